What follows belongs to an exercise in optimizing a design on an open flow for small area and a short achievable clock period; a production flow would make more cautious choices.
Function was checked by simulation only, so behaviour that the tests miss may differ from the original.
Order is by start time. A run may have started before the one above it ended, and the first run may already hold edits.
Not every run is shown, and edits may drop behaviour that the tests do not exercise.

[flow/design.v]
module EdgeRasterizer(clock,									 
						in_sig_start_new_triangle, 				 
						in_sig_get_boundary_coords, 			 
						in_sig_form_edges, 						 
						in_sig_pixel_loop_setup,				 
						in_sig_rasterize_pixels, 				 
						in_v0_screen_x, in_v0_screen_y,			 
						in_v1_screen_x, in_v1_screen_y,			 
						in_v2_screen_x, in_v2_screen_y,			 
						in_v0_depth, in_v1_depth, in_v2_depth,	 
						in_color,								 
						out_sig_rasterize_write_pixel,			 
						out_sig_rasterize_done, 				 
						out_pixel_x, out_pixel_y,				 
						out_pixel_depth,						 
						out_pixel_color);						 
	input [0:0] clock;
	input [0:0] in_sig_start_new_triangle;
	input [0:0] in_sig_get_boundary_coords;
	input [0:0] in_sig_form_edges;
	input [0:0] in_sig_pixel_loop_setup;
	input [0:0] in_sig_rasterize_pixels;
	input [15:0] in_v0_screen_x, in_v0_screen_y;
	input [15:0] in_v1_screen_x, in_v1_screen_y;
	input [15:0] in_v2_screen_x, in_v2_screen_y;
	input [1:0] in_v0_depth, in_v1_depth, in_v2_depth;
	input [15:0] in_color;
	output [0:0] out_sig_rasterize_write_pixel;
	output [0:0] out_sig_rasterize_done;
	output [15:0] out_pixel_x, out_pixel_y;
	output [1:0] out_pixel_depth;
	output [15:0] out_pixel_color;
	reg [15:0] start_v0_screen_x, start_v0_screen_y;
	reg [15:0] start_v1_screen_x, start_v1_screen_y;
	reg [15:0] start_v2_screen_x, start_v2_screen_y;
	reg [1:0] start_v0_depth, start_v1_depth, start_v2_depth;
	reg [15:0] start_color;
	always @(posedge clock) begin
		if (in_sig_start_new_triangle) begin
			start_v0_screen_x <= in_v0_screen_x;
			start_v0_screen_y <= in_v0_screen_y;
			start_v1_screen_x <= in_v1_screen_x;
			start_v1_screen_y <= in_v1_screen_y;
			start_v2_screen_x <= in_v2_screen_x;
			start_v2_screen_y <= in_v2_screen_y;
			start_v0_depth <= in_v0_depth;
			start_v1_depth <= in_v1_depth;
			start_v2_depth <= in_v2_depth;
			start_color <= in_color;
		end
	end
	reg [15:0] min_x, min_y;
	reg [15:0] max_x, max_y;
	reg [15:0] triangle_area;
	reg [15:0] v0_depth_16, v1_depth_16, v2_depth_16;
	always @(posedge clock) begin
		if (in_sig_get_boundary_coords) begin
			if (start_v0_screen_x < start_v1_screen_x &&
				start_v0_screen_x < start_v2_screen_x) begin
				min_x <= start_v0_screen_x;
			end
			else if (start_v1_screen_x < start_v0_screen_x &&
					start_v1_screen_x < start_v2_screen_x) begin
				min_x <= start_v1_screen_x;	
			end
			else begin
				min_x <= start_v2_screen_x;
			end
			if (start_v0_screen_y < start_v1_screen_y &&
				start_v0_screen_y < start_v2_screen_y) begin
				min_y <= start_v0_screen_y;
			end
			else if (start_v1_screen_y < start_v0_screen_y &&
				start_v1_screen_y < start_v2_screen_y) begin
				min_y <= start_v1_screen_y;
			end
			else begin
				min_y <= start_v2_screen_y;
			end
			if (start_v0_screen_x > start_v1_screen_x &&
				start_v0_screen_x > start_v2_screen_x) begin
				max_x <= start_v0_screen_x;
			end
			else if (start_v1_screen_x > start_v0_screen_x &&
					start_v1_screen_x > start_v2_screen_x) begin
				max_x <= start_v1_screen_x;
			end
			else begin
				max_x <= start_v2_screen_x;
			end
			if (start_v0_screen_y > start_v1_screen_y &&
				start_v0_screen_y > start_v2_screen_y) begin
				max_y <= start_v0_screen_y;
			end
			else if (start_v1_screen_y > start_v0_screen_y &&
					start_v1_screen_y > start_v2_screen_y) begin
				max_y <= start_v1_screen_y;
			end
			else begin
				max_y <= start_v2_screen_y;
			end
			triangle_area <= 	(start_v0_screen_x * start_v1_screen_y) +
								(start_v1_screen_x * start_v2_screen_y) +
								(start_v2_screen_x * start_v0_screen_y) -
								(start_v0_screen_x * start_v2_screen_y) -
								(start_v1_screen_x * start_v0_screen_y) - 
								(start_v2_screen_x * start_v1_screen_y);
			v0_depth_16 <= 16'b0 + (start_v0_depth << 7);
			v1_depth_16 <= 16'b0 + (start_v1_depth << 7);
			v2_depth_16 <= 16'b0 + (start_v2_depth << 7);
		end
	end
	reg [15:0] edge0_a, edge0_b, edge0_c;
	reg [15:0] edge1_a, edge1_b, edge1_c;
	reg [15:0] edge2_a, edge2_b, edge2_c;
	reg [15:0] inverse_triangle_area;
	always @(posedge clock) begin
		if (in_sig_form_edges) begin
			edge0_a <= start_v1_screen_y - start_v2_screen_y;
			edge0_b <= start_v2_screen_x - start_v1_screen_x;
			edge0_c <= start_v2_screen_y * start_v1_screen_x -
						start_v2_screen_x * start_v1_screen_y;
			edge1_a <= start_v2_screen_y - start_v0_screen_y;
			edge1_b <= start_v0_screen_x - start_v2_screen_x;
			edge1_c <= start_v0_screen_y * start_v2_screen_x -
						start_v0_screen_x * start_v2_screen_y;
			edge2_a <= start_v0_screen_y - start_v1_screen_y;
			edge2_b <= start_v1_screen_x - start_v0_screen_x;
			edge2_c <= start_v1_screen_y * start_v0_screen_x - 
						start_v1_screen_x * start_v0_screen_y;
			inverse_triangle_area <= (triangle_area == 16'd0) ? 16'd0 : (1'b1 << 7) / (triangle_area);
		end
	end
	reg [15:0] x_pixel_iter;
	reg [15:0] y_pixel_iter;
	reg [15:0] out_pixel_x_reg, out_pixel_y_reg;
	reg [15:0] out_pixel_depth_reg;	 
	reg [15:0] out_pixel_color_reg;
	reg [0:0] out_sig_rasterize_write_pixel_reg;	 
	reg [0:0] out_sig_rasterize_done_reg;	 
	always @(posedge clock) begin
		if (in_sig_pixel_loop_setup) begin
			x_pixel_iter <= min_x;
			y_pixel_iter <= min_y;
		end
		if (in_sig_rasterize_pixels) begin
			if ( (edge0_a * x_pixel_iter + edge0_b * y_pixel_iter + edge0_c) <= 16'h7FFF && 		 
				 (edge1_a * x_pixel_iter + edge1_b * y_pixel_iter + edge1_c) <= 16'h7FFF && 		 
				 (edge2_a * x_pixel_iter + edge2_b * y_pixel_iter + edge2_c) <= 16'h7FFF ) begin 	 
				out_pixel_x_reg <= x_pixel_iter;
				out_pixel_y_reg <= y_pixel_iter;
				out_pixel_color_reg <= start_color; 
				out_pixel_depth_reg <= v0_depth_16
										+
										(
										(v1_depth_16 - v0_depth_16) * 
										((edge1_a * x_pixel_iter + edge1_b * y_pixel_iter + edge1_c) * inverse_triangle_area)
										>> 7)
										+
										(
										(v2_depth_16 - v0_depth_16) * 
										((edge2_a * x_pixel_iter + edge2_b * y_pixel_iter + edge2_c) * inverse_triangle_area)
										>> 7);	
				out_sig_rasterize_write_pixel_reg <= 1'b1;
			end
			else begin
				out_sig_rasterize_write_pixel_reg <= 1'b0;
			end
			if (x_pixel_iter < max_x) begin
				x_pixel_iter <= x_pixel_iter + 16'd1;
			end
			else if (x_pixel_iter >= max_x && y_pixel_iter < max_y) begin
				x_pixel_iter <= min_x;
				y_pixel_iter <= y_pixel_iter + 16'd1;
			end
			if (x_pixel_iter >= max_x && y_pixel_iter >= max_y) begin
				out_sig_rasterize_done_reg <= 1'b1;
			end
			else begin	 
				out_sig_rasterize_done_reg <= 1'b0;
			end
		end
		else begin
			out_sig_rasterize_done_reg <= 1'b0;
			out_sig_rasterize_write_pixel_reg <= 1'b0;
		end
	end
	assign out_sig_rasterize_done = out_sig_rasterize_done_reg;
	assign out_sig_rasterize_write_pixel = out_sig_rasterize_write_pixel_reg;
	assign out_pixel_x = out_pixel_x_reg;
	assign out_pixel_y = out_pixel_y_reg;
	assign out_pixel_depth = (out_pixel_depth_reg >= 16'b101000000) ? 2'b11 :	 
							((out_pixel_depth_reg[6] == 1'b1) ? (out_pixel_depth_reg[8:7] + 1'b1) : (out_pixel_depth_reg[8:7]));
	assign out_pixel_color = out_pixel_color_reg;
endmodule
[flow/run.sh]
#!/bin/bash
# synth_recipe.tcl (not shown) runs the flow's synth.tcl, then flattens the netlist and writes it again
# the make line also repeats each setting of config.mk as NAME=value (left out here)
make -C /OpenROAD-flow-scripts/flow DESIGN_CONFIG=/design/flow/config.mk WORK_HOME=/design/flow/orfs CLKGATE_MAP_FILE= SYNTH_SCRIPT=/design/flow/synth_recipe.tcl finish
[flow/config.mk]
export PLATFORM = sky130hd
export DESIGN_NAME = EdgeRasterizer
export DESIGN_NICKNAME = EdgeRasterizer
export VERILOG_FILES = /design/flow/design.v
export SDC_FILE = /design/flow/constraint.sdc
export NUM_CORES = 4
export LEC_CHECK = 0
export CAP_MARGIN = 20
export CORE_MARGIN = 2
export CORE_UTILIZATION = 40
export SLEW_MARGIN = 20
[flow/constraint.sdc]
create_clock -name core_clock -period 28.0 [get_ports {clock}]
set_input_delay 5.6000 -clock core_clock [delete_from_list [all_inputs] [get_ports {clock}]]
set_output_delay 5.6000 -clock core_clock [all_outputs]
set_load 0.01 [all_outputs]
==> results of run 1 <==
[critical path: cells and delay by family (launching register included)]
kind,cells,cell delay (ps)
AO/OA/AOI/OAI,58,11770
AND/OR/NAND/NOR,38,6430
adder cells (fa/ha/maj),14,4220
buffers and inverters,9,1370
multiplexers,5,1250
flip-flops,1,470
XOR/XNOR,1,180
[worst max path at each step]
| stage | endpoint | slack (ps) |
|---|---|---|
| floorplan | inverse_triangle_area[0] | 2650 |
| global placement | inverse_triangle_area[0] | 1000 |
| detailed placement | inverse_triangle_area[0] | 910 |
| CTS | inverse_triangle_area[0] | 720 |
| global route | inverse_triangle_area[0] | -20 |
| finish | inverse_triangle_area[0] | 1990 |
[metal layers]
layer / vias up / routed length (um) / part of all wire [%] / global-route usage [%]
li1: 29600 / - / - / -
met1: 33600 / 125000 / 42 / 38.7
met2: 3047 / 130000 / 44 / 43.5
met3: 732 / 28800 / 9.6 / 6.03
met4: 10 / 14900 / 5.0 / 11.7
met5: - / 244 / 0.082 / 0
[cell families after synthesis]
group / share of synthesized area [%]
simple gates: 14.6
mux: 1.28
flops: 15.8
fa+ha+maj: 43.7
buf+inv: 10.1
compound gates: 7.48
xor+xnor: 7.01
[cell type report]
cell class / instances / share of cell area [%]
antenna: 15 / 0.0406
clock buffer: 62 / 1.56
clock inverter: 31 / 0.343
inverter: 1891 / 7.68
multi-input combinational: 6591 / 66.8
sequential: 450 / 14.3
tap: 2704 / 3.66
timing repair buffer: 634 / 5.65
[through the flow]
step	instance area [um^2]	std cells	hold WS [ps]	utilization [%]
detailed placement	90500	12300	405	43.7
global placement	90500	12300	401	43.7
finish	92400	12400	415	44.7
floorplan	83100	9264	400	-
CTS	92300	12400	420	44.6
global route	92400	12400	423	44.7
[cells in the mapped netlist, drive strengths merged, types with 41 or more instances]
library cell | number | area [um^2]
nor2b | 93 | 582
o21ai | 221 | 1110
fa | 1191 | 23800
a21oi | 242 | 1220
edfxtp | 416 | 12500
nor3 | 92 | 465
xor2 | 135 | 1180
and2 | 368 | 2300
xnor2 | 528 | 4620
clkbuf | 291 | 1090
buf | 41 | 169
inv | 1851 | 6950
o21a | 75 | 563
a21o | 98 | 736
ha | 1000 | 12500
a21boi | 48 | 360
mux2i | 68 | 681
nor2 | 714 | 2680
nand2b | 57 | 357
nand2 | 1129 | 4240
nand3 | 68 | 340
[what timing repair did]
item,4_1_cts,5_1_grt
resized for setup,0,23
setup endpoints to repair,0,2
buffers inserted,0,4
==> qor.yml, run 1 <==
critical_path:
  critPathLaunch: "triangle_area[14]"
  slowest_delay_ps: 640
  r2r-start: "triangle_area[14]"
  worstSetupPathType: "register to register"
  worstPathRequired_ps: 28440
  r2r_slack_ps: 1990
  r2r-end: "inverse_triangle_area[0]"
  critPathMaxFanout: 8
  critPathLaunchType: "register"
  end_kind: "register"
  critPathSlowestCell: "or4_4"
  worstPathArrival_ps: 26450
  rr_worst_depth: 125
timing:
  slew_headroom_pct: 27.4
  period_share_pct: 92.9
  setup_violations: 0
  final_max_slew_viol_count: 0
  min_period_ps: 26010
  fin_ws_ps: 1990
  fin_tns_setup_ps: 0
  fmax_mhz: 38.4
  clock_skew_ps: 31.9
  tightestPinTransition_ps: 1090
  finalHoldViolations: 0
clock_network:
  clockBufferDepth: 3
  path_clk_slew_ps: 70
  clkLatencyLatePin_ps: 720
  cts_made_buffers: 51
  cts_sinks: 450
  htreeDepth: 2
  cts_tree: "yes"
  cts_root_buf: "clkbuf_16"
  hold_buffers: 0
hold_path:
  hold_path_class: "register to register"
  holdPathStages: 0
  whs_endpoint: "v2_depth_16[7]"
  hp-start: "start_v2_depth[0]"
drt:
  vias: 67000
  drc: 0
  dr.pass1.iters: 6
  wl_per_cell_um: 24.1
  vias_per_cell: 5.41
  first_iter_violations: 6396
  wirelength_um: 299000
  ant_nets: 0
synthesis:
  ys.flop_type: "edfxtp_1"
  ys_seq_area_share_pct: 15.8
  synth-edff-count: 416
  yosys_warnings: 1
  syn-cell-area_um2: 83100
  synthCells: 9264
  synthArstFlopShare_pct: 0
  ys_ff_latch: 450
  avgSynthCellArea_um2: 8.97
  synth_nets: 11600
  ys_types: 93
finish:
  fillCellCount: 20200
  ff_latch_area_um2: 13200
  multiInputGateArea_um2: 61700
  drive_above_1_share_pct: 7.05
  layout_common_cells: "inv_1 (1,844), fa_1 (1,191), nand2_1 (1,127), ha_1 (1,000), nor2_1 (713)"
  mostFrequentLayoutCell: "inv_1"
  nets: 11900
  syn_to_final_growth_pct: 11.1
die:
  die_w_um: 460
  boundaryPins: 176
  core-area_um2: 207000
  die_area_um2: 212000
  placementRows: 167
  start_util_pct: 40.2
  die_y_um: 460
global_route:
  grt_pass1_vias: 68700
  grt_pass1_wl_um: 443000
  antenna_found_initial: 20
  track_usage_pct: 28.3
  grt_max_degree: 87
  grt-ovfl-total: 0
place:
  dp_hpwl_um: 233000
  io_buffer_count: 175
  place_congestion: 1.00
  dp_slack_ps: 908
run_status:
  outcome: "timing/DRC/antenna clean"
flow_run:
  drv_cap: 0
Power of run 1 is left out: the tool's default activity adds up to more than one toggle a clock period on the data nets, which glitch-free logic cannot reach.
==> inputs of run 2 (changes only) <==
==> flow/design.v (replaced) <==
module EdgeRasterizer(clock,
						in_sig_start_new_triangle,
						in_sig_get_boundary_coords,
						in_sig_form_edges,
						in_sig_pixel_loop_setup,
						in_sig_rasterize_pixels,
						in_v0_screen_x, in_v0_screen_y,
						in_v1_screen_x, in_v1_screen_y,
						in_v2_screen_x, in_v2_screen_y,
						in_v0_depth, in_v1_depth, in_v2_depth,
						in_color,
						out_sig_rasterize_write_pixel,
						out_sig_rasterize_done,
						out_pixel_x, out_pixel_y,
						out_pixel_depth,
						out_pixel_color);
	input [0:0] clock;
	input [0:0] in_sig_start_new_triangle;
	input [0:0] in_sig_get_boundary_coords;
	input [0:0] in_sig_form_edges;
	input [0:0] in_sig_pixel_loop_setup;
	input [0:0] in_sig_rasterize_pixels;
	input [15:0] in_v0_screen_x, in_v0_screen_y;
	input [15:0] in_v1_screen_x, in_v1_screen_y;
	input [15:0] in_v2_screen_x, in_v2_screen_y;
	input [1:0] in_v0_depth, in_v1_depth, in_v2_depth;
	input [15:0] in_color;
	output [0:0] out_sig_rasterize_write_pixel;
	output [0:0] out_sig_rasterize_done;
	output [15:0] out_pixel_x, out_pixel_y;
	output [1:0] out_pixel_depth;
	output [15:0] out_pixel_color;
	wire st = in_sig_start_new_triangle;
	wire bd = in_sig_get_boundary_coords;
	wire fe = in_sig_form_edges;
	wire ls = in_sig_pixel_loop_setup;
	wire rs = in_sig_rasterize_pixels;
	reg ph_b, ph_c, ph_d;	 
	always @(posedge clock) begin
		if (st | bd | fe | ls | rs) begin
			ph_b <= bd;
			ph_c <= fe;
			ph_d <= ls;
		end
	end
	reg [15:0] r0, r1, r2, r3, r4, r5;
	reg [1:0] dep0, dep1, dep2;
	reg [15:0] color;
	reg [15:0] max_x;
	reg [15:0] x, y;
	reg [15:0] area;
	reg [15:0] e1, e2;
	reg [8:0] m1, m2;
	reg j1, j2;
	wire [15:0] vx0 = r0, vy0 = r1, vx1 = r2, vy1 = r3, vx2 = r4, vy2 = r5;
	wire [16:0] sa1 = {1'b0, vy2} - {1'b0, vy0};	 
	wire [16:0] sa2 = {1'b0, vy0} - {1'b0, vy1};	 
	wire [16:0] sb1 = {1'b0, vx0} - {1'b0, vx2};	 
	wire [16:0] sb2 = {1'b0, vx1} - {1'b0, vx0};	 
	wire za1 = ~|sa1[15:0], za2 = ~|sa2[15:0], zb1 = ~|sb1[15:0], zb2 = ~|sb2[15:0];
	wire x10 = sb2[16], x01 = ~sb2[16] & ~zb2;	 
	wire x02 = sb1[16], x20 = ~sb1[16] & ~zb1;
	wire x12 = vx1 < vx2, x21 = vx2 < vx1;
	wire y20 = sa1[16], y02 = ~sa1[16] & ~za1;
	wire y01 = sa2[16], y10 = ~sa2[16] & ~za2;
	wire y12 = vy1 < vy2, y21 = vy2 < vy1;
	wire ix0 = x01 & x02, ix1 = x10 & x12;		 
	wire iy0 = y01 & y02, iy1 = y10 & y12;		 
	wire kx0 = x10 & x20, kx1 = x01 & x21;		 
	wire ky0 = y10 & y20, ky1 = y01 & y21;		 
	wire [15:0] mnx = ix0 ? vx0 : ix1 ? vx1 : vx2;
	wire [15:0] mny = iy0 ? vy0 : iy1 ? vy1 : vy2;
	wire [15:0] mxx = kx0 ? vx0 : kx1 ? vx1 : vx2;
	wire [15:0] mxy = ky0 ? vy0 : ky1 ? vy1 : vy2;
	wire [15:0] xj = iy0 ? vx0 : iy1 ? vx1 : vx2;
	wire [15:0] q1 = ph_b ? r3 : r4;
	wire [15:0] q2 = ph_b ? r2 : r4;
	wire [15:0] z1 = ph_b ? 16'd0 : ph_c ? (j1 ? area : 16'd0) : r2;
	wire [15:0] z2 = ph_b ? 16'd0 : ph_c ? (j2 ? area : 16'd0) : r3;
	wire [15:0] p1 = r0 * q1 + z1;
	wire [15:0] p2 = r1 * q2 + z2;
	wire [7:0] inv = (area[15:8] != 8'd0 || area[7:0] == 8'd0) ? 8'd0 :
		(area[7:0] <= 8'd1) ? 8'd128 :
		(area[7:0] <= 8'd2) ? 8'd64 :
		(area[7:0] <= 8'd3) ? 8'd42 :
		(area[7:0] <= 8'd4) ? 8'd32 :
		(area[7:0] <= 8'd5) ? 8'd25 :
		(area[7:0] <= 8'd6) ? 8'd21 :
		(area[7:0] <= 8'd7) ? 8'd18 :
		(area[7:0] <= 8'd8) ? 8'd16 :
		(area[7:0] <= 8'd9) ? 8'd14 :
		(area[7:0] <= 8'd10) ? 8'd12 :
		(area[7:0] <= 8'd11) ? 8'd11 :
		(area[7:0] <= 8'd12) ? 8'd10 :
		(area[7:0] <= 8'd14) ? 8'd9 :
		(area[7:0] <= 8'd16) ? 8'd8 :
		(area[7:0] <= 8'd18) ? 8'd7 :
		(area[7:0] <= 8'd21) ? 8'd6 :
		(area[7:0] <= 8'd25) ? 8'd5 :
		(area[7:0] <= 8'd32) ? 8'd4 :
		(area[7:0] <= 8'd42) ? 8'd3 :
		(area[7:0] <= 8'd64) ? 8'd2 :
		(area[7:0] <= 8'd128) ? 8'd1 : 8'd0;
	wire [8:0] dd1 = {7'd0, dep1} - {7'd0, dep0};
	wire [8:0] dd2 = {7'd0, dep2} - {7'd0, dep0};
	wire [15:0] e0 = area - e1 - e2;
	wire in_tri = ~e0[15] & ~e1[15] & ~e2[15];
	wire [8:0] t1 = m1 * e1[8:0];
	wire [8:0] t2 = m2 * e2[8:0];
	wire [10:0] dsum = {2'b00, dep0, 7'b0} + {2'b00, t1} + {2'b00, t2};
	wire [1:0] dq = (dsum >= 11'd320) ? 2'b11 : (dsum[6] ? dsum[8:7] + 2'd1 : dsum[8:7]);
	wire atx = (x == max_x);
	wire aty = (y == r5);
	reg [15:0] ox, oy;
	reg [1:0] od;
	reg wr, dn;
	always @(posedge clock) begin
		if (st) begin
			r0 <= in_v0_screen_x; r1 <= in_v0_screen_y;
			r2 <= in_v1_screen_x; r3 <= in_v1_screen_y;
			r4 <= in_v2_screen_x; r5 <= in_v2_screen_y;
			dep0 <= in_v0_depth; dep1 <= in_v1_depth; dep2 <= in_v2_depth;
			color <= in_color;
		end
		if (bd) begin
			r0 <= sa1[15:0];
			r1 <= sa2[15:0];
			r2 <= sb1[15:0];
			r3 <= sb2[15:0];
			r4 <= mnx - xj;
			r5 <= mxy;
			max_x <= mxx;
			x <= mnx;
			y <= mny;
			j1 <= iy1;
			j2 <= ~iy0 & ~iy1;
		end
		if (fe) begin
			area <= p1 - p2;
		end
		if (ls) begin
			e1 <= p1;
			e2 <= p2;
			m1 <= dd1 * {1'b0, inv};
			m2 <= dd2 * {1'b0, inv};
			r4 <= x - max_x;
		end
		if (rs) begin
			if (ph_d) begin
				r2 <= p1;		 
				r3 <= p2;		 
				r4 <= x;		 
			end
			if (!atx) begin
				x <= x + 16'd1;
				e1 <= e1 + r0;
				e2 <= e2 + r1;
			end else if (!aty) begin
				x <= ph_d ? x : r4;
				y <= y + 16'd1;
				e1 <= e1 + r2;
				e2 <= e2 + r3;
			end
			ox <= x;
			oy <= y;
			od <= dq;
			wr <= in_tri;
			dn <= atx & aty;
		end else begin
			wr <= 1'b0;
			dn <= 1'b0;
		end
	end
	assign out_sig_rasterize_write_pixel = wr;
	assign out_sig_rasterize_done = dn;
	assign out_pixel_x = ox;
	assign out_pixel_y = oy;
	assign out_pixel_depth = od;
	assign out_pixel_color = color;
endmodule
==> qor.yml, run 2 <==
clock_network:
  cts_made_buffers: 39  # -24%
  cts_sinks: 273  # -39%
  hold_buffers: 0  # unchanged
  htreeDepth: 2  # unchanged
  clkLatencyLatePin_ps: 600  # -120 ps
  cts_tree: "yes"
  cts_root_buf: "clkbuf_16"
  path_clk_slew_ps: 60  # about the same
  clockBufferDepth: 3  # unchanged
  cts_resized: 0  # unchanged
  post-cts-setup-buffers: 0  # unchanged
place:
  dp_slack_ps: 19820  # +18,920 ps
  place_inst: 5595  # -54%
  dp_hpwl_um: 107000  # -54%
  place_congestion: 1.04  # +4.2%
  io_buffer_count: 175  # unchanged
synthesis:
  synth_nets: 5159  # -55%
  synthTopCellsByCount: "inv_1 (565), nand2_1 (555), ha_1 (399)"
  avgSynthCellArea_um2: 8.24  # -8.2%
  synthCells: 4367  # -53%
  synth_top_area_share_pct: 15.0  # -14 points
  synthArstFlopShare_pct: 0  # unchanged
  synth-edff-count: 175  # -58%
  yosysMostFrequentCell: "inv_1"
  synth_area_leaders: "fa_1 (15%), edfxtp_1 (15%), ha_1 (14%)"
  ys_seq_area_share_pct: 20.1  # +4.2 points
  ys_types: 77  # -17%
  yosys_warnings: 1  # unchanged
  ys_ff_latch: 273  # -39%
  ys.flop_type: "edfxtp_1"
  syn-cell-area_um2: 36000  # -57%
  synth_area_leader_cell: "fa_1"
critical_path:
  end_kind: "register"
  cp.buffers_inverters: 5  # -4
  worstPathRequired_ps: 28330  # -110 ps
  cpMostUsedCell: "fa_1"
  r2r-start: "ph_b"
  critPathLaunchType: "register"
  r2r_slack_ps: 19630  # +17,650 ps
  cp_num_cells: 24  # -81%
  slowest_delay_ps: 760  # +120 ps
  worstPathArrival_ps: 8690  # -17,760 ps
  rr_worst_depth: 24  # -81%
  r2r-end: "area[15]"
  critPathMaxFanout: 61  # +53
  cp_cell_sequence: "buf_4 -> nand2b_1 -> nand2_1 -> nand2_1 -> fa_1 -> inv_1 -> fa_1 -> inv_1 -> fa_1 -> fa_1 -> inv_1 -> fa_1 -> fa_1 -> ha_1 -> nand2_1 -> o21ai_0 -> nor2_1 -> xnor2_1 -> inv_1 -> ha_1 -> a21o_1 -> a31oi_1 -> o21ai_0 -> xnor2_1"
  worstSetupPathType: "register to register"
  endpoint: "area[15]"
  critPathLaunch: "ph_b"
  critPathSlowestCell: "nand2b_1"
  crit_family: "adder cells"
die:
  die_w_um: 304  # -34%
  core-area_um2: 88800  # -57%
  placementRows: 109  # -35%
  start_util_pct: 40.5  # +0.33 points
  die_area_um2: 92400  # -56%
  die_y_um: 304  # -34%
  boundaryPins: 176  # unchanged
timing:
  slew_headroom_pct: 8.68  # -19 points
  clock_skew_ps: 26.7  # -5.20 ps
  fin_tns_setup_ps: 0  # unchanged
  hold_ws_ps: 528  # +113 ps
  fmax_mhz: 120  # +210%
  fin_ws_ps: 19630  # +17,650 ps
  final_max_slew_viol_count: 0  # unchanged
  tightestPinTransition_ps: 1360  # +273 ps
  setup_violations: 0  # unchanged
  min_period_ps: 8370  # -17,650 ps
  period_share_pct: 29.9  # -63 points
  finalHoldViolations: 0  # unchanged
  grt_setup_unrepaired: "false"
global_route:
  antenna_found_initial: 5  # -75%
  grt_max_degree: 80  # -8.0%
  grt_pass1_vias: 31800  # -54%
  track_usage_pct: 29.1  # +0.71 points
  grt_pass1_wl_um: 203000  # -54%
  grt-ovfl-total: 0  # unchanged
drt:
  vias_per_cell: 5.79  # +6.9%
  dr.pass1.iters: 6  # unchanged
  drc: 0  # unchanged
  first_iter_violations: 3632  # -43%
  wl_per_cell_um: 24.1  # -0.27%
  vias: 32800  # -51%
  wirelength_um: 137000  # -54%
  ant_nets: 0  # unchanged
hold_path:
  hold_path_class: "register to register"
flow_run:
  drv_cap: 0  # unchanged
finish:
  drive_above_1_share_pct: 4.13  # -2.9 points
  nets: 5265  # -56%
  mostFrequentLayoutCell: "inv_1"
  syn_to_final_growth_pct: 12.0
  stdcell_count: 5670  # -54%
  layout_common_cells: "inv_1 (565), nand2_1 (554), ha_1 (399), a21oi_1 (321), nor2_1 (299)"
run_status:
  outcome: "timing/DRC/antenna clean"
-- run 2: logic make-up after synthesis --
family / share of synthesized area [%]
buf+inv: 7.77
flops: 20.1
fa+ha+maj: 28.8
compound gates: 16.9
simple gates: 16.4
xor+xnor: 6.91
mux: 3.16
-- run 2: layout make-up --
| cell class | count | area [um^2] |
|---|---|---|
| Fill cell | 8730 | 48500 |
| Inverter | 570 | 2140 |
| Multi-Input combinational cell | 3354 | 26000 |
| Tap cell | 1165 | 1460 |
| Antenna cell | 2 | 5.00 |
| Clock inverter | 21 | 216 |
| Timing Repair Buffer | 235 | 2200 |
| Sequential cell | 273 | 7220 |
| Clock buffer | 50 | 1030 |
-- run 2: layer usage --
metal	part of all wire (%)	wire length, um	global-route usage [%]
met5	0.0095	13	0
met4	5.0	6770	12.9
met3	11	14900	6.31
met2	42	57900	43.5
met1	42	57000	40.1
-- run 2: per-stage QoR --
step	util, %	area (um^2)
after global routing	45.4	40300
after floorplan	-	36000
after CTS	45.3	40300
after detailed placement	43.9	39000
final	45.4	40300
after global placement	43.9	39000
-- run 2: worst min path at each step --
stage	start	endpoint	slack [ps]	depth (start not counted)
final	y[12]	oy[12]	530	0
after global routing	y[12]	oy[12]	530	0
after CTS	y[9]	oy[9]	530	0
after detailed placement	y[15]	oy[15]	520	0
after global placement	y[5]	oy[5]	520	0
after floorplan	y[2]	oy[2]	410	0
-- run 2: worst reg2reg max path, cell delays in order, from the launching register on --
cell and delay, ps:
edfxtp_1 340, buf_4 470, nand2b_1 800, nand2_1 500, nand2_1 230, fa_1 440, inv_1 100, fa_1 400
inv_1 90, fa_1 450, fa_1 550, inv_1 50, fa_1 490, fa_1 420, ha_1 350, nand2_1 60
o21ai_0 230, nor2_1 90, xnor2_1 530, inv_1 330, ha_1 420, a21o_1 180, a31oi_1 260, o21ai_0 190
xnor2_1 150
Power of run 2 is left out for the same reason.
==> inputs of run 3 (changes only) <==
==> flow/design.v (replaced) <==
module EdgeRasterizer_add16(a, b, ci, s, co);
	input [15:0] a, b;
	input ci;
	output [15:0] s;
	output co;
	wire [15:0] p = a ^ b;
	wire [15:0] G [0:7];
	wire [15:0] P [0:7];
	assign G[0] = (a & b) | {15'd0, p[0] & ci};
	assign P[0] = p;
	genvar l, i;
	generate
		for (l = 0; l < 7; l = l + 1) begin : lv
			localparam integer D = (l < 4) ? (1 << l) : (1 << (6 - l));
			for (i = 0; i < 16; i = i + 1) begin : bt
				if ((l < 4 && i % (2 * D) == 2 * D - 1) || (l >= 4 && i >= 3 * D - 1 && (i - (3 * D - 1)) % (2 * D) == 0)) begin : op
					assign G[l + 1][i] = G[l][i] | (P[l][i] & G[l][i - D]);
					assign P[l + 1][i] = P[l][i] & P[l][i - D];
				end else begin : pass
					assign G[l + 1][i] = G[l][i];
					assign P[l + 1][i] = P[l][i];
				end
			end
		end
	endgenerate
	assign s = p ^ {G[7][14:0], ci};
	assign co = G[7][15];
endmodule
module EdgeRasterizer(clock,
						in_sig_start_new_triangle,
						in_sig_get_boundary_coords,
						in_sig_form_edges,
						in_sig_pixel_loop_setup,
						in_sig_rasterize_pixels,
						in_v0_screen_x, in_v0_screen_y,
						in_v1_screen_x, in_v1_screen_y,
						in_v2_screen_x, in_v2_screen_y,
						in_v0_depth, in_v1_depth, in_v2_depth,
						in_color,
						out_sig_rasterize_write_pixel,
						out_sig_rasterize_done,
						out_pixel_x, out_pixel_y,
						out_pixel_depth,
						out_pixel_color);
	input [0:0] clock;
	input [0:0] in_sig_start_new_triangle;
	input [0:0] in_sig_get_boundary_coords;
	input [0:0] in_sig_form_edges;
	input [0:0] in_sig_pixel_loop_setup;
	input [0:0] in_sig_rasterize_pixels;
	input [15:0] in_v0_screen_x, in_v0_screen_y;
	input [15:0] in_v1_screen_x, in_v1_screen_y;
	input [15:0] in_v2_screen_x, in_v2_screen_y;
	input [1:0] in_v0_depth, in_v1_depth, in_v2_depth;
	input [15:0] in_color;
	output [0:0] out_sig_rasterize_write_pixel;
	output [0:0] out_sig_rasterize_done;
	output [15:0] out_pixel_x, out_pixel_y;
	output [1:0] out_pixel_depth;
	output [15:0] out_pixel_color;
	wire st = in_sig_start_new_triangle;
	wire bd = in_sig_get_boundary_coords;
	wire fe = in_sig_form_edges;
	wire ls = in_sig_pixel_loop_setup;
	wire rs = in_sig_rasterize_pixels;
	reg ph_a, ph_b, ph_c, ph_d;	 
	always @(posedge clock) begin
		if (st | bd | fe | ls | rs) begin
			ph_a <= st;
			ph_b <= bd;
			ph_c <= fe;
			ph_d <= ls;
		end
	end
	reg [15:0] r0, r1, r2, r3, r4, r5;
	reg [1:0] dep0, dep1, dep2;
	reg [15:0] color;
	reg [15:0] max_x;
	reg [15:0] x, y;
	reg [15:0] area;
	reg [15:0] e1, e2;
	reg [8:0] m1, m2;
	reg j1, j2;
	reg nsel, nincx, nincy;	 
	wire [15:0] vx0 = r0, vy0 = r1, vx1 = r2, vy1 = r3, vx2 = r4, vy2 = r5;
	wire [15:0] a1, a2, b1, b2;
	wire ca1, ca2, cb1, cb2;	 
	EdgeRasterizer_add16 u_a1(vy2, ~vy0, 1'b1, a1, ca1);	 
	EdgeRasterizer_add16 u_a2(vy0, ~vy1, 1'b1, a2, ca2);	 
	EdgeRasterizer_add16 u_b1(vx0, ~vx2, 1'b1, b1, cb1);	 
	EdgeRasterizer_add16 u_b2(vx1, ~vx0, 1'b1, b2, cb2);	 
	wire za1 = ~|a1, za2 = ~|a2, zb1 = ~|b1, zb2 = ~|b2;
	wire x10 = ~cb2, x01 = cb2 & ~zb2;	 
	wire x02 = ~cb1, x20 = cb1 & ~zb1;
	wire x12 = vx1 < vx2, x21 = ~x12 & (vx1 != vx2);
	wire y20 = ~ca1, y02 = ca1 & ~za1;
	wire y01 = ~ca2, y10 = ca2 & ~za2;
	wire y12 = vy1 < vy2, y21 = ~y12 & (vy1 != vy2);
	wire ix0 = x01 & x02, ix1 = x10 & x12;		 
	wire iy0 = y01 & y02, iy1 = y10 & y12;		 
	wire kx0 = x10 & x20, kx1 = x01 & x21;		 
	wire ky0 = y10 & y20, ky1 = y01 & y21;		 
	wire [15:0] mnx = ix0 ? vx0 : ix1 ? vx1 : vx2;
	wire [15:0] mny = iy0 ? vy0 : iy1 ? vy1 : vy2;
	wire [15:0] mxx = kx0 ? vx0 : kx1 ? vx1 : vx2;
	wire [15:0] mxy = ky0 ? vy0 : ky1 ? vy1 : vy2;
	wire [15:0] xj = iy0 ? vx0 : iy1 ? vx1 : vx2;
	wire [15:0] q1 = ph_b ? r3 : r4;
	wire [15:0] q2 = ph_b ? r2 : r4;
	wire m1t_p1 = r0[0] & q1[0];
	wire m1t_p2 = r0[1] & q1[0];
	wire m1t_p3 = r0[2] & q1[0];
	wire m1t_p4 = r0[3] & q1[0];
	wire m1t_p5 = r0[4] & q1[0];
	wire m1t_p6 = r0[5] & q1[0];
	wire m1t_p7 = r0[6] & q1[0];
	wire m1t_p8 = r0[7] & q1[0];
	wire m1t_p9 = r0[8] & q1[0];
	wire m1t_p10 = r0[9] & q1[0];
	wire m1t_p11 = r0[10] & q1[0];
	wire m1t_p12 = r0[11] & q1[0];
	wire m1t_p13 = r0[12] & q1[0];
	wire m1t_p14 = r0[13] & q1[0];
	wire m1t_p15 = r0[14] & q1[0];
	wire m1t_p16 = r0[15] & q1[0];
	wire m1t_p17 = r0[0] & q1[1];
	wire m1t_p18 = r0[1] & q1[1];
	wire m1t_p19 = r0[2] & q1[1];
	wire m1t_p20 = r0[3] & q1[1];
	wire m1t_p21 = r0[4] & q1[1];
	wire m1t_p22 = r0[5] & q1[1];
	wire m1t_p23 = r0[6] & q1[1];
	wire m1t_p24 = r0[7] & q1[1];
	wire m1t_p25 = r0[8] & q1[1];
	wire m1t_p26 = r0[9] & q1[1];
	wire m1t_p27 = r0[10] & q1[1];
	wire m1t_p28 = r0[11] & q1[1];
	wire m1t_p29 = r0[12] & q1[1];
	wire m1t_p30 = r0[13] & q1[1];
	wire m1t_p31 = r0[14] & q1[1];
	wire m1t_p32 = r0[0] & q1[2];
	wire m1t_p33 = r0[1] & q1[2];
	wire m1t_p34 = r0[2] & q1[2];
	wire m1t_p35 = r0[3] & q1[2];
	wire m1t_p36 = r0[4] & q1[2];
	wire m1t_p37 = r0[5] & q1[2];
	wire m1t_p38 = r0[6] & q1[2];
	wire m1t_p39 = r0[7] & q1[2];
	wire m1t_p40 = r0[8] & q1[2];
	wire m1t_p41 = r0[9] & q1[2];
	wire m1t_p42 = r0[10] & q1[2];
	wire m1t_p43 = r0[11] & q1[2];
	wire m1t_p44 = r0[12] & q1[2];
	wire m1t_p45 = r0[13] & q1[2];
	wire m1t_p46 = r0[0] & q1[3];
	wire m1t_p47 = r0[1] & q1[3];
	wire m1t_p48 = r0[2] & q1[3];
	wire m1t_p49 = r0[3] & q1[3];
	wire m1t_p50 = r0[4] & q1[3];
	wire m1t_p51 = r0[5] & q1[3];
	wire m1t_p52 = r0[6] & q1[3];
	wire m1t_p53 = r0[7] & q1[3];
	wire m1t_p54 = r0[8] & q1[3];
	wire m1t_p55 = r0[9] & q1[3];
	wire m1t_p56 = r0[10] & q1[3];
	wire m1t_p57 = r0[11] & q1[3];
	wire m1t_p58 = r0[12] & q1[3];
	wire m1t_p59 = r0[0] & q1[4];
	wire m1t_p60 = r0[1] & q1[4];
	wire m1t_p61 = r0[2] & q1[4];
	wire m1t_p62 = r0[3] & q1[4];
	wire m1t_p63 = r0[4] & q1[4];
	wire m1t_p64 = r0[5] & q1[4];
	wire m1t_p65 = r0[6] & q1[4];
	wire m1t_p66 = r0[7] & q1[4];
	wire m1t_p67 = r0[8] & q1[4];
	wire m1t_p68 = r0[9] & q1[4];
	wire m1t_p69 = r0[10] & q1[4];
	wire m1t_p70 = r0[11] & q1[4];
	wire m1t_p71 = r0[0] & q1[5];
	wire m1t_p72 = r0[1] & q1[5];
	wire m1t_p73 = r0[2] & q1[5];
	wire m1t_p74 = r0[3] & q1[5];
	wire m1t_p75 = r0[4] & q1[5];
	wire m1t_p76 = r0[5] & q1[5];
	wire m1t_p77 = r0[6] & q1[5];
	wire m1t_p78 = r0[7] & q1[5];
	wire m1t_p79 = r0[8] & q1[5];
	wire m1t_p80 = r0[9] & q1[5];
	wire m1t_p81 = r0[10] & q1[5];
	wire m1t_p82 = r0[0] & q1[6];
	wire m1t_p83 = r0[1] & q1[6];
	wire m1t_p84 = r0[2] & q1[6];
	wire m1t_p85 = r0[3] & q1[6];
	wire m1t_p86 = r0[4] & q1[6];
	wire m1t_p87 = r0[5] & q1[6];
	wire m1t_p88 = r0[6] & q1[6];
	wire m1t_p89 = r0[7] & q1[6];
	wire m1t_p90 = r0[8] & q1[6];
	wire m1t_p91 = r0[9] & q1[6];
	wire m1t_p92 = r0[0] & q1[7];
	wire m1t_p93 = r0[1] & q1[7];
	wire m1t_p94 = r0[2] & q1[7];
	wire m1t_p95 = r0[3] & q1[7];
	wire m1t_p96 = r0[4] & q1[7];
	wire m1t_p97 = r0[5] & q1[7];
	wire m1t_p98 = r0[6] & q1[7];
	wire m1t_p99 = r0[7] & q1[7];
	wire m1t_p100 = r0[8] & q1[7];
	wire m1t_p101 = r0[0] & q1[8];
	wire m1t_p102 = r0[1] & q1[8];
	wire m1t_p103 = r0[2] & q1[8];
	wire m1t_p104 = r0[3] & q1[8];
	wire m1t_p105 = r0[4] & q1[8];
	wire m1t_p106 = r0[5] & q1[8];
	wire m1t_p107 = r0[6] & q1[8];
	wire m1t_p108 = r0[7] & q1[8];
	wire m1t_p109 = r0[0] & q1[9];
	wire m1t_p110 = r0[1] & q1[9];
	wire m1t_p111 = r0[2] & q1[9];
	wire m1t_p112 = r0[3] & q1[9];
	wire m1t_p113 = r0[4] & q1[9];
	wire m1t_p114 = r0[5] & q1[9];
	wire m1t_p115 = r0[6] & q1[9];
	wire m1t_p116 = r0[0] & q1[10];
	wire m1t_p117 = r0[1] & q1[10];
	wire m1t_p118 = r0[2] & q1[10];
	wire m1t_p119 = r0[3] & q1[10];
	wire m1t_p120 = r0[4] & q1[10];
	wire m1t_p121 = r0[5] & q1[10];
	wire m1t_p122 = r0[0] & q1[11];
	wire m1t_p123 = r0[1] & q1[11];
	wire m1t_p124 = r0[2] & q1[11];
	wire m1t_p125 = r0[3] & q1[11];
	wire m1t_p126 = r0[4] & q1[11];
	wire m1t_p127 = r0[0] & q1[12];
	wire m1t_p128 = r0[1] & q1[12];
	wire m1t_p129 = r0[2] & q1[12];
	wire m1t_p130 = r0[3] & q1[12];
	wire m1t_p131 = r0[0] & q1[13];
	wire m1t_p132 = r0[1] & q1[13];
	wire m1t_p133 = r0[2] & q1[13];
	wire m1t_p134 = r0[0] & q1[14];
	wire m1t_p135 = r0[1] & q1[14];
	wire m1t_p136 = r0[0] & q1[15];
	wire m1t_s137 = m1t_p14 ^ m1t_p29;
	wire m1t_c138 = m1t_p14 & m1t_p29;
	wire m1t_s139 = m1t_p15 ^ m1t_p30 ^ m1t_p44;
	wire m1t_c140 = (m1t_p15 & m1t_p30) | (m1t_p15 & m1t_p44) | (m1t_p30 & m1t_p44);
	wire m1t_s141 = m1t_p57 ^ m1t_p69;
	wire m1t_c142 = m1t_p57 & m1t_p69;
	wire m1t_s143 = m1t_p16 ^ m1t_p31 ^ m1t_p45;
	wire m1t_c144 = (m1t_p16 & m1t_p31) | (m1t_p16 & m1t_p45) | (m1t_p31 & m1t_p45);
	wire m1t_s145 = m1t_p58 ^ m1t_p70 ^ m1t_p81;
	wire m1t_c146 = (m1t_p58 & m1t_p70) | (m1t_p58 & m1t_p81) | (m1t_p70 & m1t_p81);
	wire m1t_s147 = m1t_p91 ^ m1t_p100;
	wire m1t_c148 = m1t_p91 & m1t_p100;
	wire m1t_s149 = m1t_p10 ^ m1t_p25;
	wire m1t_c150 = m1t_p10 & m1t_p25;
	wire m1t_s151 = m1t_p11 ^ m1t_p26 ^ m1t_p40;
	wire m1t_c152 = (m1t_p11 & m1t_p26) | (m1t_p11 & m1t_p40) | (m1t_p26 & m1t_p40);
	wire m1t_s153 = m1t_p53 ^ m1t_p65;
	wire m1t_c154 = m1t_p53 & m1t_p65;
	wire m1t_s155 = m1t_p12 ^ m1t_p27 ^ m1t_p41;
	wire m1t_c156 = (m1t_p12 & m1t_p27) | (m1t_p12 & m1t_p41) | (m1t_p27 & m1t_p41);
	wire m1t_s157 = m1t_p54 ^ m1t_p66 ^ m1t_p77;
	wire m1t_c158 = (m1t_p54 & m1t_p66) | (m1t_p54 & m1t_p77) | (m1t_p66 & m1t_p77);
	wire m1t_s159 = m1t_p87 ^ m1t_p96;
	wire m1t_c160 = m1t_p87 & m1t_p96;
	wire m1t_s161 = m1t_p13 ^ m1t_p28 ^ m1t_p42;
	wire m1t_c162 = (m1t_p13 & m1t_p28) | (m1t_p13 & m1t_p42) | (m1t_p28 & m1t_p42);
	wire m1t_s163 = m1t_p55 ^ m1t_p67 ^ m1t_p78;
	wire m1t_c164 = (m1t_p55 & m1t_p67) | (m1t_p55 & m1t_p78) | (m1t_p67 & m1t_p78);
	wire m1t_s165 = m1t_p88 ^ m1t_p97 ^ m1t_p105;
	wire m1t_c166 = (m1t_p88 & m1t_p97) | (m1t_p88 & m1t_p105) | (m1t_p97 & m1t_p105);
	wire m1t_s167 = m1t_p112 ^ m1t_p118;
	wire m1t_c168 = m1t_p112 & m1t_p118;
	wire m1t_s169 = m1t_s137 ^ m1t_p43 ^ m1t_p56;
	wire m1t_c170 = (m1t_s137 & m1t_p43) | (m1t_s137 & m1t_p56) | (m1t_p43 & m1t_p56);
	wire m1t_s171 = m1t_p68 ^ m1t_p79 ^ m1t_p89;
	wire m1t_c172 = (m1t_p68 & m1t_p79) | (m1t_p68 & m1t_p89) | (m1t_p79 & m1t_p89);
	wire m1t_s173 = m1t_p98 ^ m1t_p106 ^ m1t_p113;
	wire m1t_c174 = (m1t_p98 & m1t_p106) | (m1t_p98 & m1t_p113) | (m1t_p106 & m1t_p113);
	wire m1t_s175 = m1t_p119 ^ m1t_p124 ^ m1t_p128;
	wire m1t_c176 = (m1t_p119 & m1t_p124) | (m1t_p119 & m1t_p128) | (m1t_p124 & m1t_p128);
	wire m1t_s177 = m1t_s139 ^ m1t_s141 ^ m1t_p80;
	wire m1t_c178 = (m1t_s139 & m1t_s141) | (m1t_s139 & m1t_p80) | (m1t_s141 & m1t_p80);
	wire m1t_s179 = m1t_p90 ^ m1t_p99 ^ m1t_p107;
	wire m1t_c180 = (m1t_p90 & m1t_p99) | (m1t_p90 & m1t_p107) | (m1t_p99 & m1t_p107);
	wire m1t_s181 = m1t_p114 ^ m1t_p120 ^ m1t_p125;
	wire m1t_c182 = (m1t_p114 & m1t_p120) | (m1t_p114 & m1t_p125) | (m1t_p120 & m1t_p125);
	wire m1t_s183 = m1t_p129 ^ m1t_p132 ^ m1t_p134;
	wire m1t_c184 = (m1t_p129 & m1t_p132) | (m1t_p129 & m1t_p134) | (m1t_p132 & m1t_p134);
	wire m1t_s185 = m1t_s143 ^ m1t_s145 ^ m1t_s147;
	wire m1t_c186 = (m1t_s143 & m1t_s145) | (m1t_s143 & m1t_s147) | (m1t_s145 & m1t_s147);
	wire m1t_s187 = m1t_p108 ^ m1t_p115 ^ m1t_p121;
	wire m1t_c188 = (m1t_p108 & m1t_p115) | (m1t_p108 & m1t_p121) | (m1t_p115 & m1t_p121);
	wire m1t_s189 = m1t_p126 ^ m1t_p130 ^ m1t_p133;
	wire m1t_c190 = (m1t_p126 & m1t_p130) | (m1t_p126 & m1t_p133) | (m1t_p130 & m1t_p133);
	wire m1t_s191 = m1t_p135 ^ m1t_p136 ^ m1t_c140;
	wire m1t_c192 = (m1t_p135 & m1t_p136) | (m1t_p135 & m1t_c140) | (m1t_p136 & m1t_c140);
	wire m1t_s193 = m1t_p7 ^ m1t_p22;
	wire m1t_c194 = m1t_p7 & m1t_p22;
	wire m1t_s195 = m1t_p8 ^ m1t_p23 ^ m1t_p37;
	wire m1t_c196 = (m1t_p8 & m1t_p23) | (m1t_p8 & m1t_p37) | (m1t_p23 & m1t_p37);
	wire m1t_s197 = m1t_p50 ^ m1t_p62;
	wire m1t_c198 = m1t_p50 & m1t_p62;
	wire m1t_s199 = m1t_p9 ^ m1t_p24 ^ m1t_p38;
	wire m1t_c200 = (m1t_p9 & m1t_p24) | (m1t_p9 & m1t_p38) | (m1t_p24 & m1t_p38);
	wire m1t_s201 = m1t_p51 ^ m1t_p63 ^ m1t_p74;
	wire m1t_c202 = (m1t_p51 & m1t_p63) | (m1t_p51 & m1t_p74) | (m1t_p63 & m1t_p74);
	wire m1t_s203 = m1t_p84 ^ m1t_p93;
	wire m1t_c204 = m1t_p84 & m1t_p93;
	wire m1t_s205 = m1t_s149 ^ m1t_p39 ^ m1t_p52;
	wire m1t_c206 = (m1t_s149 & m1t_p39) | (m1t_s149 & m1t_p52) | (m1t_p39 & m1t_p52);
	wire m1t_s207 = m1t_p64 ^ m1t_p75 ^ m1t_p85;
	wire m1t_c208 = (m1t_p64 & m1t_p75) | (m1t_p64 & m1t_p85) | (m1t_p75 & m1t_p85);
	wire m1t_s209 = m1t_p94 ^ m1t_p102 ^ m1t_p109;
	wire m1t_c210 = (m1t_p94 & m1t_p102) | (m1t_p94 & m1t_p109) | (m1t_p102 & m1t_p109);
	wire m1t_s211 = m1t_s151 ^ m1t_s153 ^ m1t_p76;
	wire m1t_c212 = (m1t_s151 & m1t_s153) | (m1t_s151 & m1t_p76) | (m1t_s153 & m1t_p76);
	wire m1t_s213 = m1t_p86 ^ m1t_p95 ^ m1t_p103;
	wire m1t_c214 = (m1t_p86 & m1t_p95) | (m1t_p86 & m1t_p103) | (m1t_p95 & m1t_p103);
	wire m1t_s215 = m1t_p110 ^ m1t_p116 ^ m1t_c150;
	wire m1t_c216 = (m1t_p110 & m1t_p116) | (m1t_p110 & m1t_c150) | (m1t_p116 & m1t_c150);
	wire m1t_s217 = m1t_s155 ^ m1t_s157 ^ m1t_s159;
	wire m1t_c218 = (m1t_s155 & m1t_s157) | (m1t_s155 & m1t_s159) | (m1t_s157 & m1t_s159);
	wire m1t_s219 = m1t_p104 ^ m1t_p111 ^ m1t_p117;
	wire m1t_c220 = (m1t_p104 & m1t_p111) | (m1t_p104 & m1t_p117) | (m1t_p111 & m1t_p117);
	wire m1t_s221 = m1t_p122 ^ m1t_c152 ^ m1t_c154;
	wire m1t_c222 = (m1t_p122 & m1t_c152) | (m1t_p122 & m1t_c154) | (m1t_c152 & m1t_c154);
	wire m1t_s223 = m1t_s161 ^ m1t_s163 ^ m1t_s165;
	wire m1t_c224 = (m1t_s161 & m1t_s163) | (m1t_s161 & m1t_s165) | (m1t_s163 & m1t_s165);
	wire m1t_s225 = m1t_s167 ^ m1t_p123 ^ m1t_p127;
	wire m1t_c226 = (m1t_s167 & m1t_p123) | (m1t_s167 & m1t_p127) | (m1t_p123 & m1t_p127);
	wire m1t_s227 = m1t_c156 ^ m1t_c158 ^ m1t_c160;
	wire m1t_c228 = (m1t_c156 & m1t_c158) | (m1t_c156 & m1t_c160) | (m1t_c158 & m1t_c160);
	wire m1t_s229 = m1t_s169 ^ m1t_s171 ^ m1t_s173;
	wire m1t_c230 = (m1t_s169 & m1t_s171) | (m1t_s169 & m1t_s173) | (m1t_s171 & m1t_s173);
	wire m1t_s231 = m1t_s175 ^ m1t_p131 ^ m1t_c162;
	wire m1t_c232 = (m1t_s175 & m1t_p131) | (m1t_s175 & m1t_c162) | (m1t_p131 & m1t_c162);
	wire m1t_s233 = m1t_c164 ^ m1t_c166 ^ m1t_c168;
	wire m1t_c234 = (m1t_c164 & m1t_c166) | (m1t_c164 & m1t_c168) | (m1t_c166 & m1t_c168);
	wire m1t_s235 = m1t_s177 ^ m1t_s179 ^ m1t_s181;
	wire m1t_c236 = (m1t_s177 & m1t_s179) | (m1t_s177 & m1t_s181) | (m1t_s179 & m1t_s181);
	wire m1t_s237 = m1t_s183 ^ m1t_c138 ^ m1t_c170;
	wire m1t_c238 = (m1t_s183 & m1t_c138) | (m1t_s183 & m1t_c170) | (m1t_c138 & m1t_c170);
	wire m1t_s239 = m1t_c172 ^ m1t_c174 ^ m1t_c176;
	wire m1t_c240 = (m1t_c172 & m1t_c174) | (m1t_c172 & m1t_c176) | (m1t_c174 & m1t_c176);
	wire m1t_s241 = m1t_s185 ^ m1t_s187 ^ m1t_s189;
	wire m1t_c242 = (m1t_s185 & m1t_s187) | (m1t_s185 & m1t_s189) | (m1t_s187 & m1t_s189);
	wire m1t_s243 = m1t_s191 ^ m1t_c142 ^ m1t_c178;
	wire m1t_c244 = (m1t_s191 & m1t_c142) | (m1t_s191 & m1t_c178) | (m1t_c142 & m1t_c178);
	wire m1t_s245 = m1t_c180 ^ m1t_c182 ^ m1t_c184;
	wire m1t_c246 = (m1t_c180 & m1t_c182) | (m1t_c180 & m1t_c184) | (m1t_c182 & m1t_c184);
	wire m1t_s247 = m1t_p5 ^ m1t_p20;
	wire m1t_c248 = m1t_p5 & m1t_p20;
	wire m1t_s249 = m1t_p6 ^ m1t_p21 ^ m1t_p35;
	wire m1t_c250 = (m1t_p6 & m1t_p21) | (m1t_p6 & m1t_p35) | (m1t_p21 & m1t_p35);
	wire m1t_s251 = m1t_p48 ^ m1t_p60;
	wire m1t_c252 = m1t_p48 & m1t_p60;
	wire m1t_s253 = m1t_s193 ^ m1t_p36 ^ m1t_p49;
	wire m1t_c254 = (m1t_s193 & m1t_p36) | (m1t_s193 & m1t_p49) | (m1t_p36 & m1t_p49);
	wire m1t_s255 = m1t_p61 ^ m1t_p72 ^ m1t_p82;
	wire m1t_c256 = (m1t_p61 & m1t_p72) | (m1t_p61 & m1t_p82) | (m1t_p72 & m1t_p82);
	wire m1t_s257 = m1t_s195 ^ m1t_s197 ^ m1t_p73;
	wire m1t_c258 = (m1t_s195 & m1t_s197) | (m1t_s195 & m1t_p73) | (m1t_s197 & m1t_p73);
	wire m1t_s259 = m1t_p83 ^ m1t_p92 ^ m1t_c194;
	wire m1t_c260 = (m1t_p83 & m1t_p92) | (m1t_p83 & m1t_c194) | (m1t_p92 & m1t_c194);
	wire m1t_s261 = m1t_s199 ^ m1t_s201 ^ m1t_s203;
	wire m1t_c262 = (m1t_s199 & m1t_s201) | (m1t_s199 & m1t_s203) | (m1t_s201 & m1t_s203);
	wire m1t_s263 = m1t_p101 ^ m1t_c196 ^ m1t_c198;
	wire m1t_c264 = (m1t_p101 & m1t_c196) | (m1t_p101 & m1t_c198) | (m1t_c196 & m1t_c198);
	wire m1t_s265 = m1t_s205 ^ m1t_s207 ^ m1t_s209;
	wire m1t_c266 = (m1t_s205 & m1t_s207) | (m1t_s205 & m1t_s209) | (m1t_s207 & m1t_s209);
	wire m1t_s267 = m1t_c200 ^ m1t_c202 ^ m1t_c204;
	wire m1t_c268 = (m1t_c200 & m1t_c202) | (m1t_c200 & m1t_c204) | (m1t_c202 & m1t_c204);
	wire m1t_s269 = m1t_s211 ^ m1t_s213 ^ m1t_s215;
	wire m1t_c270 = (m1t_s211 & m1t_s213) | (m1t_s211 & m1t_s215) | (m1t_s213 & m1t_s215);
	wire m1t_s271 = m1t_c206 ^ m1t_c208 ^ m1t_c210;
	wire m1t_c272 = (m1t_c206 & m1t_c208) | (m1t_c206 & m1t_c210) | (m1t_c208 & m1t_c210);
	wire m1t_s273 = m1t_s217 ^ m1t_s219 ^ m1t_s221;
	wire m1t_c274 = (m1t_s217 & m1t_s219) | (m1t_s217 & m1t_s221) | (m1t_s219 & m1t_s221);
	wire m1t_s275 = m1t_c212 ^ m1t_c214 ^ m1t_c216;
	wire m1t_c276 = (m1t_c212 & m1t_c214) | (m1t_c212 & m1t_c216) | (m1t_c214 & m1t_c216);
	wire m1t_s277 = m1t_s223 ^ m1t_s225 ^ m1t_s227;
	wire m1t_c278 = (m1t_s223 & m1t_s225) | (m1t_s223 & m1t_s227) | (m1t_s225 & m1t_s227);
	wire m1t_s279 = m1t_c218 ^ m1t_c220 ^ m1t_c222;
	wire m1t_c280 = (m1t_c218 & m1t_c220) | (m1t_c218 & m1t_c222) | (m1t_c220 & m1t_c222);
	wire m1t_s281 = m1t_s229 ^ m1t_s231 ^ m1t_s233;
	wire m1t_c282 = (m1t_s229 & m1t_s231) | (m1t_s229 & m1t_s233) | (m1t_s231 & m1t_s233);
	wire m1t_s283 = m1t_c224 ^ m1t_c226 ^ m1t_c228;
	wire m1t_c284 = (m1t_c224 & m1t_c226) | (m1t_c224 & m1t_c228) | (m1t_c226 & m1t_c228);
	wire m1t_s285 = m1t_s235 ^ m1t_s237 ^ m1t_s239;
	wire m1t_c286 = (m1t_s235 & m1t_s237) | (m1t_s235 & m1t_s239) | (m1t_s237 & m1t_s239);
	wire m1t_s287 = m1t_c230 ^ m1t_c232 ^ m1t_c234;
	wire m1t_c288 = (m1t_c230 & m1t_c232) | (m1t_c230 & m1t_c234) | (m1t_c232 & m1t_c234);
	wire m1t_s289 = m1t_s241 ^ m1t_s243 ^ m1t_s245;
	wire m1t_c290 = (m1t_s241 & m1t_s243) | (m1t_s241 & m1t_s245) | (m1t_s243 & m1t_s245);
	wire m1t_s291 = m1t_c236 ^ m1t_c238 ^ m1t_c240;
	wire m1t_c292 = (m1t_c236 & m1t_c238) | (m1t_c236 & m1t_c240) | (m1t_c238 & m1t_c240);
	wire m1t_s293 = m1t_p4 ^ m1t_p19;
	wire m1t_c294 = m1t_p4 & m1t_p19;
	wire m1t_s295 = m1t_s247 ^ m1t_p34 ^ m1t_p47;
	wire m1t_c296 = (m1t_s247 & m1t_p34) | (m1t_s247 & m1t_p47) | (m1t_p34 & m1t_p47);
	wire m1t_s297 = m1t_s249 ^ m1t_s251 ^ m1t_p71;
	wire m1t_c298 = (m1t_s249 & m1t_s251) | (m1t_s249 & m1t_p71) | (m1t_s251 & m1t_p71);
	wire m1t_s299 = m1t_s253 ^ m1t_s255 ^ m1t_c250;
	wire m1t_c300 = (m1t_s253 & m1t_s255) | (m1t_s253 & m1t_c250) | (m1t_s255 & m1t_c250);
	wire m1t_s301 = m1t_s257 ^ m1t_s259 ^ m1t_c254;
	wire m1t_c302 = (m1t_s257 & m1t_s259) | (m1t_s257 & m1t_c254) | (m1t_s259 & m1t_c254);
	wire m1t_s303 = m1t_s261 ^ m1t_s263 ^ m1t_c258;
	wire m1t_c304 = (m1t_s261 & m1t_s263) | (m1t_s261 & m1t_c258) | (m1t_s263 & m1t_c258);
	wire m1t_s305 = m1t_s265 ^ m1t_s267 ^ m1t_c262;
	wire m1t_c306 = (m1t_s265 & m1t_s267) | (m1t_s265 & m1t_c262) | (m1t_s267 & m1t_c262);
	wire m1t_s307 = m1t_s269 ^ m1t_s271 ^ m1t_c266;
	wire m1t_c308 = (m1t_s269 & m1t_s271) | (m1t_s269 & m1t_c266) | (m1t_s271 & m1t_c266);
	wire m1t_s309 = m1t_s273 ^ m1t_s275 ^ m1t_c270;
	wire m1t_c310 = (m1t_s273 & m1t_s275) | (m1t_s273 & m1t_c270) | (m1t_s275 & m1t_c270);
	wire m1t_s311 = m1t_s277 ^ m1t_s279 ^ m1t_c274;
	wire m1t_c312 = (m1t_s277 & m1t_s279) | (m1t_s277 & m1t_c274) | (m1t_s279 & m1t_c274);
	wire m1t_s313 = m1t_s281 ^ m1t_s283 ^ m1t_c278;
	wire m1t_c314 = (m1t_s281 & m1t_s283) | (m1t_s281 & m1t_c278) | (m1t_s283 & m1t_c278);
	wire m1t_s315 = m1t_s285 ^ m1t_s287 ^ m1t_c282;
	wire m1t_c316 = (m1t_s285 & m1t_s287) | (m1t_s285 & m1t_c282) | (m1t_s287 & m1t_c282);
	wire m1t_s317 = m1t_s289 ^ m1t_s291 ^ m1t_c286;
	wire m1t_c318 = (m1t_s289 & m1t_s291) | (m1t_s289 & m1t_c286) | (m1t_s291 & m1t_c286);
	wire m1t_s319 = m1t_p3 ^ m1t_p18;
	wire m1t_c320 = m1t_p3 & m1t_p18;
	wire m1t_s321 = m1t_s293 ^ m1t_p33 ^ m1t_p46;
	wire m1t_c322 = (m1t_s293 & m1t_p33) | (m1t_s293 & m1t_p46) | (m1t_p33 & m1t_p46);
	wire m1t_s323 = m1t_s295 ^ m1t_p59 ^ m1t_c294;
	wire m1t_c324 = (m1t_s295 & m1t_p59) | (m1t_s295 & m1t_c294) | (m1t_p59 & m1t_c294);
	wire m1t_s325 = m1t_s297 ^ m1t_c248 ^ m1t_c296;
	wire m1t_c326 = (m1t_s297 & m1t_c248) | (m1t_s297 & m1t_c296) | (m1t_c248 & m1t_c296);
	wire m1t_s327 = m1t_s299 ^ m1t_c252 ^ m1t_c298;
	wire m1t_c328 = (m1t_s299 & m1t_c252) | (m1t_s299 & m1t_c298) | (m1t_c252 & m1t_c298);
	wire m1t_s329 = m1t_s301 ^ m1t_c256 ^ m1t_c300;
	wire m1t_c330 = (m1t_s301 & m1t_c256) | (m1t_s301 & m1t_c300) | (m1t_c256 & m1t_c300);
	wire m1t_s331 = m1t_s303 ^ m1t_c260 ^ m1t_c302;
	wire m1t_c332 = (m1t_s303 & m1t_c260) | (m1t_s303 & m1t_c302) | (m1t_c260 & m1t_c302);
	wire m1t_s333 = m1t_s305 ^ m1t_c264 ^ m1t_c304;
	wire m1t_c334 = (m1t_s305 & m1t_c264) | (m1t_s305 & m1t_c304) | (m1t_c264 & m1t_c304);
	wire m1t_s335 = m1t_s307 ^ m1t_c268 ^ m1t_c306;
	wire m1t_c336 = (m1t_s307 & m1t_c268) | (m1t_s307 & m1t_c306) | (m1t_c268 & m1t_c306);
	wire m1t_s337 = m1t_s309 ^ m1t_c272 ^ m1t_c308;
	wire m1t_c338 = (m1t_s309 & m1t_c272) | (m1t_s309 & m1t_c308) | (m1t_c272 & m1t_c308);
	wire m1t_s339 = m1t_s311 ^ m1t_c276 ^ m1t_c310;
	wire m1t_c340 = (m1t_s311 & m1t_c276) | (m1t_s311 & m1t_c310) | (m1t_c276 & m1t_c310);
	wire m1t_s341 = m1t_s313 ^ m1t_c280 ^ m1t_c312;
	wire m1t_c342 = (m1t_s313 & m1t_c280) | (m1t_s313 & m1t_c312) | (m1t_c280 & m1t_c312);
	wire m1t_s343 = m1t_s315 ^ m1t_c284 ^ m1t_c314;
	wire m1t_c344 = (m1t_s315 & m1t_c284) | (m1t_s315 & m1t_c314) | (m1t_c284 & m1t_c314);
	wire m1t_s345 = m1t_s317 ^ m1t_c288 ^ m1t_c316;
	wire m1t_c346 = (m1t_s317 & m1t_c288) | (m1t_s317 & m1t_c316) | (m1t_c288 & m1t_c316);
	wire [15:0] s1v = {m1t_s345, m1t_s343, m1t_s341, m1t_s339, m1t_s337, m1t_s335, m1t_s333, m1t_s331, m1t_s329, m1t_s327, m1t_s325, m1t_s323, m1t_s321, m1t_s319, m1t_p2, m1t_p1};
	wire [15:0] c1v = {m1t_c344, m1t_c342, m1t_c340, m1t_c338, m1t_c336, m1t_c334, m1t_c332, m1t_c330, m1t_c328, m1t_c326, m1t_c324, m1t_c322, m1t_c320, m1t_p32, m1t_p17, 1'b0};
	wire m2t_p1 = r1[0] & q2[0];
	wire m2t_p2 = r1[1] & q2[0];
	wire m2t_p3 = r1[2] & q2[0];
	wire m2t_p4 = r1[3] & q2[0];
	wire m2t_p5 = r1[4] & q2[0];
	wire m2t_p6 = r1[5] & q2[0];
	wire m2t_p7 = r1[6] & q2[0];
	wire m2t_p8 = r1[7] & q2[0];
	wire m2t_p9 = r1[8] & q2[0];
	wire m2t_p10 = r1[9] & q2[0];
	wire m2t_p11 = r1[10] & q2[0];
	wire m2t_p12 = r1[11] & q2[0];
	wire m2t_p13 = r1[12] & q2[0];
	wire m2t_p14 = r1[13] & q2[0];
	wire m2t_p15 = r1[14] & q2[0];
	wire m2t_p16 = r1[15] & q2[0];
	wire m2t_p17 = r1[0] & q2[1];
	wire m2t_p18 = r1[1] & q2[1];
	wire m2t_p19 = r1[2] & q2[1];
	wire m2t_p20 = r1[3] & q2[1];
	wire m2t_p21 = r1[4] & q2[1];
	wire m2t_p22 = r1[5] & q2[1];
	wire m2t_p23 = r1[6] & q2[1];
	wire m2t_p24 = r1[7] & q2[1];
	wire m2t_p25 = r1[8] & q2[1];
	wire m2t_p26 = r1[9] & q2[1];
	wire m2t_p27 = r1[10] & q2[1];
	wire m2t_p28 = r1[11] & q2[1];
	wire m2t_p29 = r1[12] & q2[1];
	wire m2t_p30 = r1[13] & q2[1];
	wire m2t_p31 = r1[14] & q2[1];
	wire m2t_p32 = r1[0] & q2[2];
	wire m2t_p33 = r1[1] & q2[2];
	wire m2t_p34 = r1[2] & q2[2];
	wire m2t_p35 = r1[3] & q2[2];
	wire m2t_p36 = r1[4] & q2[2];
	wire m2t_p37 = r1[5] & q2[2];
	wire m2t_p38 = r1[6] & q2[2];
	wire m2t_p39 = r1[7] & q2[2];
	wire m2t_p40 = r1[8] & q2[2];
	wire m2t_p41 = r1[9] & q2[2];
	wire m2t_p42 = r1[10] & q2[2];
	wire m2t_p43 = r1[11] & q2[2];
	wire m2t_p44 = r1[12] & q2[2];
	wire m2t_p45 = r1[13] & q2[2];
	wire m2t_p46 = r1[0] & q2[3];
	wire m2t_p47 = r1[1] & q2[3];
	wire m2t_p48 = r1[2] & q2[3];
	wire m2t_p49 = r1[3] & q2[3];
	wire m2t_p50 = r1[4] & q2[3];
	wire m2t_p51 = r1[5] & q2[3];
	wire m2t_p52 = r1[6] & q2[3];
	wire m2t_p53 = r1[7] & q2[3];
	wire m2t_p54 = r1[8] & q2[3];
	wire m2t_p55 = r1[9] & q2[3];
	wire m2t_p56 = r1[10] & q2[3];
	wire m2t_p57 = r1[11] & q2[3];
	wire m2t_p58 = r1[12] & q2[3];
	wire m2t_p59 = r1[0] & q2[4];
	wire m2t_p60 = r1[1] & q2[4];
	wire m2t_p61 = r1[2] & q2[4];
	wire m2t_p62 = r1[3] & q2[4];
	wire m2t_p63 = r1[4] & q2[4];
	wire m2t_p64 = r1[5] & q2[4];
	wire m2t_p65 = r1[6] & q2[4];
	wire m2t_p66 = r1[7] & q2[4];
	wire m2t_p67 = r1[8] & q2[4];
	wire m2t_p68 = r1[9] & q2[4];
	wire m2t_p69 = r1[10] & q2[4];
	wire m2t_p70 = r1[11] & q2[4];
	wire m2t_p71 = r1[0] & q2[5];
	wire m2t_p72 = r1[1] & q2[5];
	wire m2t_p73 = r1[2] & q2[5];
	wire m2t_p74 = r1[3] & q2[5];
	wire m2t_p75 = r1[4] & q2[5];
	wire m2t_p76 = r1[5] & q2[5];
	wire m2t_p77 = r1[6] & q2[5];
	wire m2t_p78 = r1[7] & q2[5];
	wire m2t_p79 = r1[8] & q2[5];
	wire m2t_p80 = r1[9] & q2[5];
	wire m2t_p81 = r1[10] & q2[5];
	wire m2t_p82 = r1[0] & q2[6];
	wire m2t_p83 = r1[1] & q2[6];
	wire m2t_p84 = r1[2] & q2[6];
	wire m2t_p85 = r1[3] & q2[6];
	wire m2t_p86 = r1[4] & q2[6];
	wire m2t_p87 = r1[5] & q2[6];
	wire m2t_p88 = r1[6] & q2[6];
	wire m2t_p89 = r1[7] & q2[6];
	wire m2t_p90 = r1[8] & q2[6];
	wire m2t_p91 = r1[9] & q2[6];
	wire m2t_p92 = r1[0] & q2[7];
	wire m2t_p93 = r1[1] & q2[7];
	wire m2t_p94 = r1[2] & q2[7];
	wire m2t_p95 = r1[3] & q2[7];
	wire m2t_p96 = r1[4] & q2[7];
	wire m2t_p97 = r1[5] & q2[7];
	wire m2t_p98 = r1[6] & q2[7];
	wire m2t_p99 = r1[7] & q2[7];
	wire m2t_p100 = r1[8] & q2[7];
	wire m2t_p101 = r1[0] & q2[8];
	wire m2t_p102 = r1[1] & q2[8];
	wire m2t_p103 = r1[2] & q2[8];
	wire m2t_p104 = r1[3] & q2[8];
	wire m2t_p105 = r1[4] & q2[8];
	wire m2t_p106 = r1[5] & q2[8];
	wire m2t_p107 = r1[6] & q2[8];
	wire m2t_p108 = r1[7] & q2[8];
	wire m2t_p109 = r1[0] & q2[9];
	wire m2t_p110 = r1[1] & q2[9];
	wire m2t_p111 = r1[2] & q2[9];
	wire m2t_p112 = r1[3] & q2[9];
	wire m2t_p113 = r1[4] & q2[9];
	wire m2t_p114 = r1[5] & q2[9];
	wire m2t_p115 = r1[6] & q2[9];
	wire m2t_p116 = r1[0] & q2[10];
	wire m2t_p117 = r1[1] & q2[10];
	wire m2t_p118 = r1[2] & q2[10];
	wire m2t_p119 = r1[3] & q2[10];
	wire m2t_p120 = r1[4] & q2[10];
	wire m2t_p121 = r1[5] & q2[10];
	wire m2t_p122 = r1[0] & q2[11];
	wire m2t_p123 = r1[1] & q2[11];
	wire m2t_p124 = r1[2] & q2[11];
	wire m2t_p125 = r1[3] & q2[11];
	wire m2t_p126 = r1[4] & q2[11];
	wire m2t_p127 = r1[0] & q2[12];
	wire m2t_p128 = r1[1] & q2[12];
	wire m2t_p129 = r1[2] & q2[12];
	wire m2t_p130 = r1[3] & q2[12];
	wire m2t_p131 = r1[0] & q2[13];
	wire m2t_p132 = r1[1] & q2[13];
	wire m2t_p133 = r1[2] & q2[13];
	wire m2t_p134 = r1[0] & q2[14];
	wire m2t_p135 = r1[1] & q2[14];
	wire m2t_p136 = r1[0] & q2[15];
	wire m2t_s137 = m2t_p14 ^ m2t_p29;
	wire m2t_c138 = m2t_p14 & m2t_p29;
	wire m2t_s139 = m2t_p15 ^ m2t_p30 ^ m2t_p44;
	wire m2t_c140 = (m2t_p15 & m2t_p30) | (m2t_p15 & m2t_p44) | (m2t_p30 & m2t_p44);
	wire m2t_s141 = m2t_p57 ^ m2t_p69;
	wire m2t_c142 = m2t_p57 & m2t_p69;
	wire m2t_s143 = m2t_p16 ^ m2t_p31 ^ m2t_p45;
	wire m2t_c144 = (m2t_p16 & m2t_p31) | (m2t_p16 & m2t_p45) | (m2t_p31 & m2t_p45);
	wire m2t_s145 = m2t_p58 ^ m2t_p70 ^ m2t_p81;
	wire m2t_c146 = (m2t_p58 & m2t_p70) | (m2t_p58 & m2t_p81) | (m2t_p70 & m2t_p81);
	wire m2t_s147 = m2t_p91 ^ m2t_p100;
	wire m2t_c148 = m2t_p91 & m2t_p100;
	wire m2t_s149 = m2t_p10 ^ m2t_p25;
	wire m2t_c150 = m2t_p10 & m2t_p25;
	wire m2t_s151 = m2t_p11 ^ m2t_p26 ^ m2t_p40;
	wire m2t_c152 = (m2t_p11 & m2t_p26) | (m2t_p11 & m2t_p40) | (m2t_p26 & m2t_p40);
	wire m2t_s153 = m2t_p53 ^ m2t_p65;
	wire m2t_c154 = m2t_p53 & m2t_p65;
	wire m2t_s155 = m2t_p12 ^ m2t_p27 ^ m2t_p41;
	wire m2t_c156 = (m2t_p12 & m2t_p27) | (m2t_p12 & m2t_p41) | (m2t_p27 & m2t_p41);
	wire m2t_s157 = m2t_p54 ^ m2t_p66 ^ m2t_p77;
	wire m2t_c158 = (m2t_p54 & m2t_p66) | (m2t_p54 & m2t_p77) | (m2t_p66 & m2t_p77);
	wire m2t_s159 = m2t_p87 ^ m2t_p96;
	wire m2t_c160 = m2t_p87 & m2t_p96;
	wire m2t_s161 = m2t_p13 ^ m2t_p28 ^ m2t_p42;
	wire m2t_c162 = (m2t_p13 & m2t_p28) | (m2t_p13 & m2t_p42) | (m2t_p28 & m2t_p42);
	wire m2t_s163 = m2t_p55 ^ m2t_p67 ^ m2t_p78;
	wire m2t_c164 = (m2t_p55 & m2t_p67) | (m2t_p55 & m2t_p78) | (m2t_p67 & m2t_p78);
	wire m2t_s165 = m2t_p88 ^ m2t_p97 ^ m2t_p105;
	wire m2t_c166 = (m2t_p88 & m2t_p97) | (m2t_p88 & m2t_p105) | (m2t_p97 & m2t_p105);
	wire m2t_s167 = m2t_p112 ^ m2t_p118;
	wire m2t_c168 = m2t_p112 & m2t_p118;
	wire m2t_s169 = m2t_s137 ^ m2t_p43 ^ m2t_p56;
	wire m2t_c170 = (m2t_s137 & m2t_p43) | (m2t_s137 & m2t_p56) | (m2t_p43 & m2t_p56);
	wire m2t_s171 = m2t_p68 ^ m2t_p79 ^ m2t_p89;
	wire m2t_c172 = (m2t_p68 & m2t_p79) | (m2t_p68 & m2t_p89) | (m2t_p79 & m2t_p89);
	wire m2t_s173 = m2t_p98 ^ m2t_p106 ^ m2t_p113;
	wire m2t_c174 = (m2t_p98 & m2t_p106) | (m2t_p98 & m2t_p113) | (m2t_p106 & m2t_p113);
	wire m2t_s175 = m2t_p119 ^ m2t_p124 ^ m2t_p128;
	wire m2t_c176 = (m2t_p119 & m2t_p124) | (m2t_p119 & m2t_p128) | (m2t_p124 & m2t_p128);
	wire m2t_s177 = m2t_s139 ^ m2t_s141 ^ m2t_p80;
	wire m2t_c178 = (m2t_s139 & m2t_s141) | (m2t_s139 & m2t_p80) | (m2t_s141 & m2t_p80);
	wire m2t_s179 = m2t_p90 ^ m2t_p99 ^ m2t_p107;
	wire m2t_c180 = (m2t_p90 & m2t_p99) | (m2t_p90 & m2t_p107) | (m2t_p99 & m2t_p107);
	wire m2t_s181 = m2t_p114 ^ m2t_p120 ^ m2t_p125;
	wire m2t_c182 = (m2t_p114 & m2t_p120) | (m2t_p114 & m2t_p125) | (m2t_p120 & m2t_p125);
	wire m2t_s183 = m2t_p129 ^ m2t_p132 ^ m2t_p134;
	wire m2t_c184 = (m2t_p129 & m2t_p132) | (m2t_p129 & m2t_p134) | (m2t_p132 & m2t_p134);
	wire m2t_s185 = m2t_s143 ^ m2t_s145 ^ m2t_s147;
	wire m2t_c186 = (m2t_s143 & m2t_s145) | (m2t_s143 & m2t_s147) | (m2t_s145 & m2t_s147);
	wire m2t_s187 = m2t_p108 ^ m2t_p115 ^ m2t_p121;
	wire m2t_c188 = (m2t_p108 & m2t_p115) | (m2t_p108 & m2t_p121) | (m2t_p115 & m2t_p121);
	wire m2t_s189 = m2t_p126 ^ m2t_p130 ^ m2t_p133;
	wire m2t_c190 = (m2t_p126 & m2t_p130) | (m2t_p126 & m2t_p133) | (m2t_p130 & m2t_p133);
	wire m2t_s191 = m2t_p135 ^ m2t_p136 ^ m2t_c140;
	wire m2t_c192 = (m2t_p135 & m2t_p136) | (m2t_p135 & m2t_c140) | (m2t_p136 & m2t_c140);
	wire m2t_s193 = m2t_p7 ^ m2t_p22;
	wire m2t_c194 = m2t_p7 & m2t_p22;
	wire m2t_s195 = m2t_p8 ^ m2t_p23 ^ m2t_p37;
	wire m2t_c196 = (m2t_p8 & m2t_p23) | (m2t_p8 & m2t_p37) | (m2t_p23 & m2t_p37);
	wire m2t_s197 = m2t_p50 ^ m2t_p62;
	wire m2t_c198 = m2t_p50 & m2t_p62;
	wire m2t_s199 = m2t_p9 ^ m2t_p24 ^ m2t_p38;
	wire m2t_c200 = (m2t_p9 & m2t_p24) | (m2t_p9 & m2t_p38) | (m2t_p24 & m2t_p38);
	wire m2t_s201 = m2t_p51 ^ m2t_p63 ^ m2t_p74;
	wire m2t_c202 = (m2t_p51 & m2t_p63) | (m2t_p51 & m2t_p74) | (m2t_p63 & m2t_p74);
	wire m2t_s203 = m2t_p84 ^ m2t_p93;
	wire m2t_c204 = m2t_p84 & m2t_p93;
	wire m2t_s205 = m2t_s149 ^ m2t_p39 ^ m2t_p52;
	wire m2t_c206 = (m2t_s149 & m2t_p39) | (m2t_s149 & m2t_p52) | (m2t_p39 & m2t_p52);
	wire m2t_s207 = m2t_p64 ^ m2t_p75 ^ m2t_p85;
	wire m2t_c208 = (m2t_p64 & m2t_p75) | (m2t_p64 & m2t_p85) | (m2t_p75 & m2t_p85);
	wire m2t_s209 = m2t_p94 ^ m2t_p102 ^ m2t_p109;
	wire m2t_c210 = (m2t_p94 & m2t_p102) | (m2t_p94 & m2t_p109) | (m2t_p102 & m2t_p109);
	wire m2t_s211 = m2t_s151 ^ m2t_s153 ^ m2t_p76;
	wire m2t_c212 = (m2t_s151 & m2t_s153) | (m2t_s151 & m2t_p76) | (m2t_s153 & m2t_p76);
	wire m2t_s213 = m2t_p86 ^ m2t_p95 ^ m2t_p103;
	wire m2t_c214 = (m2t_p86 & m2t_p95) | (m2t_p86 & m2t_p103) | (m2t_p95 & m2t_p103);
	wire m2t_s215 = m2t_p110 ^ m2t_p116 ^ m2t_c150;
	wire m2t_c216 = (m2t_p110 & m2t_p116) | (m2t_p110 & m2t_c150) | (m2t_p116 & m2t_c150);
	wire m2t_s217 = m2t_s155 ^ m2t_s157 ^ m2t_s159;
	wire m2t_c218 = (m2t_s155 & m2t_s157) | (m2t_s155 & m2t_s159) | (m2t_s157 & m2t_s159);
	wire m2t_s219 = m2t_p104 ^ m2t_p111 ^ m2t_p117;
	wire m2t_c220 = (m2t_p104 & m2t_p111) | (m2t_p104 & m2t_p117) | (m2t_p111 & m2t_p117);
	wire m2t_s221 = m2t_p122 ^ m2t_c152 ^ m2t_c154;
	wire m2t_c222 = (m2t_p122 & m2t_c152) | (m2t_p122 & m2t_c154) | (m2t_c152 & m2t_c154);
	wire m2t_s223 = m2t_s161 ^ m2t_s163 ^ m2t_s165;
	wire m2t_c224 = (m2t_s161 & m2t_s163) | (m2t_s161 & m2t_s165) | (m2t_s163 & m2t_s165);
	wire m2t_s225 = m2t_s167 ^ m2t_p123 ^ m2t_p127;
	wire m2t_c226 = (m2t_s167 & m2t_p123) | (m2t_s167 & m2t_p127) | (m2t_p123 & m2t_p127);
	wire m2t_s227 = m2t_c156 ^ m2t_c158 ^ m2t_c160;
	wire m2t_c228 = (m2t_c156 & m2t_c158) | (m2t_c156 & m2t_c160) | (m2t_c158 & m2t_c160);
	wire m2t_s229 = m2t_s169 ^ m2t_s171 ^ m2t_s173;
	wire m2t_c230 = (m2t_s169 & m2t_s171) | (m2t_s169 & m2t_s173) | (m2t_s171 & m2t_s173);
	wire m2t_s231 = m2t_s175 ^ m2t_p131 ^ m2t_c162;
	wire m2t_c232 = (m2t_s175 & m2t_p131) | (m2t_s175 & m2t_c162) | (m2t_p131 & m2t_c162);
	wire m2t_s233 = m2t_c164 ^ m2t_c166 ^ m2t_c168;
	wire m2t_c234 = (m2t_c164 & m2t_c166) | (m2t_c164 & m2t_c168) | (m2t_c166 & m2t_c168);
	wire m2t_s235 = m2t_s177 ^ m2t_s179 ^ m2t_s181;
	wire m2t_c236 = (m2t_s177 & m2t_s179) | (m2t_s177 & m2t_s181) | (m2t_s179 & m2t_s181);
	wire m2t_s237 = m2t_s183 ^ m2t_c138 ^ m2t_c170;
	wire m2t_c238 = (m2t_s183 & m2t_c138) | (m2t_s183 & m2t_c170) | (m2t_c138 & m2t_c170);
	wire m2t_s239 = m2t_c172 ^ m2t_c174 ^ m2t_c176;
	wire m2t_c240 = (m2t_c172 & m2t_c174) | (m2t_c172 & m2t_c176) | (m2t_c174 & m2t_c176);
	wire m2t_s241 = m2t_s185 ^ m2t_s187 ^ m2t_s189;
	wire m2t_c242 = (m2t_s185 & m2t_s187) | (m2t_s185 & m2t_s189) | (m2t_s187 & m2t_s189);
	wire m2t_s243 = m2t_s191 ^ m2t_c142 ^ m2t_c178;
	wire m2t_c244 = (m2t_s191 & m2t_c142) | (m2t_s191 & m2t_c178) | (m2t_c142 & m2t_c178);
	wire m2t_s245 = m2t_c180 ^ m2t_c182 ^ m2t_c184;
	wire m2t_c246 = (m2t_c180 & m2t_c182) | (m2t_c180 & m2t_c184) | (m2t_c182 & m2t_c184);
	wire m2t_s247 = m2t_p5 ^ m2t_p20;
	wire m2t_c248 = m2t_p5 & m2t_p20;
	wire m2t_s249 = m2t_p6 ^ m2t_p21 ^ m2t_p35;
	wire m2t_c250 = (m2t_p6 & m2t_p21) | (m2t_p6 & m2t_p35) | (m2t_p21 & m2t_p35);
	wire m2t_s251 = m2t_p48 ^ m2t_p60;
	wire m2t_c252 = m2t_p48 & m2t_p60;
	wire m2t_s253 = m2t_s193 ^ m2t_p36 ^ m2t_p49;
	wire m2t_c254 = (m2t_s193 & m2t_p36) | (m2t_s193 & m2t_p49) | (m2t_p36 & m2t_p49);
	wire m2t_s255 = m2t_p61 ^ m2t_p72 ^ m2t_p82;
	wire m2t_c256 = (m2t_p61 & m2t_p72) | (m2t_p61 & m2t_p82) | (m2t_p72 & m2t_p82);
	wire m2t_s257 = m2t_s195 ^ m2t_s197 ^ m2t_p73;
	wire m2t_c258 = (m2t_s195 & m2t_s197) | (m2t_s195 & m2t_p73) | (m2t_s197 & m2t_p73);
	wire m2t_s259 = m2t_p83 ^ m2t_p92 ^ m2t_c194;
	wire m2t_c260 = (m2t_p83 & m2t_p92) | (m2t_p83 & m2t_c194) | (m2t_p92 & m2t_c194);
	wire m2t_s261 = m2t_s199 ^ m2t_s201 ^ m2t_s203;
	wire m2t_c262 = (m2t_s199 & m2t_s201) | (m2t_s199 & m2t_s203) | (m2t_s201 & m2t_s203);
	wire m2t_s263 = m2t_p101 ^ m2t_c196 ^ m2t_c198;
	wire m2t_c264 = (m2t_p101 & m2t_c196) | (m2t_p101 & m2t_c198) | (m2t_c196 & m2t_c198);
	wire m2t_s265 = m2t_s205 ^ m2t_s207 ^ m2t_s209;
	wire m2t_c266 = (m2t_s205 & m2t_s207) | (m2t_s205 & m2t_s209) | (m2t_s207 & m2t_s209);
	wire m2t_s267 = m2t_c200 ^ m2t_c202 ^ m2t_c204;
	wire m2t_c268 = (m2t_c200 & m2t_c202) | (m2t_c200 & m2t_c204) | (m2t_c202 & m2t_c204);
	wire m2t_s269 = m2t_s211 ^ m2t_s213 ^ m2t_s215;
	wire m2t_c270 = (m2t_s211 & m2t_s213) | (m2t_s211 & m2t_s215) | (m2t_s213 & m2t_s215);
	wire m2t_s271 = m2t_c206 ^ m2t_c208 ^ m2t_c210;
	wire m2t_c272 = (m2t_c206 & m2t_c208) | (m2t_c206 & m2t_c210) | (m2t_c208 & m2t_c210);
	wire m2t_s273 = m2t_s217 ^ m2t_s219 ^ m2t_s221;
	wire m2t_c274 = (m2t_s217 & m2t_s219) | (m2t_s217 & m2t_s221) | (m2t_s219 & m2t_s221);
	wire m2t_s275 = m2t_c212 ^ m2t_c214 ^ m2t_c216;
	wire m2t_c276 = (m2t_c212 & m2t_c214) | (m2t_c212 & m2t_c216) | (m2t_c214 & m2t_c216);
	wire m2t_s277 = m2t_s223 ^ m2t_s225 ^ m2t_s227;
	wire m2t_c278 = (m2t_s223 & m2t_s225) | (m2t_s223 & m2t_s227) | (m2t_s225 & m2t_s227);
	wire m2t_s279 = m2t_c218 ^ m2t_c220 ^ m2t_c222;
	wire m2t_c280 = (m2t_c218 & m2t_c220) | (m2t_c218 & m2t_c222) | (m2t_c220 & m2t_c222);
	wire m2t_s281 = m2t_s229 ^ m2t_s231 ^ m2t_s233;
	wire m2t_c282 = (m2t_s229 & m2t_s231) | (m2t_s229 & m2t_s233) | (m2t_s231 & m2t_s233);
	wire m2t_s283 = m2t_c224 ^ m2t_c226 ^ m2t_c228;
	wire m2t_c284 = (m2t_c224 & m2t_c226) | (m2t_c224 & m2t_c228) | (m2t_c226 & m2t_c228);
	wire m2t_s285 = m2t_s235 ^ m2t_s237 ^ m2t_s239;
	wire m2t_c286 = (m2t_s235 & m2t_s237) | (m2t_s235 & m2t_s239) | (m2t_s237 & m2t_s239);
	wire m2t_s287 = m2t_c230 ^ m2t_c232 ^ m2t_c234;
	wire m2t_c288 = (m2t_c230 & m2t_c232) | (m2t_c230 & m2t_c234) | (m2t_c232 & m2t_c234);
	wire m2t_s289 = m2t_s241 ^ m2t_s243 ^ m2t_s245;
	wire m2t_c290 = (m2t_s241 & m2t_s243) | (m2t_s241 & m2t_s245) | (m2t_s243 & m2t_s245);
	wire m2t_s291 = m2t_c236 ^ m2t_c238 ^ m2t_c240;
	wire m2t_c292 = (m2t_c236 & m2t_c238) | (m2t_c236 & m2t_c240) | (m2t_c238 & m2t_c240);
	wire m2t_s293 = m2t_p4 ^ m2t_p19;
	wire m2t_c294 = m2t_p4 & m2t_p19;
	wire m2t_s295 = m2t_s247 ^ m2t_p34 ^ m2t_p47;
	wire m2t_c296 = (m2t_s247 & m2t_p34) | (m2t_s247 & m2t_p47) | (m2t_p34 & m2t_p47);
	wire m2t_s297 = m2t_s249 ^ m2t_s251 ^ m2t_p71;
	wire m2t_c298 = (m2t_s249 & m2t_s251) | (m2t_s249 & m2t_p71) | (m2t_s251 & m2t_p71);
	wire m2t_s299 = m2t_s253 ^ m2t_s255 ^ m2t_c250;
	wire m2t_c300 = (m2t_s253 & m2t_s255) | (m2t_s253 & m2t_c250) | (m2t_s255 & m2t_c250);
	wire m2t_s301 = m2t_s257 ^ m2t_s259 ^ m2t_c254;
	wire m2t_c302 = (m2t_s257 & m2t_s259) | (m2t_s257 & m2t_c254) | (m2t_s259 & m2t_c254);
	wire m2t_s303 = m2t_s261 ^ m2t_s263 ^ m2t_c258;
	wire m2t_c304 = (m2t_s261 & m2t_s263) | (m2t_s261 & m2t_c258) | (m2t_s263 & m2t_c258);
	wire m2t_s305 = m2t_s265 ^ m2t_s267 ^ m2t_c262;
	wire m2t_c306 = (m2t_s265 & m2t_s267) | (m2t_s265 & m2t_c262) | (m2t_s267 & m2t_c262);
	wire m2t_s307 = m2t_s269 ^ m2t_s271 ^ m2t_c266;
	wire m2t_c308 = (m2t_s269 & m2t_s271) | (m2t_s269 & m2t_c266) | (m2t_s271 & m2t_c266);
	wire m2t_s309 = m2t_s273 ^ m2t_s275 ^ m2t_c270;
	wire m2t_c310 = (m2t_s273 & m2t_s275) | (m2t_s273 & m2t_c270) | (m2t_s275 & m2t_c270);
	wire m2t_s311 = m2t_s277 ^ m2t_s279 ^ m2t_c274;
	wire m2t_c312 = (m2t_s277 & m2t_s279) | (m2t_s277 & m2t_c274) | (m2t_s279 & m2t_c274);
	wire m2t_s313 = m2t_s281 ^ m2t_s283 ^ m2t_c278;
	wire m2t_c314 = (m2t_s281 & m2t_s283) | (m2t_s281 & m2t_c278) | (m2t_s283 & m2t_c278);
	wire m2t_s315 = m2t_s285 ^ m2t_s287 ^ m2t_c282;
	wire m2t_c316 = (m2t_s285 & m2t_s287) | (m2t_s285 & m2t_c282) | (m2t_s287 & m2t_c282);
	wire m2t_s317 = m2t_s289 ^ m2t_s291 ^ m2t_c286;
	wire m2t_c318 = (m2t_s289 & m2t_s291) | (m2t_s289 & m2t_c286) | (m2t_s291 & m2t_c286);
	wire m2t_s319 = m2t_p3 ^ m2t_p18;
	wire m2t_c320 = m2t_p3 & m2t_p18;
	wire m2t_s321 = m2t_s293 ^ m2t_p33 ^ m2t_p46;
	wire m2t_c322 = (m2t_s293 & m2t_p33) | (m2t_s293 & m2t_p46) | (m2t_p33 & m2t_p46);
	wire m2t_s323 = m2t_s295 ^ m2t_p59 ^ m2t_c294;
	wire m2t_c324 = (m2t_s295 & m2t_p59) | (m2t_s295 & m2t_c294) | (m2t_p59 & m2t_c294);
	wire m2t_s325 = m2t_s297 ^ m2t_c248 ^ m2t_c296;
	wire m2t_c326 = (m2t_s297 & m2t_c248) | (m2t_s297 & m2t_c296) | (m2t_c248 & m2t_c296);
	wire m2t_s327 = m2t_s299 ^ m2t_c252 ^ m2t_c298;
	wire m2t_c328 = (m2t_s299 & m2t_c252) | (m2t_s299 & m2t_c298) | (m2t_c252 & m2t_c298);
	wire m2t_s329 = m2t_s301 ^ m2t_c256 ^ m2t_c300;
	wire m2t_c330 = (m2t_s301 & m2t_c256) | (m2t_s301 & m2t_c300) | (m2t_c256 & m2t_c300);
	wire m2t_s331 = m2t_s303 ^ m2t_c260 ^ m2t_c302;
	wire m2t_c332 = (m2t_s303 & m2t_c260) | (m2t_s303 & m2t_c302) | (m2t_c260 & m2t_c302);
	wire m2t_s333 = m2t_s305 ^ m2t_c264 ^ m2t_c304;
	wire m2t_c334 = (m2t_s305 & m2t_c264) | (m2t_s305 & m2t_c304) | (m2t_c264 & m2t_c304);
	wire m2t_s335 = m2t_s307 ^ m2t_c268 ^ m2t_c306;
	wire m2t_c336 = (m2t_s307 & m2t_c268) | (m2t_s307 & m2t_c306) | (m2t_c268 & m2t_c306);
	wire m2t_s337 = m2t_s309 ^ m2t_c272 ^ m2t_c308;
	wire m2t_c338 = (m2t_s309 & m2t_c272) | (m2t_s309 & m2t_c308) | (m2t_c272 & m2t_c308);
	wire m2t_s339 = m2t_s311 ^ m2t_c276 ^ m2t_c310;
	wire m2t_c340 = (m2t_s311 & m2t_c276) | (m2t_s311 & m2t_c310) | (m2t_c276 & m2t_c310);
	wire m2t_s341 = m2t_s313 ^ m2t_c280 ^ m2t_c312;
	wire m2t_c342 = (m2t_s313 & m2t_c280) | (m2t_s313 & m2t_c312) | (m2t_c280 & m2t_c312);
	wire m2t_s343 = m2t_s315 ^ m2t_c284 ^ m2t_c314;
	wire m2t_c344 = (m2t_s315 & m2t_c284) | (m2t_s315 & m2t_c314) | (m2t_c284 & m2t_c314);
	wire m2t_s345 = m2t_s317 ^ m2t_c288 ^ m2t_c316;
	wire m2t_c346 = (m2t_s317 & m2t_c288) | (m2t_s317 & m2t_c316) | (m2t_c288 & m2t_c316);
	wire [15:0] s2v = {m2t_s345, m2t_s343, m2t_s341, m2t_s339, m2t_s337, m2t_s335, m2t_s333, m2t_s331, m2t_s329, m2t_s327, m2t_s325, m2t_s323, m2t_s321, m2t_s319, m2t_p2, m2t_p1};
	wire [15:0] c2v = {m2t_c344, m2t_c342, m2t_c340, m2t_c338, m2t_c336, m2t_c334, m2t_c332, m2t_c330, m2t_c328, m2t_c326, m2t_c324, m2t_c322, m2t_c320, m2t_p32, m2t_p17, 1'b0};
	wire [15:0] u1 = ph_b ? ~s2v : ph_d ? r2 : (j1 ? area : 16'd0);
	wire [15:0] v1 = ph_b ? ~c2v : 16'd0;
	wire [15:0] f1s = s1v ^ c1v ^ u1;
	wire [15:0] f1c = (s1v & c1v) | (s1v & u1) | (c1v & u1);
	wire [15:0] g1s = f1s ^ {f1c[14:0], ph_b} ^ v1;
	wire [15:0] g1c = (f1s & {f1c[14:0], ph_b}) | (f1s & v1) | ({f1c[14:0], ph_b} & v1);
	wire [15:0] res1 = g1s + {g1c[14:0], ph_b};
	wire [15:0] u2 = ph_d ? r3 : (j2 ? area : 16'd0);
	wire [15:0] f2s = s2v ^ c2v ^ u2;
	wire [15:0] f2c = (s2v & c2v) | (s2v & u2) | (c2v & u2);
	wire [15:0] res2 = f2s + {f2c[14:0], 1'b0};
	wire [15:0] xd;
	wire xd_c;
	EdgeRasterizer_add16 u_xd(x, ph_b ? ~r4 : ~max_x, 1'b1, xd, xd_c);
	wire [7:0] inv = (area[15:8] != 8'd0 || area[7:0] == 8'd0) ? 8'd0 :
		(area[7:0] <= 8'd1) ? 8'd128 :
		(area[7:0] <= 8'd2) ? 8'd64 :
		(area[7:0] <= 8'd3) ? 8'd42 :
		(area[7:0] <= 8'd4) ? 8'd32 :
		(area[7:0] <= 8'd5) ? 8'd25 :
		(area[7:0] <= 8'd6) ? 8'd21 :
		(area[7:0] <= 8'd7) ? 8'd18 :
		(area[7:0] <= 8'd8) ? 8'd16 :
		(area[7:0] <= 8'd9) ? 8'd14 :
		(area[7:0] <= 8'd10) ? 8'd12 :
		(area[7:0] <= 8'd11) ? 8'd11 :
		(area[7:0] <= 8'd12) ? 8'd10 :
		(area[7:0] <= 8'd14) ? 8'd9 :
		(area[7:0] <= 8'd16) ? 8'd8 :
		(area[7:0] <= 8'd18) ? 8'd7 :
		(area[7:0] <= 8'd21) ? 8'd6 :
		(area[7:0] <= 8'd25) ? 8'd5 :
		(area[7:0] <= 8'd32) ? 8'd4 :
		(area[7:0] <= 8'd42) ? 8'd3 :
		(area[7:0] <= 8'd64) ? 8'd2 :
		(area[7:0] <= 8'd128) ? 8'd1 : 8'd0;
	wire [8:0] dd1 = {7'd0, dep1} - {7'd0, dep0};
	wire [8:0] dd2 = {7'd0, dep2} - {7'd0, dep0};
	wire [15:0] e0 = area - e1 - e2;
	wire in_tri = ~e0[15] & ~e1[15] & ~e2[15];
	wire [8:0] t1 = (e1[0] ? m1 : 9'd0) + (e1[1] ? {m1[7:0], 1'b0} : 9'd0) + (e1[2] ? {m1[6:0], 2'b0} : 9'd0)
		+ (e1[3] ? {m1[5:0], 3'b0} : 9'd0) + (e1[4] ? {m1[4:0], 4'b0} : 9'd0) + (e1[5] ? {m1[3:0], 5'b0} : 9'd0)
		+ (e1[6] ? {m1[2:0], 6'b0} : 9'd0) + (e1[7] ? {m1[1:0], 7'b0} : 9'd0) + (e1[8] ? {m1[0], 8'b0} : 9'd0);
	wire [8:0] t2 = (e2[0] ? m2 : 9'd0) + (e2[1] ? {m2[7:0], 1'b0} : 9'd0) + (e2[2] ? {m2[6:0], 2'b0} : 9'd0)
		+ (e2[3] ? {m2[5:0], 3'b0} : 9'd0) + (e2[4] ? {m2[4:0], 4'b0} : 9'd0) + (e2[5] ? {m2[3:0], 5'b0} : 9'd0)
		+ (e2[6] ? {m2[2:0], 6'b0} : 9'd0) + (e2[7] ? {m2[1:0], 7'b0} : 9'd0) + (e2[8] ? {m2[0], 8'b0} : 9'd0);
	wire [10:0] dsum = {2'b00, dep0, 7'b0} + {2'b00, t1} + {2'b00, t2};
	wire [1:0] dq = (dsum >= 11'd320) ? 2'b11 : (dsum[6] ? dsum[8:7] + 2'd1 : dsum[8:7]);
	wire [15:0] xi, yi;
	wire xi_c, yi_c;
	EdgeRasterizer_add16 u_xi(x, 16'd0, nincx, xi, xi_c);
	EdgeRasterizer_add16 u_yi(y, 16'd0, nincy, yi, yi_c);
	wire [15:0] nx = nsel ? r4 : xi;
	wire atx = (nx == max_x);
	wire aty = (yi == r5);
	wire [15:0] st1 = atx ? r2 : r0;
	wire [15:0] st2 = atx ? r3 : r1;
	wire [15:0] e1n, e2n;
	wire e1n_c, e2n_c;
	EdgeRasterizer_add16 u_e1(e1, st1, 1'b0, e1n, e1n_c);
	EdgeRasterizer_add16 u_e2(e2, st2, 1'b0, e2n, e2n_c);
	wire hold = atx & aty;
	reg [1:0] od;
	reg wr, dn;
	always @(posedge clock) begin
		if (st) begin
			dep0 <= in_v0_depth;
			dep1 <= in_v1_depth;
			dep2 <= in_v2_depth;
			color <= in_color;
		end
		if (st | bd) begin
			r0 <= st ? in_v0_screen_x : a1;
			r1 <= st ? in_v0_screen_y : a2;
			r5 <= st ? in_v2_screen_y : mxy;
		end
		if (st | bd | (rs & ph_d)) begin
			r2 <= st ? in_v1_screen_x : ph_a ? b1 : res1;	 
			r3 <= st ? in_v1_screen_y : ph_a ? b2 : res2;	 
		end
		if (st | bd | fe | ls | (rs & ph_d))
			r4 <= st ? in_v2_screen_x : ph_a ? xj : ph_d ? x : xd;
		if (bd) begin
			max_x <= mxx;
			j1 <= iy1;
			j2 <= ~iy0 & ~iy1;
		end
		if (bd | rs) begin
			x <= ph_a ? mnx : nx;
			y <= ph_a ? mny : yi;
		end
		if (fe)
			area <= res1;
		if (ls) begin
			m1 <= dd1 * {1'b0, inv};
			m2 <= dd2 * {1'b0, inv};
		end
		if (ls | (rs & ~hold)) begin
			e1 <= ph_c ? res1 : e1n;
			e2 <= ph_c ? res2 : e2n;
		end
		if (ls | rs) begin
			nsel <= ~ph_c & atx & ~aty;
			nincx <= ~ph_c & ~atx;
			nincy <= ~ph_c & atx & ~aty;
		end
		od <= dq;
		wr <= rs & in_tri;
		dn <= rs & hold;
	end
	assign out_sig_rasterize_write_pixel = wr;
	assign out_sig_rasterize_done = dn;
	assign out_pixel_x = x;
	assign out_pixel_y = y;
	assign out_pixel_depth = od;
	assign out_pixel_color = color;
endmodule
==> qor.yml, run 3 <==
run_status:
  outcome: "timing/DRC/antenna clean"
clock_network:
  clkLatencyLatePin_ps: 600  # about the same
  post-cts-setup-buffers: 0  # unchanged
  cts_resized: 0  # unchanged
  cts_tree: "yes"
  htreeDepth: 1  # -1
  path_clk_slew_ps: 70  # about the same
  cts_root_buf: "clkbuf_16"
  cts_sinks: 244  # -11%
  cts_made_buffers: 30  # -23%
  clockBufferDepth: 3  # unchanged
  hold_buffers: 0  # unchanged
critical_path:
  r2r-end: "r2[15]"
  worstPathRequired_ps: 28320  # about the same
  critPathSlowestCell: "edfxtp_1"
  critPathLaunchType: "register"
  worstSetupPathType: "register to register"
  rr_worst_depth: 28  # +17%
  end_kind: "register"
  r2r-start: "ph_b"
  slowest_delay_ps: 1050  # +290 ps
  worstPathArrival_ps: 10140  # +1450 ps
  r2r_slack_ps: 18180  # -1450 ps
  cpMostUsedCell: "fa_1"
  critPathMaxFanout: 64  # +4.9%
die:
  die_area_um2: 80500  # -13%
  placementRows: 102  # -6.4%
  die_y_um: 284  # -6.7%
  start_util_pct: 40.4  # -0.14 points
  die_w_um: 284  # -6.7%
  core-area_um2: 77500  # -13%
  boundaryPins: 176  # unchanged
synthesis:
  yosysMostFrequentCell: "inv_1"
  avgSynthCellArea_um2: 9.28  # +13%
  synth_top_area_share_pct: 23.0  # +8.1 points
  synth-edff-count: 240  # +37%
  ys.flop_type: "edfxtp_1"
  synth_area_leader_cell: "edfxtp_1"
  synthArstFlopShare_pct: 0  # unchanged
  ys_seq_area_share_pct: 23.3  # +3.2 points
  syn-cell-area_um2: 31300  # -13%
  synthTopCellsByCount: "inv_1 (495), nor2_1 (376), fa_1 (328)"
  yosys_warnings: 2  # +1
  ys_ff_latch: 244  # -11%
  ys_types: 70  # -9.1%
  synthCells: 3372  # -23%
  synth_area_leaders: "edfxtp_1 (23%), fa_1 (21%), ha_1 (12%)"
  synth_nets: 4116  # -20%
place:
  dp_hpwl_um: 86100  # -19%
  io_buffer_count: 175  # unchanged
  place_inst: 4527  # -19%
  place_congestion: 1.01  # -3.0%
global_route:
  grt_pass1_wl_um: 166000  # -18%
  grt_pass1_vias: 25500  # -20%
  use_met2_pct: 41.6  # -2.0 points
  busiest_layer: "met2"
  grt-ovfl-total: 0  # unchanged
  antenna_found_initial: 0  # -5
  met1_usage_pct: 39.0  # -1.1 points
  grt_max_degree: 159  # +99%
  track_usage_pct: 27.5  # -1.6 points
  met3_usage_pct: 5.45  # -0.86 points
drt:
  first_iter_violations: 2654  # -27%
  dr.pass1.iters: 6  # unchanged
  drc: 0  # unchanged
  vias: 25500  # -22%
  wirelength_um: 111000  # -19%
  wl_per_cell_um: 24.1  # +0.24%
  vias_per_cell: 5.56  # -3.9%
  ant_nets: 0  # unchanged
hold_path:
  hp-start: "e1[15]"
  hold_path_class: "register to register"
  whs_endpoint: "wr"
  holdPathStages: 1  # +1
finish:
  syn_to_final_growth_pct: 13.0
  nets: 4263  # -19%
  layout_common_cells: "inv_1 (495), nor2_1 (375), fa_1 (328), nand2_1 (307), ha_1 (292)"
  diodes: 0  # -2
  final_util_pct: 45.6  # +0.24 points
  stdcell_count: 4581  # -19%
  drive_above_1_share_pct: 5.54  # +1.4 points
  mostFrequentLayoutCell: "inv_1"
timing:
  finalHoldViolations: 0  # unchanged
  fin_tns_setup_ps: 0  # unchanged
  grt_setup_unrepaired: "false"
  fmax_mhz: 102  # -15%
  clock_skew_ps: 29.0  # +2.28 ps
  final_max_slew_viol_count: 0  # unchanged
  setup_violations: 0  # unchanged
  period_share_pct: 35.1  # +5.2 points
  slew_headroom_pct: 28.2  # +20 points
  tightestPinTransition_ps: 1080  # -281 ps
  min_period_ps: 9820  # +1450 ps
flow_run:
  drv_cap: 0  # unchanged
[run 3: cell count changes after synthesis, moves of 59 or more]
cell	before	now
o21ai_0	274	167
dfxtp_1	98	4
nor2_1	303	376
nand3_1	82	17
edfxtp_1	175	240
inv_1	565	495
fa_1	269	328
a21oi_1	321	150
nand2_1	555	307
ha_1	399	292
[run 3: kinds of logic after synthesis]
group / Yosys count / share of synthesized area [%]
compound gates: 560 / 11.4
xor+xnor: 239 / 6.78
fa+ha+maj: 620 / 32.7
buf+inv: 629 / 7.64
flops: 244 / 23.3
mux: 165 / 5.52
simple gates: 915 / 12.7
[run 3: area by class of cell]
| cell class | count | area, um^2 |
|---|---|---|
| repair buffers | 240 | 2250 |
| flip-flops and latches | 244 | 7290 |
| clock inverters | 22 | 186 |
| inverters | 504 | 1890 |
| clock buffers | 32 | 779 |
| well taps | 1040 | 1300 |
| fillers | 7532 | 42100 |
| multi-input cells | 2499 | 21600 |
[run 3: how the worst max path moves through the flow]
stage | startpoint | end | depth (start not counted)
floorplan | in_sig_start_new_triangle[0] | r4[0] | 5
global placement | ph_b | r2[15] | 28
detailed placement | ph_b | r2[15] | 28
CTS | ph_b | r2[15] | 28
global route | ph_b | r2[15] | 28
finish | ph_b | r2[15] | 28
[run 3: worst max-delay path: cells and delay by family (launching register included)]
kind                       cells  cell delay [ps]
adders and majority gates      8             4070
DFF                            1             1050
AOI/OAI and AO/OA              4             1010
xor gates and xnor gates       8             1690
buffers and inverters          6             1360
and+or+nand+nor                2              280
[run 3: per-stage QoR]
stage / hold slack [ps] / cell area [um^2] / setup WS [ps]
finish: 701 / 35300 / 18180
floorplan: 437 / 31300 / 20020
global placement: 660 / 34400 / 18340
global route: 708 / 35300 / 17740
CTS: 680 / 35300 / 18270
detailed placement: 653 / 34400 / 18300
[run 3: metal layers]
layer	vias to the layer above	routed length, um
met5	-	0
met4	0	4580
met3	238	11000
met2	1295	47700
met1	12500	47300
li1	11500	-
Power of run 3 is left out for the same reason.
==> inputs of run 4 (changes only) <==
--- a/flow/design.v
+++ b/flow/design.v
@@ -63,13 +63,14 @@
 	wire fe = in_sig_form_edges;
 	wire ls = in_sig_pixel_loop_setup;
 	wire rs = in_sig_rasterize_pixels;
-	reg ph_a, ph_b, ph_c, ph_d;	 
+	reg ph_a, ph_b, ph_c;	 
+	reg setup_bc;		 
 	always @(posedge clock) begin
 		if (st | bd | fe | ls | rs) begin
 			ph_a <= st;
 			ph_b <= bd;
 			ph_c <= fe;
-			ph_d <= ls;
+			setup_bc <= bd | fe;
 		end
 	end
 	reg [15:0] r0, r1, r2, r3, r4, r5;
@@ -79,6 +80,7 @@
 	reg [15:0] x, y;
 	reg [15:0] area;
 	reg [15:0] e1, e2;
+	reg [15:0] rs1, rs2;	 
 	reg [8:0] m1, m2;
 	reg j1, j2;
 	reg nsel, nincx, nincy;	 
@@ -105,144 +107,146 @@
 	wire [15:0] mxx = kx0 ? vx0 : kx1 ? vx1 : vx2;
 	wire [15:0] mxy = ky0 ? vy0 : ky1 ? vy1 : vy2;
 	wire [15:0] xj = iy0 ? vx0 : iy1 ? vx1 : vx2;
-	wire [15:0] q1 = ph_b ? r3 : r4;
-	wire [15:0] q2 = ph_b ? r2 : r4;
-	wire m1t_p1 = r0[0] & q1[0];
-	wire m1t_p2 = r0[1] & q1[0];
-	wire m1t_p3 = r0[2] & q1[0];
-	wire m1t_p4 = r0[3] & q1[0];
-	wire m1t_p5 = r0[4] & q1[0];
-	wire m1t_p6 = r0[5] & q1[0];
-	wire m1t_p7 = r0[6] & q1[0];
-	wire m1t_p8 = r0[7] & q1[0];
-	wire m1t_p9 = r0[8] & q1[0];
-	wire m1t_p10 = r0[9] & q1[0];
-	wire m1t_p11 = r0[10] & q1[0];
-	wire m1t_p12 = r0[11] & q1[0];
-	wire m1t_p13 = r0[12] & q1[0];
-	wire m1t_p14 = r0[13] & q1[0];
-	wire m1t_p15 = r0[14] & q1[0];
-	wire m1t_p16 = r0[15] & q1[0];
-	wire m1t_p17 = r0[0] & q1[1];
-	wire m1t_p18 = r0[1] & q1[1];
-	wire m1t_p19 = r0[2] & q1[1];
-	wire m1t_p20 = r0[3] & q1[1];
-	wire m1t_p21 = r0[4] & q1[1];
-	wire m1t_p22 = r0[5] & q1[1];
-	wire m1t_p23 = r0[6] & q1[1];
-	wire m1t_p24 = r0[7] & q1[1];
-	wire m1t_p25 = r0[8] & q1[1];
-	wire m1t_p26 = r0[9] & q1[1];
-	wire m1t_p27 = r0[10] & q1[1];
-	wire m1t_p28 = r0[11] & q1[1];
-	wire m1t_p29 = r0[12] & q1[1];
-	wire m1t_p30 = r0[13] & q1[1];
-	wire m1t_p31 = r0[14] & q1[1];
-	wire m1t_p32 = r0[0] & q1[2];
-	wire m1t_p33 = r0[1] & q1[2];
-	wire m1t_p34 = r0[2] & q1[2];
-	wire m1t_p35 = r0[3] & q1[2];
-	wire m1t_p36 = r0[4] & q1[2];
-	wire m1t_p37 = r0[5] & q1[2];
-	wire m1t_p38 = r0[6] & q1[2];
-	wire m1t_p39 = r0[7] & q1[2];
-	wire m1t_p40 = r0[8] & q1[2];
-	wire m1t_p41 = r0[9] & q1[2];
-	wire m1t_p42 = r0[10] & q1[2];
-	wire m1t_p43 = r0[11] & q1[2];
-	wire m1t_p44 = r0[12] & q1[2];
-	wire m1t_p45 = r0[13] & q1[2];
-	wire m1t_p46 = r0[0] & q1[3];
-	wire m1t_p47 = r0[1] & q1[3];
-	wire m1t_p48 = r0[2] & q1[3];
-	wire m1t_p49 = r0[3] & q1[3];
-	wire m1t_p50 = r0[4] & q1[3];
-	wire m1t_p51 = r0[5] & q1[3];
-	wire m1t_p52 = r0[6] & q1[3];
-	wire m1t_p53 = r0[7] & q1[3];
-	wire m1t_p54 = r0[8] & q1[3];
-	wire m1t_p55 = r0[9] & q1[3];
-	wire m1t_p56 = r0[10] & q1[3];
-	wire m1t_p57 = r0[11] & q1[3];
-	wire m1t_p58 = r0[12] & q1[3];
-	wire m1t_p59 = r0[0] & q1[4];
-	wire m1t_p60 = r0[1] & q1[4];
-	wire m1t_p61 = r0[2] & q1[4];
-	wire m1t_p62 = r0[3] & q1[4];
-	wire m1t_p63 = r0[4] & q1[4];
-	wire m1t_p64 = r0[5] & q1[4];
-	wire m1t_p65 = r0[6] & q1[4];
-	wire m1t_p66 = r0[7] & q1[4];
-	wire m1t_p67 = r0[8] & q1[4];
-	wire m1t_p68 = r0[9] & q1[4];
-	wire m1t_p69 = r0[10] & q1[4];
-	wire m1t_p70 = r0[11] & q1[4];
-	wire m1t_p71 = r0[0] & q1[5];
-	wire m1t_p72 = r0[1] & q1[5];
-	wire m1t_p73 = r0[2] & q1[5];
-	wire m1t_p74 = r0[3] & q1[5];
-	wire m1t_p75 = r0[4] & q1[5];
-	wire m1t_p76 = r0[5] & q1[5];
-	wire m1t_p77 = r0[6] & q1[5];
-	wire m1t_p78 = r0[7] & q1[5];
-	wire m1t_p79 = r0[8] & q1[5];
-	wire m1t_p80 = r0[9] & q1[5];
-	wire m1t_p81 = r0[10] & q1[5];
-	wire m1t_p82 = r0[0] & q1[6];
-	wire m1t_p83 = r0[1] & q1[6];
-	wire m1t_p84 = r0[2] & q1[6];
-	wire m1t_p85 = r0[3] & q1[6];
-	wire m1t_p86 = r0[4] & q1[6];
-	wire m1t_p87 = r0[5] & q1[6];
-	wire m1t_p88 = r0[6] & q1[6];
-	wire m1t_p89 = r0[7] & q1[6];
-	wire m1t_p90 = r0[8] & q1[6];
-	wire m1t_p91 = r0[9] & q1[6];
-	wire m1t_p92 = r0[0] & q1[7];
-	wire m1t_p93 = r0[1] & q1[7];
-	wire m1t_p94 = r0[2] & q1[7];
-	wire m1t_p95 = r0[3] & q1[7];
-	wire m1t_p96 = r0[4] & q1[7];
-	wire m1t_p97 = r0[5] & q1[7];
-	wire m1t_p98 = r0[6] & q1[7];
-	wire m1t_p99 = r0[7] & q1[7];
-	wire m1t_p100 = r0[8] & q1[7];
-	wire m1t_p101 = r0[0] & q1[8];
-	wire m1t_p102 = r0[1] & q1[8];
-	wire m1t_p103 = r0[2] & q1[8];
-	wire m1t_p104 = r0[3] & q1[8];
-	wire m1t_p105 = r0[4] & q1[8];
-	wire m1t_p106 = r0[5] & q1[8];
-	wire m1t_p107 = r0[6] & q1[8];
-	wire m1t_p108 = r0[7] & q1[8];
-	wire m1t_p109 = r0[0] & q1[9];
-	wire m1t_p110 = r0[1] & q1[9];
-	wire m1t_p111 = r0[2] & q1[9];
-	wire m1t_p112 = r0[3] & q1[9];
-	wire m1t_p113 = r0[4] & q1[9];
-	wire m1t_p114 = r0[5] & q1[9];
-	wire m1t_p115 = r0[6] & q1[9];
-	wire m1t_p116 = r0[0] & q1[10];
-	wire m1t_p117 = r0[1] & q1[10];
-	wire m1t_p118 = r0[2] & q1[10];
-	wire m1t_p119 = r0[3] & q1[10];
-	wire m1t_p120 = r0[4] & q1[10];
-	wire m1t_p121 = r0[5] & q1[10];
-	wire m1t_p122 = r0[0] & q1[11];
-	wire m1t_p123 = r0[1] & q1[11];
-	wire m1t_p124 = r0[2] & q1[11];
-	wire m1t_p125 = r0[3] & q1[11];
-	wire m1t_p126 = r0[4] & q1[11];
-	wire m1t_p127 = r0[0] & q1[12];
-	wire m1t_p128 = r0[1] & q1[12];
-	wire m1t_p129 = r0[2] & q1[12];
-	wire m1t_p130 = r0[3] & q1[12];
-	wire m1t_p131 = r0[0] & q1[13];
-	wire m1t_p132 = r0[1] & q1[13];
-	wire m1t_p133 = r0[2] & q1[13];
-	wire m1t_p134 = r0[0] & q1[14];
-	wire m1t_p135 = r0[1] & q1[14];
-	wire m1t_p136 = r0[0] & q1[15];
+	wire [15:0] p1 = {r0[15:9], setup_bc ? r0[8:0] : m1};
+	wire [15:0] p2 = {r1[15:9], setup_bc ? r1[8:0] : m2};
+	wire [15:0] q1 = ph_b ? r3 : {r4[15:9], ph_c ? r4[8:0] : e1[8:0]};
+	wire [15:0] q2 = ph_b ? r2 : {r4[15:9], ph_c ? r4[8:0] : e2[8:0]};
+	wire m1t_p1 = p1[0] & q1[0];
+	wire m1t_p2 = p1[1] & q1[0];
+	wire m1t_p3 = p1[2] & q1[0];
+	wire m1t_p4 = p1[3] & q1[0];
+	wire m1t_p5 = p1[4] & q1[0];
+	wire m1t_p6 = p1[5] & q1[0];
+	wire m1t_p7 = p1[6] & q1[0];
+	wire m1t_p8 = p1[7] & q1[0];
+	wire m1t_p9 = p1[8] & q1[0];
+	wire m1t_p10 = p1[9] & q1[0];
+	wire m1t_p11 = p1[10] & q1[0];
+	wire m1t_p12 = p1[11] & q1[0];
+	wire m1t_p13 = p1[12] & q1[0];
+	wire m1t_p14 = p1[13] & q1[0];
+	wire m1t_p15 = p1[14] & q1[0];
+	wire m1t_p16 = p1[15] & q1[0];
+	wire m1t_p17 = p1[0] & q1[1];
+	wire m1t_p18 = p1[1] & q1[1];
+	wire m1t_p19 = p1[2] & q1[1];
+	wire m1t_p20 = p1[3] & q1[1];
+	wire m1t_p21 = p1[4] & q1[1];
+	wire m1t_p22 = p1[5] & q1[1];
+	wire m1t_p23 = p1[6] & q1[1];
+	wire m1t_p24 = p1[7] & q1[1];
+	wire m1t_p25 = p1[8] & q1[1];
+	wire m1t_p26 = p1[9] & q1[1];
+	wire m1t_p27 = p1[10] & q1[1];
+	wire m1t_p28 = p1[11] & q1[1];
+	wire m1t_p29 = p1[12] & q1[1];
+	wire m1t_p30 = p1[13] & q1[1];
+	wire m1t_p31 = p1[14] & q1[1];
+	wire m1t_p32 = p1[0] & q1[2];
+	wire m1t_p33 = p1[1] & q1[2];
+	wire m1t_p34 = p1[2] & q1[2];
+	wire m1t_p35 = p1[3] & q1[2];
+	wire m1t_p36 = p1[4] & q1[2];
+	wire m1t_p37 = p1[5] & q1[2];
+	wire m1t_p38 = p1[6] & q1[2];
+	wire m1t_p39 = p1[7] & q1[2];
+	wire m1t_p40 = p1[8] & q1[2];
+	wire m1t_p41 = p1[9] & q1[2];
+	wire m1t_p42 = p1[10] & q1[2];
+	wire m1t_p43 = p1[11] & q1[2];
+	wire m1t_p44 = p1[12] & q1[2];
+	wire m1t_p45 = p1[13] & q1[2];
+	wire m1t_p46 = p1[0] & q1[3];
+	wire m1t_p47 = p1[1] & q1[3];
+	wire m1t_p48 = p1[2] & q1[3];
+	wire m1t_p49 = p1[3] & q1[3];
+	wire m1t_p50 = p1[4] & q1[3];
+	wire m1t_p51 = p1[5] & q1[3];
+	wire m1t_p52 = p1[6] & q1[3];
+	wire m1t_p53 = p1[7] & q1[3];
+	wire m1t_p54 = p1[8] & q1[3];
+	wire m1t_p55 = p1[9] & q1[3];
+	wire m1t_p56 = p1[10] & q1[3];
+	wire m1t_p57 = p1[11] & q1[3];
+	wire m1t_p58 = p1[12] & q1[3];
+	wire m1t_p59 = p1[0] & q1[4];
+	wire m1t_p60 = p1[1] & q1[4];
+	wire m1t_p61 = p1[2] & q1[4];
+	wire m1t_p62 = p1[3] & q1[4];
+	wire m1t_p63 = p1[4] & q1[4];
+	wire m1t_p64 = p1[5] & q1[4];
+	wire m1t_p65 = p1[6] & q1[4];
+	wire m1t_p66 = p1[7] & q1[4];
+	wire m1t_p67 = p1[8] & q1[4];
+	wire m1t_p68 = p1[9] & q1[4];
+	wire m1t_p69 = p1[10] & q1[4];
+	wire m1t_p70 = p1[11] & q1[4];
+	wire m1t_p71 = p1[0] & q1[5];
+	wire m1t_p72 = p1[1] & q1[5];
+	wire m1t_p73 = p1[2] & q1[5];
+	wire m1t_p74 = p1[3] & q1[5];
+	wire m1t_p75 = p1[4] & q1[5];
+	wire m1t_p76 = p1[5] & q1[5];
+	wire m1t_p77 = p1[6] & q1[5];
+	wire m1t_p78 = p1[7] & q1[5];
+	wire m1t_p79 = p1[8] & q1[5];
+	wire m1t_p80 = p1[9] & q1[5];
+	wire m1t_p81 = p1[10] & q1[5];
+	wire m1t_p82 = p1[0] & q1[6];
+	wire m1t_p83 = p1[1] & q1[6];
+	wire m1t_p84 = p1[2] & q1[6];
+	wire m1t_p85 = p1[3] & q1[6];
+	wire m1t_p86 = p1[4] & q1[6];
+	wire m1t_p87 = p1[5] & q1[6];
+	wire m1t_p88 = p1[6] & q1[6];
+	wire m1t_p89 = p1[7] & q1[6];
+	wire m1t_p90 = p1[8] & q1[6];
+	wire m1t_p91 = p1[9] & q1[6];
+	wire m1t_p92 = p1[0] & q1[7];
+	wire m1t_p93 = p1[1] & q1[7];
+	wire m1t_p94 = p1[2] & q1[7];
+	wire m1t_p95 = p1[3] & q1[7];
+	wire m1t_p96 = p1[4] & q1[7];
+	wire m1t_p97 = p1[5] & q1[7];
+	wire m1t_p98 = p1[6] & q1[7];
+	wire m1t_p99 = p1[7] & q1[7];
+	wire m1t_p100 = p1[8] & q1[7];
+	wire m1t_p101 = p1[0] & q1[8];
+	wire m1t_p102 = p1[1] & q1[8];
+	wire m1t_p103 = p1[2] & q1[8];
+	wire m1t_p104 = p1[3] & q1[8];
+	wire m1t_p105 = p1[4] & q1[8];
+	wire m1t_p106 = p1[5] & q1[8];
+	wire m1t_p107 = p1[6] & q1[8];
+	wire m1t_p108 = p1[7] & q1[8];
+	wire m1t_p109 = p1[0] & q1[9];
+	wire m1t_p110 = p1[1] & q1[9];
+	wire m1t_p111 = p1[2] & q1[9];
+	wire m1t_p112 = p1[3] & q1[9];
+	wire m1t_p113 = p1[4] & q1[9];
+	wire m1t_p114 = p1[5] & q1[9];
+	wire m1t_p115 = p1[6] & q1[9];
+	wire m1t_p116 = p1[0] & q1[10];
+	wire m1t_p117 = p1[1] & q1[10];
+	wire m1t_p118 = p1[2] & q1[10];
+	wire m1t_p119 = p1[3] & q1[10];
+	wire m1t_p120 = p1[4] & q1[10];
+	wire m1t_p121 = p1[5] & q1[10];
+	wire m1t_p122 = p1[0] & q1[11];
+	wire m1t_p123 = p1[1] & q1[11];
+	wire m1t_p124 = p1[2] & q1[11];
+	wire m1t_p125 = p1[3] & q1[11];
+	wire m1t_p126 = p1[4] & q1[11];
+	wire m1t_p127 = p1[0] & q1[12];
+	wire m1t_p128 = p1[1] & q1[12];
+	wire m1t_p129 = p1[2] & q1[12];
+	wire m1t_p130 = p1[3] & q1[12];
+	wire m1t_p131 = p1[0] & q1[13];
+	wire m1t_p132 = p1[1] & q1[13];
+	wire m1t_p133 = p1[2] & q1[13];
+	wire m1t_p134 = p1[0] & q1[14];
+	wire m1t_p135 = p1[1] & q1[14];
+	wire m1t_p136 = p1[0] & q1[15];
 	wire m1t_s137 = m1t_p14 ^ m1t_p29;
 	wire m1t_c138 = m1t_p14 & m1t_p29;
 	wire m1t_s139 = m1t_p15 ^ m1t_p30 ^ m1t_p44;
@@ -455,142 +459,142 @@
 	wire m1t_c346 = (m1t_s317 & m1t_c288) | (m1t_s317 & m1t_c316) | (m1t_c288 & m1t_c316);
 	wire [15:0] s1v = {m1t_s345, m1t_s343, m1t_s341, m1t_s339, m1t_s337, m1t_s335, m1t_s333, m1t_s331, m1t_s329, m1t_s327, m1t_s325, m1t_s323, m1t_s321, m1t_s319, m1t_p2, m1t_p1};
 	wire [15:0] c1v = {m1t_c344, m1t_c342, m1t_c340, m1t_c338, m1t_c336, m1t_c334, m1t_c332, m1t_c330, m1t_c328, m1t_c326, m1t_c324, m1t_c322, m1t_c320, m1t_p32, m1t_p17, 1'b0};
-	wire m2t_p1 = r1[0] & q2[0];
-	wire m2t_p2 = r1[1] & q2[0];
-	wire m2t_p3 = r1[2] & q2[0];
-	wire m2t_p4 = r1[3] & q2[0];
-	wire m2t_p5 = r1[4] & q2[0];
-	wire m2t_p6 = r1[5] & q2[0];
-	wire m2t_p7 = r1[6] & q2[0];
-	wire m2t_p8 = r1[7] & q2[0];
-	wire m2t_p9 = r1[8] & q2[0];
-	wire m2t_p10 = r1[9] & q2[0];
-	wire m2t_p11 = r1[10] & q2[0];
-	wire m2t_p12 = r1[11] & q2[0];
-	wire m2t_p13 = r1[12] & q2[0];
-	wire m2t_p14 = r1[13] & q2[0];
-	wire m2t_p15 = r1[14] & q2[0];
-	wire m2t_p16 = r1[15] & q2[0];
-	wire m2t_p17 = r1[0] & q2[1];
-	wire m2t_p18 = r1[1] & q2[1];
-	wire m2t_p19 = r1[2] & q2[1];
-	wire m2t_p20 = r1[3] & q2[1];
-	wire m2t_p21 = r1[4] & q2[1];
-	wire m2t_p22 = r1[5] & q2[1];
-	wire m2t_p23 = r1[6] & q2[1];
-	wire m2t_p24 = r1[7] & q2[1];
-	wire m2t_p25 = r1[8] & q2[1];
-	wire m2t_p26 = r1[9] & q2[1];
-	wire m2t_p27 = r1[10] & q2[1];
-	wire m2t_p28 = r1[11] & q2[1];
-	wire m2t_p29 = r1[12] & q2[1];
-	wire m2t_p30 = r1[13] & q2[1];
-	wire m2t_p31 = r1[14] & q2[1];
-	wire m2t_p32 = r1[0] & q2[2];
-	wire m2t_p33 = r1[1] & q2[2];
-	wire m2t_p34 = r1[2] & q2[2];
-	wire m2t_p35 = r1[3] & q2[2];
-	wire m2t_p36 = r1[4] & q2[2];
-	wire m2t_p37 = r1[5] & q2[2];
-	wire m2t_p38 = r1[6] & q2[2];
-	wire m2t_p39 = r1[7] & q2[2];
-	wire m2t_p40 = r1[8] & q2[2];
-	wire m2t_p41 = r1[9] & q2[2];
-	wire m2t_p42 = r1[10] & q2[2];
-	wire m2t_p43 = r1[11] & q2[2];
-	wire m2t_p44 = r1[12] & q2[2];
-	wire m2t_p45 = r1[13] & q2[2];
-	wire m2t_p46 = r1[0] & q2[3];
-	wire m2t_p47 = r1[1] & q2[3];
-	wire m2t_p48 = r1[2] & q2[3];
-	wire m2t_p49 = r1[3] & q2[3];
-	wire m2t_p50 = r1[4] & q2[3];
-	wire m2t_p51 = r1[5] & q2[3];
-	wire m2t_p52 = r1[6] & q2[3];
-	wire m2t_p53 = r1[7] & q2[3];
-	wire m2t_p54 = r1[8] & q2[3];
-	wire m2t_p55 = r1[9] & q2[3];
-	wire m2t_p56 = r1[10] & q2[3];
-	wire m2t_p57 = r1[11] & q2[3];
-	wire m2t_p58 = r1[12] & q2[3];
-	wire m2t_p59 = r1[0] & q2[4];
-	wire m2t_p60 = r1[1] & q2[4];
-	wire m2t_p61 = r1[2] & q2[4];
-	wire m2t_p62 = r1[3] & q2[4];
-	wire m2t_p63 = r1[4] & q2[4];
-	wire m2t_p64 = r1[5] & q2[4];
-	wire m2t_p65 = r1[6] & q2[4];
-	wire m2t_p66 = r1[7] & q2[4];
-	wire m2t_p67 = r1[8] & q2[4];
-	wire m2t_p68 = r1[9] & q2[4];
-	wire m2t_p69 = r1[10] & q2[4];
-	wire m2t_p70 = r1[11] & q2[4];
-	wire m2t_p71 = r1[0] & q2[5];
-	wire m2t_p72 = r1[1] & q2[5];
-	wire m2t_p73 = r1[2] & q2[5];
-	wire m2t_p74 = r1[3] & q2[5];
-	wire m2t_p75 = r1[4] & q2[5];
-	wire m2t_p76 = r1[5] & q2[5];
-	wire m2t_p77 = r1[6] & q2[5];
-	wire m2t_p78 = r1[7] & q2[5];
-	wire m2t_p79 = r1[8] & q2[5];
-	wire m2t_p80 = r1[9] & q2[5];
-	wire m2t_p81 = r1[10] & q2[5];
-	wire m2t_p82 = r1[0] & q2[6];
-	wire m2t_p83 = r1[1] & q2[6];
-	wire m2t_p84 = r1[2] & q2[6];
-	wire m2t_p85 = r1[3] & q2[6];
-	wire m2t_p86 = r1[4] & q2[6];
-	wire m2t_p87 = r1[5] & q2[6];
-	wire m2t_p88 = r1[6] & q2[6];
-	wire m2t_p89 = r1[7] & q2[6];
-	wire m2t_p90 = r1[8] & q2[6];
-	wire m2t_p91 = r1[9] & q2[6];
-	wire m2t_p92 = r1[0] & q2[7];
-	wire m2t_p93 = r1[1] & q2[7];
-	wire m2t_p94 = r1[2] & q2[7];
-	wire m2t_p95 = r1[3] & q2[7];
-	wire m2t_p96 = r1[4] & q2[7];
-	wire m2t_p97 = r1[5] & q2[7];
-	wire m2t_p98 = r1[6] & q2[7];
-	wire m2t_p99 = r1[7] & q2[7];
-	wire m2t_p100 = r1[8] & q2[7];
-	wire m2t_p101 = r1[0] & q2[8];
-	wire m2t_p102 = r1[1] & q2[8];
-	wire m2t_p103 = r1[2] & q2[8];
-	wire m2t_p104 = r1[3] & q2[8];
-	wire m2t_p105 = r1[4] & q2[8];
-	wire m2t_p106 = r1[5] & q2[8];
-	wire m2t_p107 = r1[6] & q2[8];
-	wire m2t_p108 = r1[7] & q2[8];
-	wire m2t_p109 = r1[0] & q2[9];
-	wire m2t_p110 = r1[1] & q2[9];
-	wire m2t_p111 = r1[2] & q2[9];
-	wire m2t_p112 = r1[3] & q2[9];
-	wire m2t_p113 = r1[4] & q2[9];
-	wire m2t_p114 = r1[5] & q2[9];
-	wire m2t_p115 = r1[6] & q2[9];
-	wire m2t_p116 = r1[0] & q2[10];
-	wire m2t_p117 = r1[1] & q2[10];
-	wire m2t_p118 = r1[2] & q2[10];
-	wire m2t_p119 = r1[3] & q2[10];
-	wire m2t_p120 = r1[4] & q2[10];
-	wire m2t_p121 = r1[5] & q2[10];
-	wire m2t_p122 = r1[0] & q2[11];
-	wire m2t_p123 = r1[1] & q2[11];
-	wire m2t_p124 = r1[2] & q2[11];
-	wire m2t_p125 = r1[3] & q2[11];
-	wire m2t_p126 = r1[4] & q2[11];
-	wire m2t_p127 = r1[0] & q2[12];
-	wire m2t_p128 = r1[1] & q2[12];
-	wire m2t_p129 = r1[2] & q2[12];
-	wire m2t_p130 = r1[3] & q2[12];
-	wire m2t_p131 = r1[0] & q2[13];
-	wire m2t_p132 = r1[1] & q2[13];
-	wire m2t_p133 = r1[2] & q2[13];
-	wire m2t_p134 = r1[0] & q2[14];
-	wire m2t_p135 = r1[1] & q2[14];
-	wire m2t_p136 = r1[0] & q2[15];
+	wire m2t_p1 = p2[0] & q2[0];
+	wire m2t_p2 = p2[1] & q2[0];
+	wire m2t_p3 = p2[2] & q2[0];
+	wire m2t_p4 = p2[3] & q2[0];
+	wire m2t_p5 = p2[4] & q2[0];
+	wire m2t_p6 = p2[5] & q2[0];
+	wire m2t_p7 = p2[6] & q2[0];
+	wire m2t_p8 = p2[7] & q2[0];
+	wire m2t_p9 = p2[8] & q2[0];
+	wire m2t_p10 = p2[9] & q2[0];
+	wire m2t_p11 = p2[10] & q2[0];
+	wire m2t_p12 = p2[11] & q2[0];
+	wire m2t_p13 = p2[12] & q2[0];
+	wire m2t_p14 = p2[13] & q2[0];
+	wire m2t_p15 = p2[14] & q2[0];
+	wire m2t_p16 = p2[15] & q2[0];
+	wire m2t_p17 = p2[0] & q2[1];
+	wire m2t_p18 = p2[1] & q2[1];
+	wire m2t_p19 = p2[2] & q2[1];
+	wire m2t_p20 = p2[3] & q2[1];
+	wire m2t_p21 = p2[4] & q2[1];
+	wire m2t_p22 = p2[5] & q2[1];
+	wire m2t_p23 = p2[6] & q2[1];
+	wire m2t_p24 = p2[7] & q2[1];
+	wire m2t_p25 = p2[8] & q2[1];
+	wire m2t_p26 = p2[9] & q2[1];
+	wire m2t_p27 = p2[10] & q2[1];
+	wire m2t_p28 = p2[11] & q2[1];
+	wire m2t_p29 = p2[12] & q2[1];
+	wire m2t_p30 = p2[13] & q2[1];
+	wire m2t_p31 = p2[14] & q2[1];
+	wire m2t_p32 = p2[0] & q2[2];
+	wire m2t_p33 = p2[1] & q2[2];
+	wire m2t_p34 = p2[2] & q2[2];
+	wire m2t_p35 = p2[3] & q2[2];
+	wire m2t_p36 = p2[4] & q2[2];
+	wire m2t_p37 = p2[5] & q2[2];
+	wire m2t_p38 = p2[6] & q2[2];
+	wire m2t_p39 = p2[7] & q2[2];
+	wire m2t_p40 = p2[8] & q2[2];
+	wire m2t_p41 = p2[9] & q2[2];
+	wire m2t_p42 = p2[10] & q2[2];
+	wire m2t_p43 = p2[11] & q2[2];
+	wire m2t_p44 = p2[12] & q2[2];
+	wire m2t_p45 = p2[13] & q2[2];
+	wire m2t_p46 = p2[0] & q2[3];
+	wire m2t_p47 = p2[1] & q2[3];
+	wire m2t_p48 = p2[2] & q2[3];
+	wire m2t_p49 = p2[3] & q2[3];
+	wire m2t_p50 = p2[4] & q2[3];
+	wire m2t_p51 = p2[5] & q2[3];
+	wire m2t_p52 = p2[6] & q2[3];
+	wire m2t_p53 = p2[7] & q2[3];
+	wire m2t_p54 = p2[8] & q2[3];
+	wire m2t_p55 = p2[9] & q2[3];
+	wire m2t_p56 = p2[10] & q2[3];
+	wire m2t_p57 = p2[11] & q2[3];
+	wire m2t_p58 = p2[12] & q2[3];
+	wire m2t_p59 = p2[0] & q2[4];
+	wire m2t_p60 = p2[1] & q2[4];
+	wire m2t_p61 = p2[2] & q2[4];
+	wire m2t_p62 = p2[3] & q2[4];
+	wire m2t_p63 = p2[4] & q2[4];
+	wire m2t_p64 = p2[5] & q2[4];
+	wire m2t_p65 = p2[6] & q2[4];
+	wire m2t_p66 = p2[7] & q2[4];
+	wire m2t_p67 = p2[8] & q2[4];
+	wire m2t_p68 = p2[9] & q2[4];
+	wire m2t_p69 = p2[10] & q2[4];
+	wire m2t_p70 = p2[11] & q2[4];
+	wire m2t_p71 = p2[0] & q2[5];
+	wire m2t_p72 = p2[1] & q2[5];
+	wire m2t_p73 = p2[2] & q2[5];
+	wire m2t_p74 = p2[3] & q2[5];
+	wire m2t_p75 = p2[4] & q2[5];
+	wire m2t_p76 = p2[5] & q2[5];
+	wire m2t_p77 = p2[6] & q2[5];
+	wire m2t_p78 = p2[7] & q2[5];
+	wire m2t_p79 = p2[8] & q2[5];
+	wire m2t_p80 = p2[9] & q2[5];
+	wire m2t_p81 = p2[10] & q2[5];
+	wire m2t_p82 = p2[0] & q2[6];
+	wire m2t_p83 = p2[1] & q2[6];
+	wire m2t_p84 = p2[2] & q2[6];
+	wire m2t_p85 = p2[3] & q2[6];
+	wire m2t_p86 = p2[4] & q2[6];
+	wire m2t_p87 = p2[5] & q2[6];
+	wire m2t_p88 = p2[6] & q2[6];
+	wire m2t_p89 = p2[7] & q2[6];
+	wire m2t_p90 = p2[8] & q2[6];
+	wire m2t_p91 = p2[9] & q2[6];
+	wire m2t_p92 = p2[0] & q2[7];
+	wire m2t_p93 = p2[1] & q2[7];
+	wire m2t_p94 = p2[2] & q2[7];
+	wire m2t_p95 = p2[3] & q2[7];
+	wire m2t_p96 = p2[4] & q2[7];
+	wire m2t_p97 = p2[5] & q2[7];
+	wire m2t_p98 = p2[6] & q2[7];
+	wire m2t_p99 = p2[7] & q2[7];
+	wire m2t_p100 = p2[8] & q2[7];
+	wire m2t_p101 = p2[0] & q2[8];
+	wire m2t_p102 = p2[1] & q2[8];
+	wire m2t_p103 = p2[2] & q2[8];
+	wire m2t_p104 = p2[3] & q2[8];
+	wire m2t_p105 = p2[4] & q2[8];
+	wire m2t_p106 = p2[5] & q2[8];
+	wire m2t_p107 = p2[6] & q2[8];
+	wire m2t_p108 = p2[7] & q2[8];
+	wire m2t_p109 = p2[0] & q2[9];
+	wire m2t_p110 = p2[1] & q2[9];
+	wire m2t_p111 = p2[2] & q2[9];
+	wire m2t_p112 = p2[3] & q2[9];
+	wire m2t_p113 = p2[4] & q2[9];
+	wire m2t_p114 = p2[5] & q2[9];
+	wire m2t_p115 = p2[6] & q2[9];
+	wire m2t_p116 = p2[0] & q2[10];
+	wire m2t_p117 = p2[1] & q2[10];
+	wire m2t_p118 = p2[2] & q2[10];
+	wire m2t_p119 = p2[3] & q2[10];
+	wire m2t_p120 = p2[4] & q2[10];
+	wire m2t_p121 = p2[5] & q2[10];
+	wire m2t_p122 = p2[0] & q2[11];
+	wire m2t_p123 = p2[1] & q2[11];
+	wire m2t_p124 = p2[2] & q2[11];
+	wire m2t_p125 = p2[3] & q2[11];
+	wire m2t_p126 = p2[4] & q2[11];
+	wire m2t_p127 = p2[0] & q2[12];
+	wire m2t_p128 = p2[1] & q2[12];
+	wire m2t_p129 = p2[2] & q2[12];
+	wire m2t_p130 = p2[3] & q2[12];
+	wire m2t_p131 = p2[0] & q2[13];
+	wire m2t_p132 = p2[1] & q2[13];
+	wire m2t_p133 = p2[2] & q2[13];
+	wire m2t_p134 = p2[0] & q2[14];
+	wire m2t_p135 = p2[1] & q2[14];
+	wire m2t_p136 = p2[0] & q2[15];
 	wire m2t_s137 = m2t_p14 ^ m2t_p29;
 	wire m2t_c138 = m2t_p14 & m2t_p29;
 	wire m2t_s139 = m2t_p15 ^ m2t_p30 ^ m2t_p44;
@@ -803,20 +807,20 @@
 	wire m2t_c346 = (m2t_s317 & m2t_c288) | (m2t_s317 & m2t_c316) | (m2t_c288 & m2t_c316);
 	wire [15:0] s2v = {m2t_s345, m2t_s343, m2t_s341, m2t_s339, m2t_s337, m2t_s335, m2t_s333, m2t_s331, m2t_s329, m2t_s327, m2t_s325, m2t_s323, m2t_s321, m2t_s319, m2t_p2, m2t_p1};
 	wire [15:0] c2v = {m2t_c344, m2t_c342, m2t_c340, m2t_c338, m2t_c336, m2t_c334, m2t_c332, m2t_c330, m2t_c328, m2t_c326, m2t_c324, m2t_c322, m2t_c320, m2t_p32, m2t_p17, 1'b0};
-	wire [15:0] u1 = ph_b ? ~s2v : ph_d ? r2 : (j1 ? area : 16'd0);
+	wire [15:0] u1 = ph_b ? ~s2v : (ph_c & j1) ? area : 16'd0;
 	wire [15:0] v1 = ph_b ? ~c2v : 16'd0;
 	wire [15:0] f1s = s1v ^ c1v ^ u1;
 	wire [15:0] f1c = (s1v & c1v) | (s1v & u1) | (c1v & u1);
 	wire [15:0] g1s = f1s ^ {f1c[14:0], ph_b} ^ v1;
 	wire [15:0] g1c = (f1s & {f1c[14:0], ph_b}) | (f1s & v1) | ({f1c[14:0], ph_b} & v1);
 	wire [15:0] res1 = g1s + {g1c[14:0], ph_b};
-	wire [15:0] u2 = ph_d ? r3 : (j2 ? area : 16'd0);
+	wire [15:0] u2 = (ph_c & j2) ? area : 16'd0;
 	wire [15:0] f2s = s2v ^ c2v ^ u2;
 	wire [15:0] f2c = (s2v & c2v) | (s2v & u2) | (c2v & u2);
 	wire [15:0] res2 = f2s + {f2c[14:0], 1'b0};
 	wire [15:0] xd;
 	wire xd_c;
-	EdgeRasterizer_add16 u_xd(x, ph_b ? ~r4 : ~max_x, 1'b1, xd, xd_c);
+	EdgeRasterizer_add16 u_xd(x, ~r4, 1'b1, xd, xd_c);
 	wire [7:0] inv = (area[15:8] != 8'd0 || area[7:0] == 8'd0) ? 8'd0 :
 		(area[7:0] <= 8'd1) ? 8'd128 :
 		(area[7:0] <= 8'd2) ? 8'd64 :
@@ -843,14 +847,10 @@
 	wire [8:0] dd2 = {7'd0, dep2} - {7'd0, dep0};
 	wire [15:0] e0 = area - e1 - e2;
 	wire in_tri = ~e0[15] & ~e1[15] & ~e2[15];
-	wire [8:0] t1 = (e1[0] ? m1 : 9'd0) + (e1[1] ? {m1[7:0], 1'b0} : 9'd0) + (e1[2] ? {m1[6:0], 2'b0} : 9'd0)
-		+ (e1[3] ? {m1[5:0], 3'b0} : 9'd0) + (e1[4] ? {m1[4:0], 4'b0} : 9'd0) + (e1[5] ? {m1[3:0], 5'b0} : 9'd0)
-		+ (e1[6] ? {m1[2:0], 6'b0} : 9'd0) + (e1[7] ? {m1[1:0], 7'b0} : 9'd0) + (e1[8] ? {m1[0], 8'b0} : 9'd0);
-	wire [8:0] t2 = (e2[0] ? m2 : 9'd0) + (e2[1] ? {m2[7:0], 1'b0} : 9'd0) + (e2[2] ? {m2[6:0], 2'b0} : 9'd0)
-		+ (e2[3] ? {m2[5:0], 3'b0} : 9'd0) + (e2[4] ? {m2[4:0], 4'b0} : 9'd0) + (e2[5] ? {m2[3:0], 5'b0} : 9'd0)
-		+ (e2[6] ? {m2[2:0], 6'b0} : 9'd0) + (e2[7] ? {m2[1:0], 7'b0} : 9'd0) + (e2[8] ? {m2[0], 8'b0} : 9'd0);
-	wire [10:0] dsum = {2'b00, dep0, 7'b0} + {2'b00, t1} + {2'b00, t2};
-	wire [1:0] dq = (dsum >= 11'd320) ? 2'b11 : (dsum[6] ? dsum[8:7] + 2'd1 : dsum[8:7]);
+	wire [8:0] t1 = s1v[8:0] + c1v[8:0];
+	wire [8:0] t2 = s2v[8:0] + c2v[8:0];
+	wire [10:0] dsum = {2'b00, t1} + {2'b00, t2} + {2'b00, dep0, 1'b1, 6'd0};
+	wire [1:0] dq = (dsum[10:9] != 2'b00) ? 2'b11 : dsum[8:7];
 	wire [15:0] xi, yi;
 	wire xi_c, yi_c;
 	EdgeRasterizer_add16 u_xi(x, 16'd0, nincx, xi, xi_c);
@@ -858,13 +858,12 @@
 	wire [15:0] nx = nsel ? r4 : xi;
 	wire atx = (nx == max_x);
 	wire aty = (yi == r5);
-	wire [15:0] st1 = atx ? r2 : r0;
-	wire [15:0] st2 = atx ? r3 : r1;
 	wire [15:0] e1n, e2n;
 	wire e1n_c, e2n_c;
-	EdgeRasterizer_add16 u_e1(e1, st1, 1'b0, e1n, e1n_c);
-	EdgeRasterizer_add16 u_e2(e2, st2, 1'b0, e2n, e2n_c);
+	EdgeRasterizer_add16 u_e1(atx ? rs1 : e1, atx ? r2 : r0, 1'b0, e1n, e1n_c);
+	EdgeRasterizer_add16 u_e2(atx ? rs2 : e2, atx ? r3 : r1, 1'b0, e2n, e2n_c);
 	wire hold = atx & aty;
+	wire wrap = atx & ~aty;
 	reg [1:0] od;
 	reg wr, dn;
 	always @(posedge clock) begin
@@ -879,12 +878,12 @@
 			r1 <= st ? in_v0_screen_y : a2;
 			r5 <= st ? in_v2_screen_y : mxy;
 		end
-		if (st | bd | (rs & ph_d)) begin
-			r2 <= st ? in_v1_screen_x : ph_a ? b1 : res1;	 
-			r3 <= st ? in_v1_screen_y : ph_a ? b2 : res2;	 
+		if (st | bd) begin
+			r2 <= st ? in_v1_screen_x : b1;
+			r3 <= st ? in_v1_screen_y : b2;
 		end
-		if (st | bd | fe | ls | (rs & ph_d))
-			r4 <= st ? in_v2_screen_x : ph_a ? xj : ph_d ? x : xd;
+		if (st | bd | fe | ls)
+			r4 <= st ? in_v2_screen_x : ph_a ? xj : ph_b ? xd : x;
 		if (bd) begin
 			max_x <= mxx;
 			j1 <= iy1;
@@ -904,10 +903,14 @@
 			e1 <= ph_c ? res1 : e1n;
 			e2 <= ph_c ? res2 : e2n;
 		end
+		if (ls | (rs & wrap)) begin
+			rs1 <= ph_c ? res1 : e1n;
+			rs2 <= ph_c ? res2 : e2n;
+		end
 		if (ls | rs) begin
-			nsel <= ~ph_c & atx & ~aty;
+			nsel <= ~ph_c & wrap;
 			nincx <= ~ph_c & ~atx;
-			nincy <= ~ph_c & atx & ~aty;
+			nincy <= ~ph_c & wrap;
 		end
 		od <= dq;
 		wr <= rs & in_tri;
==> qor.yml, run 4 <==
run_status:
  outcome: "timing/DRC/antenna clean"
drt:
  first_iter_violations: 2221  # -16%
  wirelength_um: 103000  # -6.8%
  dr.pass1.iters: 5  # -1
  ant_nets: 0  # unchanged
  wl_per_cell_um: 23.3  # -3.4%
  vias: 24100  # -5.3%
  vias_per_cell: 5.46  # -1.8%
  drc: 0  # unchanged
die:
  boundaryPins: 176  # unchanged
  core-area_um2: 77200  # -0.33%
  die_y_um: 283  # -0.31%
  placementRows: 102  # unchanged
  die_w_um: 283  # -0.31%
  die_area_um2: 80000  # -0.62%
  start_util_pct: 40.3  # -0.12 points
global_route:
  grt_pass1_vias: 24200  # -5.3%
  grt_max_degree: 90  # -43%
  antenna_found_initial: 1  # +1
  grt_pass1_wl_um: 154000  # -7.0%
  grt-ovfl-total: 0  # unchanged
  track_usage_pct: 26.2  # -1.2 points
place:
  dp_slack_ps: 19200  # +897 ps
  place_congestion: 0.933  # -7.7%
  io_buffer_count: 175  # unchanged
  dp_hpwl_um: 81600  # -5.2%
timing:
  setup_violations: 0  # unchanged
  period_share_pct: 31.8  # -3.3 points
  hold_ws_ps: 498  # -203 ps
  slew_headroom_pct: 21.7  # -6.5 points
  fmax_mhz: 112  # +10%
  tightestPinTransition_ps: 1140  # +64.7 ps
  fin_ws_ps: 19100  # +920 ps
  clock_skew_ps: 40.0  # +11.0 ps
  final_max_slew_viol_count: 0  # unchanged
  fin_tns_setup_ps: 0  # unchanged
  finalHoldViolations: 0  # unchanged
  grt_setup_unrepaired: "false"
  min_period_ps: 8900  # -920 ps
synthesis:
  synth-edff-count: 272  # +13%
  avgSynthCellArea_um2: 9.70  # +4.6%
  yosysMostFrequentCell: "inv_1"
  synth_nets: 3895  # -5.4%
  synth_top_area_share_pct: 26.3  # +3.2 points
  synth_top_family_by_area: "adder cells"
  synth_area_leader_cell: "edfxtp_1"
  ys.flop_type: "edfxtp_1"
  ys_seq_area_share_pct: 26.5  # +3.2 points
  synth_compound_area_share_pct: 10.2  # -1.2 points
  yosys_warnings: 2  # unchanged
  synth_area_leaders: "edfxtp_1 (26%), fa_1 (19%), ha_1 (11%)"
  synth_mux_area_share_pct: 8.58  # +3.1 points
  syn-cell-area_um2: 31100  # -0.62%
  ys_types: 80  # +14%
  synthArstFlopShare_pct: 0  # unchanged
  synthCells: 3205  # -5.0%
  synthTopCellsByCount: "inv_1 (491), nor2_1 (379), fa_1 (291)"
  synth_xor_area_share_pct: 6.03  # -0.75 points
  synth_fa_ha_area_share_pct: 29.8  # -2.9 points
  synthSimpleGateAreaFrac_pct: 11.1  # -1.7 points
  ys_ff_latch: 276  # +13%
clock_network:
  cts_resized: 0  # unchanged
  hold_buffers: 0  # unchanged
  cts_tree: "yes"
  post-cts-setup-buffers: 0  # unchanged
  cts_root_buf: "clkbuf_16"
  cts_made_buffers: 37  # +23%
  htreeDepth: 2  # +1
  clkLatencyLatePin_ps: 580  # -20 ps
  path_clk_slew_ps: 60  # about the same
  cts_sinks: 276  # +13%
  clockBufferDepth: 3  # unchanged
critical_path:
  worstSetupPathType: "register to register"
  critPathLaunchType: "register"
  slowest_delay_ps: 720  # -330 ps
  crit_family: "adder cells"
  critPathMaxFanout: 45  # -30%
  cp.buffers_inverters: 6  # unchanged
  worstPathRequired_ps: 28300  # -20 ps
  end_kind: "register"
  critPathSlowestCell: "nor2_1"
  cpMostUsedCell: "xnor2_1"
  worstPathArrival_ps: 9200  # -940 ps
finish:
  nets: 4040  # -5.2%
  diodes: 0  # unchanged
  syn_to_final_growth_pct: 13.5
  final_util_pct: 45.7  # +0.070 points
  drive_above_1_share_pct: 6.75  # +1.2 points
  mostFrequentLayoutCell: "inv_1"
  layout_common_cells: "inv_1 (491), nor2_1 (379), fa_1 (291), ha_1 (275), edfxtp_1 (272)"
hold_path:
  hold_path_class: "register to register"
flow_run:
  drv_cap: 0  # unchanged
run 4: layout make-up:
class	count	area [um^2]
Inverter	494	1870
Clock inverter	25	319
Tap cell	1040	1300
Sequential cell	276	8250
Multi-Input combinational cell	2317	20500
Timing Repair Buffer	224	2120
Fill cell	7385	41900
Clock buffer	41	962
run 4: logic make-up (layout without fill, tap and decap cells):
logic type                 after synthesis  count (layout)
and+or+nand+nor                        793             793
xor gates and xnor gates               210             210
DFF                                    276             276
muxes                                  244             244
AOI/OAI and AO/OA                      504             504
adders and majority gates              566             566
buffers and inverters                  612             784
run 4: stage by stage:
step                instance area (um^2)  cells
CTS                                35300   4417
detailed placement                 34000   4351
floorplan                          31100   3205
global placement                   34000   4351
finish                             35300   4417
global route                       35300   4417
run 4: worst reg2reg max path, delay by kind of cell (launching register included):
| kind | cells | cell delay [ps] |
|---|---|---|
| and+or+nand+nor | 3 | 950 |
| AOI/OAI and AO/OA | 1 | 200 |
| adders and majority gates | 8 | 4120 |
| buffers and inverters | 6 | 1170 |
| muxes | 1 | 270 |
| DFF | 1 | 420 |
| xor gates and xnor gates | 9 | 1540 |
run 4: path summary, 6_finish.rpt:
check | startpoint | end | slack (ps) | cells after the start
max | ph_c | rs1[15] | 19100 | 28
min | e2[15] | wr | 500 | 1
max reg2reg | ph_c | rs1[15] | 19100 | 28
min reg2reg | e2[15] | wr | 500 | 1
run 4: routing by layer:
| metal | part of all wire, % | vias to the layer above | wire (um) | GRT usage [%] |
|---|---|---|---|---|
| met5 | 0 | - | 0 | 0 |
| met2 | 46 | 1045 | 47100 | 42.1 |
| met3 | 8.3 | 159 | 8570 | 3.94 |
| met4 | 3.8 | 0 | 3910 | 9.35 |
| met1 | 42 | 11900 | 43400 | 35.9 |
| li1 | - | 11000 | - | - |
Power of run 4 is left out for the same reason.
==> inputs of run 5 (changes only) <==
--- a/flow/design.v
+++ b/flow/design.v
@@ -807,42 +807,42 @@
 	wire m2t_c346 = (m2t_s317 & m2t_c288) | (m2t_s317 & m2t_c316) | (m2t_c288 & m2t_c316);
 	wire [15:0] s2v = {m2t_s345, m2t_s343, m2t_s341, m2t_s339, m2t_s337, m2t_s335, m2t_s333, m2t_s331, m2t_s329, m2t_s327, m2t_s325, m2t_s323, m2t_s321, m2t_s319, m2t_p2, m2t_p1};
 	wire [15:0] c2v = {m2t_c344, m2t_c342, m2t_c340, m2t_c338, m2t_c336, m2t_c334, m2t_c332, m2t_c330, m2t_c328, m2t_c326, m2t_c324, m2t_c322, m2t_c320, m2t_p32, m2t_p17, 1'b0};
-	wire [15:0] u1 = ph_b ? ~s2v : (ph_c & j1) ? area : 16'd0;
-	wire [15:0] v1 = ph_b ? ~c2v : 16'd0;
+	wire [15:0] area_c;
+	wire area_cc;
+	EdgeRasterizer_add16 u_area(e1, ~e2, 1'b1, area_c, area_cc);
+	wire [15:0] u1 = (ph_c & j1) ? area_c : 16'd0;
 	wire [15:0] f1s = s1v ^ c1v ^ u1;
 	wire [15:0] f1c = (s1v & c1v) | (s1v & u1) | (c1v & u1);
-	wire [15:0] g1s = f1s ^ {f1c[14:0], ph_b} ^ v1;
-	wire [15:0] g1c = (f1s & {f1c[14:0], ph_b}) | (f1s & v1) | ({f1c[14:0], ph_b} & v1);
-	wire [15:0] res1 = g1s + {g1c[14:0], ph_b};
-	wire [15:0] u2 = (ph_c & j2) ? area : 16'd0;
+	wire [15:0] res1 = f1s + {f1c[14:0], 1'b0};
+	wire [15:0] u2 = (ph_c & j2) ? area_c : 16'd0;
 	wire [15:0] f2s = s2v ^ c2v ^ u2;
 	wire [15:0] f2c = (s2v & c2v) | (s2v & u2) | (c2v & u2);
 	wire [15:0] res2 = f2s + {f2c[14:0], 1'b0};
 	wire [15:0] xd;
 	wire xd_c;
 	EdgeRasterizer_add16 u_xd(x, ~r4, 1'b1, xd, xd_c);
-	wire [7:0] inv = (area[15:8] != 8'd0 || area[7:0] == 8'd0) ? 8'd0 :
-		(area[7:0] <= 8'd1) ? 8'd128 :
-		(area[7:0] <= 8'd2) ? 8'd64 :
-		(area[7:0] <= 8'd3) ? 8'd42 :
-		(area[7:0] <= 8'd4) ? 8'd32 :
-		(area[7:0] <= 8'd5) ? 8'd25 :
-		(area[7:0] <= 8'd6) ? 8'd21 :
-		(area[7:0] <= 8'd7) ? 8'd18 :
-		(area[7:0] <= 8'd8) ? 8'd16 :
-		(area[7:0] <= 8'd9) ? 8'd14 :
-		(area[7:0] <= 8'd10) ? 8'd12 :
-		(area[7:0] <= 8'd11) ? 8'd11 :
-		(area[7:0] <= 8'd12) ? 8'd10 :
-		(area[7:0] <= 8'd14) ? 8'd9 :
-		(area[7:0] <= 8'd16) ? 8'd8 :
-		(area[7:0] <= 8'd18) ? 8'd7 :
-		(area[7:0] <= 8'd21) ? 8'd6 :
-		(area[7:0] <= 8'd25) ? 8'd5 :
-		(area[7:0] <= 8'd32) ? 8'd4 :
-		(area[7:0] <= 8'd42) ? 8'd3 :
-		(area[7:0] <= 8'd64) ? 8'd2 :
-		(area[7:0] <= 8'd128) ? 8'd1 : 8'd0;
+	wire [7:0] inv = (area_c[15:8] != 8'd0 || area_c[7:0] == 8'd0) ? 8'd0 :
+		(area_c[7:0] <= 8'd1) ? 8'd128 :
+		(area_c[7:0] <= 8'd2) ? 8'd64 :
+		(area_c[7:0] <= 8'd3) ? 8'd42 :
+		(area_c[7:0] <= 8'd4) ? 8'd32 :
+		(area_c[7:0] <= 8'd5) ? 8'd25 :
+		(area_c[7:0] <= 8'd6) ? 8'd21 :
+		(area_c[7:0] <= 8'd7) ? 8'd18 :
+		(area_c[7:0] <= 8'd8) ? 8'd16 :
+		(area_c[7:0] <= 8'd9) ? 8'd14 :
+		(area_c[7:0] <= 8'd10) ? 8'd12 :
+		(area_c[7:0] <= 8'd11) ? 8'd11 :
+		(area_c[7:0] <= 8'd12) ? 8'd10 :
+		(area_c[7:0] <= 8'd14) ? 8'd9 :
+		(area_c[7:0] <= 8'd16) ? 8'd8 :
+		(area_c[7:0] <= 8'd18) ? 8'd7 :
+		(area_c[7:0] <= 8'd21) ? 8'd6 :
+		(area_c[7:0] <= 8'd25) ? 8'd5 :
+		(area_c[7:0] <= 8'd32) ? 8'd4 :
+		(area_c[7:0] <= 8'd42) ? 8'd3 :
+		(area_c[7:0] <= 8'd64) ? 8'd2 :
+		(area_c[7:0] <= 8'd128) ? 8'd1 : 8'd0;
 	wire [8:0] dd1 = {7'd0, dep1} - {7'd0, dep0};
 	wire [8:0] dd2 = {7'd0, dep2} - {7'd0, dep0};
 	wire [15:0] e0 = area - e1 - e2;
@@ -893,15 +893,14 @@
 			x <= ph_a ? mnx : nx;
 			y <= ph_a ? mny : yi;
 		end
-		if (fe)
-			area <= res1;
 		if (ls) begin
+			area <= area_c;
 			m1 <= dd1 * {1'b0, inv};
 			m2 <= dd2 * {1'b0, inv};
 		end
-		if (ls | (rs & ~hold)) begin
-			e1 <= ph_c ? res1 : e1n;
-			e2 <= ph_c ? res2 : e2n;
+		if (fe | ls | (rs & ~hold)) begin
+			e1 <= setup_bc ? res1 : e1n;
+			e2 <= setup_bc ? res2 : e2n;
 		end
 		if (ls | (rs & wrap)) begin
 			rs1 <= ph_c ? res1 : e1n;
==> qor.yml, run 5 <==
clock_network:
  cts_sinks: 276  # unchanged
  path_clk_slew_ps: 60  # about the same
  hold_buffers: 0  # unchanged
  cts_resized: 0  # unchanged
  cts_made_buffers: 38  # +2.7%
  clockBufferDepth: 3  # unchanged
  htreeDepth: 2  # unchanged
  cts_tree: "yes"
  post-cts-setup-buffers: 0  # unchanged
  clkLatencyLatePin_ps: 580  # about the same
  cts_root_buf: "clkbuf_16"
critical_path:
  critPathLaunchType: "register"
  slowest_delay_ps: 520  # -200 ps
  worstSetupPathType: "register to register"
  critPathSlowestCell: "buf_4"
  cp.buffers_inverters: 3  # -3
  end_kind: "register"
  crit_family: "simple AND/OR/NAND/NOR gates"
  cpMostUsedCell: "and3_1"
  worstPathRequired_ps: 28420  # +120 ps
  critPathMaxFanout: 45  # unchanged
  worstPathArrival_ps: 8230  # -970 ps
synthesis:
  synthArstFlopShare_pct: 0  # unchanged
  avgSynthCellArea_um2: 9.77  # +0.71%
  synth_top_area_share_pct: 25.9  # -0.33 points
  synthTopCellsByCount: "inv_1 (462), nor2_1 (381), ha_1 (300)"
  yosys_warnings: 2  # unchanged
  ys_ff_latch: 276  # unchanged
  ys_seq_area_share_pct: 26.2  # -0.34 points
  synth_nets: 3932  # +0.95%
  ys_types: 80  # unchanged
  synth_area_leaders: "edfxtp_1 (26%), fa_1 (18%), ha_1 (12%)"
  ys.flop_type: "edfxtp_1"
  synth-edff-count: 272  # unchanged
  synthCells: 3223  # +0.56%
  yosysMostFrequentCell: "inv_1"
  synth_area_leader_cell: "edfxtp_1"
  syn-cell-area_um2: 31500  # +1.3%
timing:
  tightestPinTransition_ps: 1070  # -72.9 ps
  period_share_pct: 27.9  # -3.9 points
  grt_setup_unrepaired: "false"
  finalHoldViolations: 0  # unchanged
  slew_headroom_pct: 27.3  # +5.6 points
  fin_tns_setup_ps: 0  # unchanged
  fmax_mhz: 128  # +14%
  clock_skew_ps: 34.7  # -5.26 ps
  min_period_ps: 7800  # -1100 ps
  hold_ws_ps: 724  # +226 ps
  setup_violations: 0  # unchanged
  final_max_slew_viol_count: 0  # unchanged
finish:
  final_util_pct: 46.0  # +0.27 points
  mostFrequentLayoutCell: "inv_1"
  syn_to_final_growth_pct: 13.5  # about the same
  drive_above_1_share_pct: 7.90  # +1.1 points
  multiInputGateArea_um2: 21000  # +2.6%
  diodes: 0  # unchanged
  nets: 4087  # +1.2%
  stdcell_count: 4447  # +0.68%
  ff_latch_area_um2: 8250  # unchanged
  layout_common_cells: "inv_1 (462), nor2_1 (379), ha_1 (300), fa_1 (285), edfxtp_1 (272)"
  fillCellCount: 7347  # -0.51%
global_route:
  track_usage_pct: 25.1  # -1.1 points
  grt-ovfl-total: 0  # unchanged
  antenna_found_initial: 0  # -1
  grt_pass1_wl_um: 154000  # -0.17%
  grt_max_degree: 75  # -17%
  grt_pass1_vias: 24400  # +0.76%
place:
  dp_hpwl_um: 79100  # -3.0%
  place_congestion: 0.933  # about the same
  io_buffer_count: 175  # unchanged
  place_inst: 4377  # +0.60%
drt:
  wl_per_cell_um: 22.6  # -3.0%
  drc: 0  # unchanged
  wirelength_um: 101000  # -2.3%
  dr.pass1.iters: 6  # +1
  vias_per_cell: 5.43  # -0.59%
  first_iter_violations: 2051  # -7.7%
  ant_nets: 0  # unchanged
  vias: 24100  # +0.087%
die:
  die_w_um: 285  # +0.63%
  start_util_pct: 40.5  # +0.25 points
  die_area_um2: 81000  # +1.3%
  core-area_um2: 77700  # +0.66%
  boundaryPins: 176  # unchanged
  placementRows: 102  # unchanged
  die_y_um: 285  # +0.63%
hold_path:
  hold_path_class: "register to register"
run_status:
  outcome: "timing/DRC/antenna clean"
flow_run:
  drv_cap: 0  # unchanged
==> run 5: cells by family after synthesis <==
family,count (synthesis),synth area share [%]
AOI/OAI and AO/OA,497,9.87
muxes,249,8.55
and+or+nand+nor,815,11.7
adders and majority gates,585,30.0
DFF,276,26.2
xor gates and xnor gates,212,6.26
buffers and inverters,589,7.41
==> run 5: worst register-to-register path, delay by kind of cell, from the launching register on <==
kind	cells	cell delay, ps
AOI/OAI and AO/OA	8	1760
xor gates and xnor gates	1	110
adders and majority gates	6	1540
buffers and inverters	3	650
DFF	1	430
muxes	3	740
and+or+nand+nor	9	2410
==> run 5: cell type report <==
class,instances,area share (%)
clock inverter,26,0.820
multi-input combinational,2358,58.8
tap,1040,3.64
inverter,481,5.05
sequential,276,23.1
timing repair buffer,223,5.91
clock buffer,43,2.71
==> run 5: stage by stage <==
stage,instance area (um^2),setup WS [ps]
final,35700,20200
after global placement,34400,20140
after CTS,35700,20050
after detailed placement,34400,20080
after floorplan,31500,19410
after global routing,35700,19610
==> run 5: path summary, 6_finish.rpt <==
check	end	from	cells after the start	slack, ps
max	rs1[14]	x[0]	30	20200
min	y[1]	r5[1]	2	720
max reg2reg	rs1[14]	x[0]	30	20200
min reg2reg	y[1]	r5[1]	2	720
==> run 5: metal layers <==
| layer | part of all wire, % | vias to the layer above | GRT usage [%] | wire (um) |
|---|---|---|---|---|
| met2 | 46 | 916 | 40.7 | 46200 |
| met1 | 43 | 12000 | 34.5 | 43200 |
| met3 | 7.6 | 152 | 3.47 | 7600 |
| met4 | 3.6 | 0 | 8.01 | 3610 |
| li1 | - | 11100 | - | - |
| met5 | 0 | - | 0 | 0 |
Power of run 5 is left out for the same reason.
==> inputs of run 6 (changes only) <==
--- a/flow/design.v
+++ b/flow/design.v
@@ -813,11 +813,9 @@
 	wire [15:0] u1 = (ph_c & j1) ? area_c : 16'd0;
 	wire [15:0] f1s = s1v ^ c1v ^ u1;
 	wire [15:0] f1c = (s1v & c1v) | (s1v & u1) | (c1v & u1);
-	wire [15:0] res1 = f1s + {f1c[14:0], 1'b0};
 	wire [15:0] u2 = (ph_c & j2) ? area_c : 16'd0;
 	wire [15:0] f2s = s2v ^ c2v ^ u2;
 	wire [15:0] f2c = (s2v & c2v) | (s2v & u2) | (c2v & u2);
-	wire [15:0] res2 = f2s + {f2c[14:0], 1'b0};
 	wire [15:0] xd;
 	wire xd_c;
 	EdgeRasterizer_add16 u_xd(x, ~r4, 1'b1, xd, xd_c);
@@ -845,7 +843,11 @@
 		(area_c[7:0] <= 8'd128) ? 8'd1 : 8'd0;
 	wire [8:0] dd1 = {7'd0, dep1} - {7'd0, dep0};
 	wire [8:0] dd2 = {7'd0, dep2} - {7'd0, dep0};
-	wire [15:0] e0 = area - e1 - e2;
+	wire [15:0] z0s = area ^ ~e1 ^ ~e2;
+	wire [15:0] z0c = (area & ~e1) | (area & ~e2) | (~e1 & ~e2);
+	wire [15:0] e0;
+	wire e0_c;
+	EdgeRasterizer_add16 u_e0(z0s, {z0c[14:0], 1'b1}, 1'b1, e0, e0_c);
 	wire in_tri = ~e0[15] & ~e1[15] & ~e2[15];
 	wire [8:0] t1 = s1v[8:0] + c1v[8:0];
 	wire [8:0] t2 = s2v[8:0] + c2v[8:0];
@@ -858,10 +860,12 @@
 	wire [15:0] nx = nsel ? r4 : xi;
 	wire atx = (nx == max_x);
 	wire aty = (yi == r5);
-	wire [15:0] e1n, e2n;
-	wire e1n_c, e2n_c;
-	EdgeRasterizer_add16 u_e1(atx ? rs1 : e1, atx ? r2 : r0, 1'b0, e1n, e1n_c);
-	EdgeRasterizer_add16 u_e2(atx ? rs2 : e2, atx ? r3 : r1, 1'b0, e2n, e2n_c);
+	wire [15:0] ea1 = setup_bc ? f1s : atx ? rs1 : e1;
+	wire [15:0] eb1 = setup_bc ? {f1c[14:0], 1'b0} : atx ? r2 : r0;
+	wire [15:0] ea2 = setup_bc ? f2s : atx ? rs2 : e2;
+	wire [15:0] eb2 = setup_bc ? {f2c[14:0], 1'b0} : atx ? r3 : r1;
+	wire [15:0] e1n = ea1 + eb1;
+	wire [15:0] e2n = ea2 + eb2;
 	wire hold = atx & aty;
 	wire wrap = atx & ~aty;
 	reg [1:0] od;
@@ -899,12 +903,12 @@
 			m2 <= dd2 * {1'b0, inv};
 		end
 		if (fe | ls | (rs & ~hold)) begin
-			e1 <= setup_bc ? res1 : e1n;
-			e2 <= setup_bc ? res2 : e2n;
+			e1 <= e1n;
+			e2 <= e2n;
 		end
 		if (ls | (rs & wrap)) begin
-			rs1 <= ph_c ? res1 : e1n;
-			rs2 <= ph_c ? res2 : e2n;
+			rs1 <= e1n;
+			rs2 <= e2n;
 		end
 		if (ls | rs) begin
 			nsel <= ~ph_c & wrap;
==> qor.yml, run 6 <==
die:
  die_w_um: 279  # -2.0%
  die_y_um: 279  # -2.0%
  boundaryPins: 176  # unchanged
  die_area_um2: 77700  # -4.0%
  start_util_pct: 40.5  # about the same
  placementRows: 100  # -2.0%
  core-area_um2: 74600  # -4.1%
finish:
  nets: 3923  # -4.0%
  syn_to_final_growth_pct: 13.3
  drive_above_1_share_pct: 6.34  # -1.6 points
  fillCellCount: 7162  # -2.5%
  layout_common_cells: "inv_1 (389), nor2_1 (333), ha_1 (273), edfxtp_1 (272), fa_1 (270)"
  mostFrequentLayoutCell: "inv_1"
global_route:
  grt-ovfl-total: 0  # unchanged
  grt_max_degree: 81  # +8.0%
  track_usage_pct: 25.4  # +0.37 points
  antenna_found_initial: 3  # +3
  grt_pass1_wl_um: 148000  # -3.9%
  grt_pass1_vias: 23800  # -2.4%
drt:
  ant_nets: 0  # unchanged
  vias_per_cell: 5.58  # +2.8%
  vias: 23700  # -1.7%
  drc: 0  # unchanged
  wirelength_um: 98900  # -1.7%
  first_iter_violations: 2203  # +7.4%
  wl_per_cell_um: 23.3  # +2.8%
  dr.pass1.iters: 5  # -1
critical_path:
  r2r-end: "m2[8]"
  slowest_delay_ps: 670  # +150 ps
  end_kind: "register"
  rr_worst_depth: 32  # +6.7%
  worstPathRequired_ps: 28310  # -110 ps
  worstSetupPathType: "register to register"
  r2r_slack_ps: 20040  # -160 ps
  r2r-start: "e1[0]"
  critPathLaunchType: "register"
  critPathMaxFanout: 8  # -82%
  worstPathArrival_ps: 8270  # +40 ps
  cp.buffers_inverters: 4  # +1
  critPathSlowestCell: "a311oi_1"
  crit_family: "compound AO/OA/AOI/OAI gates"
synthesis:
  synth_area_leader_cell: "edfxtp_1"
  synthCells: 3111  # -3.5%
  ys_seq_area_share_pct: 27.3  # +1.1 points
  synth_nets: 3778  # -3.9%
  ys_types: 78  # -2.5%
  yosysMostFrequentCell: "inv_1"
  yosys_warnings: 2  # unchanged
  synth_area_leaders: "edfxtp_1 (27%), fa_1 (18%), ha_1 (11%)"
  ys_ff_latch: 276  # unchanged
  synthArstFlopShare_pct: 0  # unchanged
  avgSynthCellArea_um2: 9.71  # -0.60%
  synth-edff-count: 272  # unchanged
  synthTopCellsByCount: "inv_1 (389), nor2_1 (334), ha_1 (273)"
  ys.flop_type: "edfxtp_1"
  syn-cell-area_um2: 30200  # -4.1%
  synth_top_area_share_pct: 27.0  # +1.1 points
timing:
  fmax_mhz: 126  # -2.0%
  final_max_slew_viol_count: 0  # unchanged
  grt_setup_unrepaired: "false"
  finalHoldViolations: 0  # unchanged
  min_period_ps: 7960  # +162 ps
  period_share_pct: 28.4  # +0.58 points
  tightestPinTransition_ps: 1030  # -39.7 ps
  setup_violations: 0  # unchanged
  fin_tns_setup_ps: 0  # unchanged
  clock_skew_ps: 46.6  # +11.9 ps
  slew_headroom_pct: 29.4  # +2.1 points
place:
  io_buffer_count: 175  # unchanged
  place_congestion: 0.936  # +0.32%
  dp_hpwl_um: 78100  # -1.3%
clock_network:
  clockBufferDepth: 3  # unchanged
  post-cts-setup-buffers: 0  # unchanged
  cts_made_buffers: 37  # -2.6%
  cts_resized: 0  # unchanged
  hold_buffers: 0  # unchanged
  cts_sinks: 276  # unchanged
  clkLatencyLatePin_ps: 610  # +30 ps
  path_clk_slew_ps: 60  # about the same
  cts_root_buf: "clkbuf_16"
  htreeDepth: 2  # unchanged
  cts_tree: "yes"
hold_path:
  hold_path_class: "register to register"
  hp-start: "rs1[0]"
  whs_endpoint: "e1[0]"
  holdPathStages: 3  # +1
run_status:
  outcome: "timing/DRC/antenna clean"
flow_run:
  drv_cap: 0  # unchanged
==> run 6: how the worst max path moves through the flow <==
stage | start | to | slack (ps) | depth (start not counted)
5_1_grt | e1[0] | m2[8] | 19540 | 32
6_report | e1[0] | m2[8] | 20040 | 32
3_3_place_gp | in_sig_start_new_triangle[0] | r5[10] | 20020 | 3
4_1_cts | e1[0] | m2[8] | 20100 | 32
2_1_floorplan | in_sig_rasterize_pixels[0] | rs1[0] | 19420 | 2
3_5_place_dp | in_sig_start_new_triangle[0] | r5[10] | 19990 | 3
==> run 6: final cells by class <==
type	instances	area (um^2)	area share, %
Antenna cell	1	2.50	0.00731
Clock buffer	48	967	2.83
Clock inverter	17	213	0.621
Inverter	391	1470	4.29
Multi-Input combinational cell	2323	20000	58.4
Sequential cell	276	8250	24.1
Tap cell	969	1210	3.54
Timing Repair Buffer	227	2140	6.25
==> run 6: metal layers <==
metal	global-route usage [%]	wire, um	vias to the layer above
met2	40.4	45000	964
met3	6.26	9610	163
met5	0	0	-
met4	7.17	2750	0
met1	34.5	41500	11700
li1	-	-	10900
==> run 6: logic make-up after synthesis <==
logic type	count (synthesis)	share of synthesized area, %
AO/OA/AOI/OAI	539	11.2
XOR/XNOR	204	5.91
adder cells (fa/ha/maj)	543	29.2
buffers and inverters	512	6.70
flip-flops	276	27.3
multiplexers	208	7.12
AND/OR/NAND/NOR	829	12.6
==> run 6: metrics by stage <==
stage	std cells	worst slack (ps)	hold WS (ps)	utilization, %	instance area (um^2)
after floorplan	3111	19420	585	-	30200
after global placement	4186	20020	748	44.3	33000
final	4252	20040	737	45.9	34200
after CTS	4251	20100	742	45.9	34200
after global routing	4251	19540	780	45.9	34200
after detailed placement	4186	19990	751	44.3	33000
==> run 6: worst register-to-register path: cells and delay by family (launching register included) <==
kind | cells | cell delay, ps
AOI/OAI and AO/OA | 14 | 3020
buffers and inverters | 4 | 340
DFF | 1 | 460
and+or+nand+nor | 3 | 740
xor gates and xnor gates | 5 | 980
adders and majority gates | 6 | 2110
Power of run 6 is left out for the same reason.
==> inputs of run 7 (changes only) <==
--- a/flow/design.v
+++ b/flow/design.v
@@ -807,9 +807,7 @@
 	wire m2t_c346 = (m2t_s317 & m2t_c288) | (m2t_s317 & m2t_c316) | (m2t_c288 & m2t_c316);
 	wire [15:0] s2v = {m2t_s345, m2t_s343, m2t_s341, m2t_s339, m2t_s337, m2t_s335, m2t_s333, m2t_s331, m2t_s329, m2t_s327, m2t_s325, m2t_s323, m2t_s321, m2t_s319, m2t_p2, m2t_p1};
 	wire [15:0] c2v = {m2t_c344, m2t_c342, m2t_c340, m2t_c338, m2t_c336, m2t_c334, m2t_c332, m2t_c330, m2t_c328, m2t_c326, m2t_c324, m2t_c322, m2t_c320, m2t_p32, m2t_p17, 1'b0};
-	wire [15:0] area_c;
-	wire area_cc;
-	EdgeRasterizer_add16 u_area(e1, ~e2, 1'b1, area_c, area_cc);
+	wire [15:0] area_c = e1 - e2;
 	wire [15:0] u1 = (ph_c & j1) ? area_c : 16'd0;
 	wire [15:0] f1s = s1v ^ c1v ^ u1;
 	wire [15:0] f1c = (s1v & c1v) | (s1v & u1) | (c1v & u1);
@@ -843,20 +841,14 @@
 		(area_c[7:0] <= 8'd128) ? 8'd1 : 8'd0;
 	wire [8:0] dd1 = {7'd0, dep1} - {7'd0, dep0};
 	wire [8:0] dd2 = {7'd0, dep2} - {7'd0, dep0};
-	wire [15:0] z0s = area ^ ~e1 ^ ~e2;
-	wire [15:0] z0c = (area & ~e1) | (area & ~e2) | (~e1 & ~e2);
-	wire [15:0] e0;
-	wire e0_c;
-	EdgeRasterizer_add16 u_e0(z0s, {z0c[14:0], 1'b1}, 1'b1, e0, e0_c);
+	wire [15:0] e0 = area - e1 - e2;
 	wire in_tri = ~e0[15] & ~e1[15] & ~e2[15];
 	wire [8:0] t1 = s1v[8:0] + c1v[8:0];
 	wire [8:0] t2 = s2v[8:0] + c2v[8:0];
 	wire [10:0] dsum = {2'b00, t1} + {2'b00, t2} + {2'b00, dep0, 1'b1, 6'd0};
 	wire [1:0] dq = (dsum[10:9] != 2'b00) ? 2'b11 : dsum[8:7];
-	wire [15:0] xi, yi;
-	wire xi_c, yi_c;
-	EdgeRasterizer_add16 u_xi(x, 16'd0, nincx, xi, xi_c);
-	EdgeRasterizer_add16 u_yi(y, 16'd0, nincy, yi, yi_c);
+	wire [15:0] xi = x + {15'd0, nincx};
+	wire [15:0] yi = y + {15'd0, nincy};
 	wire [15:0] nx = nsel ? r4 : xi;
 	wire atx = (nx == max_x);
 	wire aty = (yi == r5);
==> qor.yml, run 7 <==
run_status:
  outcome: "timing/DRC/antenna clean"
critical_path:
  r2r-start: "setup_bc"
  critPathLaunch: "in_sig_start_new_triangle[0]"
  worstPathArrival_ps: 8120  # -150 ps
  r2r_slack_ps: 20300  # +260 ps
  critPathMaxFanout: 84  # +76
  worstPathRequired_ps: 28210  # -100 ps
  end_kind: "register"
  rr_worst_depth: 20  # -38%
  r2r-end: "rs1[14]"
  critPathLaunchType: "input pin"
  endpoint: "r5[3]"
  worstSetupPathType: "input pin to register"
synthesis:
  yosys_warnings: 2  # unchanged
  synthArstFlopShare_pct: 0  # unchanged
  avgSynthCellArea_um2: 9.42  # -3.0%
  ys_types: 90  # +15%
  synth_area_leader_cell: "edfxtp_1"
  synth_nets: 3943  # +4.4%
  synth_area_leaders: "edfxtp_1 (26%), fa_1 (17%), ha_1 (11%)"
  yosysMostFrequentCell: "inv_1"
  synth_top_area_share_pct: 26.3  # -0.71 points
  synthCells: 3292  # +5.8%
  ys_ff_latch: 276  # unchanged
  syn-cell-area_um2: 31000  # +2.7%
  ys_seq_area_share_pct: 26.6  # -0.71 points
  synth-edff-count: 272  # unchanged
  synthTopCellsByCount: "inv_1 (413), nor2_1 (377), edfxtp_1 (272)"
  ys.flop_type: "edfxtp_1"
die:
  core-area_um2: 77100  # +3.4%
  die_y_um: 282  # +1.3%
  boundaryPins: 176  # unchanged
  placementRows: 102  # +2.0%
  start_util_pct: 40.2  # -0.27 points
  die_area_um2: 79800  # +2.6%
  die_w_um: 282  # +1.3%
drt:
  wl_per_cell_um: 23.1  # -0.80%
  drc: 0  # unchanged
  first_iter_violations: 2500  # +13%
  wirelength_um: 104000  # +5.2%
  ant_nets: 0  # unchanged
  vias: 25200  # +6.2%
  dr.pass1.iters: 5  # unchanged
  vias_per_cell: 5.59  # +0.14%
timing:
  final_max_slew_viol_count: 0  # unchanged
  grt_setup_unrepaired: "false"
  setup_violations: 0  # unchanged
  min_period_ps: 7920  # -47.8 ps
  tightestPinTransition_ps: 1210  # +179 ps
  fin_tns_setup_ps: 0  # unchanged
  clock_skew_ps: 50.3  # +3.70 ps
  slew_headroom_pct: 17.1  # -12 points
  period_share_pct: 28.3  # -0.17 points
  finalHoldViolations: 0  # unchanged
  fmax_mhz: 126  # +0.60%
clock_network:
  hold_buffers: 0  # unchanged
  cts_tree: "yes"
  post-cts-setup-buffers: 0  # unchanged
  clkLatencyLatePin_ps: 590  # -20 ps
  cts_resized: 0  # unchanged
  cts_made_buffers: 36  # -2.7%
  cts_root_buf: "clkbuf_16"
  clockBufferDepth: 3  # unchanged
  cts_sinks: 276  # unchanged
  htreeDepth: 2  # unchanged
  path_clk_slew_ps: 60  # about the same
global_route:
  track_usage_pct: 26.3  # +0.90 points
  grt_max_degree: 85  # +4.9%
  grt_pass1_vias: 25000  # +5.2%
  antenna_found_initial: 2  # -1
  grt-ovfl-total: 0  # unchanged
  grt_pass1_wl_um: 156000  # +5.7%
finish:
  fillCellCount: 7416  # +3.5%
  multiInputGateArea_um2: 20700  # +3.6%
  mostFrequentLayoutCell: "inv_1"
  layout_common_cells: "inv_1 (413), nor2_1 (377), edfxtp_1 (272), ha_1 (265), fa_1 (262)"
  ff_latch_area_um2: 8250  # unchanged
  drive_above_1_share_pct: 6.23  # -0.11 points
  nets: 4089  # +4.2%
  syn_to_final_growth_pct: 13.7
flow_run:
  drv_cap: 0  # unchanged
hold_path:
  hold_path_class: "register to register"
  holdPathStages: 3  # unchanged
place:
  dp_hpwl_um: 81400  # +4.1%
  place_congestion: 0.950  # +1.5%
  io_buffer_count: 175  # unchanged
-- run 7: cell count changes after synthesis, moves of 12 or more --
cell      previous run  this run
o21ai_0            128       197
xor2_1              52        64
and3_1              35         7
nor2_1             334       377
o21a_1              42        23
a211oi_1            10        33
nand2b_1            37        49
inv_1              389       413
a21oi_1            136       159
nand2_1            214       232
o21ai_1             36         3
mux2i_1            164       180
-- run 7: cells by family after synthesis --
logic type                 share of synthesized area, %
and+or+nand+nor                                    13.1
adders and majority gates                          27.6
xor gates and xnor gates                           6.06
AOI/OAI and AO/OA                                  12.5
buffers and inverters                              6.84
DFF                                                26.6
muxes                                              7.27
-- run 7: layout make-up --
cell class	instances	share of cell area [%]
Inverter	417	4.44
Sequential cell	276	23.4
Clock inverter	23	0.784
Tap cell	1040	3.69
Multi-Input combinational cell	2471	58.7
Antenna cell	2	0.0142
Clock buffer	43	2.69
Timing Repair Buffer	236	6.33
-- run 7: layer usage --
layer / wire [um] / part of all wire, % / up-vias / GRT usage, %
met4: 4830 / 4.6 / 0 / 11.3
li1: - / - / 11500 / -
met5: 0 / 0 / - / 0
met1: 44000 / 42 / 12300 / 36.0
met3: 8540 / 8.2 / 218 / 3.96
met2: 46600 / 45 / 1127 / 41.5
-- run 7: metrics by stage --
| stage | setup slack (ps) | cells | instance area [um^2] | hold slack [ps] | utilization, % |
|---|---|---|---|---|---|
| after detailed placement | 19530 | 4438 | 34000 | 564 | 44.1 |
| after floorplan | 20390 | 3292 | 31000 | 538 | - |
| after global routing | 19890 | 4506 | 35300 | 611 | 45.7 |
| after CTS | 20090 | 4504 | 35200 | 573 | 45.7 |
| after global placement | 19540 | 4438 | 34000 | 554 | 44.1 |
| final | 20080 | 4508 | 35300 | 572 | 45.8 |
-- run 7: worst min-delay path by stage --
stage / from / to
6_report: area[15] / wr
5_1_grt: area[15] / wr
4_1_cts: area[15] / wr
3_5_place_dp: area[15] / wr
3_3_place_gp: area[15] / wr
2_1_floorplan: area[15] / wr
-- run 7: worst max-delay path: stages --
cell and delay (ps):
buf_6 380, buf_4 600, buf_4 780, a21o_1 670
Power of run 7 is left out for the same reason.
==> inputs of run 8 (changes only) <==
--- a/flow/design.v
+++ b/flow/design.v
@@ -76,7 +76,7 @@
 	reg [15:0] r0, r1, r2, r3, r4, r5;
 	reg [1:0] dep0, dep1, dep2;
 	reg [15:0] color;
-	reg [15:0] max_x;
+	reg [15:0] max_x;		 
 	reg [15:0] x, y;
 	reg [15:0] area;
 	reg [15:0] e1, e2;
@@ -84,6 +84,8 @@
 	reg [8:0] m1, m2;
 	reg j1, j2;
 	reg nsel, nincx, nincy;	 
+	reg natx, naty;		 
+	reg w0, h0;		 
 	wire [15:0] vx0 = r0, vy0 = r1, vx1 = r2, vy1 = r3, vx2 = r4, vy2 = r5;
 	wire [15:0] a1, a2, b1, b2;
 	wire ca1, ca2, cb1, cb2;	 
@@ -107,6 +109,18 @@
 	wire [15:0] mxx = kx0 ? vx0 : kx1 ? vx1 : vx2;
 	wire [15:0] mxy = ky0 ? vy0 : ky1 ? vy1 : vy2;
 	wire [15:0] xj = iy0 ? vx0 : iy1 ? vx1 : vx2;
+	wire [15:0] mxx_z, mxy_z;	 
+	assign mxx_z[0] = 1'b1;
+	assign mxy_z[0] = 1'b1;
+	genvar gi;
+	generate
+		for (gi = 1; gi < 16; gi = gi + 1) begin : dec
+			assign mxx_z[gi] = ~|mxx[gi - 1:0];
+			assign mxy_z[gi] = ~|mxy[gi - 1:0];
+		end
+	endgenerate
+	wire [15:0] mxx_m1 = mxx ^ mxx_z;
+	wire [15:0] mxy_m1 = mxy ^ mxy_z;
 	wire [15:0] p1 = {r0[15:9], setup_bc ? r0[8:0] : m1};
 	wire [15:0] p2 = {r1[15:9], setup_bc ? r1[8:0] : m2};
 	wire [15:0] q1 = ph_b ? r3 : {r4[15:9], ph_c ? r4[8:0] : e1[8:0]};
@@ -850,8 +864,8 @@
 	wire [15:0] xi = x + {15'd0, nincx};
 	wire [15:0] yi = y + {15'd0, nincy};
 	wire [15:0] nx = nsel ? r4 : xi;
-	wire atx = (nx == max_x);
-	wire aty = (yi == r5);
+	wire atx = natx;
+	wire aty = naty;
 	wire [15:0] ea1 = setup_bc ? f1s : atx ? rs1 : e1;
 	wire [15:0] eb1 = setup_bc ? {f1c[14:0], 1'b0} : atx ? r2 : r0;
 	wire [15:0] ea2 = setup_bc ? f2s : atx ? rs2 : e2;
@@ -872,7 +886,7 @@
 		if (st | bd) begin
 			r0 <= st ? in_v0_screen_x : a1;
 			r1 <= st ? in_v0_screen_y : a2;
-			r5 <= st ? in_v2_screen_y : mxy;
+			r5 <= st ? in_v2_screen_y : mxy_m1;
 		end
 		if (st | bd) begin
 			r2 <= st ? in_v1_screen_x : b1;
@@ -881,7 +895,9 @@
 		if (st | bd | fe | ls)
 			r4 <= st ? in_v2_screen_x : ph_a ? xj : ph_b ? xd : x;
 		if (bd) begin
-			max_x <= mxx;
+			max_x <= mxx_m1;
+			w0 <= mnx == mxx;
+			h0 <= mny == mxy;
 			j1 <= iy1;
 			j2 <= ~iy0 & ~iy1;
 		end
@@ -906,6 +922,8 @@
 			nsel <= ~ph_c & wrap;
 			nincx <= ~ph_c & ~atx;
 			nincy <= ~ph_c & wrap;
+			natx <= ph_c ? w0 : hold | (wrap ? w0 : nx == max_x);
+			naty <= ph_c ? h0 : wrap ? yi == r5 : naty;
 		end
 		od <= dq;
 		wr <= rs & in_tri;
==> qor.yml, run 8 <==
synthesis:
  synth_nets: 4143  # +5.1%
  avgSynthCellArea_um2: 9.15  # -2.9%
  synth_top_area_share_pct: 26.0  # -0.33 points
  ys_types: 97  # +7.8%
  yosysMostFrequentCell: "nor2_1"
  ys_seq_area_share_pct: 26.3  # -0.34 points
  ys.flop_type: "edfxtp_1"
  synth-edff-count: 276  # +1.5%
  synth_area_leader_cell: "edfxtp_1"
  synthCells: 3485  # +5.9%
  synth_area_leaders: "edfxtp_1 (26%), fa_1 (16%), ha_1 (11%)"
  synthTopCellsByCount: "nor2_1 (415), inv_1 (401), nand2_1 (296)"
  ys_ff_latch: 280  # +1.4%
  yosys_warnings: 2  # unchanged
  synthArstFlopShare_pct: 0  # unchanged
  syn-cell-area_um2: 31900  # +2.8%
global_route:
  grt_pass1_vias: 25000  # -0.024%
  grt-ovfl-total: 0  # unchanged
  grt_pass1_wl_um: 155000  # -0.87%
  grt_max_degree: 107  # +26%
  antenna_found_initial: 2  # unchanged
  track_usage_pct: 25.1  # -1.3 points
timing:
  grt_setup_unrepaired: "false"
  fin_tns_setup_ps: 0  # unchanged
  final_max_slew_viol_count: 0  # unchanged
  period_share_pct: 28.1  # -0.19 points
  setup_violations: 0  # unchanged
  min_period_ps: 7860  # -51.8 ps
  clock_skew_ps: 31.8  # -18.5 ps
  hold_ws_ps: 572  # -0.363 ps
  tightestPinTransition_ps: 1200  # -13.2 ps
  finalHoldViolations: 0  # unchanged
  fmax_mhz: 127  # +0.66%
  slew_headroom_pct: 20.3  # +3.2 points
run_status:
  outcome: "timing/DRC/antenna clean"
clock_network:
  hold_buffers: 0  # unchanged
  clkLatencyLatePin_ps: 580  # about the same
  post-cts-setup-buffers: 0  # unchanged
  cts_sinks: 280  # +1.4%
  cts_root_buf: "clkbuf_16"
  cts_made_buffers: 36  # unchanged
  cts_tree: "yes"
  htreeDepth: 2  # unchanged
  cts_resized: 0  # unchanged
  path_clk_slew_ps: 60  # about the same
  clockBufferDepth: 3  # unchanged
finish:
  drive_above_1_share_pct: 5.24  # -0.99 points
  mostFrequentLayoutCell: "nor2_1"
  syn_to_final_growth_pct: 13.0
  nets: 4276  # +4.6%
  layout_common_cells: "nor2_1 (415), inv_1 (401), nand2_1 (296), edfxtp_1 (276), ha_1 (272)"
  diodes: 0  # -2
drt:
  wirelength_um: 103000  # -0.66%
  dr_wl_met2_um: 46800  # +0.41%
  ant_nets: 0  # unchanged
  top_layer: "met5"
  wl_met3_um: 8830  # +3.3%
  dr.pass1.iters: 6  # +1
  vias: 25700  # +1.9%
  drt-met1-wl_um: 43900  # -0.14%
  drc: 0  # unchanged
  first_iter_violations: 2355  # -5.8%
  vias_per_cell: 5.47  # -2.1%
  wl_per_cell_um: 22.0  # -4.6%
critical_path:
  worstPathRequired_ps: 28300  # +90 ps
  worstPathArrival_ps: 8160  # +40 ps
  critPathMaxFanout: 58  # -31%
  critPathLaunchType: "register"
  worstSetupPathType: "register to register"
  end_kind: "register"
die:
  placementRows: 103  # +0.98%
  die_w_um: 286  # +1.3%
  die_area_um2: 82000  # +2.7%
  die_y_um: 286  # +1.3%
  start_util_pct: 40.3  # +0.11 points
  boundaryPins: 176  # unchanged
  core-area_um2: 79000  # +2.5%
place:
  io_buffer_count: 175  # unchanged
  dp_hpwl_um: 82800  # +1.7%
  place_congestion: 0.981  # +3.3%
flow_run:
  drv_cap: 0  # unchanged
hold_path:
  hold_path_class: "register to register"
## run 8: worst paths after layout
path / start / endpoint / slack (ps) / depth (start not counted)
hold / removal: e1[15] / wr / 570 / 1
setup reg to reg: ph_b / rs1[15] / 20140 / 20
setup / recovery: ph_b / rs1[15] / 20140 / 20
hold reg to reg: e1[15] / wr / 570 / 1
## run 8: cells by family (layout without fill, tap and decap cells)
kind of cell | Yosys count | after routing | synth area share (%)
flip-flops | 280 | 280 | 26.3
buffers and inverters | 537 | 696 | 6.46
AO/OA/AOI/OAI | 652 | 652 | 12.5
adder cells (fa/ha/maj) | 534 | 534 | 27.1
XOR/XNOR | 257 | 257 | 7.09
AND/OR/NAND/NOR | 1053 | 1053 | 15.1
multiplexers | 172 | 172 | 5.48
## run 8: critical path, cell delays in order (launching register included)
cell and delay, ps:
edfxtp_1 1060, buf_4 620, nor2_1 160, nor2_1 670, nor2_1 130, ha_1 310, inv_1 50, fa_1 490
fa_1 550, inv_1 60, fa_1 520, fa_1 520, fa_1 480, nand2_1 70, o21ai_0 100, ha_1 290
o311ai_0 780, o2111ai_1 230, a21oi_1 210, xnor2_1 150, xnor2_1 100
## run 8: metrics by stage
step	utilization [%]	cells	cell area (um^2)	setup slack (ps)
finish	45.6	4694	36000	20140
CTS	45.6	4693	36000	20210
global route	45.6	4694	36000	19700
detailed placement	44.0	4629	34800	20020
floorplan	-	3485	31900	20700
global placement	44.0	4629	34800	20040
## run 8: final cells by class
cell class	count	area, um^2
timing repair buffer	226	2140
clock buffer	44	931
multi-input combinational	2668	21500
inverter	406	1520
clock inverter	20	273
tap	1050	1310
sequential	280	8370
fill	7633	43000
## run 8: per-layer routing
| metal | vias to the layer above | global-route usage [%] |
|---|---|---|
| li1 | 12100 | - |
| met1 | 12500 | 33.7 |
| met2 | 878 | 39.6 |
| met3 | 172 | 5.90 |
| met4 | 2 | 8.61 |
| met5 | - | 0 |
Power of run 8 is left out for the same reason.
==> inputs of run 9 (changes only) <==
--- a/flow/design.v
+++ b/flow/design.v
@@ -81,7 +81,8 @@
 	reg [15:0] area;
 	reg [15:0] e1, e2;
 	reg [15:0] rs1, rs2;	 
-	reg [8:0] m1, m2;
+	reg [8:0] p1l, p2l;	 
+	reg [15:0] q1r, q2r;	 
 	reg j1, j2;
 	reg nsel, nincx, nincy;	 
 	reg natx, naty;		 
@@ -121,10 +122,10 @@
 	endgenerate
 	wire [15:0] mxx_m1 = mxx ^ mxx_z;
 	wire [15:0] mxy_m1 = mxy ^ mxy_z;
-	wire [15:0] p1 = {r0[15:9], setup_bc ? r0[8:0] : m1};
-	wire [15:0] p2 = {r1[15:9], setup_bc ? r1[8:0] : m2};
-	wire [15:0] q1 = ph_b ? r3 : {r4[15:9], ph_c ? r4[8:0] : e1[8:0]};
-	wire [15:0] q2 = ph_b ? r2 : {r4[15:9], ph_c ? r4[8:0] : e2[8:0]};
+	wire [15:0] p1 = {r0[15:9], p1l};
+	wire [15:0] p2 = {r1[15:9], p2l};
+	wire [15:0] q1 = q1r;
+	wire [15:0] q2 = q2r;
 	wire m1t_p1 = p1[0] & q1[0];
 	wire m1t_p2 = p1[1] & q1[0];
 	wire m1t_p3 = p1[2] & q1[0];
@@ -892,8 +893,8 @@
 			r2 <= st ? in_v1_screen_x : b1;
 			r3 <= st ? in_v1_screen_y : b2;
 		end
-		if (st | bd | fe | ls)
-			r4 <= st ? in_v2_screen_x : ph_a ? xj : ph_b ? xd : x;
+		if (st | bd | fe)
+			r4 <= st ? in_v2_screen_x : ph_a ? xj : x;
 		if (bd) begin
 			max_x <= mxx_m1;
 			w0 <= mnx == mxx;
@@ -905,10 +906,15 @@
 			x <= ph_a ? mnx : nx;
 			y <= ph_a ? mny : yi;
 		end
-		if (ls) begin
+		if (ls)
 			area <= area_c;
-			m1 <= dd1 * {1'b0, inv};
-			m2 <= dd2 * {1'b0, inv};
+		if (bd | ls) begin
+			p1l <= ph_a ? a1[8:0] : dd1 * {1'b0, inv};
+			p2l <= ph_a ? a2[8:0] : dd2 * {1'b0, inv};
+		end
+		if (bd | fe | ls | (rs & ~hold)) begin
+			q1r <= ph_a ? b2 : ph_b ? xd : e1n;
+			q2r <= ph_a ? b1 : ph_b ? xd : e2n;
 		end
 		if (fe | ls | (rs & ~hold)) begin
 			e1 <= e1n;
==> qor.yml, run 9 <==
synthesis:
  yosys_warnings: 2  # unchanged
  avgSynthCellArea_um2: 9.34  # +2.2%
  synth-edff-count: 308  # +12%
  ys.flop_type: "edfxtp_1"
  ys_ff_latch: 312  # +11%
  yosysMostFrequentCell: "inv_1"
  synthCells: 3578  # +2.7%
  synth_area_leaders: "edfxtp_1 (28%), fa_1 (16%), ha_1 (10%)"
  synth_top_area_share_pct: 27.7  # +1.7 points
  synth_area_leader_cell: "edfxtp_1"
  ys_types: 93  # -4.1%
  syn-cell-area_um2: 33400  # +4.9%
  ys_seq_area_share_pct: 27.9  # +1.6 points
  synthArstFlopShare_pct: 0  # unchanged
  synth_nets: 4237  # +2.3%
  synthTopCellsByCount: "inv_1 (400), nand2_1 (382), edfxtp_1 (308)"
timing:
  period_share_pct: 27.2  # -0.86 points
  hold_ws_ps: 587  # +14.9 ps
  fmax_mhz: 131  # +3.1%
  tightestPinTransition_ps: 1150  # -41.1 ps
  finalHoldViolations: 0  # unchanged
  grt_setup_unrepaired: "false"
  min_period_ps: 7620  # -240 ps
  clock_skew_ps: 38.1  # +6.29 ps
  setup_violations: 0  # unchanged
  fin_tns_setup_ps: 0  # unchanged
  final_max_slew_viol_count: 0  # unchanged
  slew_headroom_pct: 23.1  # +2.7 points
finish:
  diodes: 0  # unchanged
  layout_common_cells: "inv_1 (400), nand2_1 (382), edfxtp_1 (308), ha_1 (273), fa_1 (262)"
  nets: 4339  # +1.5%
  fillCellCount: 8056  # +5.5%
  drive_above_1_share_pct: 3.83  # -1.4 points
  syn_to_final_growth_pct: 12.1
  stdcell_count: 4790  # +2.0%
  mostFrequentLayoutCell: "inv_1"
global_route:
  antenna_found_initial: 3  # +1
  grt_max_degree: 118  # +10%
  grt_pass1_wl_um: 169000  # +8.9%
  track_usage_pct: 26.1  # +1.0 points
  grt-ovfl-total: 0  # unchanged
  grt_pass1_vias: 26600  # +6.2%
flow_run:
  drv_cap: 0  # unchanged
die:
  start_util_pct: 40.2  # -0.14 points
  placementRows: 106  # +2.9%
  die_w_um: 293  # +2.4%
  boundaryPins: 176  # unchanged
  core-area_um2: 83200  # +5.3%
  die_y_um: 293  # +2.4%
  die_area_um2: 85900  # +4.8%
drt:
  vias: 27100  # +5.4%
  wirelength_um: 112000  # +8.7%
  first_iter_violations: 3068  # +30%
  vias_per_cell: 5.65  # +3.3%
  wl_per_cell_um: 23.4  # +6.5%
  drc: 0  # unchanged
  ant_nets: 0  # unchanged
  dr.pass1.iters: 6  # unchanged
critical_path:
  r2r_slack_ps: 20380  # +240 ps
  critPathMaxFanout: 8  # -86%
  worstSetupPathType: "register to register"
  end_kind: "register"
  r2r-start: "e1[0]"
  worstPathArrival_ps: 7940  # -220 ps
  worstPathRequired_ps: 28320  # +20 ps
  critPathLaunch: "e1[0]"
  critPathLaunchType: "register"
clock_network:
  cts_resized: 0  # unchanged
  cts_root_buf: "clkbuf_16"
  htreeDepth: 2  # unchanged
  clkLatencyLatePin_ps: 600  # +20 ps
  cts_tree: "yes"
  path_clk_slew_ps: 70  # about the same
  hold_buffers: 0  # unchanged
  clockBufferDepth: 3  # unchanged
  cts_made_buffers: 39  # +8.3%
  post-cts-setup-buffers: 0  # unchanged
  cts_sinks: 312  # +11%
hold_path:
  hold_path_class: "register to register"
  hp-start: "w0"
place:
  io_buffer_count: 175  # unchanged
  dp_hpwl_um: 87000  # +5.1%
  place_congestion: 0.951  # -3.0%
  place_inst: 4718  # +1.9%
run_status:
  outcome: "timing/DRC/antenna clean"
-- run 9: changes by cell type in the layout (fill, tap and decap cells not counted), sizes merged, moves of 11 or more --
| cell | previous run | this run |
|---|---|---|
| xnor2 | 190 | 166 |
| nor3 | 50 | 39 |
| mux2i | 155 | 129 |
| o21ai | 211 | 239 |
| edfxtp | 276 | 308 |
| a211oi | 34 | 50 |
| a31oi | 11 | 34 |
| or2 | 37 | 12 |
| nor2 | 417 | 192 |
| nand2 | 298 | 382 |
| buf | 53 | 32 |
| xor2 | 67 | 86 |
| and2 | 9 | 224 |
-- run 9: kinds of logic after synthesis --
logic type / after synthesis / synth area share, %
simple gates: 1087 / 15.9
compound gates: 701 / 12.9
buf+inv: 548 / 6.35
fa+ha+maj: 535 / 25.9
flops: 312 / 27.9
xor+xnor: 254 / 6.74
mux: 141 / 4.27
-- run 9: layer usage --
metal / global-route usage (%) / routed length, um / part of all wire [%] / up-vias
met5: 0 / 11 / 0.0098 / -
met4: 9.18 / 4590 / 4.1 / 2
met3: 4.11 / 9610 / 8.6 / 213
met2: 41.0 / 49700 / 44 / 1263
met1: 36.6 / 48400 / 43 / 13200
li1: - / - / - / 12400
-- run 9: path summary, 6_finish.rpt --
check                               to  cells past startpoint
worst max-delay path            p1l[8]                     25
worst min-delay path              natx                      2
worst max register to register  p1l[8]                     25
worst min register to register    natx                      2
-- run 9: worst max-delay path, cell delays in order (launching register included) --
cell       delay, ps
edfxtp_1         380
inv_1             90
ha_1             220
fa_1             420
o21ba_1          230
or3_1            350
a2111oi_0        570
nand3b_1         240
nand2_1           80
a211oi_2         680
nand4_1          290
or3_1            550
a2111oi_4        440
nand2_1          140
fa_1             530
inv_1             50
fa_1             390
ha_1             210
a21o_1           170
a21oi_1          220
o21bai_1          90
a21oi_1          170
xnor2_1          160
xnor2_1          110
xnor2_1          420
mux2i_1          160
-- run 9: area by class of cell --
type	count	area [um^2]	share of cell area (%)
multi-input cells	2718	22000	58.7
clock inverters	23	269	0.718
repair buffers	206	2010	5.35
clock buffers	48	1010	2.70
flip-flops and latches	312	9330	24.9
well taps	1080	1350	3.61
inverters	403	1520	4.04
-- run 9: through the flow --
stage                     setup slack [ps]  utilization, %  area, um^2
after floorplan                      20480               -       33400
after global placement               19990            43.5       36200
after detailed placement             19960            43.5       36200
after CTS                            20420            45.0       37400
after global routing                 20010            45.1       37500
final                                20380            45.1       37500
Power of run 9 is left out for the same reason.
==> inputs of run 10 (changes only) <==
--- a/flow/design.v
+++ b/flow/design.v
@@ -82,7 +82,6 @@
 	reg [15:0] e1, e2;
 	reg [15:0] rs1, rs2;	 
 	reg [8:0] p1l, p2l;	 
-	reg [15:0] q1r, q2r;	 
 	reg j1, j2;
 	reg nsel, nincx, nincy;	 
 	reg natx, naty;		 
@@ -124,8 +123,8 @@
 	wire [15:0] mxy_m1 = mxy ^ mxy_z;
 	wire [15:0] p1 = {r0[15:9], p1l};
 	wire [15:0] p2 = {r1[15:9], p2l};
-	wire [15:0] q1 = q1r;
-	wire [15:0] q2 = q2r;
+	wire [15:0] q1 = e1;
+	wire [15:0] q2 = e2;
 	wire m1t_p1 = p1[0] & q1[0];
 	wire m1t_p2 = p1[1] & q1[0];
 	wire m1t_p3 = p1[2] & q1[0];
@@ -822,7 +821,7 @@
 	wire m2t_c346 = (m2t_s317 & m2t_c288) | (m2t_s317 & m2t_c316) | (m2t_c288 & m2t_c316);
 	wire [15:0] s2v = {m2t_s345, m2t_s343, m2t_s341, m2t_s339, m2t_s337, m2t_s335, m2t_s333, m2t_s331, m2t_s329, m2t_s327, m2t_s325, m2t_s323, m2t_s321, m2t_s319, m2t_p2, m2t_p1};
 	wire [15:0] c2v = {m2t_c344, m2t_c342, m2t_c340, m2t_c338, m2t_c336, m2t_c334, m2t_c332, m2t_c330, m2t_c328, m2t_c326, m2t_c324, m2t_c322, m2t_c320, m2t_p32, m2t_p17, 1'b0};
-	wire [15:0] area_c = e1 - e2;
+	wire [15:0] area_c = rs1 - rs2;
 	wire [15:0] u1 = (ph_c & j1) ? area_c : 16'd0;
 	wire [15:0] f1s = s1v ^ c1v ^ u1;
 	wire [15:0] f1c = (s1v & c1v) | (s1v & u1) | (c1v & u1);
@@ -887,11 +886,9 @@
 		if (st | bd) begin
 			r0 <= st ? in_v0_screen_x : a1;
 			r1 <= st ? in_v0_screen_y : a2;
-			r5 <= st ? in_v2_screen_y : mxy_m1;
-		end
-		if (st | bd) begin
-			r2 <= st ? in_v1_screen_x : b1;
-			r3 <= st ? in_v1_screen_y : b2;
+			r2 <= bd ? b1 : in_v1_screen_x;
+			r3 <= bd ? b2 : in_v1_screen_y;
+			r5 <= bd ? mxy_m1 : in_v2_screen_y;
 		end
 		if (st | bd | fe)
 			r4 <= st ? in_v2_screen_x : ph_a ? xj : x;
@@ -913,14 +910,10 @@
 			p2l <= ph_a ? a2[8:0] : dd2 * {1'b0, inv};
 		end
 		if (bd | fe | ls | (rs & ~hold)) begin
-			q1r <= ph_a ? b2 : ph_b ? xd : e1n;
-			q2r <= ph_a ? b1 : ph_b ? xd : e2n;
-		end
-		if (fe | ls | (rs & ~hold)) begin
-			e1 <= e1n;
-			e2 <= e2n;
+			e1 <= ph_a ? b2 : ph_b ? xd : e1n;
+			e2 <= ph_a ? b1 : ph_b ? xd : e2n;
 		end
-		if (ls | (rs & wrap)) begin
+		if (fe | ls | (rs & wrap)) begin
 			rs1 <= e1n;
 			rs2 <= e2n;
 		end
--- a/flow/config.mk
+++ b/flow/config.mk
@@ -5,7 +5,7 @@
 export SDC_FILE = /design/flow/constraint.sdc
 export NUM_CORES = 4
 export LEC_CHECK = 0
-export CAP_MARGIN = 20
+export CAP_MARGIN = 80
 export CORE_MARGIN = 2
 export CORE_UTILIZATION = 40
-export SLEW_MARGIN = 20
+export SLEW_MARGIN = 80
==> qor.yml, run 10 <==
run_status:
  outcome: "timing/DRC/antenna clean"
synthesis:
  syn-cell-area_um2: 32100  # -4.0%
  ys_seq_area_share_pct: 26.1  # -1.8 points
  synth_top_family_by_area: "adder cells"
  yosysMostFrequentCell: "inv_1"
  synth_nets: 4127  # -2.6%
  avgSynthCellArea_um2: 9.22  # -1.4%
  synth-edff-count: 276  # -10%
  synth_area_leaders: "edfxtp_1 (26%), fa_1 (16%), ha_1 (10%)"
  synthCells: 3481  # -2.7%
  synthTopCellsByCount: "inv_1 (454), nand2_1 (316), edfxtp_1 (276)"
  synthArstFlopShare_pct: 0  # unchanged
  synth_mux_area_share_pct: 5.43  # +1.2 points
  synth_area_leader_cell: "edfxtp_1"
  synth_fa_ha_area_share_pct: 26.5  # +0.58 points
  synth_top_area_share_pct: 25.8  # -1.8 points
  synthSimpleGateAreaFrac_pct: 15.1  # -0.80 points
  ys_types: 84  # -9.7%
  ys_ff_latch: 280  # -10%
  synth_compound_area_share_pct: 12.6  # -0.31 points
  synth_xor_area_share_pct: 7.21  # +0.47 points
  ys.flop_type: "edfxtp_1"
  yosys_warnings: 2  # unchanged
drt:
  first_iter_violations: 2646  # -14%
  dr.pass1.iters: 6  # unchanged
  vias_per_cell: 5.52  # -2.3%
  drc: 0  # unchanged
  wirelength_um: 112000  # -0.30%
  ant_nets: 0  # unchanged
  wl_per_cell_um: 22.5  # -3.9%
  vias: 27400  # +1.3%
timing:
  fmax_mhz: 137  # +4.4%
  tightestPinTransition_ps: 314  # -840 ps
  fin_ws_ps: 20700  # +324 ps
  min_period_ps: 7300  # -324 ps
  grt_setup_unrepaired: "false"
  period_share_pct: 26.1  # -1.2 points
  clock_skew_ps: 32.6  # -5.51 ps
  final_max_slew_viol_count: 0  # unchanged
  setup_violations: 0  # unchanged
  slew_headroom_pct: 78.7  # +56 points
  fin_tns_setup_ps: 0  # unchanged
  finalHoldViolations: 0  # unchanged
flow_run:
  drv_cap: 0  # unchanged
clock_network:
  cts_sinks: 280  # -10%
  hold_buffers: 0  # unchanged
  cts_root_buf: "clkbuf_16"
  clockBufferDepth: 3  # unchanged
  cts_made_buffers: 37  # -5.1%
  cts_resized: 0  # unchanged
  clkLatencyLatePin_ps: 590  # about the same
  path_clk_slew_ps: 60  # about the same
  post-cts-setup-buffers: 0  # unchanged
  htreeDepth: 2  # unchanged
  cts_tree: "yes"
die:
  placementRows: 103  # -2.8%
  boundaryPins: 176  # unchanged
  start_util_pct: 40.5  # +0.28 points
  core-area_um2: 79300  # -4.7%
  die_area_um2: 82500  # -4.0%
  die_w_um: 287  # -2.0%
  die_y_um: 287  # -2.0%
finish:
  nets: 4537  # +4.6%
  mostFrequentLayoutCell: "inv_1"
  drive_above_1_share_pct: 17.7  # +14 points
  fillCellCount: 7280  # -9.6%
  diodes: 0  # unchanged
  stdcell_count: 4970  # +3.8%
  layout_common_cells: "inv_1 (441), nand2_1 (311), edfxtp_1 (276), ha_1 (252), fa_1 (250)"
  syn_to_final_growth_pct: 26.7
global_route:
  grt-ovfl-total: 0  # unchanged
  grt_pass1_vias: 27200  # +2.4%
  track_usage_pct: 27.0  # +0.92 points
  grt_max_degree: 46  # -61%
  grt_pass1_wl_um: 168000  # -0.51%
  antenna_found_initial: 6  # +3
place:
  io_buffer_count: 175  # unchanged
  dp_hpwl_um: 93100  # +6.9%
  place_congestion: 0.960  # +0.89%
  dp_slack_ps: 20590  # +624 ps
  place_inst: 4884  # +3.5%
critical_path:
  critPathLaunch: "x[13]"
  worstPathArrival_ps: 1700  # -6240 ps
  end_kind: "output pin"
  r2r-start: "r0[14]"
  worstPathRequired_ps: 22400  # -5920 ps
  cp_cell_sequence: "clkdlybuf4s50_1"
  critPathLaunchType: "register"
  critPathMaxFanout: 6  # -2
  worstSetupPathType: "register to output pin"
  cp.buffers_inverters: 1  # -1
  slowest_delay_ps: 620  # -60 ps
  critPathSlowestCell: "clkdlybuf4s50_1"
  crit_family: "buffers and inverters"
hold_path:
  hp-start: "w0"
  hold_path_class: "register to register"
[run 10: stage by stage]
stage	util [%]	area (um^2)	hold WS, ps
6_report	51.3	40700	609
5_1_grt	51.3	40700	632
3_3_place_gp	44.0	34900	582
3_5_place_dp	49.0	38800	583
2_1_floorplan	-	32100	493
4_1_cts	50.6	40100	584
[run 10: layout make-up]
| type | count | area [um^2] | share of cell area [%] |
|---|---|---|---|
| tap | 1050 | 1310 | 3.23 |
| inverter | 455 | 1720 | 4.23 |
| multi-input combinational | 2606 | 23300 | 57.2 |
| sequential | 280 | 8370 | 20.6 |
| clock buffer | 43 | 948 | 2.33 |
| timing repair buffer | 511 | 4730 | 11.6 |
| clock inverter | 25 | 319 | 0.785 |
[run 10: worst paths after layout]
path | cells after the start | slack, ps | end
hold / removal | 2 | 610 | natx
setup / recovery | 1 | 20700 | out_pixel_x[13]
setup reg to reg | 22 | 21140 | e1[15]
hold reg to reg | 2 | 610 | natx
[run 10: logic make-up (layout without fill, tap and decap cells)]
kind of cell,count (synthesis),in the layout
simple gates,995,995
compound gates,661,661
buf+inv,595,1034
fa+ha+maj,522,522
flops,280,280
xor+xnor,258,258
mux,170,170
[run 10: tightest hold or removal path, stage by stage, from the launching register on]
cell and delay (ps):
edfxtp_1 350, nor2_1 50, a21oi_1 100
[run 10: metal layers]
layer  part of all wire, %  GRT usage [%]  up-vias  wire length (um)
met5                 0.013              0        -                14
met4                   4.6           11.1        2              5170
met3                   8.9           4.30      236             10000
met2                    45           43.3     1304             50800
met1                    41           36.5    13300             46000
li1                      -              -    12600                 -
Power of run 10 is left out for the same reason.
==> inputs of run 11 (changes only) <==
--- a/flow/config.mk
+++ b/flow/config.mk
@@ -5,7 +5,7 @@
 export SDC_FILE = /design/flow/constraint.sdc
 export NUM_CORES = 4
 export LEC_CHECK = 0
-export CAP_MARGIN = 80
+export CAP_MARGIN = 20
 export CORE_MARGIN = 2
 export CORE_UTILIZATION = 40
-export SLEW_MARGIN = 80
+export SLEW_MARGIN = 20
==> qor.yml, run 11 <==
timing:
  slew_headroom_pct: 25.6  # -53 points
  clock_skew_ps: 32.5  # -0.0585 ps
  min_period_ps: 7440  # +135 ps
  fin_ws_ps: 20560  # -135 ps
  tightestPinTransition_ps: 1110  # +796 ps
  period_share_pct: 26.6  # +0.48 points
  fmax_mhz: 134  # -1.8%
  grt_setup_unrepaired: "false"
  setup_violations: 0  # unchanged
  finalHoldViolations: 0  # unchanged
  fin_tns_setup_ps: 0  # unchanged
  final_max_slew_viol_count: 0  # unchanged
synthesis:
  synthSimpleGateAreaFrac_pct: 15.1  # unchanged
  ys_ff_latch: 280  # unchanged
  ys_seq_area_share_pct: 26.1  # unchanged
  synth_area_leaders: "edfxtp_1 (26%), fa_1 (16%), ha_1 (10%)"
  synthCells: 3481  # unchanged
  syn-cell-area_um2: 32100  # unchanged
  synth_fa_ha_area_share_pct: 26.5  # unchanged
  yosysMostFrequentCell: "inv_1"
  synthArstFlopShare_pct: 0  # unchanged
  synth_compound_area_share_pct: 12.6  # unchanged
  synth_area_leader_cell: "edfxtp_1"
  synth_xor_area_share_pct: 7.21  # unchanged
  synth-edff-count: 276  # unchanged
  ys_types: 84  # unchanged
  synth_top_family_by_area: "adder cells"
  yosys_warnings: 2  # unchanged
  ys.flop_type: "edfxtp_1"
  synth_top_area_share_pct: 25.8  # unchanged
  synth_mux_area_share_pct: 5.43  # unchanged
  synth_nets: 4127  # unchanged
  avgSynthCellArea_um2: 9.22  # unchanged
  synthTopCellsByCount: "inv_1 (454), nand2_1 (316), edfxtp_1 (276)"
die:
  die_y_um: 287  # unchanged
  die_w_um: 287  # unchanged
  start_util_pct: 40.5  # unchanged
  boundaryPins: 176  # unchanged
  core-area_um2: 79300  # unchanged
  placementRows: 103  # unchanged
  die_area_um2: 82500  # unchanged
clock_network:
  htreeDepth: 2  # unchanged
  clkLatencyLatePin_ps: 580  # about the same
  path_clk_slew_ps: 60  # about the same
  cts_sinks: 280  # unchanged
  cts_made_buffers: 35  # -5.4%
  hold_buffers: 0  # unchanged
  clockBufferDepth: 3  # unchanged
  post-cts-setup-buffers: 0  # unchanged
  cts_resized: 0  # unchanged
  cts_tree: "yes"
  cts_root_buf: "clkbuf_16"
critical_path:
  worstSetupPathType: "input pin to register"
  worstPathRequired_ps: 28250  # +5850 ps
  worstPathArrival_ps: 7680  # +5980 ps
  critPathMaxFanout: 58  # +52
  critPathLaunchType: "input pin"
  end_kind: "register"
place:
  dpl_cell_area_um2: 34900  # -10%
  place_congestion: 0.960  # unchanged
  dp_hpwl_um: 85500  # -8.1%
  io_buffer_count: 175  # unchanged
  dp_slack_ps: 19770  # -816 ps
drt:
  first_iter_violations: 2574  # -2.7%
  dr.pass1.iters: 7  # +1
  wl_per_cell_um: 23.3  # +3.5%
  vias_per_cell: 5.60  # +1.4%
  vias: 26100  # -4.7%
  ant_nets: 0  # unchanged
  wirelength_um: 109000  # -2.7%
  drc: 0  # unchanged
finish:
  final_util_pct: 45.5  # -5.8 points
  fillCellCount: 7723  # +6.1%
  syn_to_final_growth_pct: 12.3
  drive_above_1_share_pct: 4.81  # -13 points
  mostFrequentLayoutCell: "inv_1"
  layout_common_cells: "inv_1 (453), nand2_1 (316), edfxtp_1 (276), fa_1 (262), ha_1 (260)"
  nets: 4235  # -6.7%
  fin_area_um2: 36000  # -11%
flow_run:
  drv_cap: 0  # unchanged
global_route:
  grt_max_degree: 81  # +76%
  grt-ovfl-total: 0  # unchanged
  grt_pass1_vias: 25500  # -6.3%
  grt_pass1_wl_um: 162000  # -3.4%
  track_usage_pct: 26.3  # -0.78 points
  antenna_found_initial: 5  # -1
hold_path:
  hold_path_class: "register to register"
run_status:
  outcome: "timing/DRC/antenna clean"
==> run 11: layout make-up <==
cell class / count / area, um^2 / area share [%]
clock buffer: 41 / 948 / 2.63
clock inverter: 22 / 188 / 0.521
tap: 1050 / 1310 / 3.65
sequential: 280 / 8370 / 23.2
timing repair buffer: 211 / 2030 / 5.64
antenna: 3 / 7.51 / 0.0208
inverter: 455 / 1710 / 4.74
multi-input combinational: 2606 / 21500 / 59.6
==> run 11: stage by stage <==
| step | cells | hold WS (ps) |
|---|---|---|
| after floorplan | 3481 | 493 |
| after global placement | 4601 | 582 |
| after detailed placement | 4601 | 578 |
| after CTS | 4664 | 594 |
| after global routing | 4665 | 648 |
| final | 4668 | 591 |
==> run 11: path summary, 6_finish.rpt <==
path | startpoint | end | slack (ps) | cells after the start
worst max-delay path | in_sig_get_boundary_coords[0] | r1[9] | 20560 | 5
worst max register to register | e1[2] | e1[15] | 20960 | 20
worst min-delay path | w0 | natx | 590 | 2
worst min register to register | w0 | natx | 590 | 2
==> run 11: critical path: stages <==
cell    delay [ps]
buf_4          460
buf_4          630
or2_4          220
buf_4          350
buf_16         330
==> run 11: logic make-up after synthesis <==
family	after synthesis
buf+inv	595
xor+xnor	258
simple gates	995
compound gates	661
mux	170
flops	280
fa+ha+maj	522
==> run 11: metal layers <==
metal	vias up	wire length [um]	track usage [%]
met5	-	0	0
met4	0	3950	8.61
met3	190	9130	4.20
met2	1212	49600	42.4
met1	12700	46200	36.0
li1	12000	-	-
Power of run 11 is left out for the same reason.
==> inputs of run 12 (changes only) <==
--- a/flow/design.v
+++ b/flow/design.v
@@ -85,7 +85,7 @@
 	reg j1, j2;
 	reg nsel, nincx, nincy;	 
 	reg natx, naty;		 
-	reg w0, h0;		 
+	reg w0;			 
 	wire [15:0] vx0 = r0, vy0 = r1, vx1 = r2, vy1 = r3, vx2 = r4, vy2 = r5;
 	wire [15:0] a1, a2, b1, b2;
 	wire ca1, ca2, cb1, cb2;	 
@@ -115,12 +115,12 @@
 	genvar gi;
 	generate
 		for (gi = 1; gi < 16; gi = gi + 1) begin : dec
-			assign mxx_z[gi] = ~|mxx[gi - 1:0];
-			assign mxy_z[gi] = ~|mxy[gi - 1:0];
+			assign mxx_z[gi] = ~|max_x[gi - 1:0];
+			assign mxy_z[gi] = ~|r5[gi - 1:0];
 		end
 	endgenerate
-	wire [15:0] mxx_m1 = mxx ^ mxx_z;
-	wire [15:0] mxy_m1 = mxy ^ mxy_z;
+	wire [15:0] mxx_m1 = max_x ^ mxx_z;
+	wire [15:0] mxy_m1 = r5 ^ mxy_z;
 	wire [15:0] p1 = {r0[15:9], p1l};
 	wire [15:0] p2 = {r1[15:9], p2l};
 	wire [15:0] q1 = e1;
@@ -853,8 +853,37 @@
 		(area_c[7:0] <= 8'd42) ? 8'd3 :
 		(area_c[7:0] <= 8'd64) ? 8'd2 :
 		(area_c[7:0] <= 8'd128) ? 8'd1 : 8'd0;
-	wire [8:0] dd1 = {7'd0, dep1} - {7'd0, dep0};
-	wire [8:0] dd2 = {7'd0, dep2} - {7'd0, dep0};
+	wire [8:0] inv3 = (area_c[15:8] != 8'd0 || area_c[7:0] == 8'd0) ? 9'd0 :
+		(area_c[7:0] <= 8'd1) ? 9'd384 :
+		(area_c[7:0] <= 8'd2) ? 9'd192 :
+		(area_c[7:0] <= 8'd3) ? 9'd126 :
+		(area_c[7:0] <= 8'd4) ? 9'd96 :
+		(area_c[7:0] <= 8'd5) ? 9'd75 :
+		(area_c[7:0] <= 8'd6) ? 9'd63 :
+		(area_c[7:0] <= 8'd7) ? 9'd54 :
+		(area_c[7:0] <= 8'd8) ? 9'd48 :
+		(area_c[7:0] <= 8'd9) ? 9'd42 :
+		(area_c[7:0] <= 8'd10) ? 9'd36 :
+		(area_c[7:0] <= 8'd11) ? 9'd33 :
+		(area_c[7:0] <= 8'd12) ? 9'd30 :
+		(area_c[7:0] <= 8'd14) ? 9'd27 :
+		(area_c[7:0] <= 8'd16) ? 9'd24 :
+		(area_c[7:0] <= 8'd18) ? 9'd21 :
+		(area_c[7:0] <= 8'd21) ? 9'd18 :
+		(area_c[7:0] <= 8'd25) ? 9'd15 :
+		(area_c[7:0] <= 8'd32) ? 9'd12 :
+		(area_c[7:0] <= 8'd42) ? 9'd9 :
+		(area_c[7:0] <= 8'd64) ? 9'd6 :
+		(area_c[7:0] <= 8'd128) ? 9'd3 : 9'd0;
+	function [8:0] dinv;
+		input [1:0] d;
+		input [7:0] i1;
+		input [8:0] i3;
+		dinv = (d == 2'd0) ? 9'd0 : (d == 2'd1) ? {1'b0, i1} : (d == 2'd2) ? {i1, 1'b0} : i3;
+	endfunction
+	wire [8:0] di0 = dinv(dep0, inv, inv3);
+	wire [8:0] m1v = dinv(dep1, inv, inv3) - di0;
+	wire [8:0] m2v = dinv(dep2, inv, inv3) - di0;
 	wire [15:0] e0 = area - e1 - e2;
 	wire in_tri = ~e0[15] & ~e1[15] & ~e2[15];
 	wire [8:0] t1 = s1v[8:0] + c1v[8:0];
@@ -888,14 +917,16 @@
 			r1 <= st ? in_v0_screen_y : a2;
 			r2 <= bd ? b1 : in_v1_screen_x;
 			r3 <= bd ? b2 : in_v1_screen_y;
-			r5 <= bd ? mxy_m1 : in_v2_screen_y;
 		end
+		if (st | bd | ls)
+			r5 <= st ? in_v2_screen_y : ph_a ? mxy : mxy_m1;	 
+		if (bd | ls)
+			max_x <= ph_a ? mxx : mxx_m1;	 
+		if (ls)
+			w0 <= x == max_x;
 		if (st | bd | fe)
 			r4 <= st ? in_v2_screen_x : ph_a ? xj : x;
 		if (bd) begin
-			max_x <= mxx_m1;
-			w0 <= mnx == mxx;
-			h0 <= mny == mxy;
 			j1 <= iy1;
 			j2 <= ~iy0 & ~iy1;
 		end
@@ -906,8 +937,8 @@
 		if (ls)
 			area <= area_c;
 		if (bd | ls) begin
-			p1l <= ph_a ? a1[8:0] : dd1 * {1'b0, inv};
-			p2l <= ph_a ? a2[8:0] : dd2 * {1'b0, inv};
+			p1l <= ph_a ? a1[8:0] : m1v;
+			p2l <= ph_a ? a2[8:0] : m2v;
 		end
 		if (bd | fe | ls | (rs & ~hold)) begin
 			e1 <= ph_a ? b2 : ph_b ? xd : e1n;
@@ -921,8 +952,8 @@
 			nsel <= ~ph_c & wrap;
 			nincx <= ~ph_c & ~atx;
 			nincy <= ~ph_c & wrap;
-			natx <= ph_c ? w0 : hold | (wrap ? w0 : nx == max_x);
-			naty <= ph_c ? h0 : wrap ? yi == r5 : naty;
+			natx <= ph_c ? x == max_x : hold | (wrap ? w0 : nx == max_x);
+			naty <= ph_c ? y == r5 : wrap ? yi == r5 : naty;
 		end
 		od <= dq;
 		wr <= rs & in_tri;
==> qor.yml, run 12 <==
run_status:
  outcome: "timing/DRC/antenna clean"
synthesis:
  ys_ff_latch: 279  # -0.36%
  ys_seq_area_share_pct: 26.2  # +0.16 points
  yosys_warnings: 2  # unchanged
  synth-edff-count: 275  # -0.36%
  synth_top_area_share_pct: 26.0  # +0.16 points
  syn-cell-area_um2: 31800  # -0.96%
  avgSynthCellArea_um2: 9.15  # -0.74%
  synthCells: 3473  # -0.23%
  synthTopCellsByCount: "inv_1 (417), nand2_1 (317), edfxtp_1 (275)"
  yosysMostFrequentCell: "inv_1"
  ys.flop_type: "edfxtp_1"
  synth_area_leaders: "edfxtp_1 (26%), fa_1 (15%), ha_1 (9.9%)"
  ys_types: 79  # -6.0%
  synthArstFlopShare_pct: 0  # unchanged
  synth_nets: 4095  # -0.78%
  synth_area_leader_cell: "edfxtp_1"
finish:
  diodes: 0  # -3
  drive_above_1_share_pct: 4.15  # -0.67 points
  nets: 4188  # -1.1%
  mostFrequentLayoutCell: "inv_1"
  fillCellCount: 7679  # -0.57%
  layout_common_cells: "inv_1 (417), nand2_1 (317), edfxtp_1 (275), ha_1 (252), fa_1 (246)"
  syn_to_final_growth_pct: 12.4  # about the same
clock_network:
  hold_buffers: 0  # unchanged
  cts_resized: 0  # unchanged
  cts_root_buf: "clkbuf_16"
  clkLatencyLatePin_ps: 580  # about the same
  cts_tree: "yes"
  post-cts-setup-buffers: 0  # unchanged
  path_clk_slew_ps: 60  # about the same
  clockBufferDepth: 3  # unchanged
  htreeDepth: 2  # unchanged
  cts_made_buffers: 35  # unchanged
  cts_sinks: 279  # -0.36%
timing:
  slew_headroom_pct: 26.3  # +0.73 points
  period_share_pct: 28.8  # +2.2 points
  final_max_slew_viol_count: 0  # unchanged
  fin_tns_setup_ps: 0  # unchanged
  min_period_ps: 8060  # +626 ps
  tightestPinTransition_ps: 1090  # -15.1 ps
  fmax_mhz: 124  # -7.8%
  finalHoldViolations: 0  # unchanged
  hold_ws_ps: 546  # -44.6 ps
  setup_violations: 0  # unchanged
  clock_skew_ps: 26.4  # -6.12 ps
  grt_setup_unrepaired: "false"
die:
  start_util_pct: 40.3  # -0.19 points
  die_y_um: 286  # -0.48%
  die_area_um2: 81700  # -0.95%
  boundaryPins: 176  # unchanged
  core-area_um2: 78900  # -0.49%
  placementRows: 103  # unchanged
  die_w_um: 286  # -0.48%
hold_path:
  whs_endpoint: "wr"
  holdPathStages: 1  # -1
  hp-start: "e2[15]"
  hold_path_class: "register to register"
place:
  io_buffer_count: 175  # unchanged
  place_congestion: 0.967  # +0.77%
  dp_hpwl_um: 90300  # +5.6%
global_route:
  grt_max_degree: 69  # -15%
  grt-ovfl-total: 0  # unchanged
  met3_usage_pct: 4.09  # -0.11 points
  antenna_found_initial: 4  # -1
  grt_pass1_vias: 26100  # +2.3%
  met1_usage_pct: 37.9  # +1.9 points
  use_met2_pct: 44.4  # +2.1 points
  grt_pass1_wl_um: 171000  # +5.2%
  busiest_layer: "met2"
  track_usage_pct: 28.0  # +1.7 points
drt:
  vias: 26700  # +2.1%
  ant_nets: 0  # unchanged
  vias_per_cell: 5.75  # +2.6%
  first_iter_violations: 2972  # +15%
  wl_per_cell_um: 24.8  # +6.4%
  dr.pass1.iters: 8  # +1
  drc: 0  # unchanged
  wirelength_um: 115000  # +5.8%
critical_path:
  critPathLaunch: "in_sig_pixel_loop_setup[0]"
  critPathLaunchType: "input pin"
  r2r-start: "r0[12]"
  rr_worst_depth: 21  # +5.0%
  end_kind: "register"
  r2r_slack_ps: 20950  # about the same
  worstPathArrival_ps: 8240  # +560 ps
  r2r-end: "e1[15]"
  worstSetupPathType: "input pin to register"
  critPathMaxFanout: 35  # -40%
  worstPathRequired_ps: 28180  # -70 ps
flow_run:
  drv_cap: 0  # unchanged
run 12: area by class of cell:
type	count	area, um^2	area share, %
clock buffer	40	916	2.56
clock inverter	23	259	0.725
inverter	421	1580	4.43
multi-input combinational	2620	21300	59.6
sequential	279	8340	23.4
tap	1050	1310	3.68
timing repair buffer	209	2010	5.62
run 12: worst max-delay path: stages:
cell and delay (ps):
clkdlybuf4s50_1 450, buf_4 310, or2_2 890, o21ai_0 270
nand2b_1 680
run 12: worst max path at each step:
stage            end  slack, ps  cells after the start
4_1_cts        r5[5]      19960                      5
5_1_grt        r5[2]      19810                      5
6_report       r5[2]      19940                      5
2_1_floorplan  r5[0]      20630                      4
3_5_place_dp   r5[2]      19380                      5
3_3_place_gp   r5[2]      19440                      5
run 12: logic make-up (layout without fill, tap and decap cells):
| group | Yosys count | count (layout) | synth area share (%) |
|---|---|---|---|
| buffers and inverters | 574 | 693 | 6.82 |
| XOR/XNOR | 263 | 263 | 7.25 |
| flip-flops | 279 | 279 | 26.2 |
| multiplexers | 149 | 149 | 4.79 |
| adder cells (fa/ha/maj) | 498 | 498 | 25.4 |
| AND/OR/NAND/NOR | 1021 | 1021 | 15.8 |
| AO/OA/AOI/OAI | 689 | 689 | 13.7 |
run 12: routing by layer:
metal | up-vias | share of wire (%)
met5 | - | 0.011
met4 | 2 | 5.1
met3 | 235 | 7.8
met2 | 1201 | 45
met1 | 13200 | 42
li1 | 12100 | -
run 12: per-stage QoR:
stage | utilization (%) | cells | setup slack (ps) | cell area [um^2]
floorplan | - | 3473 | 20630 | 31800
global placement | 43.8 | 4578 | 19440 | 34500
detailed placement | 43.8 | 4579 | 19380 | 34500
CTS | 45.3 | 4642 | 19960 | 35700
global route | 45.3 | 4642 | 19810 | 35700
finish | 45.3 | 4642 | 19940 | 35700
Power of run 12 is left out for the same reason.
==> inputs of run 13 (changes only) <==
--- a/flow/design.v
+++ b/flow/design.v
@@ -76,7 +76,7 @@
 	reg [15:0] r0, r1, r2, r3, r4, r5;
 	reg [1:0] dep0, dep1, dep2;
 	reg [15:0] color;
-	reg [15:0] max_x;		 
+	reg [15:0] max_x;
 	reg [15:0] x, y;
 	reg [15:0] area;
 	reg [15:0] e1, e2;
@@ -109,18 +109,6 @@
 	wire [15:0] mxx = kx0 ? vx0 : kx1 ? vx1 : vx2;
 	wire [15:0] mxy = ky0 ? vy0 : ky1 ? vy1 : vy2;
 	wire [15:0] xj = iy0 ? vx0 : iy1 ? vx1 : vx2;
-	wire [15:0] mxx_z, mxy_z;	 
-	assign mxx_z[0] = 1'b1;
-	assign mxy_z[0] = 1'b1;
-	genvar gi;
-	generate
-		for (gi = 1; gi < 16; gi = gi + 1) begin : dec
-			assign mxx_z[gi] = ~|max_x[gi - 1:0];
-			assign mxy_z[gi] = ~|r5[gi - 1:0];
-		end
-	endgenerate
-	wire [15:0] mxx_m1 = max_x ^ mxx_z;
-	wire [15:0] mxy_m1 = r5 ^ mxy_z;
 	wire [15:0] p1 = {r0[15:9], p1l};
 	wire [15:0] p2 = {r1[15:9], p2l};
 	wire [15:0] q1 = e1;
@@ -894,6 +882,9 @@
 	wire [15:0] yi = y + {15'd0, nincy};
 	wire [15:0] nx = nsel ? r4 : xi;
 	wire atx = natx;
+	wire [15:0] nxn = ~nx, yin = ~yi;
+	wire nx1_max = (max_x ^ nxn) == {max_x[14:0] | nxn[14:0], 1'b0};
+	wire yi1_max = (r5 ^ yin) == {r5[14:0] | yin[14:0], 1'b0};
 	wire aty = naty;
 	wire [15:0] ea1 = setup_bc ? f1s : atx ? rs1 : e1;
 	wire [15:0] eb1 = setup_bc ? {f1c[14:0], 1'b0} : atx ? r2 : r0;
@@ -917,34 +908,32 @@
 			r1 <= st ? in_v0_screen_y : a2;
 			r2 <= bd ? b1 : in_v1_screen_x;
 			r3 <= bd ? b2 : in_v1_screen_y;
+			r5 <= bd ? mxy : in_v2_screen_y;
 		end
-		if (st | bd | ls)
-			r5 <= st ? in_v2_screen_y : ph_a ? mxy : mxy_m1;	 
-		if (bd | ls)
-			max_x <= ph_a ? mxx : mxx_m1;	 
-		if (ls)
-			w0 <= x == max_x;
-		if (st | bd | fe)
-			r4 <= st ? in_v2_screen_x : ph_a ? xj : x;
-		if (bd) begin
+		if (ph_a) begin
+			max_x <= mxx;
 			j1 <= iy1;
 			j2 <= ~iy0 & ~iy1;
 		end
-		if (bd | rs) begin
+		if (ph_c) begin
+			w0 <= x == max_x;
+			area <= area_c;
+		end
+		if (st | bd | fe)
+			r4 <= st ? in_v2_screen_x : ph_a ? xj : x;
+		if (ph_a | rs) begin
 			x <= ph_a ? mnx : nx;
 			y <= ph_a ? mny : yi;
 		end
-		if (ls)
-			area <= area_c;
-		if (bd | ls) begin
+		if (ph_a | ls) begin
 			p1l <= ph_a ? a1[8:0] : m1v;
 			p2l <= ph_a ? a2[8:0] : m2v;
 		end
-		if (bd | fe | ls | (rs & ~hold)) begin
+		if (ph_a | fe | ls | (rs & ~hold)) begin
 			e1 <= ph_a ? b2 : ph_b ? xd : e1n;
 			e2 <= ph_a ? b1 : ph_b ? xd : e2n;
 		end
-		if (fe | ls | (rs & wrap)) begin
+		if (ph_b | ls | (rs & wrap)) begin
 			rs1 <= e1n;
 			rs2 <= e2n;
 		end
@@ -952,8 +941,8 @@
 			nsel <= ~ph_c & wrap;
 			nincx <= ~ph_c & ~atx;
 			nincy <= ~ph_c & wrap;
-			natx <= ph_c ? x == max_x : hold | (wrap ? w0 : nx == max_x);
-			naty <= ph_c ? y == r5 : wrap ? yi == r5 : naty;
+			natx <= ph_c ? x == max_x : hold | (wrap ? w0 : nx1_max);
+			naty <= ph_c ? y == r5 : wrap ? yi1_max : naty;
 		end
 		od <= dq;
 		wr <= rs & in_tri;
==> qor.yml, run 13 <==
synthesis:
  synth_area_leaders: "edfxtp_1 (26%), fa_1 (16%), ha_1 (11%)"
  yosysMostFrequentCell: "inv_1"
  synthArstFlopShare_pct: 0  # unchanged
  synth-edff-count: 275  # unchanged
  avgSynthCellArea_um2: 9.34  # +2.1%
  synthCells: 3380  # -2.7%
  syn-cell-area_um2: 31600  # -0.67%
  synth_nets: 4024  # -1.7%
  synthTopCellsByCount: "inv_1 (409), nand2_1 (288), edfxtp_1 (275)"
  ys_seq_area_share_pct: 26.4  # +0.18 points
  ys.flop_type: "edfxtp_1"
  synth_area_leader_cell: "edfxtp_1"
  synth_top_area_share_pct: 26.2  # +0.18 points
  yosys_warnings: 2  # unchanged
  ys_types: 87  # +10%
  ys_ff_latch: 279  # unchanged
die:
  die_y_um: 285  # -0.33%
  placementRows: 103  # unchanged
  start_util_pct: 40.1  # -0.14 points
  boundaryPins: 176  # unchanged
  die_area_um2: 81200  # -0.66%
  core-area_um2: 78600  # -0.33%
  die_w_um: 285  # -0.33%
critical_path:
  critPathSlowestCell: "clkdlybuf4s50_1"
  worstPathArrival_ps: 1830  # -6410 ps
  critPathLaunch: "x[2]"
  critPathMaxFanout: 10  # -71%
  r2r-end: "e1[15]"
  end_kind: "output pin"
  cp_cell_sequence: "clkdlybuf4s50_1"
  cp.buffers_inverters: 1  # -1
  critPathLaunchType: "register"
  r2r_slack_ps: 20800  # -150 ps
  crit_family: "buffers and inverters"
  slowest_delay_ps: 630  # -260 ps
  worstSetupPathType: "register to output pin"
  worstPathRequired_ps: 22400  # -5780 ps
  rr_worst_depth: 21  # unchanged
  r2r-start: "e1[2]"
flow_run:
  drv_cap: 0  # unchanged
clock_network:
  cts_sinks: 279  # unchanged
  path_clk_slew_ps: 50  # about the same
  clkLatencyLatePin_ps: 590  # about the same
  cts_root_buf: "clkbuf_16"
  cts_resized: 0  # unchanged
  clockBufferDepth: 3  # unchanged
  htreeDepth: 2  # unchanged
  hold_buffers: 0  # unchanged
  post-cts-setup-buffers: 0  # unchanged
  cts_made_buffers: 37  # +5.7%
  cts_tree: "yes"
timing:
  fin_tns_setup_ps: 0  # unchanged
  min_period_ps: 7430  # -632 ps
  clock_skew_ps: 35.6  # +9.19 ps
  fin_ws_ps: 20570  # +632 ps
  tightestPinTransition_ps: 1130  # +31.4 ps
  setup_violations: 0  # unchanged
  fmax_mhz: 135  # +8.5%
  finalHoldViolations: 0  # unchanged
  period_share_pct: 26.5  # -2.3 points
  grt_setup_unrepaired: "false"
  final_max_slew_viol_count: 0  # unchanged
  hold_ws_ps: 579  # +32.8 ps
  slew_headroom_pct: 24.9  # -1.4 points
global_route:
  track_usage_pct: 26.4  # -1.5 points
  grt_pass1_wl_um: 162000  # -5.3%
  grt-ovfl-total: 0  # unchanged
  grt_max_degree: 94  # +36%
  antenna_found_initial: 1  # -3
  grt_pass1_vias: 25200  # -3.4%
place:
  place_inst: 4501  # -1.7%
  io_buffer_count: 175  # unchanged
  dp_hpwl_um: 84300  # -6.7%
  place_congestion: 0.934  # -3.4%
  dp_slack_ps: 20000  # +619 ps
finish:
  mostFrequentLayoutCell: "inv_1"
  diodes: 0  # unchanged
  layout_common_cells: "inv_1 (408), nand2_1 (288), edfxtp_1 (275), ha_1 (274), fa_1 (246)"
  nets: 4134  # -1.3%
  stdcell_count: 4565  # -1.7%
  drive_above_1_share_pct: 4.27  # +0.12 points
  syn_to_final_growth_pct: 12.5
hold_path:
  hold_path_class: "register to register"
  whs_endpoint: "wr"
  holdPathStages: 1  # unchanged
  hp-start: "e1[15]"
drt:
  wl_per_cell_um: 23.5  # -5.2%
  first_iter_violations: 2805  # -5.6%
  drc: 0  # unchanged
  dr.pass1.iters: 6  # -2
  vias: 25500  # -4.4%
  wirelength_um: 107000  # -6.7%
  vias_per_cell: 5.59  # -2.8%
  ant_nets: 0  # unchanged
run_status:
  outcome: "timing/DRC/antenna clean"
run 13: cell types whose count changed in the layout (fill, tap and decap cells not counted), sizes merged, moves of 12 or more:
cell    delta
nor3      +12
a221o     +15
a222oi    -18
mux2i     +39
o21ai     +18
nand2     -28
a211oi    -38
ha        +22
o21a      +19
o211ai    -17
a21oi     -62
run 13: through the flow:
| step | instance area (um^2) | utilization [%] |
|---|---|---|
| floorplan | 31600 | - |
| global placement | 34400 | 43.7 |
| detailed placement | 34400 | 43.7 |
| CTS | 35500 | 45.2 |
| global route | 35500 | 45.2 |
| finish | 35500 | 45.2 |
run 13: worst max-delay path by stage:
stage	to	slack, ps	cells after the start
floorplan	ph_a	20180	4
detailed placement	r4[12]	20000	4
CTS	out_pixel_x[2]	20540	1
global placement	r4[13]	20040	4
global route	e1[15]	20350	21
finish	out_pixel_x[2]	20570	1
run 13: cell families after synthesis:
| kind of cell | synth area share (%) |
|---|---|
| AOI/OAI and AO/OA | 12.1 |
| xor gates and xnor gates | 6.77 |
| adders and majority gates | 26.5 |
| buffers and inverters | 6.71 |
| DFF | 26.4 |
| muxes | 6.09 |
| and+or+nand+nor | 15.4 |
run 13: metal layers:
layer / wire, um / GRT usage, % / part of all wire, % / vias up
li1: - / - / - / 11800
met5: 10 / 0 / 0.0093 / -
met3: 8370 / 3.66 / 7.8 / 179
met2: 48500 / 41.9 / 45 / 1159
met4: 4520 / 10.1 / 4.2 / 2
met1: 46100 / 36.7 / 43 / 12400
run 13: cell type report:
class	instances	area, um^2
Clock buffer	50	996
Timing Repair Buffer	211	2010
Multi-Input combinational cell	2541	21100
Tap cell	1050	1310
Inverter	420	1580
Sequential cell	279	8340
Clock inverter	14	129
Fill cell	7683	43100
Power of run 13 is left out for the same reason.
==> inputs of run 14 (changes only) <==
--- a/flow/config.mk
+++ b/flow/config.mk
@@ -8,4 +8,4 @@
 export CAP_MARGIN = 20
 export CORE_MARGIN = 2
 export CORE_UTILIZATION = 40
-export SLEW_MARGIN = 20
+export SLEW_MARGIN = 45
==> qor.yml, run 14 <==
global_route:
  track_usage_pct: 26.3  # -0.16 points
  grt_pass1_wl_um: 161000  # -0.49%
  grt_max_degree: 94  # unchanged
  grt-ovfl-total: 0  # unchanged
  antenna_found_initial: 1  # unchanged
  grt_pass1_vias: 25300  # +0.44%
place:
  dp_hpwl_um: 84200  # about the same
  io_buffer_count: 175  # unchanged
  place_congestion: 0.934  # unchanged
  dpl_cell_area_um2: 34400  # +0.16%
finish:
  syn_to_final_growth_pct: 12.7
  fin_area_um2: 35600  # +0.19%
  fillCellCount: 7681  # -0.026%
  nets: 4136  # +0.048%
  mostFrequentLayoutCell: "inv_1"
  diodes: 0  # unchanged
  drive_above_1_share_pct: 4.49  # +0.22 points
  layout_common_cells: "inv_1 (407), nand2_1 (287), edfxtp_1 (275), ha_1 (274), fa_1 (246)"
clock_network:
  cts_made_buffers: 37  # unchanged
  cts_resized: 0  # unchanged
  hold_buffers: 0  # unchanged
  htreeDepth: 2  # unchanged
  path_clk_slew_ps: 60  # about the same
  cts_sinks: 279  # unchanged
  cts_root_buf: "clkbuf_16"
  clkLatencyLatePin_ps: 580  # about the same
  clockBufferDepth: 3  # unchanged
  cts_tree: "yes"
  post-cts-setup-buffers: 0  # unchanged
synthesis:
  synthTopCellsByCount: "inv_1 (409), nand2_1 (288), edfxtp_1 (275)"
  synth_compound_area_share_pct: 12.1  # unchanged
  synthCells: 3380  # unchanged
  synth_xor_area_share_pct: 6.77  # unchanged
  yosys_warnings: 2  # unchanged
  ys.flop_type: "edfxtp_1"
  ys_types: 87  # unchanged
  yosysMostFrequentCell: "inv_1"
  synth-edff-count: 275  # unchanged
  synth_area_leaders: "edfxtp_1 (26%), fa_1 (16%), ha_1 (11%)"
  synthSimpleGateAreaFrac_pct: 15.4  # unchanged
  synthArstFlopShare_pct: 0  # unchanged
  synth_mux_area_share_pct: 6.09  # unchanged
  synth_top_area_share_pct: 26.2  # unchanged
  ys_seq_area_share_pct: 26.4  # unchanged
  ys_ff_latch: 279  # unchanged
  avgSynthCellArea_um2: 9.34  # unchanged
  synth_top_family_by_area: "adder cells"
  synth_area_leader_cell: "edfxtp_1"
  synth_nets: 4024  # unchanged
  synth_fa_ha_area_share_pct: 26.5  # unchanged
  syn-cell-area_um2: 31600  # unchanged
drt:
  first_iter_violations: 2860  # +2.0%
  wl_per_cell_um: 23.4  # -0.60%
  drc: 0  # unchanged
  vias: 25400  # -0.54%
  dr.pass1.iters: 6  # unchanged
  ant_nets: 0  # unchanged
  vias_per_cell: 5.55  # -0.65%
  wirelength_um: 107000  # -0.49%
hold_path:
  hp-start: "e2[15]"
  hold_path_class: "register to register"
die:
  start_util_pct: 40.1  # unchanged
  die_area_um2: 81200  # unchanged
  placementRows: 103  # unchanged
  die_y_um: 285  # unchanged
  boundaryPins: 176  # unchanged
  die_w_um: 285  # unchanged
  core-area_um2: 78600  # unchanged
timing:
  final_max_slew_viol_count: 0  # unchanged
  fmax_mhz: 135  # about the same
  slew_headroom_pct: 44.6  # +20 points
  finalHoldViolations: 0  # unchanged
  fin_tns_setup_ps: 0  # unchanged
  min_period_ps: 7430  # -2.30 ps
  tightestPinTransition_ps: 831  # -296 ps
  grt_setup_unrepaired: "false"
  period_share_pct: 26.5  # about the same
  setup_violations: 0  # unchanged
  clock_skew_ps: 40.2  # +4.60 ps
critical_path:
  r2r-start: "e1[2]"
  slowest_delay_ps: 630  # about the same
  crit_family: "buffers and inverters"
  critPathLaunch: "x[2]"
  cp_cell_sequence: "clkdlybuf4s50_1"
  worstPathArrival_ps: 1830  # about the same
  critPathSlowestCell: "clkdlybuf4s50_1"
  critPathMaxFanout: 10  # unchanged
  worstSetupPathType: "register to output pin"
  critPathLaunchType: "register"
  worstPathRequired_ps: 22400  # about the same
  r2r_slack_ps: 20750  # -50 ps
  cp.buffers_inverters: 1  # unchanged
  end_kind: "output pin"
run_status:
  outcome: "timing/DRC/antenna clean"
flow_run:
  drv_cap: 0  # unchanged
[run 14: cell count changes in the layout (fill, tap and decap cells not counted), sizes merged]
cell      delta
clkbuf       -1
clkinv       +4
clkinvlp     -1
buf          +2
inv          +1
[run 14: layout make-up]
cell class	count	area [um^2]	share of cell area (%)
Tap cell	1050	1310	3.69
Clock inverter	18	148	0.415
Inverter	420	1580	4.43
Clock buffer	49	992	2.79
Multi-Input combinational cell	2541	21200	59.5
Sequential cell	279	8340	23.4
Timing Repair Buffer	213	2040	5.74
[run 14: routing by layer]
metal	wire, um	part of all wire (%)	track usage, %	up-vias
met3	7550	7.1	3.06	168
met4	4230	4.0	9.37	0
met5	0	0	0	-
met1	46700	44	36.8	12300
met2	48400	45	42.0	1119
li1	-	-	-	11800
[run 14: cells by family (layout without fill, tap and decap cells)]
family / after synthesis / count (layout)
compound gates: 602 / 602
xor+xnor: 243 / 243
fa+ha+maj: 521 / 521
buf+inv: 560 / 700
flops: 279 / 279
mux: 189 / 189
simple gates: 986 / 986
[run 14: metrics by stage]
stage | hold WS [ps] | util [%] | instances | setup slack [ps]
2_1_floorplan | 439 | - | 3380 | 20180
3_3_place_gp | 578 | 43.7 | 4501 | 20040
3_5_place_dp | 566 | 43.8 | 4503 | 19980
4_1_cts | 571 | 45.2 | 4570 | 20550
5_1_grt | 575 | 45.2 | 4570 | 20280
6_report | 569 | 45.2 | 4570 | 20570
[run 14: worst paths after layout]
path / cells past startpoint / to
setup / recovery: 1 / out_pixel_x[2]
hold / removal: 1 / wr
setup reg to reg: 21 / e1[15]
hold reg to reg: 1 / wr
Power of run 14 is left out for the same reason.
==> inputs of run 15 (changes only) <==
--- a/flow/design.v
+++ b/flow/design.v
@@ -878,8 +878,13 @@
 	wire [8:0] t2 = s2v[8:0] + c2v[8:0];
 	wire [10:0] dsum = {2'b00, t1} + {2'b00, t2} + {2'b00, dep0, 1'b1, 6'd0};
 	wire [1:0] dq = (dsum[10:9] != 2'b00) ? 2'b11 : dsum[8:7];
-	wire [15:0] xi = x + {15'd0, nincx};
-	wire [15:0] yi = y + {15'd0, nincy};
+	wire [16:0] xc, yc;
+	assign xc[0] = nincx;
+	assign yc[0] = nincy;
+	assign xc[16:1] = x & xc[15:0];
+	assign yc[16:1] = y & yc[15:0];
+	wire [15:0] xi = x ^ xc[15:0];
+	wire [15:0] yi = y ^ yc[15:0];
 	wire [15:0] nx = nsel ? r4 : xi;
 	wire atx = natx;
 	wire [15:0] nxn = ~nx, yin = ~yi;
==> qor.yml, run 15 <==
place:
  dp_hpwl_um: 87100  # +3.3%
  io_buffer_count: 175  # unchanged
  place_congestion: 0.953  # +2.0%
  dp_slack_ps: 20010  # +30.4 ps
  place_inst: 4499  # -0.089%
synthesis:
  yosys_warnings: 2  # unchanged
  synthTopCellsByCount: "nand2_1 (411), inv_1 (407), ha_1 (300)"
  ys_ff_latch: 279  # unchanged
  avgSynthCellArea_um2: 9.25  # -0.92%
  ys.flop_type: "edfxtp_1"
  yosysMostFrequentCell: "nand2_1"
  synthCells: 3400  # +0.59%
  ys_seq_area_share_pct: 26.5  # +0.089 points
  synth_area_leaders: "edfxtp_1 (26%), fa_1 (16%), ha_1 (12%)"
  ys_types: 81  # -6.9%
  synth_area_leader_cell: "edfxtp_1"
  syn-cell-area_um2: 31500  # -0.34%
  synthArstFlopShare_pct: 0  # unchanged
  synth-edff-count: 275  # unchanged
  synth_top_area_share_pct: 26.3  # +0.088 points
  synth_nets: 4070  # +1.1%
die:
  die_w_um: 284  # -0.17%
  start_util_pct: 40.5  # +0.39 points
  placementRows: 102  # -0.97%
  die_y_um: 284  # -0.17%
  core-area_um2: 77600  # -1.3%
  die_area_um2: 80900  # -0.33%
  boundaryPins: 176  # unchanged
clock_network:
  post-cts-setup-buffers: 0  # unchanged
  cts_tree: "yes"
  cts_made_buffers: 37  # unchanged
  clkLatencyLatePin_ps: 590  # about the same
  path_clk_slew_ps: 60  # about the same
  clockBufferDepth: 3  # unchanged
  cts_root_buf: "clkbuf_16"
  hold_buffers: 0  # unchanged
  htreeDepth: 2  # unchanged
  cts_resized: 0  # unchanged
  cts_sinks: 279  # unchanged
hold_path:
  hold_path_class: "register to register"
  hp-start: "e2[15]"
  holdPathStages: 1  # unchanged
  whs_endpoint: "wr"
drt:
  vias_per_cell: 5.66  # +2.0%
  top_layer: "met5"
  wirelength_um: 112000  # +5.0%
  drt-met1-wl_um: 47300  # +1.2%
  vias: 25900  # +2.0%
  dr.pass1.iters: 6  # unchanged
  first_iter_violations: 2887  # +0.94%
  wl_per_cell_um: 24.6  # +5.0%
  dr_wl_met2_um: 50800  # +5.0%
  ant_nets: 0  # unchanged
  drc: 0  # unchanged
  wl_met3_um: 8780  # +16%
critical_path:
  cp.buffers_inverters: 4  # +3
  r2r-start: "e2[0]"
  critPathLaunchType: "input pin"
  worstPathArrival_ps: 7680  # +5850 ps
  worstSetupPathType: "input pin to register"
  cp_cell_sequence: "buf_4 -> buf_4 -> nor2_1 -> inv_2 -> buf_6 -> or3_1"
  crit_family: "buffers and inverters"
  end_kind: "register"
  critPathMaxFanout: 65  # +55
  r2r-end: "e2[15]"
  rr_worst_depth: 21  # unchanged
  critPathSlowestCell: "buf_6"
  slowest_delay_ps: 530  # -100 ps
  worstPathRequired_ps: 28280  # +5880 ps
  r2r_slack_ps: 21260  # +510 ps
  cpMostUsedCell: "buf_4"
global_route:
  track_usage_pct: 27.8  # +1.5 points
  grt-ovfl-total: 0  # unchanged
  grt_max_degree: 102  # +8.5%
  antenna_found_initial: 2  # +1
  grt_pass1_vias: 25800  # +1.8%
  grt_pass1_wl_um: 168000  # +4.6%
finish:
  diodes: 0  # unchanged
  multiInputGateArea_um2: 21100  # -0.23%
  drive_above_1_share_pct: 5.16  # +0.67 points
  ff_latch_area_um2: 8340  # unchanged
  fillCellCount: 7558  # -1.6%
  mostFrequentLayoutCell: "nand2_1"
  nets: 4169  # +0.80%
  stdcell_count: 4567  # -0.066%
  syn_to_final_growth_pct: 13.0
  layout_common_cells: "nand2_1 (411), inv_1 (403), ha_1 (300), edfxtp_1 (275), fa_1 (246)"
timing:
  tightestPinTransition_ps: 827  # -3.66 ps
  period_share_pct: 26.4  # -0.085 points
  finalHoldViolations: 0  # unchanged
  final_max_slew_viol_count: 0  # unchanged
  grt_setup_unrepaired: "false"
  clock_skew_ps: 43.6  # +3.45 ps
  fin_tns_setup_ps: 0  # unchanged
  setup_violations: 0  # unchanged
  slew_headroom_pct: 44.9  # +0.31 points
  fin_ws_ps: 20600  # +23.9 ps
  min_period_ps: 7400  # -23.9 ps
  fmax_mhz: 135  # +0.32%
flow_run:
  drv_cap: 0  # unchanged
run_status:
  outcome: "timing/DRC/antenna clean"
-- run 15: how the worst max path moves through the flow --
stage	start	cells after the start	to
floorplan	in_sig_start_new_triangle[0]	4	r4[0]
global placement	in_sig_start_new_triangle[0]	6	ph_a
detailed placement	in_sig_start_new_triangle[0]	6	ph_b
CTS	in_sig_start_new_triangle[0]	6	ph_c
global route	in_sig_start_new_triangle[0]	6	ph_b
finish	in_sig_start_new_triangle[0]	6	ph_b
-- run 15: layout make-up --
class,count,share of cell area (%)
clock inverters,25,0.658
well taps,1040,3.66
repair buffers,213,5.85
multi-input cells,2559,59.4
clock buffers,42,2.69
flip-flops and latches,279,23.5
inverters,409,4.32
-- run 15: metrics by stage --
step | instance area, um^2 | hold slack, ps | util [%]
after floorplan | 31500 | 436 | -
after global placement | 34200 | 550 | 44.0
after detailed placement | 34300 | 554 | 44.2
after CTS | 35500 | 564 | 45.8
after global routing | 35600 | 566 | 45.8
final | 35600 | 556 | 45.8
-- run 15: metal layers --
metal	vias up	GRT usage [%]
li1	11800	-
met1	12700	37.8
met2	1198	44.2
met3	241	4.35
met4	2	11.6
met5	-	0
-- run 15: logic make-up (layout without fill, tap and decap cells) --
family          after synthesis  count (layout)  share of synthesized area (%)
simple gates                987             987                           14.9
compound gates              646             646                           12.8
buf+inv                     562             689                           6.73
fa+ha+maj                   546             546                           27.6
flops                       279             279                           26.5
xor+xnor                    222             222                           6.27
mux                         158             158                           5.18
-- run 15: worst register-to-register path, delay by kind of cell (launching register included) --
| family | cells | cell delay [ps] |
|---|---|---|
| buffers and inverters | 3 | 520 |
| flip-flops | 1 | 840 |
| AND/OR/NAND/NOR | 3 | 520 |
| XOR/XNOR | 7 | 1540 |
| adder cells (fa/ha/maj) | 6 | 2780 |
| AO/OA/AOI/OAI | 2 | 270 |
Power of run 15 is left out for the same reason.
==> inputs of run 16 (changes only) <==
--- a/flow/design.v
+++ b/flow/design.v
@@ -935,8 +935,8 @@
 			p2l <= ph_a ? a2[8:0] : m2v;
 		end
 		if (ph_a | fe | ls | (rs & ~hold)) begin
-			e1 <= ph_a ? b2 : ph_b ? xd : e1n;
-			e2 <= ph_a ? b1 : ph_b ? xd : e2n;
+			e1 <= (ph_a | ph_b) ? (ph_a ? b2 : xd) : e1n;
+			e2 <= (ph_a | ph_b) ? (ph_a ? b1 : xd) : e2n;
 		end
 		if (ph_b | ls | (rs & wrap)) begin
 			rs1 <= e1n;
==> qor.yml, run 16 <==
drt:
  drt-met1-wl_um: 46300  # -2.1%
  vias_per_cell: 5.67  # +0.10%
  first_iter_violations: 2621  # -9.2%
  wirelength_um: 108000  # -3.5%
  drc: 0  # unchanged
  dr_wl_met2_um: 49100  # -3.5%
  ant_nets: 0  # unchanged
  vias: 25300  # -2.1%
  wl_met3_um: 8440  # -3.9%
  wl_per_cell_um: 24.2  # -1.3%
  dr.pass1.iters: 7  # +1
  top_layer: "met4"
critical_path:
  worstPathArrival_ps: 7720  # +40 ps
  cp_cell_sequence: "buf_2 -> buf_6 -> nor2_1 -> inv_2 -> buf_4 -> or3_1"
  critPathLaunchType: "input pin"
  end_kind: "register"
  r2r-start: "e1[0]"
  slowest_delay_ps: 630  # +100 ps
  cp.buffers_inverters: 4  # unchanged
  worstPathRequired_ps: 28250  # -30 ps
  critPathMaxFanout: 68  # +4.6%
  critPathSlowestCell: "buf_4"
  critPathLaunch: "in_sig_get_boundary_coords[0]"
  crit_family: "buffers and inverters"
  worstSetupPathType: "input pin to register"
synthesis:
  synthArstFlopShare_pct: 0  # unchanged
  synth_nets: 3952  # -2.9%
  synth_top_area_share_pct: 26.2  # -0.085 points
  ys_ff_latch: 279  # unchanged
  ys.flop_type: "edfxtp_1"
  yosys_warnings: 2  # unchanged
  ys_types: 80  # -1.2%
  synth_area_leaders: "edfxtp_1 (26%), fa_1 (16%), ha_1 (12%)"
  yosysMostFrequentCell: "inv_1"
  syn-cell-area_um2: 31600  # +0.33%
  ys_seq_area_share_pct: 26.4  # -0.086 points
  avgSynthCellArea_um2: 9.62  # +3.9%
  synth_area_leader_cell: "edfxtp_1"
  synthTopCellsByCount: "inv_1 (409), ha_1 (300), edfxtp_1 (275)"
  synth-edff-count: 275  # unchanged
  synthCells: 3282  # -3.5%
clock_network:
  cts_made_buffers: 37  # unchanged
  post-cts-setup-buffers: 0  # unchanged
  path_clk_slew_ps: 60  # about the same
  htreeDepth: 2  # unchanged
  hold_buffers: 0  # unchanged
  cts_root_buf: "clkbuf_16"
  cts_sinks: 279  # unchanged
  cts_resized: 0  # unchanged
  cts_tree: "yes"
  clockBufferDepth: 3  # unchanged
  clkLatencyLatePin_ps: 590  # about the same
timing:
  slew_headroom_pct: 39.9  # -5.0 points
  setup_violations: 0  # unchanged
  clock_skew_ps: 38.3  # -5.33 ps
  min_period_ps: 7480  # +72.4 ps
  tightestPinTransition_ps: 899  # +71.6 ps
  fin_tns_setup_ps: 0  # unchanged
  final_max_slew_viol_count: 0  # unchanged
  period_share_pct: 26.7  # +0.26 points
  finalHoldViolations: 0  # unchanged
  grt_setup_unrepaired: "false"
  fmax_mhz: 134  # -0.97%
global_route:
  antenna_found_initial: 1  # -1
  grt-ovfl-total: 0  # unchanged
  grt_max_degree: 117  # +15%
  grt_pass1_vias: 25100  # -2.7%
  grt_pass1_wl_um: 162000  # -3.7%
  track_usage_pct: 26.6  # -1.2 points
die:
  boundaryPins: 176  # unchanged
  die_area_um2: 81200  # +0.32%
  die_w_um: 285  # +0.16%
  die_y_um: 285  # +0.16%
  placementRows: 103  # +0.98%
  core-area_um2: 78500  # +1.1%
  start_util_pct: 40.2  # -0.33 points
finish:
  drive_above_1_share_pct: 5.50  # +0.34 points
  layout_common_cells: "inv_1 (407), ha_1 (300), edfxtp_1 (275), fa_1 (245), nand2_1 (242)"
  diodes: 0  # unchanged
  nets: 4064  # -2.5%
  fin_area_um2: 35700  # +0.37%
  mostFrequentLayoutCell: "inv_1"
  ff_latch_area_um2: 8340  # unchanged
  fillCellCount: 7572  # +0.19%
  syn_to_final_growth_pct: 13.1  # about the same
  multiInputGateArea_um2: 21200  # +0.38%
run_status:
  outcome: "timing/DRC/antenna clean"
place:
  dp_hpwl_um: 84600  # -2.8%
  place_congestion: 0.955  # +0.21%
  dpl_cell_area_um2: 34400  # +0.21%
  io_buffer_count: 175  # unchanged
flow_run:
  drv_cap: 0  # unchanged
hold_path:
  hp-start: "e2[15]"
  hold_path_class: "register to register"
## run 16: changes by cell type after synthesis, moves of 10 or more
cell | previous run | this run
o21ai_0 | 202 | 186
a31oi_1 | 56 | 40
mux2i_1 | 121 | 178
a211oi_1 | 12 | 37
xnor2_1 | 156 | 173
nand2_1 | 411 | 243
o211ai_1 | 21 | 4
o211a_1 | 22 | 3
a21oi_1 | 155 | 134
clkbuf_1 | 132 | 112
nor3_1 | 25 | 35
o21a_1 | 25 | 36
## run 16: worst paths after layout
path                               end  slack (ps)  cells after the start
worst min register to register      wr         590                      1
worst max register to register  e1[15]       20970                     20
worst min-delay path                wr         590                      1
worst max-delay path              ph_c       20520                      6
## run 16: cell type report
type	instances	share of cell area, %
repair buffers	210	5.76
clock inverters	18	0.743
clock buffers	44	2.73
inverters	412	4.33
multi-input cells	2454	59.4
well taps	1050	3.68
flip-flops and latches	279	23.4
## run 16: per-stage QoR
step / hold WS [ps] / util, % / setup slack (ps) / instances
final: 591 / 45.5 / 20520 / 4467
after global routing: 617 / 45.5 / 20430 / 4467
after floorplan: 462 / - / 20170 / 3282
after CTS: 588 / 45.4 / 20560 / 4465
after global placement: 579 / 43.7 / 19810 / 4400
after detailed placement: 581 / 43.8 / 19980 / 4403
## run 16: cell families (layout without fill, tap and decap cells)
kind of cell / after synthesis / count (layout) / synth area share [%]
adders and majority gates: 546 / 546 / 27.5
DFF: 279 / 279 / 26.4
buffers and inverters: 549 / 684 / 6.61
xor gates and xnor gates: 230 / 230 / 6.41
muxes: 223 / 223 / 7.26
AOI/OAI and AO/OA: 608 / 608 / 12.2
and+or+nand+nor: 847 / 847 / 13.6
## run 16: per-layer routing
layer  vias up  track usage, %
met5         -               0
met4         0            9.64
met3       199            3.72
met2      1169            42.4
met1     12400            36.8
li1      11500               -
Power of run 16 is left out for the same reason.
